This is an optimization exercise on Yosys and OpenROAD, whose aim is small area, not a production implementation. In this exercise RTL edits were held to simulation tests only and were not proved equivalent to the original. The runs stand in the order in which they began. Some may have run side by side, so a run need not build on the results above it, and the first need not be the original design. Some runs may be left out. An edit can pass the tests and still lose a function that they never use. No activity file was given, so power comes from the tool's default toggle rates.

File: flow/constraint.sdc
create_clock -name core_clock -period 8.0 [get_ports {clk}]
set_input_delay 1.6000 -clock core_clock [delete_from_list [all_inputs] [get_ports {clk}]]
set_output_delay 1.6000 -clock core_clock [all_outputs]
set_load 0.01 [all_outputs]
File: flow/run.sh
#!/bin/bash
# synth_recipe.tcl (not shown) runs the flow's synth.tcl, then flattens the netlist and writes it again
# the make line also repeats each setting of config.mk as NAME=value (left out here)
make -C /OpenROAD-flow-scripts/flow DESIGN_CONFIG=/design/flow/config.mk WORK_HOME=/design/flow/orfs CLKGATE_MAP_FILE= SYNTH_SCRIPT=/design/flow/synth_recipe.tcl finish
File: flow/config.mk
export PLATFORM = sky130hd
export DESIGN_NAME = qos_core
export DESIGN_NICKNAME = qos_core
export VERILOG_FILES = /design/flow/design.v
export SDC_FILE = /design/flow/constraint.sdc
export NUM_CORES = 4
export LEC_CHECK = 0
export CAP_MARGIN = 20
export CORE_MARGIN = 2
export CORE_UTILIZATION = 40
export SLEW_MARGIN = 20
File: flow/design.v
module mux #(
    parameter DATA_WIDTH = 8
)(   
    input       [DATA_WIDTH-1:0] in_1,
    input       [DATA_WIDTH-1:0] in_2,
    input       [DATA_WIDTH-1:0] in_3,
    input       [DATA_WIDTH-1:0] in_4,
    input       [1:0] mux_ctrl,   
    output reg  [DATA_WIDTH-1:0] out   
);
    always @(*) begin   
        case (mux_ctrl)   
            2'b00:   out = in_1;   
            2'b01:   out = in_2;   
            2'b10:   out = in_3;   
            2'b11:   out = in_4;   
            default: out = 8'b0;   
        endcase
    end
endmodule
module sync_recovery(
    input clk, rst,
    input [7:0] byte_in,
    input byte_valid,
    output reg sync,
    output reg valid,
    output reg [7:0] byte_out
);
    localparam IDLE = 0, CONTAGEM = 1, VERIFICACAO = 2, SYNC_FOUND = 3;
    localparam SYNC_BYTE = 8'h47, MAX_REPS = 8'd125;
    reg [1:0] state;
    reg [7:0] count_bytes;
    reg [7:0] count_reps;
    reg flag;
    always@(posedge clk or negedge rst) begin
        if (!rst) begin
            state = IDLE;
            valid <= 1'b0;
            byte_out <= 1'b0;
            sync = 1'b0;
            flag <= 1'b0;
        end else if (byte_valid) begin
            valid <= byte_valid;
            byte_out <= byte_in;
            case (state)
                IDLE: begin
                    flag <= 1'b0;
                    count_bytes <= 1'b1;
                    count_reps <= 8'd0;
                    if (byte_in == SYNC_BYTE) begin
                        state <= CONTAGEM;
                    end 
                end 
                CONTAGEM: begin
                    sync <= 1'b0;
                    count_bytes <= count_bytes + 1'b1;
                    if (count_bytes == 8'd187) begin
                        state <= VERIFICACAO;
                    end
                end
                VERIFICACAO: begin
                    if (byte_in == SYNC_BYTE) begin
                        count_bytes <= 8'd1;
                        count_reps <= count_reps + 1'b1;
                        if (flag) sync <= 1'b1;
                        if (count_reps < MAX_REPS) state <= CONTAGEM;
                        if (count_reps >= MAX_REPS) begin
                            if (!flag) state <= SYNC_FOUND;
                            if (flag) state <= CONTAGEM;
                        end 
                    end else begin
                        count_reps <= 1'b0;
                        state <= IDLE;
                    end
                end
                SYNC_FOUND: begin
                    count_reps <= 4'd0;
                    count_bytes <= 8'd2;
                    flag <= 1'b1;
                    state <= CONTAGEM;
                end
                default: state <= IDLE;
            endcase
        end else begin 
            valid <= 1'b0;
            sync <= 1'b0;
        end
    end
endmodule
module top_sync_recovery (
    input  clk, rst,
    input  [7:0] byte_in1,
    input  [7:0] byte_in2,
    input  [7:0] byte_in3,
    input  [7:0] byte_in4,
    input  valid_in1,
    input  valid_in2,
    input  valid_in3,
    input  valid_in4,
    output sync1,
    output sync2,
    output sync3,
    output sync4,
    output valid_out1,
    output valid_out2,
    output valid_out3,
    output valid_out4,
    output [7:0] byte_out1,
    output [7:0] byte_out2,
    output [7:0] byte_out3,
    output [7:0] byte_out4
);
    sync_recovery  sync_recovery_inst1 (
        .clk(clk),
        .rst(rst),
        .byte_in(byte_in1),
        .byte_valid(valid_in1),
        .sync(sync1),
        .valid(valid_out1),
        .byte_out(byte_out1)
    );
    sync_recovery  sync_recovery_inst2 (
        .clk(clk),
        .rst(rst),
        .byte_in(byte_in2),
        .byte_valid(valid_in2),
        .sync(sync2),
        .valid(valid_out2),
        .byte_out(byte_out2)
    );
    sync_recovery  sync_recovery_inst3 (
        .clk(clk),
        .rst(rst),
        .byte_in(byte_in3),
        .byte_valid(valid_in3),
        .sync(sync3),
        .valid(valid_out3),
        .byte_out(byte_out3)
    );
    sync_recovery  sync_recovery_inst4 (
        .clk(clk),
        .rst(rst),
        .byte_in(byte_in4),
        .byte_valid(valid_in4),
        .sync(sync4),
        .valid(valid_out4),
        .byte_out(byte_out4)
    );
endmodule
module packet_loss_counter (
    input  clk,
    input  reset_n,
    input  valid,
    input  sync,
    input  en_reset_counter,
    input  [7:0] ts_data,
    output [7:0] error_count
);
    localparam IDLE         = 0,
               COUNT        = 1,
               PROCESSING   = 2;
    reg [1:0] state;
    reg [1:0] byte_counter;
    reg [1:0] adaption_field_ctrl;
    reg [3:0] previous_cc;           
    reg [3:0] current_cc;            
    reg firt_cc_flag;                
    reg [7:0] error_count_;
    assign error_count = en_reset_counter ? 8'd0 : error_count_;
    always @(posedge clk, negedge reset_n) begin
        if (!reset_n) begin
            state <= 0;
            byte_counter <= 0;
            adaption_field_ctrl <= 0;
            previous_cc <= 0;
            current_cc <= 0;
            firt_cc_flag <= 1;
            error_count_ <= 0;
        end else if (en_reset_counter) begin
            state <= 0;
            byte_counter <= 0;
            adaption_field_ctrl <= 0;
            previous_cc <= 0;
            current_cc <= 0;
            firt_cc_flag <= 1;
            error_count_ <= 0;
        end else if (valid) begin
            case (state)
                IDLE: begin
                    if (sync) begin
                        state <= COUNT;
                        byte_counter <= 0;
                    end
                end
                COUNT: begin
                    if (byte_counter == 2'd2) begin
                        current_cc <= ts_data[3:0];
                        adaption_field_ctrl <= ts_data[5:4];
                        byte_counter <= 0;
                        state <= PROCESSING;
                    end else begin
                        byte_counter <= byte_counter + 1'b1;
                    end
                end
                PROCESSING: begin
                    if ((adaption_field_ctrl == 2'b00) || (adaption_field_ctrl == 2'b10)) begin
                        byte_counter <= 0;
                    end else if (!firt_cc_flag) begin
                        if (current_cc == previous_cc + 1'b1) begin
                            byte_counter <= 0;
                        end else begin 
                            error_count_ <= error_count_ + 1'b1;
                        end
                        previous_cc <= current_cc;
                    end else begin
                        previous_cc <= current_cc;
                        firt_cc_flag <= 0;
                    end
                    state <= IDLE;
                end
                default: state <= IDLE;
            endcase
        end
    end
endmodule
module top_packet_loss_counter(
    input  clk,
    input  reset_n,
    input  [3:0] valid,
    input  [3:0] sync,
    input  en_reset_counter,
    input  [7:0] data0,
    input  [7:0] data1,
    input  [7:0] data2,
    input  [7:0] data3,
    output [31:0] error_count
);
    packet_loss_counter counter_unit1 (
        .clk(clk),
        .reset_n(reset_n),
        .valid(valid[0]),
        .sync(sync[0]),
        .en_reset_counter(en_reset_counter),
        .ts_data(data0),
        .error_count(error_count[7:0])
    );
    packet_loss_counter counter_unit2 (
        .clk(clk),
        .reset_n(reset_n),
        .valid(valid[1]),
        .sync(sync[1]),
        .en_reset_counter(en_reset_counter),
        .ts_data(data1),
        .error_count(error_count[15:8])
    );
    packet_loss_counter counter_unit3 (
        .clk(clk),
        .reset_n(reset_n),
        .valid(valid[2]),
        .sync(sync[2]),
        .en_reset_counter(en_reset_counter),
        .ts_data(data2),
        .error_count(error_count[23:16])
    );
    packet_loss_counter counter_unit4 (
        .clk(clk),
        .reset_n(reset_n),
        .valid(valid[3]),
        .sync(sync[3]),
        .en_reset_counter(en_reset_counter),
        .ts_data(data3),
        .error_count(error_count[31:24])
    );
endmodule
module memory_mapped (
    input              clk,
    input              rstn,
    input              mm_write_en,
    input              mm_read_en,
    input       [7:0]  mm_addr,
    input       [31:0] mm_wdata,
    output reg  [31:0] mm_rdata,
    output             fallback_enable,
    output             manual_enable,
    output      [1:0]  manual_channel,
    output      [7:0]  channel_priority,
    output      [19:0] reset_timer,   
    input       [1:0]  active_channel,
    input       [3:0]  signal_present,
    input       [7:0]  error_count_ch0,
    input       [7:0]  error_count_ch1,
    input       [7:0]  error_count_ch2,
    input       [7:0]  error_count_ch3
);
    reg [31:0] mm_reg [0:2];
    assign fallback_enable       = mm_reg[0][0];
    assign manual_enable         = mm_reg[0][1];
    assign manual_channel        = mm_reg[0][3:2];
    assign channel_priority      = mm_reg[0][11:4];
    assign reset_timer           = mm_reg[0][31:12];
    always @(posedge clk or negedge rstn) begin
        if (!rstn) begin
            mm_reg[0][0] <= 0;
            mm_reg[0][1] <= 0;
            mm_reg[0][3:2] <= 2'b00;
            mm_reg[0][11:4] <= 8'b11100100;
            mm_reg[0][31:12] <= 0;
            mm_reg[1] <= 0;
            mm_reg[2] <= 0;
        end else begin
            mm_reg[1] <= {26'd0, signal_present, active_channel};
            mm_reg[2] <= {error_count_ch3, error_count_ch2, error_count_ch1, error_count_ch0};
            if (mm_write_en)
                if      (mm_addr  == 8'h00) begin
                    mm_reg[0]    <= mm_wdata;
                end
            if (mm_read_en)
                if      (mm_addr  == 8'h00) mm_rdata  <= mm_reg[0];
                else if (mm_addr  == 8'h01) mm_rdata  <= mm_reg[1];
                else if (mm_addr  == 8'h02) mm_rdata  <= mm_reg[2];
        end
    end
endmodule
module main_control(
    input         clk,
    input         rstn,
    input  [31:0] err_count,
    input  [3:0]  sync,
    input         mm_write_en,
    input         mm_read_en,
    input  [7:0]  mm_addr,
    input  [31:0] mm_wdata,
    output [31:0] mm_rdata,
    output [1:0]  mux_control,
    output        en_reset_counter
);
    localparam IDLE        = 2'd0;
    localparam CONFIG_MODE = 2'd1;
    localparam AUTO_MODE   = 2'd2;
    localparam MANUAL_MODE = 2'd3;
    localparam CHANNEL1    = 2'd0;
    localparam CHANNEL2    = 2'd1;
    localparam CHANNEL3    = 2'd2;
    localparam CHANNEL4    = 2'd3;
    wire        fallback_enable;
    wire        manual_enable;
    wire [1:0]  manual_channel;
    wire [7:0]  channel_priority;
    wire [19:0] reset_timer;
    reg  [1:0]  active_channel;
    reg [19:0] intern_counter;
    reg [3:0]  signal_present_ctrl;
    reg        reset_packet_loss_counter;
    reg        mm_write_en_fall_detection;
    assign mux_control        = active_channel;
    assign en_reset_counter   = reset_packet_loss_counter;
    memory_mapped mm_mapped (
        .clk        (clk),
        .rstn       (rstn),
        .mm_write_en(mm_write_en),
        .mm_read_en (mm_read_en),
        .mm_addr    (mm_addr),
        .mm_wdata   (mm_wdata),
        .mm_rdata   (mm_rdata),
        .fallback_enable (fallback_enable),
        .manual_enable   (manual_enable),
        .manual_channel  (manual_channel),
        .channel_priority(channel_priority),
        .reset_timer     (reset_timer),
        .active_channel (active_channel),
        .signal_present (signal_present_ctrl),
        .error_count_ch0(err_count[7:0]),
        .error_count_ch1(err_count[15:8]),
        .error_count_ch2(err_count[23:16]),
        .error_count_ch3(err_count[31:24])
    );
    always @(posedge clk or negedge rstn) begin : INTERN_COUNTER_LOGIC
        if(!rstn) begin
            intern_counter    <= 20'd0;
        end 
        else begin 
            if      (intern_counter == reset_timer) intern_counter <= 20'd0;  
            else if (mm_write_en == 1'b1)           intern_counter <= 20'd0;  
            else                                    intern_counter <= intern_counter + 1;
        end
    end
    reg [3:0] signal_present_q;
    always @(*) begin : CHANNEL_SIGNAL_LOGIC
        if(!rstn)
            signal_present_ctrl = 4'b0000;
        else if (reset_packet_loss_counter)      
            signal_present_ctrl = 4'b0000;
        else                                     
            signal_present_ctrl = signal_present_q | sync;
    end
    always @(posedge clk or negedge rstn) begin : CHANNEL_SIGNAL_REG
        if(!rstn) signal_present_q <= 4'b0000;
        else      signal_present_q <= signal_present_ctrl;
    end
    always @(posedge clk or negedge rstn) begin : MAIN_ALWAYS
        if(!rstn) begin
            active_channel             <= CHANNEL1;
            reset_packet_loss_counter  <= 1'b0;
            mm_write_en_fall_detection <= 1'b0;
        end
        else 
            if(mm_write_en) begin
                reset_packet_loss_counter <= 1'b1;
                mm_write_en_fall_detection <= mm_write_en;
            end
            else begin
                if (manual_enable) active_channel <= manual_channel;         
                else begin
                    if (mm_write_en_fall_detection != mm_write_en) begin     
                        active_channel              <= channel_priority[1:0];
                        mm_write_en_fall_detection  <= mm_write_en;
                        reset_packet_loss_counter   <= 1'b0;
                    end
                    else begin                                               
                        reset_packet_loss_counter <= 1'b0;
                        if (intern_counter > reset_timer-1) begin
                            active_channel            <= select_new_channel(fallback_enable,channel_priority,err_count,signal_present_ctrl);
                            reset_packet_loss_counter <= 1'b1;
                        end
                    end
                end
            end
    end
    function [1:0] select_new_channel(
        input        fallback_enable,
        input [7:0]  channel_priority,
        input [31:0] err_count,
        input [3:0]  signal_present_ctrl
        );
        reg [1:0] partial_result [0:1];
        begin
            if(!valid_decode(channel_priority[7:6],signal_present_ctrl))
                partial_result[0] = channel_priority[5:4];
            else
                if(!valid_decode(channel_priority[5:4],signal_present_ctrl))
                    partial_result[0] = channel_priority[7:6];
                else begin
                    if(fallback_enable)   
                        partial_result[0] = (priority_decode(channel_priority[7:6],err_count) <  priority_decode(channel_priority[5:4],err_count)) ? channel_priority[7:6]: channel_priority[5:4];
                    else                  
                        partial_result[0] = (priority_decode(channel_priority[7:6],err_count) <= priority_decode(channel_priority[5:4],err_count)) ? channel_priority[7:6]: channel_priority[5:4];
                end
            if(!valid_decode(channel_priority[3:2],signal_present_ctrl))
                    partial_result[1] = channel_priority[1:0];
            else
                if(!valid_decode(channel_priority[1:0],signal_present_ctrl))
                        partial_result[1] = channel_priority[3:2];
                else begin
                    if(fallback_enable)   
                        partial_result[1] = (priority_decode(channel_priority[3:2],err_count) <  priority_decode(channel_priority[1:0],err_count)) ? channel_priority[3:2]: channel_priority[1:0];
                    else                  
                        partial_result[1] = (priority_decode(channel_priority[3:2],err_count) <= priority_decode(channel_priority[1:0],err_count)) ? channel_priority[3:2]: channel_priority[1:0];
                end
            if(!valid_decode(partial_result[0],signal_present_ctrl))
                    select_new_channel = partial_result[1];
            else
                if(!valid_decode(partial_result[1],signal_present_ctrl))
                    select_new_channel = partial_result[0];
                else begin
                    if(fallback_enable)   
                        select_new_channel = (priority_decode(partial_result[0],err_count) <  priority_decode(partial_result[1],err_count)) ? partial_result[0] : partial_result[1];
                    else                  
                        select_new_channel = (priority_decode(partial_result[0],err_count) <= priority_decode(partial_result[1],err_count)) ? partial_result[0] : partial_result[1];
                end
        end
    endfunction
    function [7:0] priority_decode(
        input [1:0]  var_decode,
        input [31:0] err_count
    );
        begin
            case(var_decode)
                CHANNEL1 : priority_decode = err_count[7:0];
                CHANNEL2 : priority_decode = err_count[15:8];
                CHANNEL3 : priority_decode = err_count[23:16];
                CHANNEL4 : priority_decode = err_count[31:24];
                default   : priority_decode = 8'd0;
            endcase
        end
    endfunction
    function valid_decode(
        input [1:0] var_decode,
        input [3:0] signal_present_ctrl
    );
        begin
            case(var_decode)
                CHANNEL1 : valid_decode = signal_present_ctrl[0];
                CHANNEL2 : valid_decode = signal_present_ctrl[1];
                CHANNEL3 : valid_decode = signal_present_ctrl[2];
                CHANNEL4 : valid_decode = signal_present_ctrl[3];
                default   : valid_decode = 1'b0;
            endcase
        end
    endfunction
endmodule
module qos_core (
    input         clk,
    input         rst_n,
    input         valid1,
    input  [7:0]  ts_data1,
    input         valid2,
    input  [7:0]  ts_data2,
    input         valid3,
    input  [7:0]  ts_data3,
    input         valid4,
    input  [7:0]  ts_data4,
    input         mm_write_en,
    input         mm_read_en,
    input  [7:0]  mm_addr,
    input  [31:0] mm_wdata,
    output [31:0] mm_rdata,
    output        valid_out,
    output        syn_out,
    output [7:0]  ts_data_out
);
    wire sync_out1, sync_out2, sync_out3, sync_out4;
    wire srvalid_out1, srvalid_out2, srvalid_out3, srvalid_out4;
    wire [7:0] srbyte_out1, srbyte_out2, srbyte_out3, srbyte_out4;
    wire [1:0] mux_control;
    wire en_reset_counter;
    top_sync_recovery  top_sync_recovery_inst (
        .clk(clk),
        .rst(rst_n),
        .byte_in1(ts_data1),
        .byte_in2(ts_data2),
        .byte_in3(ts_data3),
        .byte_in4(ts_data4),
        .valid_in1(valid1),
        .valid_in2(valid2),
        .valid_in3(valid3),
        .valid_in4(valid4),
        .sync1(sync_out1),
        .sync2(sync_out2),
        .sync3(sync_out3),
        .sync4(sync_out4),
        .valid_out1(srvalid_out1),
        .valid_out2(srvalid_out2),
        .valid_out3(srvalid_out3),
        .valid_out4(srvalid_out4),
        .byte_out1(srbyte_out1),
        .byte_out2(srbyte_out2),
        .byte_out3(srbyte_out3),
        .byte_out4(srbyte_out4)
    );
    wire [31:0] error_count;
    top_packet_loss_counter  top_packet_loss_counter_inst (
        .clk(clk),
        .reset_n(rst_n),
        .valid({srvalid_out4,srvalid_out3,srvalid_out2,srvalid_out1}),
        .sync({sync_out4,sync_out3,sync_out2,sync_out1}),
        .en_reset_counter(en_reset_counter),
        .data0(srbyte_out1),
        .data1(srbyte_out2),
        .data2(srbyte_out3),
        .data3(srbyte_out4),
        .error_count(error_count)
    );
    main_control  main_control_inst (
        .clk(clk),
        .rstn(rst_n),
        .err_count(error_count),
        .sync({sync_out4,sync_out3,sync_out2,sync_out1}),
        .mm_write_en(mm_write_en),
        .mm_read_en(mm_read_en),
        .mm_addr(mm_addr),
        .mm_wdata(mm_wdata),
        .mm_rdata(mm_rdata),
        .mux_control(mux_control),
        .en_reset_counter(en_reset_counter)
    );
    mux #(
        .DATA_WIDTH(8)
    ) mux_data_inst (
        .in_1(srbyte_out1),
        .in_2(srbyte_out2),
        .in_3(srbyte_out3),
        .in_4(srbyte_out4),
        .mux_ctrl(mux_control),
        .out(ts_data_out)
    );
    mux #(
        .DATA_WIDTH(1)
    ) mux_valid_inst (
        .in_1(srvalid_out1),
        .in_2(srvalid_out2),
        .in_3(srvalid_out3),
        .in_4(srvalid_out4),
        .mux_ctrl(mux_control),
        .out(valid_out)
    );
    mux #(
        .DATA_WIDTH(1)
    ) mux_sync_inst (
        .in_1(sync_out1),
        .in_2(sync_out2),
        .in_3(sync_out3),
        .in_4(sync_out4),
        .mux_ctrl(mux_control),
        .out(syn_out)
    );
endmodule
==> impl_metrics.py, run 1 <==
metrics = {
    "run_status": {
        "status": "complete, no violations",
    },
    "synth": {
        "netlist_area_um2": 18840,
        "ys_warn_count": 8,
        "synth_commonest_cells": "dfrtp_1 (226), nor2_1 (186), nand2_1 (128)",
        "async_reset_ff_share_pct": 70.91,
        "synth_top_flop_cell": "dfrtp_1",
        "synth_seq_area_share_pct": 46.43,
        "synth_seq_cells": 330,
        "post-synth-top-count-cell": "dfrtp_1",
        "syn_inst": 1715,
        "netlist_top_cells_area": "dfrtp_1 (30%), edfxtp_1 (15%), ha_1 (6.8%)",
        "synth_nets": 1898,
        "yosysTopAreaCell": "dfrtp_1",
        "synth_edf_count": 96,
        "avgSynthCellArea_um2": 10.99,
        "ys_types": 63,
        "synth.top_cell.area_share_pct": 30.01,
    },
    "cts": {
        "cts_hold_buf": 0,
        "clk_pin_slew_ns": 0.06,
        "cts_max_level": 2,
        "clock-sinks": 330,
        "clk_path_buf_depth": 3,
        "clkLatencyLatePin_ns": 0.56,
        "cts_tree": "built",
        "numCtsBuffers": 39,
        "root_buffer": "clkbuf_16",
        "post_cts_buffers": 0,
        "cts_resized": 0,
    },
    "setup_path": {
        "end_kind": "flip-flop",
        "crit_family": "compound AO/OA/AOI/OAI gates",
        "critPathMaxStageDelay_ns": 0.85,
        "cp-start-kind": "flip-flop",
        "r2r_slack_ns": 1.40,
        "cp_slowest_cell": "dfrtp_4",
        "critical_path_required_ns": 8.47,
        "worstPathCellList": "nor2b_1 > mux4_2 > ha_1 > a21oi_1 > o21ai_0 > a2111oi_0 > or3_1 > nand2_1 > mux2i_1 > buf_4 > mux2_2 > ha_1 > nor2b_1 > o21a_1 > o21ai_0 > a21oi_1 > o31a_1 > o21ai_0 > a2111oi_0 > or4_1 > o31ai_1",
        "path_buf_inv": 1,
        "critPathMaxFanout": 66,
        "crit_top_cell": "o21ai_0",
        "critPathArrivalTime_ns": 7.06,
        "critPathKind": "reg -> reg",
    },
    "finish": {
        "largest_reg_flops": 67,
        "fin_nets": 2012,
        "fillers": 4235,
        "post-route-util_pct": 47.13,
        "antennaDiodeCount": 0,
        "drive_gt1_share_pct": 12.43,
        "syn_to_final_growth_pct": 16.45,
        "ff_latch_area_um2": 8752,
        "multiInputGateArea_um2": 9594,
    },
    "power_and_ir_drop": {
        "irDropWorstVdd_mv": 0.1652,
        "power_frac_comb_pct": 16.1,
        "switching_share_pct": 28.18,
        "clkPwrFrac_pct": 38.5,
        "seqPwrFrac_pct": 45.4,
        "power.switching_uw": 1264,
        "p_int_uw": 3221,
        "power.leakage_uw": 0.009590,
        "p_per_area_nw_per_um2": 204.4,
    },
    "global_routing": {
        "grt_max_degree": 67,
        "antenna_found_initial": 1,
        "met1_usage_pct": 26.03,
        "grt.busiest_layer": "met2",
        "grt_usage_pct": 19.11,
        "met2_usage_pct": 31.02,
        "grt_pass1_wl_um": 75130,
        "grt_pass1_vias": 13640,
        "globalRouteMet3Util_pct": 3.612,
        "grt_overflow_total": 0,
    },
    "drt": {
        "firstDrtPassIters": 5,
        "drt_iter0_drc": 955,
        "drc": 0,
        "wl_per_cell_um": 18.80,
        "ant_nets": 0,
        "vias": 13320,
        "wirelength_um": 46350,
        "viasPerCell": 5.402,
    },
    "sta": {
        "final-setup-viol-count": 0,
        "layout_min_cycle_time_ns": 6.596,
        "worst_slew_pin_slew_ns": 0.9749,
        "setup_ws_ns": 1.404,
        "hold_violations": 0,
        "clock_skew_ns": 0.01388,
        "fmax_mhz": 151.6,
        "rsz0062_at_grt": "no",
        "tns_ns": 0,
        "maxSlewViolCount": 0,
        "whs_ns": 0.5076,
        "fin_crit_sh_pct": 82.44,
        "relSlewSlack_pct": 34.41,
    },
    "die": {
        "initial_core_util_pct": 40.47,
        "die_area_um2": 48860,
        "die_h_um": 221.0,
        "io_pins": 122,
        "fp.coreArea_um2": 46560,
        "rows": 79,
        "die_x_um": 221.0,
    },
    "job": {
        "max_cap_viol_count": 0,
    },
    "placed_design": {
        "place.detailed.hpwl_um": 33270,
        "place_ws_ns": 1.444,
        "portBuffers": 121,
        "gp_congestion": 0.8752,
    },
    "hold_path": {
        "hold_path_class": "reg -> reg",
    },
}
cells by family (layout without fill, tap and decap cells):
logic type,count (synthesis),in the layout,share of synthesized area [%]
xor+xnor,152,152,7.065
simple gates,602,602,15.69
compound gates,183,183,6.454
buf+inv,135,278,2.789
mux,210,210,14.73
fa+ha+maj,103,103,6.839
flops,330,330,46.43
per-layer routing:
metal	vias up	routed length [um]
met3	62	2339
li1	6328	-
met1	6596	21460
met2	329	21520
met4	0	1033
met5	-	0
power groups by stage:
| stage | clock [uW] | combinational, uW | sequential [uW] |
|---|---|---|---|
| final | 1730 | 722 | 2040 |
| after global routing | 1840 | 818 | 2060 |
| after CTS | 1780 | 729 | 2040 |
| after detailed placement | 0 | 725 | 2070 |
| after global placement | 0 | 709 | 2060 |
| after floorplan | 0 | 541 | 1990 |
cells in the final DEF (no fill, tap or decap), types with 22 or more instances in the layout:
| cell type | instances |
|---|---|
| mux2i_1 | 85 |
| nand2b_1 | 22 |
| nor2b_1 | 40 |
| nand3_1 | 71 |
| mux2_2 | 79 |
| a21oi_1 | 45 |
| xnor2_1 | 69 |
| nand4_1 | 23 |
| clkbuf_16 | 39 |
| dfrtp_1 | 225 |
| inv_1 | 66 |
| nand2_1 | 128 |
| nand3b_1 | 24 |
| o21ai_0 | 50 |
| xor2_1 | 83 |
| clkdlybuf4s50_1 | 120 |
| edfxtp_1 | 96 |
| and3_1 | 28 |
| ha_1 | 103 |
| mux4_2 | 46 |
| nor2_1 | 186 |
area by class of cell:
cell class | count | area share (%)
repair buffers | 139 | 6.158
well taps | 607 | 3.461
clock buffers | 50 | 4.818
multi-input cells | 1250 | 43.72
clock inverters | 20 | 0.7755
inverters | 69 | 1.180
flip-flops and latches | 330 | 39.88
worst register-to-register path, stage by stage, from the launching register on:
cell       delay [ns]
dfrtp_4          0.85
nor2b_1          0.29
mux4_2           0.51
ha_1             0.35
a21oi_1          0.20
o21ai_0          0.18
a2111oi_0        0.70
or3_1            0.24
nand2_1          0.06
mux2i_1          0.29
buf_4            0.27
mux2_2           0.36
ha_1             0.28
nor2b_1          0.14
o21a_1           0.16
o21ai_0          0.15
a21oi_1          0.09
o31a_1           0.32
o21ai_0          0.16
a2111oi_0        0.16
or4_1            0.52
o31ai_1          0.21
worst paths after layout:
kind,startpoint,end,cells after the start
worst min-delay path,main_control_inst.mm_write_en_fall_detection,main_control_inst.mm_write_en_fall_detection,2
worst min register to register,main_control_inst.mm_write_en_fall_detection,main_control_inst.mm_write_en_fall_detection,2
max in group asynchronous,rst_n,async pin,3
worst max register to register,main_control_inst.reset_packet_loss_counter,main_control_inst.active_channel[1],21
worst max-delay path,main_control_inst.reset_packet_loss_counter,main_control_inst.active_channel[1],21
min in group asynchronous,rst_n,main_control_inst.intern_counter[11],1
per-stage QoR:
stage                     cell area [um2]  total power [uW]  std cells
final                               21940              4485       2465
after global routing                21940              4712       2465
after CTS                           21940              4545       2465
after detailed placement            20720              2792       2395
after global placement              20720              2770       2395
after floorplan                     18840              2527       1715
==> inputs of run 2 (changes only) <==
==> flow/design.v (replaced) <==
module qos_chan (
    input            clk,
    input            rst_n,
    input            vin,
    input      [7:0] din,
    input            en,
    output reg       v,
    output reg       sync,
    output reg [7:0] b,
    output     [7:0] cnt,
    output reg [7:0] r2
);
    reg  [1:0] ph;
    reg  [5:0] pl;
    reg  [6:0] reps;
    wire [7:0] pos = {ph, pl};
    wire is47   = (din == 8'h47);
    wire hunt   = ph[1] & ph[0];
    wire verif  = ph[1] & ~ph[0] & (&pl[5:2]);
    wire locked = &reps[6:1];
    wire jump   = hunt | verif;
    wire [7:0] pinc = pos + 8'd1;
    always @(posedge clk or negedge rst_n) begin
        if (!rst_n) begin
            v    <= 1'b0;
            sync <= 1'b0;
            b    <= 8'd0;
            ph   <= 2'b11;
        end else begin
            v    <= vin;
            sync <= vin & verif & is47 & locked;
            if (vin) begin
                b  <= din;
                ph <= jump ? {2{~is47}} : pinc[7:6];
            end
        end
    end
    always @(posedge clk) begin
        if (vin) begin
            pl <= jump ? 6'd1 : pinc[5:0];
            if (hunt)
                reps <= 7'd0;
            else if (verif & is47 & ~(&reps))
                reps <= reps + 7'd1;
        end
    end
    reg  [1:0] pst;
    reg        first;
    reg  [3:0] prev;
    wire [7:0] live = r2 + {7'd0, pst[1] & pst[0]};
    assign cnt = en ? 8'd0 : live;
    always @(posedge clk or negedge rst_n) begin
        if (!rst_n) begin
            pst   <= 2'd0;
            first <= 1'b1;
            r2    <= 8'd0;
        end else begin
            r2 <= cnt;
            if (en) begin
                pst   <= 2'd0;
                first <= 1'b1;
            end else begin
                case (pst)
                    2'd0: if (sync) pst <= 2'd1;
                    2'd1: if (v & pos[2]) begin
                              pst <= (b[4] & ~first & (b[3:0] != prev + 4'd1)) ? 2'd2 : 2'd0;
                              if (b[4]) first <= 1'b0;
                          end
                    2'd2: if (v) pst <= 2'd3;
                    2'd3: pst <= 2'd0;
                endcase
            end
        end
    end
    always @(posedge clk)
        if ((pst == 2'd1) & v & pos[2] & b[4])
            prev <= b[3:0];
endmodule
module main_control (
    input             clk,
    input             rstn,
    input      [31:0] err_count,    
    input      [31:0] err_reg,      
    input      [3:0]  sync,
    input             mm_write_en,
    input             mm_read_en,
    input      [7:0]  mm_addr,
    input      [31:0] mm_wdata,
    output reg [31:0] mm_rdata,
    output reg [1:0]  mux_control,
    output reg        en_reset_counter
);
    reg  [31:0] cfg;
    reg  [19:0] ic;
    reg  [3:0]  sp_q;
    reg  [1:0]  ac_q;
    reg         fall;
    wire        fb   = cfg[0];
    wire        man  = cfg[1];
    wire [1:0]  mch  = cfg[3:2];
    wire [7:0]  prio = cfg[11:4];
    wire [19:0] rt   = cfg[31:12];
    wire [3:0] sp = en_reset_counter ? 4'd0 : (sp_q | sync);
    wire hit  = (ic == rt);
    wire fire = hit & (|rt);
    always @(posedge clk)
        ic <= (hit | mm_write_en) ? 20'd0 : ic + 20'd1;
    wire [7:0] e0 = err_count[7:0];
    wire [7:0] e1 = err_count[15:8];
    wire [7:0] e2 = err_count[23:16];
    wire [7:0] e3 = err_count[31:24];
    wire lt01 = e0 < e1, eq01 = e0 == e1;
    wire lt02 = e0 < e2, eq02 = e0 == e2;
    wire lt03 = e0 < e3, eq03 = e0 == e3;
    wire lt12 = e1 < e2, eq12 = e1 == e2;
    wire lt13 = e1 < e3, eq13 = e1 == e3;
    wire lt23 = e2 < e3, eq23 = e2 == e3;
    reg [15:0] win;
    always @(*) begin
        win = {16{~fb}};
        win[{2'd0,2'd1}] = lt01 | (eq01 & ~fb);
        win[{2'd1,2'd0}] = ~(lt01 | (eq01 & fb));
        win[{2'd0,2'd2}] = lt02 | (eq02 & ~fb);
        win[{2'd2,2'd0}] = ~(lt02 | (eq02 & fb));
        win[{2'd0,2'd3}] = lt03 | (eq03 & ~fb);
        win[{2'd3,2'd0}] = ~(lt03 | (eq03 & fb));
        win[{2'd1,2'd2}] = lt12 | (eq12 & ~fb);
        win[{2'd2,2'd1}] = ~(lt12 | (eq12 & fb));
        win[{2'd1,2'd3}] = lt13 | (eq13 & ~fb);
        win[{2'd3,2'd1}] = ~(lt13 | (eq13 & fb));
        win[{2'd2,2'd3}] = lt23 | (eq23 & ~fb);
        win[{2'd3,2'd2}] = ~(lt23 | (eq23 & fb));
    end
    function [1:0] pick(input [1:0] a, input [1:0] b, input [3:0] p, input [15:0] w);
        if (!p[a])      pick = b;
        else if (!p[b]) pick = a;
        else            pick = w[{a, b}] ? a : b;
    endfunction
    wire [1:0] p0  = pick(prio[7:6], prio[5:4], sp, win);
    wire [1:0] p1  = pick(prio[3:2], prio[1:0], sp, win);
    wire [1:0] sel = pick(p0, p1, sp, win);
    always @(posedge clk or negedge rstn) begin
        if (!rstn) begin
            cfg              <= {20'd0, 8'hE4, 4'd0};
            sp_q             <= 4'd0;
            ac_q             <= 2'd0;
            mux_control      <= 2'd0;
            en_reset_counter <= 1'b0;
            fall             <= 1'b0;
        end else begin
            if (mm_write_en && mm_addr == 8'h00)
                cfg <= mm_wdata;
            sp_q <= sp;
            ac_q <= mux_control;
            if (mm_write_en) begin
                en_reset_counter <= 1'b1;
                fall             <= 1'b1;
            end else if (man) begin
                mux_control <= mch;
            end else if (fall) begin
                mux_control      <= prio[1:0];
                fall             <= 1'b0;
                en_reset_counter <= 1'b0;
            end else begin
                en_reset_counter <= fire;
                if (fire) mux_control <= sel;
            end
        end
    end
    always @(posedge clk)
        if (rstn && mm_read_en) begin
            if      (mm_addr == 8'h00) mm_rdata <= cfg;
            else if (mm_addr == 8'h01) mm_rdata <= {26'd0, sp_q, ac_q};
            else if (mm_addr == 8'h02) mm_rdata <= err_reg;
        end
endmodule
module qos_core (
    input         clk,
    input         rst_n,
    input         valid1,
    input  [7:0]  ts_data1,
    input         valid2,
    input  [7:0]  ts_data2,
    input         valid3,
    input  [7:0]  ts_data3,
    input         valid4,
    input  [7:0]  ts_data4,
    input         mm_write_en,
    input         mm_read_en,
    input  [7:0]  mm_addr,
    input  [31:0] mm_wdata,
    output [31:0] mm_rdata,
    output        valid_out,
    output        syn_out,
    output [7:0]  ts_data_out
);
    wire [3:0]  v, s;
    wire [31:0] b, cnt, r2;
    wire [1:0]  mux_control;
    wire        en_reset_counter;
    qos_chan ch1 (.clk(clk), .rst_n(rst_n), .vin(valid1), .din(ts_data1), .en(en_reset_counter),
                  .v(v[0]), .sync(s[0]), .b(b[7:0]),   .cnt(cnt[7:0]),   .r2(r2[7:0]));
    qos_chan ch2 (.clk(clk), .rst_n(rst_n), .vin(valid2), .din(ts_data2), .en(en_reset_counter),
                  .v(v[1]), .sync(s[1]), .b(b[15:8]),  .cnt(cnt[15:8]),  .r2(r2[15:8]));
    qos_chan ch3 (.clk(clk), .rst_n(rst_n), .vin(valid3), .din(ts_data3), .en(en_reset_counter),
                  .v(v[2]), .sync(s[2]), .b(b[23:16]), .cnt(cnt[23:16]), .r2(r2[23:16]));
    qos_chan ch4 (.clk(clk), .rst_n(rst_n), .vin(valid4), .din(ts_data4), .en(en_reset_counter),
                  .v(v[3]), .sync(s[3]), .b(b[31:24]), .cnt(cnt[31:24]), .r2(r2[31:24]));
    main_control main_control_inst (
        .clk(clk), .rstn(rst_n),
        .err_count(cnt), .err_reg(r2), .sync(s),
        .mm_write_en(mm_write_en), .mm_read_en(mm_read_en),
        .mm_addr(mm_addr), .mm_wdata(mm_wdata), .mm_rdata(mm_rdata),
        .mux_control(mux_control), .en_reset_counter(en_reset_counter)
    );
    assign valid_out   = v[mux_control];
    assign syn_out     = s[mux_control];
    assign ts_data_out = b[mux_control*8 +: 8];
endmodule
==> run 2 against run 1 <==
- highest routed layer unchanged
- still clean on timing, DRC and antenna
- clock skew grew 0.013 ns
- hold slack lost 0.046 ns
- clock power shrank 18%
- area after synthesis shrank 26%
- combinational power shrank 37%
- utilization grew 1.3 points
- first-iteration DRC count shrank 37%
- synthesized cell count shrank 23%
- power shrank 23%
- critical path depth shrank 2
- global-route usage grew 0.99 points
- sequential cell count shrank 76
==> impl_metrics.py, run 2 <==
metrics = {
    "cts": {
        "clkLatencyLatePin_ns": 0.58,
        "clk_pin_slew_ns": 0.06,
        "clock-sinks": 254,
        "numCtsBuffers": 30,
        "cts_tree": "built",
        "cts_max_level": 1,
        "root_buffer": "clkbuf_16",
        "cts_resized": 0,
        "post_cts_buffers": 0,
        "clk_path_buf_depth": 3,
        "cts_hold_buf": 0,
    },
    "setup_path": {
        "crit_top_cell": "ha_1",
        "end_kind": "flip-flop",
        "critPathMaxStageDelay_ns": 0.62,
        "reg2reg_from": "ch1.pst[1]",
        "r2r_slack_ns": 2.47,
        "critPathKind": "reg -> reg",
        "worstPathCellList": "and2_1 > ha_1 > ha_1 > nand3_1 > xor2_1 > nor2_1 > ha_1 > and4_1 > a221o_1 > o221a_1 > or4b_1 > o311ai_1 > a21oi_2 > mux2i_1 > o311ai_1 > o311a_1 > o311ai_2 > o21ai_2 > mux2_4",
        "critPathMaxFanout": 11,
        "critPathArrivalTime_ns": 5.99,
        "setup.worst_path.start": "ch1.pst[1]",
        "critical_path_required_ns": 8.46,
        "cp_slowest_cell": "mux2i_1",
        "cp-start-kind": "flip-flop",
    },
    "die": {
        "die_x_um": 191.3,
        "rows": 68,
        "die_h_um": 191.3,
        "io_pins": 122,
        "initial_core_util_pct": 40.62,
        "fp.coreArea_um2": 34540,
        "die_area_um2": 36590,
    },
    "synth": {
        "synth_top_flop_cell": "dfrtp_1",
        "netlist_area_um2": 14030,
        "synth_nets": 1465,
        "async_reset_ff_share_pct": 52.76,
        "post-synth-top-count-cell": "nand2_1",
        "synth.top_cell.area_share_pct": 21.40,
        "synth_seq_area_share_pct": 48.29,
        "synth_seq_cells": 254,
        "ys_warn_count": 2,
        "ys_types": 84,
        "netlist_top_cells_area": "edfxtp_1 (21%), dfrtp_1 (21%), ha_1 (6.0%)",
        "synth_edf_count": 100,
        "avgSynthCellArea_um2": 10.65,
        "synth_commonest_cells": "nand2_1 (128), dfrtp_1 (118), edfxtp_1 (100)",
        "syn_inst": 1318,
        "yosysTopAreaCell": "edfxtp_1",
    },
    "sta": {
        "worst_slew_pin_slew_ns": 1.010,
        "fin_crit_sh_pct": 69.07,
        "maxSlewViolCount": 0,
        "rsz0062_at_grt": "no",
        "whs_ns": 0.4617,
        "clock_skew_ns": 0.02692,
        "tns_ns": 0,
        "final-setup-viol-count": 0,
        "hold_violations": 0,
        "fmax_mhz": 181.0,
        "layout_min_cycle_time_ns": 5.526,
        "relSlewSlack_pct": 32.09,
    },
    "drt": {
        "wl_per_cell_um": 18.95,
        "drt_iter0_drc": 600,
        "drc": 0,
        "ant_nets": 0,
        "vias": 10420,
        "viasPerCell": 5.453,
        "wirelength_um": 36200,
        "firstDrtPassIters": 5,
    },
    "global_routing": {
        "grt_usage_pct": 20.10,
        "grt_overflow_total": 0,
        "grt_max_degree": 89,
        "grt_pass1_wl_um": 57610,
        "antenna_found_initial": 0,
        "grt_pass1_vias": 10400,
    },
    "power_and_ir_drop": {
        "irDropWorstVdd_mv": 0.1942,
        "p_per_area_nw_per_um2": 207.3,
        "power.leakage_uw": 0.006950,
    },
    "finish": {
        "mostFrequentLayoutCell": "nand2_1",
        "syn_to_final_growth_pct": 19.28,
        "fillers": 3217,
        "drive_gt1_share_pct": 12.92,
        "antennaDiodeCount": 0,
        "mostFrequentLayoutCells": "nand2_1 (128), clkdlybuf4s50_1 (120), dfrtp_1 (118)",
        "fin_nets": 1578,
    },
    "run_status": {
        "status": "complete, no violations",
    },
    "placed_design": {
        "gp_congestion": 0.9338,
        "portBuffers": 121,
        "place.detailed.hpwl_um": 26650,
    },
    "hold_path": {
        "hold_start": "ch2.first",
        "hold_path_class": "reg -> reg",
    },
    "job": {
        "max_cap_viol_count": 0,
    },
}
==> run 2: where the power goes <==
part,internal [uW],switching (uW)
clock network,850,565
registers,1480,121
logic,222,233
==> run 2: per-stage QoR <==
stage / instances / power, uW / cell area [um2] / setup slack, ns / util [%]
6_report: 1910 / 3470 / 16740 / 2.474 / 48.45
5_1_grt: 1910 / 3629 / 16740 / 2.181 / 48.45
4_1_cts: 1910 / 3512 / 16740 / 2.493 / 48.45
3_5_place_dp: 1854 / 2082 / 15700 / 2.549 / 45.44
3_3_place_gp: 1854 / 2075 / 15700 / 2.542 / 45.44
2_1_floorplan: 1318 / 1891 / 14030 / 3.093 / -
==> run 2: logic make-up (layout without fill, tap and decap cells) <==
kind of cell / count (synthesis) / in the layout / share of synthesized area (%)
and+or+nand+nor: 487 / 487 / 17.63
DFF: 254 / 254 / 48.29
AOI/OAI and AO/OA: 212 / 212 / 10.47
xor gates and xnor gates: 120 / 120 / 7.544
buffers and inverters: 96 / 233 / 2.639
muxes: 82 / 82 / 7.454
adders and majority gates: 67 / 67 / 5.974
==> run 2: per-layer routing <==
metal / track usage [%] / up-vias / wire [um]
met2: 33.85 / 294 / 16830
met4: 5.414 / 0 / 1040
li1: - / 5012 / -
met5: 0 / - / 0
met1: 27.05 / 5051 / 16450
met3: 2.901 / 59 / 1880
==> run 2: cell type report <==
class                   count  area, um2  share of cell area [%]
multi-input cells         968       6903                   41.24
well taps                 455      569.3                   3.401
repair buffers            128       1265                   7.558
inverters                  49      183.9                   1.099
clock inverters            13      178.9                   1.069
flip-flops and latches    254       6777                   40.49
clock buffers              43      860.8                   5.143
==> run 2: critical path: cells and delay by family (launching register included) <==
family          cells  cell delay (ns)
compound gates      8             1.78
xor+xnor            1             0.16
fa+ha+maj           3             0.73
flops               1             0.45
mux                 2             0.92
simple gates        5             1.38
==> run 2: worst paths after layout <==
kind,to,cells past startpoint
min reg2reg,ch2.first,2
max,main_control_inst.mux_control[0],19
min in group asynchronous,main_control_inst.cfg[20],1
max reg2reg,main_control_inst.mux_control[0],19
max in group asynchronous,ch3.b[0],2
min,ch2.first,2
==> inputs of run 3 (changes only) <==
--- a/flow/config.mk
+++ b/flow/config.mk
@@ -8,4 +8,7 @@
 export CAP_MARGIN = 20
 export CORE_MARGIN = 2
 export CORE_UTILIZATION = 40
+export CTS_BUF_LIST = sky130_fd_sc_hd__clkbuf_8
+export CTS_CLUSTER_DIAMETER = 60
+export CTS_CLUSTER_SIZE = 12
 export SLEW_MARGIN = 20
==> run 3 against run 2 <==
- still clean on timing, DRC and antenna
- non-clock buffer count unchanged
- via count about the same
- register-to-register slack got worse by 0.06 ns
- hold slack improved by 0.0018 ns
- critical path depth unchanged
- sequential share of layout area increased by 1.1 points
- setup slack got worse by 0.061 ns
==> impl_metrics.py, run 3 <==
metrics = {
    "drt": {
        "firstDrtPassIters": 7,
        "viasPerCell": 5.454,
        "wirelength_um": 36270,
        "ant_nets": 0,
        "wl_per_cell_um": 18.99,
        "vias": 10420,
        "drc": 0,
        "drt_iter0_drc": 711,
    },
    "setup_path": {
        "cp_slowest_cell": "mux2i_1",
        "path_buf_inv": 0,
        "crit_top_cell": "ha_1",
        "cp-start-kind": "flip-flop",
        "critPathMaxFanout": 11,
        "critPathMaxStageDelay_ns": 0.62,
        "critPathArrivalTime_ns": 6.08,
        "end_kind": "flip-flop",
        "worstPathCellList": "and2_1 > ha_1 > ha_1 > nand3_1 > xor2_1 > nor2_1 > ha_1 > and4_1 > a221o_1 > o221a_1 > or4b_1 > o311ai_1 > a21oi_2 > mux2i_1 > o311ai_1 > o311a_1 > o311ai_2 > o21ai_2 > mux2_4",
        "crit_family": "compound AO/OA/AOI/OAI gates",
        "critPathKind": "reg -> reg",
        "critical_path_required_ns": 8.49,
    },
    "global_routing": {
        "antenna_found_initial": 0,
        "grt_pass1_vias": 10450,
        "grt_max_degree": 89,
        "grt_overflow_total": 0,
        "grt_usage_pct": 20.14,
        "grt_pass1_wl_um": 57720,
    },
    "synth": {
        "synth_top_flop_cell": "dfrtp_1",
        "synth_edf_count": 100,
        "ys_warn_count": 2,
        "avgSynthCellArea_um2": 10.65,
        "syn_inst": 1318,
        "synth_commonest_cells": "nand2_1 (128), dfrtp_1 (118), edfxtp_1 (100)",
        "post-synth-top-count-cell": "nand2_1",
        "netlist_area_um2": 14030,
        "yosysTopAreaCell": "edfxtp_1",
        "ys_types": 84,
        "synth_seq_area_share_pct": 48.29,
        "async_reset_ff_share_pct": 52.76,
        "netlist_top_cells_area": "edfxtp_1 (21%), dfrtp_1 (21%), ha_1 (6.0%)",
        "synth_nets": 1465,
        "synth_seq_cells": 254,
        "synth.top_cell.area_share_pct": 21.40,
    },
    "sta": {
        "setup_ws_ns": 2.413,
        "fmax_mhz": 179.0,
        "maxSlewViolCount": 0,
        "fin_crit_sh_pct": 69.84,
        "final-setup-viol-count": 0,
        "tns_ns": 0,
        "hold_violations": 0,
        "layout_min_cycle_time_ns": 5.587,
        "relSlewSlack_pct": 29.94,
        "worst_slew_pin_slew_ns": 1.042,
        "rsz0062_at_grt": "no",
        "clock_skew_ns": 0.01997,
    },
    "finish": {
        "fillers": 3256,
        "mostFrequentLayoutCell": "nand2_1",
        "fin_nets": 1578,
        "antennaDiodeCount": 0,
        "mostFrequentLayoutCells": "nand2_1 (128), clkdlybuf4s50_1 (120), dfrtp_1 (118)",
        "syn_to_final_growth_pct": 16.17,
        "ff_latch_area_um2": 6777,
        "fin_area_um2": 16300,
        "drive_gt1_share_pct": 12.65,
        "post-route-util_pct": 47.19,
        "multiInputGateArea_um2": 6903,
    },
    "placed_design": {
        "gp_congestion": 0.9338,
        "dpl_cell_area_um2": 15700,
        "place_ws_ns": 2.549,
        "place.detailed.hpwl_um": 26650,
        "portBuffers": 121,
    },
    "cts": {
        "clk_pin_slew_ns": 0.08,
        "numCtsBuffers": 30,
        "root_buffer": "clkbuf_8",
        "clk_path_buf_depth": 3,
        "post_cts_buffers": 0,
        "clock-sinks": 254,
        "cts_hold_buf": 0,
        "cts_tree": "built",
        "cts_max_level": 1,
        "cts_resized": 0,
        "clkLatencyLatePin_ns": 0.62,
    },
    "die": {
        "die_area_um2": 36590,
        "rows": 68,
        "die_x_um": 191.3,
        "die_h_um": 191.3,
        "initial_core_util_pct": 40.62,
        "io_pins": 122,
        "fp.coreArea_um2": 34540,
    },
    "power_and_ir_drop": {
        "p_total_uw": 2985,
        "power.leakage_uw": 0.006798,
        "irDropWorstVdd_mv": 0.1258,
        "p_per_area_nw_per_um2": 183.1,
    },
    "hold_path": {
        "hold_path_class": "reg -> reg",
    },
    "job": {
        "max_cap_viol_count": 0,
    },
    "run_status": {
        "status": "complete, no violations",
    },
}
## run 3: cell counts after synthesis
No cell type changed its count.
## run 3: worst paths after layout
| kind | start | endpoint | slack, ns | cells past startpoint |
|---|---|---|---|---|
| hold / removal | ch2.first | ch2.first | 0.46 | 2 |
| min in group asynchronous | rst_n | main_control_inst.cfg[30] | 1.04 | 1 |
| hold reg to reg | ch2.first | ch2.first | 0.46 | 2 |
| setup reg to reg | ch1.pst[1] | main_control_inst.mux_control[0] | 2.41 | 19 |
| max in group asynchronous | rst_n | main_control_inst.mux_control[1] | 5.72 | 2 |
| setup / recovery | ch1.pst[1] | main_control_inst.mux_control[0] | 2.41 | 19 |
## run 3: logic make-up (layout without fill, tap and decap cells)
| kind of cell | count (synthesis) | count (layout) | share of synthesized area (%) |
|---|---|---|---|
| xor gates and xnor gates | 120 | 120 | 7.544 |
| buffers and inverters | 96 | 233 | 2.639 |
| muxes | 82 | 82 | 7.454 |
| AOI/OAI and AO/OA | 212 | 212 | 10.47 |
| and+or+nand+nor | 487 | 487 | 17.63 |
| adders and majority gates | 67 | 67 | 5.974 |
| DFF | 254 | 254 | 48.29 |
## run 3: per-stage QoR
step / hold WS [ns] / std cells
floorplan: 0.3796 / 1318
global placement: 0.4468 / 1854
CTS: 0.4648 / 1910
detailed placement: 0.4504 / 1854
finish: 0.4635 / 1910
global route: 0.5135 / 1910
## run 3: power breakdown
part	switching (uW)	internal [uW]
registers	121	1480
clock network	513	417
logic	235	222
total	870	2120
## run 3: worst register-to-register path: stages, from the launching register on
cell and delay (ns):
dfrtp_1 0.46, and2_1 0.16, ha_1 0.16, ha_1 0.26, nand3_1 0.13, xor2_1 0.16
nor2_1 0.34, ha_1 0.30, and4_1 0.24, a221o_1 0.43, o221a_1 0.27, or4b_1 0.52
o311ai_1 0.16, a21oi_2 0.12, mux2i_1 0.62, o311ai_1 0.23, o311a_1 0.19, o311ai_2 0.31
o21ai_2 0.11, mux2_4 0.30
## run 3: per-layer routing
| metal | vias up | track usage (%) | share of wire [%] |
|---|---|---|---|
| li1 | 5011 | - | - |
| met1 | 5062 | 27.51 | 46 |
| met2 | 281 | 33.49 | 46 |
| met3 | 63 | 2.827 | 4.5 |
| met4 | 0 | 5.473 | 2.9 |
| met5 | - | 0 | 0 |
## run 3: area by class of cell
class,count,area share (%)
Sequential cell,254,41.57
Tap cell,455,3.492
Clock buffer,32,2.702
Clock inverter,24,1.005
Timing Repair Buffer,128,7.760
Multi-Input combinational cell,968,42.34
Inverter,49,1.128
==> inputs of run 4 (changes only) <==
--- a/flow/design.v
+++ b/flow/design.v
@@ -10,38 +10,35 @@
     output     [7:0] cnt,
     output reg [7:0] r2
 );
-    reg  [1:0] ph;
-    reg  [5:0] pl;
+    reg        hunt;
+    reg  [7:0] pos;
     reg  [6:0] reps;
-    wire [7:0] pos = {ph, pl};
     wire is47   = (din == 8'h47);
-    wire hunt   = ph[1] & ph[0];
-    wire verif  = ph[1] & ~ph[0] & (&pl[5:2]);
-    wire locked = &reps[6:1];
+    wire verif  = ~hunt & (pos == 8'h4c);
+    wire locked = (reps == 7'h40);
     wire jump   = hunt | verif;
-    wire [7:0] pinc = pos + 8'd1;
     always @(posedge clk or negedge rst_n) begin
         if (!rst_n) begin
             v    <= 1'b0;
             sync <= 1'b0;
             b    <= 8'd0;
-            ph   <= 2'b11;
+            hunt <= 1'b1;
         end else begin
             v    <= vin;
             sync <= vin & verif & is47 & locked;
             if (vin) begin
-                b  <= din;
-                ph <= jump ? {2{~is47}} : pinc[7:6];
+                b <= din;
+                if (jump) hunt <= ~is47;
             end
         end
     end
     always @(posedge clk) begin
         if (vin) begin
-            pl <= jump ? 6'd1 : pinc[5:0];
+            pos <= jump ? 8'h00 : {pos[6:0], ~(pos[7] ^ pos[5] ^ pos[4] ^ pos[3])};
             if (hunt)
                 reps <= 7'd0;
-            else if (verif & is47 & ~(&reps))
-                reps <= reps + 7'd1;
+            else if (verif & is47 & ~locked)
+                reps <= {reps[5:0], ~(reps[6] ^ reps[5])};
         end
     end
     reg  [1:0] pst;
--- a/flow/config.mk
+++ b/flow/config.mk
@@ -8,7 +8,7 @@
 export CAP_MARGIN = 20
 export CORE_MARGIN = 2
 export CORE_UTILIZATION = 40
-export CTS_BUF_LIST = sky130_fd_sc_hd__clkbuf_8
-export CTS_CLUSTER_DIAMETER = 60
-export CTS_CLUSTER_SIZE = 12
+export CTS_BUF_LIST = sky130_fd_sc_hd__clkbuf_4
+export CTS_CLUSTER_DIAMETER = 40
+export CTS_CLUSTER_SIZE = 8
 export SLEW_MARGIN = 20
==> run 4 against run 3 <==
- utilization increased by 0.56 points
- critical path depth unchanged
- global-route usage decreased by 1.1 points
- combinational power decreased by 16%
- clock skew increased by 0.021 ns
- critical path type unchanged
- critical endpoint is now main_control_inst.mux_control[1]
- largest power group unchanged
==> impl_metrics.py, run 4 <==
metrics = {
    "power_and_ir_drop": {
        "power.switching_uw": 800.1,
        "power_frac_comb_pct": 12.8,
        "p_per_area_nw_per_um2": 186.3,
        "switching_share_pct": 26.76,
        "clkPwrFrac_pct": 34.5,
        "power.leakage_uw": 0.006599,
        "seqPwrFrac_pct": 52.7,
        "irDropWorstVdd_mv": 0.1491,
        "p_int_uw": 2190,
    },
    "finish": {
        "fin_cells": 1838,
        "drive_gt1_share_pct": 15.42,
        "mostFrequentLayoutCell": "clkdlybuf4s50_1",
        "fin_nets": 1492,
        "mostFrequentLayoutCells": "clkdlybuf4s50_1 (120), dfrtp_1 (118), edfxtp_1 (108)",
        "post-route-util_pct": 47.76,
        "syn_to_final_growth_pct": 17.47,
    },
    "global_routing": {
        "grt_usage_pct": 19.00,
        "grt_max_degree": 74,
        "grt.busiest_layer": "met2",
        "grt_overflow_total": 0,
        "grt_pass1_vias": 9977,
        "met2_usage_pct": 30.18,
        "met1_usage_pct": 25.35,
        "grt_pass1_wl_um": 53560,
        "antenna_found_initial": 1,
        "globalRouteMet3Util_pct": 4.768,
    },
    "cts": {
        "cts_max_level": 2,
        "root_buffer": "clkbuf_4",
        "cts_tree": "built",
        "post_cts_buffers": 0,
        "clk_path_buf_depth": 3,
        "clkLatencyLatePin_ns": 0.72,
        "clock-sinks": 258,
        "numCtsBuffers": 45,
        "cts_hold_buf": 0,
        "clk_pin_slew_ns": 0.09,
        "cts_resized": 0,
    },
    "synth": {
        "yosysTopAreaCell": "edfxtp_1",
        "syn_inst": 1216,
        "avgSynthCellArea_um2": 11.24,
        "async_reset_ff_share_pct": 50.39,
        "synth_top_flop_cell": "dfrtp_1",
        "netlist_top_cells_area": "edfxtp_1 (24%), dfrtp_1 (22%), ha_1 (5.5%)",
        "synth_seq_area_share_pct": 50.57,
        "synth_nets": 1356,
        "netlist_area_um2": 13670,
        "synth_edf_count": 108,
        "post-synth-top-count-cell": "dfrtp_1",
        "synth_commonest_cells": "dfrtp_1 (118), edfxtp_1 (108), nand2_1 (104)",
        "ys_types": 77,
        "synth_seq_cells": 258,
        "synth.top_cell.area_share_pct": 23.73,
        "ys_warn_count": 2,
    },
    "setup_path": {
        "critical_path_required_ns": 8.62,
        "cp-start-kind": "flip-flop",
        "reg2regPathDepth": 19,
        "r2r_slack_ns": 2.26,
        "critPathKind": "reg -> reg",
        "r2r-end": "main_control_inst.mux_control[1]",
        "critPathMaxFanout": 8,
        "critPathArrivalTime_ns": 6.36,
        "end_kind": "flip-flop",
        "reg2reg_from": "ch4.pst[1]",
    },
    "die": {
        "die_area_um2": 35660,
        "die_h_um": 188.8,
        "fp.coreArea_um2": 33620,
        "die_x_um": 188.8,
        "rows": 67,
        "io_pins": 122,
        "initial_core_util_pct": 40.66,
    },
    "hold_path": {
        "hold_path_class": "reg -> reg",
        "holdPathEnd": "ch4.first",
        "whs_path_depth": 2,
        "hold_start": "ch4.first",
    },
    "sta": {
        "final-setup-viol-count": 0,
        "maxSlewViolCount": 0,
        "tns_ns": 0,
        "worst_slew_pin_slew_ns": 0.9294,
        "hold_violations": 0,
        "clock_skew_ns": 0.04059,
        "layout_min_cycle_time_ns": 5.744,
        "relSlewSlack_pct": 37.84,
        "fmax_mhz": 174.1,
        "whs_ns": 0.4923,
        "rsz0062_at_grt": "no",
        "fin_crit_sh_pct": 71.80,
    },
    "drt": {
        "drt_iter0_drc": 541,
        "drc": 0,
        "ant_nets": 0,
        "wl_per_cell_um": 18.05,
        "viasPerCell": 5.359,
        "wirelength_um": 33170,
        "vias": 9850,
        "firstDrtPassIters": 5,
    },
    "job": {
        "max_cap_viol_count": 0,
    },
    "placed_design": {
        "gp_congestion": 0.8878,
        "dp.cells": 1753,
        "place.detailed.hpwl_um": 24200,
        "portBuffers": 121,
    },
    "run_status": {
        "status": "complete, no violations",
    },
}
## run 4: changes by cell type in the layout (fill, tap and decap cells not counted), sizes merged, moves of 8 or more
cell    before  now
nor2        95   82
inv         64   41
xor2        66   51
nor4        15   25
nand2      128  104
clkbuf      32   65
nor2b       20   52
nand3       63   37
mux2i       10   23
o21ai       59   36
edfxtp     100  108
a21oi       51   43
and3        23   13
## run 4: cells by family after synthesis
logic type / share of synthesized area, %
adder cells (fa/ha/maj): 5.575
flip-flops: 50.57
AO/OA/AOI/OAI: 7.910
multiplexers: 9.411
buffers and inverters: 2.444
AND/OR/NAND/NOR: 17.37
XOR/XNOR: 6.720
## run 4: final cells by class
type / count / area [um2]
Fill cell: 3062 / 17560
Sequential cell: 258 / 6912
Multi-Input combinational cell: 874 / 6439
Timing Repair Buffer: 132 / 1295
Tap cell: 448 / 560.5
Clock buffer: 65 / 488.0
Clock inverter: 18 / 201.4
Inverter: 41 / 153.9
Antenna cell: 2 / 5.005
## run 4: layer usage
layer | wire length (um) | share of wire (%) | up-vias
met5 | 0 | 0 | -
met1 | 14900 | 45 | 4770
met2 | 15190 | 46 | 272
met3 | 2130 | 6.4 | 83
li1 | - | - | 4725
met4 | 951 | 2.9 | 0
## run 4: worst max path at each step
| stage | start | depth (start not counted) | to |
|---|---|---|---|
| global placement | ch3.pst[1] | 21 | main_control_inst.mux_control[1] |
| global route | ch4.pst[1] | 19 | main_control_inst.mux_control[1] |
| CTS | ch4.pst[1] | 19 | main_control_inst.mux_control[1] |
| finish | ch4.pst[1] | 19 | main_control_inst.mux_control[1] |
| floorplan | ch4.pst[1] | 19 | main_control_inst.mux_control[1] |
| detailed placement | ch4.pst[1] | 19 | main_control_inst.mux_control[1] |
## run 4: stage by stage
step,total power [uW],setup WS [ns],cell area (um2)
final,2990,2.256,16050
after global routing,3144,1.731,16050
after CTS,3035,2.286,16050
after detailed placement,1985,2.341,15360
after global placement,1982,2.558,15360
after floorplan,1806,3.047,13670
## run 4: critical path: stages, from the launching register on
cell and delay (ns):
dfrtp_1 0.48, and2_1 0.18, ha_1 0.16, and3_1 0.21, nand3_1 0.11, xor2_1 0.14, or2_2 0.32, ha_1 0.34
nand4_1 0.14, nor2_1 0.38, nor2_1 0.10, o221a_2 0.25, a2111oi_0 0.55, o31ai_1 0.18, a211oi_2 0.61, mux4_1 0.64
mux2i_1 0.22, a21oi_1 0.10, or3_1 0.37, a31oi_1 0.17
## run 4: power groups by stage
stage                     registers [uW]  logic (uW)  clock network, uW
after CTS                           1580         384               1070
after floorplan                     1550         260                  0
after detailed placement            1600         380                  0
after global placement              1600         378                  0
final                               1580         383               1030
after global routing                1590         418               1130
==> inputs of run 5 (changes only) <==
==> flow/flow/run.sh (new file) <==
#!/bin/bash
# Standard ORFS layout (standard.sh, unchanged synthesis), with the
# port buffers made from the smallest buffer, sky130_fd_sc_hd__buf_1.
set -o pipefail
cd "$(dirname "$0")/.."
export BUFFER_PORTS_ARGS="-buffer_cell sky130_fd_sc_hd__buf_1"
bash standard.sh > standard.log 2>&1
==> flow/standard.sh (new file) <==
#!/bin/bash
# synth_recipe.tcl (not shown) runs the flow's synth.tcl, then flattens the netlist and writes it again
# the make line also repeats each setting of config.mk as NAME=value (left out here)
make -C /OpenROAD-flow-scripts/flow DESIGN_CONFIG=/design/flow/config.mk WORK_HOME=/design/flow/orfs CLKGATE_MAP_FILE= SYNTH_SCRIPT=/design/flow/synth_recipe.tcl "${@:-finish}"
--- a/flow/config.mk
+++ b/flow/config.mk
@@ -8,7 +8,7 @@
 export CAP_MARGIN = 20
 export CORE_MARGIN = 2
 export CORE_UTILIZATION = 40
-export CTS_BUF_LIST = sky130_fd_sc_hd__clkbuf_4
-export CTS_CLUSTER_DIAMETER = 40
-export CTS_CLUSTER_SIZE = 8
+export CTS_BUF_LIST = sky130_fd_sc_hd__clkbuf_8
+export CTS_CLUSTER_DIAMETER = 60
+export CTS_CLUSTER_SIZE = 12
 export SLEW_MARGIN = 20
removed: flow/run.sh
==> run 5 against run 4 <==
- register-to-register slack better by 0.03 ns
- setup slack better by 0.027 ns
- non-clock buffer count stayed put
- via count is 2.6% lower
- sequential power hardly changed
- critical endpoint unchanged
==> impl_metrics.py, run 5 <==
metrics = {
    "synth": {
        "netlist_area_um2": 13670,
        "synth_commonest_cells": "dfrtp_1 (118), edfxtp_1 (108), nand2_1 (104)",
        "post-synth-top-count-cell": "dfrtp_1",
        "synth.top_cell.area_share_pct": 23.73,
        "synth_seq_area_share_pct": 50.57,
        "synth_nets": 1356,
        "async_reset_ff_share_pct": 50.39,
        "synth_seq_cells": 258,
        "netlist_top_cells_area": "edfxtp_1 (24%), dfrtp_1 (22%), ha_1 (5.5%)",
        "synth_edf_count": 108,
        "ys_warn_count": 2,
        "avgSynthCellArea_um2": 11.24,
        "synth_top_flop_cell": "dfrtp_1",
        "syn_inst": 1216,
        "ys_types": 77,
        "yosysTopAreaCell": "edfxtp_1",
    },
    "die": {
        "die_h_um": 188.8,
        "rows": 67,
        "io_pins": 122,
        "die_area_um2": 35660,
        "initial_core_util_pct": 40.66,
        "fp.coreArea_um2": 33620,
        "die_x_um": 188.8,
    },
    "finish": {
        "fillers": 3200,
        "antennaDiodeCount": 0,
        "mostFrequentLayoutCell": "buf_1",
        "syn_to_final_growth_pct": 11.21,
        "fin_cells": 1807,
        "ff_latch_area_um2": 6912,
        "fin_nets": 1476,
        "mostFrequentLayoutCells": "buf_1 (119), dfrtp_1 (118), edfxtp_1 (108)",
        "post-route-util_pct": 45.21,
        "multiInputGateArea_um2": 6439,
        "drive_gt1_share_pct": 12.95,
    },
    "power_and_ir_drop": {
        "irDropWorstVdd_mv": 0.1384,
        "p_per_area_nw_per_um2": 186.7,
        "p_total_uw": 2838,
        "power.leakage_uw": 0.006240,
    },
    "hold_path": {
        "hold_path_class": "reg -> reg",
        "whs_path_depth": 2,
    },
    "global_routing": {
        "grt_usage_pct": 18.27,
        "grt_overflow_total": 0,
        "grt_pass1_wl_um": 52040,
        "grt_pass1_vias": 9488,
        "antenna_found_initial": 0,
        "grt_max_degree": 69,
    },
    "setup_path": {
        "critPathKind": "reg -> reg",
        "setup.worst_path.start": "ch4.pst[1]",
        "r2r_slack_ns": 2.28,
        "cp-endpoint": "main_control_inst.mux_control[1]",
        "r2r-end": "main_control_inst.mux_control[1]",
        "critPathArrivalTime_ns": 6.24,
        "end_kind": "flip-flop",
        "cp-start-kind": "flip-flop",
        "critPathMaxFanout": 8,
        "reg2regPathDepth": 19,
        "reg2reg_from": "ch4.pst[1]",
        "critical_path_required_ns": 8.53,
    },
    "drt": {
        "drt_iter0_drc": 551,
        "viasPerCell": 5.307,
        "ant_nets": 0,
        "firstDrtPassIters": 4,
        "wirelength_um": 32490,
        "vias": 9589,
        "drc": 0,
        "wl_per_cell_um": 17.98,
    },
    "sta": {
        "final-setup-viol-count": 0,
        "worst_slew_pin_slew_ns": 0.9803,
        "tns_ns": 0,
        "fmax_mhz": 174.9,
        "layout_min_cycle_time_ns": 5.717,
        "maxSlewViolCount": 0,
        "relSlewSlack_pct": 34.65,
        "rsz0062_at_grt": "no",
        "hold_violations": 0,
        "clock_skew_ns": 0.03501,
        "fin_crit_sh_pct": 71.46,
    },
    "placed_design": {
        "place.detailed.hpwl_um": 24000,
        "gp_congestion": 0.8785,
        "portBuffers": 121,
        "dp.cells": 1753,
    },
    "cts": {
        "clock-sinks": 258,
        "root_buffer": "clkbuf_8",
        "clk_path_buf_depth": 3,
        "cts_tree": "built",
        "cts_resized": 0,
        "cts_hold_buf": 0,
        "clk_pin_slew_ns": 0.09,
        "clkLatencyLatePin_ns": 0.61,
        "cts_max_level": 1,
        "numCtsBuffers": 29,
        "post_cts_buffers": 0,
    },
    "job": {
        "max_cap_viol_count": 0,
    },
    "run_status": {
        "status": "complete, no violations",
    },
}
run 5: changes by cell type in the layout (fill, tap and decap cells not counted), moves of 3 or more:
cell / previous run / this run
clkinvlp_4: 4 / 1
clkbuf_4: 65 / 1
buf_1: 0 / 119
inv_1: 40 / 52
clkbuf_8: 0 / 30
clkdlybuf4s50_1: 120 / 0
run 5: critical path, stage by stage (launching register included):
cell and delay, ns:
dfrtp_1 0.46, and2_1 0.18, ha_1 0.17, and3_1 0.22
nand3_1 0.10, xor2_1 0.14, or2_2 0.32, ha_1 0.34
nand4_1 0.16, nor2_1 0.36, nor2_1 0.11, o221a_2 0.25
a2111oi_0 0.56, o31ai_1 0.17, a211oi_2 0.63, mux4_1 0.63
mux2i_1 0.22, a21oi_1 0.09, or3_1 0.38, a31oi_1 0.16
run 5: report_power, final:
group | switching [uW] | internal (uW) | total [uW]
registers | 106 | 1480 | 1580
clock network | 502 | 424 | 926
logic | 173 | 157 | 330
run 5: cell type report:
type                            count  area share, %
Timing Repair Buffer              132          3.565
Clock inverter                     24          1.177
Tap cell                          448          3.688
Clock buffer                       30          2.717
Sequential cell                   258          45.48
Inverter                           41          1.013
Multi-Input combinational cell    874          42.36
run 5: worst min-delay path by stage:
| stage | start | endpoint | slack (ns) |
|---|---|---|---|
| floorplan | main_control_inst.mux_control[1] | main_control_inst.ac_q[1] | 0.38 |
| global placement | ch4.first | ch4.first | 0.47 |
| detailed placement | main_control_inst.ic[0] | main_control_inst.ic[0] | 0.48 |
| CTS | ch4.first | ch4.first | 0.50 |
| global route | ch4.b[7] | ch4.b[7] | 0.53 |
| finish | ch4.first | ch4.first | 0.50 |
run 5: metal layers:
| layer | global-route usage [%] | part of all wire (%) | up-vias |
|---|---|---|---|
| li1 | - | - | 4644 |
| met1 | 26.12 | 47 | 4654 |
| met2 | 29.19 | 46 | 242 |
| met3 | 2.812 | 5.0 | 49 |
| met4 | 4.387 | 2.3 | 0 |
| met5 | 0 | 0 | - |
run 5: cells by family after synthesis:
kind of cell | Yosys count | share of synthesized area (%)
fa+ha+maj | 61 | 5.575
flops | 258 | 50.57
compound gates | 159 | 7.910
mux | 101 | 9.411
xor+xnor | 104 | 6.720
simple gates | 449 | 17.37
buf+inv | 84 | 2.444
run 5: stage by stage:
stage	hold slack [ns]	setup WS, ns	cell area (um2)
after floorplan	0.3796	3.047	13670
after global placement	0.4735	2.525	14610
after detailed placement	0.4826	2.334	14610
after CTS	0.4970	2.321	15200
after global routing	0.5309	1.842	15200
final	0.4954	2.283	15200
==> inputs of run 6 (changes only) <==
--- a/flow/design.v
+++ b/flow/design.v
@@ -129,9 +129,13 @@
         win[{2'd3,2'd2}] = ~(lt23 | (eq23 & fb));
     end
     function [1:0] pick(input [1:0] a, input [1:0] b, input [3:0] p, input [15:0] w);
-        if (!p[a])      pick = b;
-        else if (!p[b]) pick = a;
-        else            pick = w[{a, b}] ? a : b;
+        integer k;
+        begin
+            pick = 2'd0;
+            for (k = 0; k < 16; k = k + 1)
+                if ({a, b} == k[3:0])
+                    pick = (!p[k[3:2]]) ? k[1:0] : (!p[k[1:0]]) ? k[3:2] : (w[k] ? k[3:2] : k[1:0]);
+        end
     endfunction
     wire [1:0] p0  = pick(prio[7:6], prio[5:4], sp, win);
     wire [1:0] p1  = pick(prio[3:2], prio[1:0], sp, win);
==> run 6 against run 5 <==
- maximum frequency is 22% higher
- clock-buffer cell count is 2 higher
- synthesized cell count is 1.8% lower
- highest routed layer is now met5
- combinational power is 6.4% higher
- still clean
- final cell count is 1.3% lower
- hold slack worse by 0.030 ns
==> impl_metrics.py, run 6 <==
metrics = {
    "hold_path": {
        "hold_start": "ch2.first",
        "whs_path_depth": 2,
        "hold_path_class": "reg -> reg",
        "holdPathEnd": "ch2.first",
    },
    "synth": {
        "async_reset_ff_share_pct": 50.39,
        "synth_edf_count": 108,
        "muxShareOfSynthArea_pct": 7.409,
        "ys_types": 75,
        "synth_seq_cells": 258,
        "synth_seq_area_share_pct": 51.67,
        "netlist_top_cells_area": "edfxtp_1 (24%), dfrtp_1 (22%), ha_1 (5.5%)",
        "avgSynthCellArea_um2": 11.20,
        "netlist_area_um2": 13380,
        "synth_xor_area_share_pct": 6.932,
        "synth.top_cell.area_share_pct": 24.25,
        "syn_inst": 1194,
        "synth_commonest_cells": "nand2_1 (120), dfrtp_1 (118), edfxtp_1 (108)",
        "synth_top_flop_cell": "dfrtp_1",
        "synth_compound_area_share_pct": 8.232,
        "ys_warn_count": 2,
        "synth_nets": 1333,
        "yosysTopAreaCell": "edfxtp_1",
        "synth_fa_ha_area_share_pct": 5.519,
        "post-synth-top-count-cell": "nand2_1",
        "synthSimpleGateAreaFrac_pct": 17.88,
        "synth_top_family_by_area": "simple AND/OR/NAND/NOR gates",
    },
    "cts": {
        "clkLatencyLatePin_ns": 0.61,
        "numCtsBuffers": 29,
        "cts_hold_buf": 0,
        "cts_tree": "built",
        "root_buffer": "clkbuf_8",
        "cts_max_level": 1,
        "cts_resized": 0,
        "clk_pin_slew_ns": 0.08,
        "clock-sinks": 258,
        "post_cts_buffers": 0,
        "clk_path_buf_depth": 3,
    },
    "placed_design": {
        "dp.cells": 1729,
        "gp_congestion": 0.9209,
        "portBuffers": 121,
        "dpl_cell_area_um2": 14330,
        "place.detailed.hpwl_um": 24480,
    },
    "die": {
        "die_area_um2": 34920,
        "initial_core_util_pct": 40.90,
        "io_pins": 122,
        "rows": 66,
        "die_h_um": 186.9,
        "fp.coreArea_um2": 32700,
        "die_x_um": 186.9,
    },
    "setup_path": {
        "reg2regPathDepth": 17,
        "critPathKind": "reg -> reg",
        "end_kind": "flip-flop",
        "critPathArrivalTime_ns": 5.17,
        "reg2reg_from": "ch4.pst[1]",
        "r2r_slack_ns": 3.32,
        "critical_path_required_ns": 8.48,
        "cp-start-kind": "flip-flop",
        "critPathMaxFanout": 7,
        "r2r-end": "main_control_inst.mux_control[1]",
    },
    "power_and_ir_drop": {
        "irDropWorstVdd_mv": 0.1477,
        "p_per_area_nw_per_um2": 192.4,
        "power.leakage_uw": 0.006196,
        "p_total_uw": 2874,
    },
    "global_routing": {
        "grt_pass1_vias": 9506,
        "antenna_found_initial": 1,
        "grt_overflow_total": 0,
        "grt_pass1_wl_um": 53160,
        "grt_max_degree": 67,
        "grt_usage_pct": 18.98,
    },
    "sta": {
        "tns_ns": 0,
        "hold_violations": 0,
        "rsz0062_at_grt": "no",
        "worst_slew_pin_slew_ns": 0.9388,
        "layout_min_cycle_time_ns": 4.685,
        "fin_crit_sh_pct": 58.56,
        "fmax_mhz": 213.5,
        "maxSlewViolCount": 0,
        "relSlewSlack_pct": 37.07,
        "final-setup-viol-count": 0,
        "clock_skew_ns": 0.02898,
    },
    "drt": {
        "drt_iter0_drc": 597,
        "vias": 9485,
        "viasPerCell": 5.320,
        "wirelength_um": 33240,
        "drc": 0,
        "wl_per_cell_um": 18.64,
        "firstDrtPassIters": 5,
        "ant_nets": 0,
    },
    "finish": {
        "fin_area_um2": 14940,
        "post-route-util_pct": 45.68,
        "antennaDiodeCount": 0,
        "mostFrequentLayoutCells": "nand2_1 (120), dfrtp_1 (118), buf_1 (118)",
        "syn_to_final_growth_pct": 11.68,
        "fin_nets": 1457,
        "mostFrequentLayoutCell": "nand2_1",
        "drive_gt1_share_pct": 13.42,
        "fin_cells": 1783,
    },
    "run_status": {
        "status": "complete, no violations",
    },
    "job": {
        "max_cap_viol_count": 0,
    },
}
-- run 6: cell count changes in the layout (fill, tap and decap cells not counted), moves of 5 or more --
cell / change
nand2_1: +16
mux2i_1: -13
o31ai_1: +5
o21ai_1: -6
nand3_1: +8
nor2_1: -9
and3_1: +5
nand2b_1: -12
o211ai_1: -5
-- run 6: metal layers --
metal	up-vias	GRT usage (%)	routed length [um]
met5	-	0	16
met4	2	5.556	879
met3	65	3.227	1718
met2	264	31.20	15440
met1	4593	25.85	15190
li1	4561	-	-
-- run 6: final cells by class --
| cell class | instances | area (um2) |
|---|---|---|
| fill | 3174 | 17760 |
| sequential | 258 | 6912 |
| multi-input combinational | 854 | 6166 |
| tap | 442 | 553.0 |
| timing repair buffer | 131 | 535.5 |
| clock buffer | 32 | 440.4 |
| clock inverter | 22 | 166.4 |
| inverter | 44 | 165.2 |
-- run 6: worst max-delay path: stages, from the launching register on --
cell and delay (ns):
dfrtp_1 0.42, and2_1 0.22, ha_1 0.23, ha_1 0.24
xnor2_1 0.21, or2_2 0.36, ha_1 0.30, a21o_1 0.18
a221o_1 0.34, a21oi_1 0.35, o22a_1 0.28, o22ai_1 0.10
a21o_1 0.22, a211oi_4 0.44, mux2i_1 0.14, or3_1 0.34
o2111ai_1 0.09, a21oi_1 0.09
-- run 6: power breakdown --
part | internal [uW] | switching [uW]
clock network | 441 | 504
logic | 164 | 187
registers | 1480 | 100
-- run 6: how the worst max path moves through the flow --
stage                                       end  depth (start not counted)  slack, ns        from
2_1_floorplan     main_control_inst.mm_rdata[0]                          3       3.12  mm_addr[7]
3_3_place_gp   main_control_inst.mux_control[1]                         17       3.45  ch4.pst[1]
3_5_place_dp   main_control_inst.mux_control[1]                         17       3.45  ch4.pst[1]
4_1_cts        main_control_inst.mux_control[1]                         17       3.40  ch4.pst[1]
5_1_grt        main_control_inst.mux_control[1]                         17       3.03  ch4.pst[0]
6_report       main_control_inst.mux_control[1]                         17       3.32  ch4.pst[1]
-- run 6: logic make-up after synthesis --
family	Yosys count
DFF	258
and+or+nand+nor	457
xor gates and xnor gates	105
muxes	79
buffers and inverters	82
AOI/OAI and AO/OA	154
adders and majority gates	59
-- run 6: through the flow --
stage          hold WS [ns]  setup WS (ns)
2_1_floorplan        0.3727          3.121
3_3_place_gp         0.4464          3.446
3_5_place_dp         0.4556          3.449
4_1_cts              0.4683          3.399
5_1_grt              0.4942          3.032
6_report             0.4656          3.315
==> inputs of run 7 (changes only) <==
==> flow/flow/run.sh (replaced) <==
#!/bin/bash
# Standard ORFS layout (standard.sh, unchanged synthesis) with:
#  - port buffers made from the smallest buffer, sky130_fd_sc_hd__buf_1;
set -o pipefail
cd "$(dirname "$0")/.."
export BUFFER_PORTS_ARGS="-buffer_cell sky130_fd_sc_hd__buf_1"
CTS_SIZE=$(sed -n 's/^export CTS_CLUSTER_SIZE *= *//p' config.mk)
CTS_DIAM=$(sed -n 's/^export CTS_CLUSTER_DIAMETER *= *//p' config.mk)
CTS_BUFS=$(sed -n 's/^export CTS_BUF_LIST *= *//p' config.mk)
export CTS_ARGS="-sink_clustering_enable -repair_clock_nets -dont_use_dummy_load -sink_clustering_size ${CTS_SIZE:-12} -sink_clustering_max_diameter ${CTS_DIAM:-60} -buf_list {${CTS_BUFS:-sky130_fd_sc_hd__clkbuf_8}}"
echo "CTS_ARGS=$CTS_ARGS" > run_settings.log
bash standard.sh > standard.log 2>&1
==> flow/config.mk (replaced) <==
export PLATFORM = sky130hd
export DESIGN_NAME = qos_core
export DESIGN_NICKNAME = qos_core
export VERILOG_FILES = /design/flow/design.v
export SDC_FILE = /design/flow/constraint.sdc
export NUM_CORES = 4
export LEC_CHECK = 0
export CAP_MARGIN = 0
export CORE_MARGIN = 2
export CORE_UTILIZATION = 40
export CTS_BUF_LIST = sky130_fd_sc_hd__clkbuf_8
export CTS_CLUSTER_DIAMETER = 60
export CTS_CLUSTER_SIZE = 14
export SLEW_MARGIN = 0
==> run 7 against run 6 <==
- register-to-register slack better by 0.02 ns
- critical path depth stayed put
- via count is 0.51% lower
- combinational power hardly changed
- highest routed layer unchanged
- maximum frequency is 0.43% higher
- non-clock buffer count stayed put
- first-iteration DRC count is 8.4% lower
- still clean on timing, DRC and antenna
- design area is 1.6% lower
==> impl_metrics.py, run 7 <==
metrics = {
    "setup_path": {
        "critPathKind": "reg -> reg",
        "r2r_slack_ns": 3.34,
        "cp-start-kind": "flip-flop",
        "critPathArrivalTime_ns": 5.10,
        "crit_top_cell": "ha_1",
        "worstPathCellList": "and2_1 > ha_1 > ha_1 > xnor2_1 > or2_2 > ha_1 > a21o_1 > a221o_1 > a21oi_1 > o22a_1 > o22ai_1 > a21o_1 > a211oi_4 > mux2i_1 > or3_1 > o2111ai_1 > a21oi_1",
        "crit_family": "compound AO/OA/AOI/OAI gates",
        "path_buf_inv": 0,
        "critical_path_required_ns": 8.43,
        "cp.depth": 17,
        "end_kind": "flip-flop",
        "critPathMaxFanout": 7,
        "reg2regPathDepth": 17,
        "critPathMaxStageDelay_ns": 0.44,
        "cp_slowest_cell": "a211oi_4",
    },
    "cts": {
        "clock-sinks": 258,
        "cts_hold_buf": 0,
        "cts_tree": "built",
        "clk_path_buf_depth": 3,
        "cts_resized": 0,
        "root_buffer": "clkbuf_8",
        "cts_max_level": 1,
        "numCtsBuffers": 27,
        "clkLatencyLatePin_ns": 0.58,
        "clk_pin_slew_ns": 0.09,
        "post_cts_buffers": 0,
    },
    "sta": {
        "fin_crit_sh_pct": 58.31,
        "layout_min_cycle_time_ns": 4.665,
        "final-setup-viol-count": 0,
        "relSlewSlack_pct": 21.78,
        "fmax_mhz": 214.4,
        "worst_slew_pin_slew_ns": 1.173,
        "whs_ns": 0.4676,
        "tns_ns": 0,
        "rsz0062_at_grt": "no",
        "maxSlewViolCount": 0,
        "clock_skew_ns": 0.06964,
        "hold_violations": 0,
    },
    "synth": {
        "synth_top_flop_cell": "dfrtp_1",
        "avgSynthCellArea_um2": 11.20,
        "synth_compound_area_share_pct": 8.232,
        "syn_inst": 1194,
        "ys_types": 75,
        "netlist_area_um2": 13380,
        "synth_seq_cells": 258,
        "synth_nets": 1333,
        "synth_edf_count": 108,
        "synth_xor_area_share_pct": 6.932,
        "ys_warn_count": 2,
        "synth_fa_ha_area_share_pct": 5.519,
        "synth_seq_area_share_pct": 51.67,
        "muxShareOfSynthArea_pct": 7.409,
        "synth_top_family_by_area": "simple AND/OR/NAND/NOR gates",
        "netlist_top_cells_area": "edfxtp_1 (24%), dfrtp_1 (22%), ha_1 (5.5%)",
        "synth_commonest_cells": "nand2_1 (120), dfrtp_1 (118), edfxtp_1 (108)",
        "yosysTopAreaCell": "edfxtp_1",
        "post-synth-top-count-cell": "nand2_1",
        "async_reset_ff_share_pct": 50.39,
        "synth.top_cell.area_share_pct": 24.25,
        "synthSimpleGateAreaFrac_pct": 17.88,
    },
    "drt": {
        "drt_iter0_drc": 547,
        "top_layer": "met5",
        "vias": 9437,
        "firstDrtPassIters": 5,
        "wl_met2_um": 15250,
        "wl_met3_um": 1706,
        "wirelength_um": 32880,
        "ant_nets": 0,
        "viasPerCell": 5.374,
        "wl_per_cell_um": 18.72,
        "wirelength_met1_um": 14920,
        "drc": 0,
    },
    "finish": {
        "fin_area_um2": 14700,
        "fin_nets": 1455,
        "antennaDiodeCount": 0,
        "fin_cells": 1756,
        "drive_gt1_share_pct": 12.40,
        "syn_to_final_growth_pct": 9.906,
        "fillers": 3170,
        "ff_latch_area_um2": 6912,
        "multiInputGateArea_um2": 6166,
        "mostFrequentLayoutCells": "nand2_1 (120), buf_1 (120), dfrtp_1 (118)",
    },
    "placed_design": {
        "place.detailed.hpwl_um": 24480,
        "gp_congestion": 0.9209,
        "portBuffers": 121,
        "dpl_cell_area_um2": 14330,
        "dp.cells": 1729,
    },
    "die": {
        "fp.coreArea_um2": 32700,
        "initial_core_util_pct": 40.90,
        "io_pins": 122,
        "die_h_um": 186.9,
        "die_area_um2": 34920,
        "die_x_um": 186.9,
        "rows": 66,
    },
    "global_routing": {
        "grt_usage_pct": 18.73,
        "grt_pass1_wl_um": 52430,
        "grt_pass1_vias": 9461,
        "grt_max_degree": 67,
        "grt_overflow_total": 0,
        "antenna_found_initial": 1,
    },
    "power_and_ir_drop": {
        "p_total_uw": 2658,
        "irDropWorstVdd_mv": 0.1354,
        "p_per_area_nw_per_um2": 180.8,
        "power.leakage_uw": 0.006034,
    },
    "run_status": {
        "status": "complete, no violations",
    },
    "job": {
        "max_cap_viol_count": 0,
    },
    "hold_path": {
        "whs_path_depth": 2,
        "hold_path_class": "reg -> reg",
    },
}
-- run 7: path summary, 6_finish.rpt --
path	start	to
worst max-delay path	ch4.pst[1]	main_control_inst.mux_control[1]
worst min-delay path	ch3.first	ch3.first
worst max register to register	ch4.pst[1]	main_control_inst.mux_control[1]
worst min register to register	ch3.first	ch3.first
max in group asynchronous	rst_n	ch1.r2[1]
min in group asynchronous	rst_n	ch2.r2[0]
-- run 7: logic make-up (layout without fill, tap and decap cells) --
family,count (synthesis),in the layout
flip-flops,258,258
buffers and inverters,82,202
XOR/XNOR,105,105
multiplexers,79,79
AO/OA/AOI/OAI,154,154
adder cells (fa/ha/maj),59,59
AND/OR/NAND/NOR,457,457
-- run 7: layout make-up --
class | count | share of cell area (%)
Tap cell | 442 | 3.762
Sequential cell | 258 | 47.02
Timing Repair Buffer | 131 | 3.626
Multi-Input combinational cell | 854 | 41.94
Inverter | 44 | 1.124
Clock buffer | 27 | 2.528
-- run 7: power breakdown --
group          internal [uW]  total [uW]  switching (uW)
registers               1480        1580             101
clock network            298         729             430
logic                    164         350             186
total                   1940        2660             717
-- run 7: per-stage QoR --
step / utilization, % / worst slack [ns]
6_report: 44.95 / 3.335
5_1_grt: 44.95 / 2.984
4_1_cts: 44.95 / 3.373
2_1_floorplan: - / 3.121
3_5_place_dp: 43.82 / 3.449
3_3_place_gp: 43.82 / 3.446
-- run 7: worst register-to-register path: stages (launching register included) --
cell and delay (ns):
dfrtp_1 0.42, and2_1 0.22, ha_1 0.23, ha_1 0.25, xnor2_1 0.21, or2_2 0.36
ha_1 0.30, a21o_1 0.18, a221o_1 0.34, a21oi_1 0.32, o22a_1 0.27, o22ai_1 0.10
a21o_1 0.23, a211oi_4 0.44, mux2i_1 0.14, or3_1 0.34, o2111ai_1 0.09, a21oi_1 0.09
-- run 7: per-layer routing --
metal	global-route usage, %	vias up
li1	-	4527
met1	25.46	4588
met2	30.71	260
met3	3.152	60
met4	5.830	2
met5	0	-
==> inputs of run 8 (changes only) <==
--- a/flow/config.mk
+++ b/flow/config.mk
@@ -5,10 +5,10 @@
 export SDC_FILE = /design/flow/constraint.sdc
 export NUM_CORES = 4
 export LEC_CHECK = 0
-export CAP_MARGIN = 0
+export CAP_MARGIN = 20
 export CORE_MARGIN = 2
 export CORE_UTILIZATION = 40
 export CTS_BUF_LIST = sky130_fd_sc_hd__clkbuf_8
 export CTS_CLUSTER_DIAMETER = 60
 export CTS_CLUSTER_SIZE = 14
-export SLEW_MARGIN = 0
+export SLEW_MARGIN = 20
==> run 8 against run 7 <==
- via count barely moved
- clock skew barely moved
- power barely moved
- register-to-register slack barely moved
- clock power barely moved
- sequential share of layout area barely moved
- final cell count did not move
- synthesized cell count did not move
- global-route usage did not move
- design area barely moved
- maximum frequency did not move
- hold slack did not move
- largest power group unchanged
==> impl_metrics.py, run 8 <==
metrics = {
    "setup_path": {
        "critPathKind": "reg -> reg",
        "reg2reg_from": "ch4.pst[1]",
        "setup.worst_path.start": "ch4.pst[1]",
        "critPathArrivalTime_ns": 5.10,
        "end_kind": "flip-flop",
        "critPathMaxFanout": 7,
        "critical_path_required_ns": 8.43,
        "cp-start-kind": "flip-flop",
    },
    "cts": {
        "numCtsBuffers": 27,
        "cts_resized": 0,
        "cts_max_level": 1,
        "clock-sinks": 258,
        "clkLatencyLatePin_ns": 0.58,
        "clk_path_buf_depth": 3,
        "clk_pin_slew_ns": 0.09,
        "cts_tree": "built",
        "cts_hold_buf": 0,
        "post_cts_buffers": 0,
        "root_buffer": "clkbuf_8",
    },
    "sta": {
        "tns_ns": 0,
        "worst_slew_pin_slew_ns": 0.9444,
        "maxSlewViolCount": 0,
        "rsz0062_at_grt": "no",
        "relSlewSlack_pct": 36.69,
        "fin_crit_sh_pct": 58.31,
        "setup_ws_ns": 3.335,
        "final-setup-viol-count": 0,
        "whs_ns": 0.4676,
        "clock_skew_ns": 0.06962,
        "hold_violations": 0,
        "layout_min_cycle_time_ns": 4.665,
        "fmax_mhz": 214.4,
    },
    "placed_design": {
        "dp.cells": 1729,
        "place.detailed.hpwl_um": 24480,
        "portBuffers": 121,
        "gp_congestion": 0.9209,
        "place_ws_ns": 3.449,
    },
    "finish": {
        "fin_cells": 1756,
        "fillers": 3168,
        "post-route-util_pct": 44.96,
        "multiInputGateArea_um2": 6166,
        "drive_gt1_share_pct": 12.56,
        "antennaDiodeCount": 0,
        "fin_nets": 1455,
        "mostFrequentLayoutCell": "nand2_1",
        "ff_latch_area_um2": 6912,
        "mostFrequentLayoutCells": "nand2_1 (120), dfrtp_1 (118), buf_1 (118)",
        "syn_to_final_growth_pct": 9.926,
    },
    "die": {
        "initial_core_util_pct": 40.90,
        "fp.coreArea_um2": 32700,
        "io_pins": 122,
        "die_x_um": 186.9,
        "die_h_um": 186.9,
        "rows": 66,
        "die_area_um2": 34920,
    },
    "drt": {
        "ant_nets": 0,
        "top_layer": "met5",
        "viasPerCell": 5.374,
        "drc": 0,
        "drt_iter0_drc": 547,
        "wl_met2_um": 15250,
        "wirelength_met1_um": 14910,
        "wl_per_cell_um": 18.73,
        "wirelength_um": 32880,
        "vias": 9436,
        "wl_met3_um": 1713,
        "firstDrtPassIters": 5,
    },
    "global_routing": {
        "grt_max_degree": 67,
        "antenna_found_initial": 1,
        "grt_pass1_vias": 9461,
        "grt_overflow_total": 0,
        "grt_pass1_wl_um": 52430,
        "grt_usage_pct": 18.73,
    },
    "synth": {
        "post-synth-top-count-cell": "nand2_1",
        "synth_nets": 1333,
        "netlist_area_um2": 13380,
        "async_reset_ff_share_pct": 50.39,
        "syn_inst": 1194,
        "synth_seq_area_share_pct": 51.67,
        "ys_types": 75,
        "synth_top_flop_cell": "dfrtp_1",
        "synth_commonest_cells": "nand2_1 (120), dfrtp_1 (118), edfxtp_1 (108)",
        "avgSynthCellArea_um2": 11.20,
        "netlist_top_cells_area": "edfxtp_1 (24%), dfrtp_1 (22%), ha_1 (5.5%)",
        "synth_edf_count": 108,
        "synth_seq_cells": 258,
        "ys_warn_count": 2,
        "synth.top_cell.area_share_pct": 24.25,
        "yosysTopAreaCell": "edfxtp_1",
    },
    "hold_path": {
        "hold_start": "ch3.first",
        "hold_path_class": "reg -> reg",
    },
    "run_status": {
        "status": "complete, no violations",
    },
    "power_and_ir_drop": {
        "power.leakage_uw": 0.006040,
        "p_per_area_nw_per_um2": 180.8,
        "irDropWorstVdd_mv": 0.1354,
    },
    "job": {
        "max_cap_viol_count": 0,
    },
}
## run 8: cell counts after synthesis
No cell type changed its count.
## run 8: cell families after synthesis
logic type,synth area share [%]
fa+ha+maj,5.519
mux,7.409
simple gates,17.88
buf+inv,2.357
flops,51.67
compound gates,8.232
xor+xnor,6.932
## run 8: critical path, stage by stage (launching register included)
cell	delay [ns]
dfrtp_1	0.42
and2_1	0.22
ha_1	0.23
ha_1	0.25
xnor2_1	0.21
or2_2	0.36
ha_1	0.30
a21o_1	0.18
a221o_1	0.34
a21oi_1	0.32
o22a_1	0.27
o22ai_1	0.10
a21o_1	0.23
a211oi_4	0.44
mux2i_1	0.14
or3_1	0.34
o2111ai_1	0.09
a21oi_1	0.09
## run 8: stage by stage
step           total power [uW]  instance area [um2]
6_report                   2658                14700
4_1_cts                    2689                14700
5_1_grt                    2791                14700
2_1_floorplan              1821                13380
3_3_place_gp               1954                14330
3_5_place_dp               1957                14330
## run 8: worst paths after layout
kind,to,slack (ns),cells past startpoint
worst max-delay path,main_control_inst.mux_control[1],3.34,17
worst min-delay path,ch3.first,0.47,2
worst max register to register,main_control_inst.mux_control[1],3.34,17
worst min register to register,ch3.first,0.47,2
max in group asynchronous,ch1.r2[1],5.32,3
min in group asynchronous,ch2.r2[0],1.29,2
## run 8: layout make-up
cell class / count / share of cell area, %
repair buffers: 131 / 3.642
well taps: 442 / 3.761
flip-flops and latches: 258 / 47.01
multi-input cells: 854 / 41.94
inverters: 44 / 1.123
clock buffers: 27 / 2.527
## run 8: routing by layer
| layer | vias to the layer above | track usage (%) |
|---|---|---|
| met5 | - | 0 |
| met4 | 2 | 5.830 |
| met3 | 60 | 3.152 |
| met2 | 260 | 30.71 |
| met1 | 4587 | 25.46 |
| li1 | 4527 | - |
## run 8: report_power, final
group,internal (uW),switching [uW]
combinational,164,186
sequential,1480,101
clock,298,430
total,1940,717
==> inputs of run 9 (changes only) <==
--- a/flow/config.mk
+++ b/flow/config.mk
@@ -7,8 +7,8 @@
 export LEC_CHECK = 0
 export CAP_MARGIN = 20
 export CORE_MARGIN = 2
-export CORE_UTILIZATION = 40
+export CORE_UTILIZATION = 65
 export CTS_BUF_LIST = sky130_fd_sc_hd__clkbuf_8
-export CTS_CLUSTER_DIAMETER = 60
-export CTS_CLUSTER_SIZE = 14
+export CTS_CLUSTER_DIAMETER = 45
+export CTS_CLUSTER_SIZE = 22
 export SLEW_MARGIN = 20
==> run 9 against run 8 <==
- still clean
- first-iteration DRC count shrank 0.37%
- via count grew 2.0%
- die area shrank 38%
- global-route usage grew 11 points
- sequential power is essentially flat
- non-clock buffer count grew 2
- largest power group unchanged
==> impl_metrics.py, run 9 <==
metrics = {
    "synth": {
        "netlist_top_cells_area": "edfxtp_1 (24%), dfrtp_1 (22%), ha_1 (5.5%)",
        "syn_inst": 1194,
        "synth_commonest_cells": "nand2_1 (120), dfrtp_1 (118), edfxtp_1 (108)",
        "yosysTopAreaCell": "edfxtp_1",
        "avgSynthCellArea_um2": 11.20,
        "async_reset_ff_share_pct": 50.39,
        "post-synth-top-count-cell": "nand2_1",
        "synth_nets": 1333,
        "synth_seq_cells": 258,
        "synth_edf_count": 108,
        "ys_types": 75,
        "synth_seq_area_share_pct": 51.67,
        "netlist_area_um2": 13380,
        "synth_top_flop_cell": "dfrtp_1",
        "synth.top_cell.area_share_pct": 24.25,
        "ys_warn_count": 2,
    },
    "power_and_ir_drop": {
        "p_total_uw": 2676,
        "power.leakage_uw": 0.006060,
        "switching_share_pct": 26.64,
        "irDropWorstVdd_mv": 0.1744,
        "seqPwrFrac_pct": 59.0,
        "clkPwrFrac_pct": 27.9,
        "power.switching_uw": 712.9,
        "p_int_uw": 1963,
        "p_per_area_nw_per_um2": 184.1,
        "power_frac_comb_pct": 13.1,
    },
    "sta": {
        "final-setup-viol-count": 0,
        "fin_crit_sh_pct": 58.78,
        "rsz0062_at_grt": "no",
        "tns_ns": 0,
        "layout_min_cycle_time_ns": 4.703,
        "maxSlewViolCount": 0,
        "relSlewSlack_pct": 35.35,
        "worst_slew_pin_slew_ns": 0.9697,
        "fmax_mhz": 212.6,
        "hold_violations": 0,
        "setup_ws_ns": 3.297,
        "clock_skew_ns": 0.04681,
    },
    "die": {
        "fp.coreArea_um2": 20230,
        "rows": 52,
        "die_h_um": 147.5,
        "initial_core_util_pct": 66.10,
        "die_area_um2": 21740,
        "die_x_um": 147.5,
        "io_pins": 122,
    },
    "finish": {
        "syn_to_final_growth_pct": 8.662,
        "post-route-util_pct": 71.83,
        "mostFrequentLayoutCells": "nand2_1 (120), buf_1 (120), dfrtp_1 (118)",
        "multiInputGateArea_um2": 6166,
        "fillers": 1518,
        "fin_nets": 1459,
        "ff_latch_area_um2": 6912,
        "drive_gt1_share_pct": 12.67,
    },
    "global_routing": {
        "grt_overflow_total": 0,
        "grt_max_degree": 68,
        "grt_usage_pct": 29.29,
        "grt_pass1_vias": 9404,
        "antenna_found_initial": 1,
        "grt_pass1_wl_um": 50120,
    },
    "placed_design": {
        "portBuffers": 121,
        "place_ws_ns": 3.418,
        "place.detailed.hpwl_um": 23230,
        "gp_congestion": 0.9117,
    },
    "drt": {
        "wl_per_cell_um": 19.82,
        "wirelength_um": 31490,
        "drc": 0,
        "viasPerCell": 6.056,
        "drt_iter0_drc": 545,
        "firstDrtPassIters": 5,
        "vias": 9623,
        "ant_nets": 0,
    },
    "cts": {
        "post_cts_buffers": 0,
        "clk_pin_slew_ns": 0.09,
        "numCtsBuffers": 29,
        "cts_hold_buf": 0,
        "cts_tree": "built",
        "cts_max_level": 1,
        "cts_resized": 0,
        "clk_path_buf_depth": 3,
        "root_buffer": "clkbuf_8",
        "clkLatencyLatePin_ns": 0.59,
        "clock-sinks": 258,
    },
    "run_status": {
        "status": "complete, no violations",
    },
    "job": {
        "max_cap_viol_count": 0,
    },
    "setup_path": {
        "critPathKind": "reg -> reg",
        "end_kind": "flip-flop",
        "cp-start-kind": "flip-flop",
        "critical_path_required_ns": 8.46,
        "critPathMaxFanout": 6,
        "critPathArrivalTime_ns": 5.16,
    },
    "hold_path": {
        "hold_path_class": "reg -> reg",
    },
}
-- run 9: changes by cell type in the layout (fill, tap and decap cells not counted) --
cell	delta
clkbuf_2	-2
diode_2	+1
buf_4	+1
buf_6	+1
clkbuf_8	+2
buf_1	+2
-- run 9: cell families after synthesis --
kind of cell | count (synthesis) | share of synthesized area (%)
buffers and inverters | 82 | 2.357
AOI/OAI and AO/OA | 154 | 8.232
muxes | 79 | 7.409
and+or+nand+nor | 457 | 17.88
xor gates and xnor gates | 105 | 6.932
adders and majority gates | 59 | 5.519
DFF | 258 | 51.67
-- run 9: layout make-up --
class / instances / share of cell area [%]
clock buffers: 29 / 2.746
flip-flops and latches: 258 / 47.56
repair buffers: 133 / 3.796
well taps: 270 / 2.324
multi-input cells: 854 / 42.42
inverters: 44 / 1.136
diodes: 1 / 0.01722
-- run 9: per-stage QoR --
step | hold slack [ns] | instance area (um2) | std cells
global route | 0.5011 | 14530 | 1588
detailed placement | 0.4540 | 14120 | 1558
finish | 0.4709 | 14530 | 1589
floorplan | 0.3727 | 13380 | 1194
CTS | 0.4683 | 14520 | 1587
global placement | 0.4468 | 14120 | 1558
-- run 9: worst max-delay path, cell delays in order, from the launching register on --
cell,delay [ns]
dfrtp_1,0.41
and2_1,0.21
ha_1,0.19
and3_1,0.24
nand3_1,0.11
xor2_1,0.14
or2_2,0.32
ha_1,0.33
nand4_1,0.20
a21oi_1,0.27
a2bb2oi_1,0.62
nor2_1,0.14
a2111oi_2,0.51
nand2_1,0.13
a31oi_1,0.24
a221oi_2,0.09
nor4b_1,0.32
a21oi_1,0.11
-- run 9: final timing paths --
check                           startpoint                                to  slack, ns  cells past startpoint
min in group asynchronous            rst_n                         ch1.r2[6]       1.21                      1
worst min-delay path             ch3.first                         ch3.first       0.47                      2
worst max register to register  ch3.pst[1]  main_control_inst.mux_control[0]       3.30                     17
worst min register to register   ch3.first                         ch3.first       0.47                      2
worst max-delay path            ch3.pst[1]  main_control_inst.mux_control[0]       3.30                     17
max in group asynchronous            rst_n                          ch1.b[0]       5.36                      2
-- run 9: power by group through the flow --
stage / combinational (uW) / sequential (uW) / clock (uW)
5_1_grt: 387 / 1590 / 802
6_report: 351 / 1580 / 746
4_1_cts: 352 / 1580 / 761
3_3_place_gp: 343 / 1600 / 0
2_1_floorplan: 273 / 1550 / 0
3_5_place_dp: 347 / 1610 / 0
-- run 9: metal layers --
| layer | global-route usage (%) | vias up | routed length, um |
|---|---|---|---|
| met5 | 0 | - | 0 |
| met4 | 9.231 | 0 | 940 |
| met3 | 4.877 | 72 | 1939 |
| met2 | 47.55 | 331 | 14730 |
| met1 | 40.98 | 4671 | 13880 |
| li1 | - | 4549 | - |
==> inputs of run 10 (changes only) <==
--- a/flow/config.mk
+++ b/flow/config.mk
@@ -7,8 +7,8 @@
 export LEC_CHECK = 0
 export CAP_MARGIN = 20
 export CORE_MARGIN = 2
-export CORE_UTILIZATION = 65
+export CORE_UTILIZATION = 40
 export CTS_BUF_LIST = sky130_fd_sc_hd__clkbuf_8
-export CTS_CLUSTER_DIAMETER = 45
-export CTS_CLUSTER_SIZE = 22
+export CTS_CLUSTER_DIAMETER = 50
+export CTS_CLUSTER_SIZE = 16
 export SLEW_MARGIN = 20
==> run 10 against run 9 <==
- hold slack got worse by 0.0073 ns
- critical endpoint is now main_control_inst.mux_control[1]
- critical path type unchanged
- clock skew up 0.035 ns
- still clean
- die area is 61% higher
==> impl_metrics.py, run 10 <==
metrics = {
    "run_status": {
        "status": "complete, no violations",
    },
    "drt": {
        "firstDrtPassIters": 5,
        "wl_per_cell_um": 18.64,
        "drt_iter0_drc": 486,
        "wirelength_um": 32880,
        "vias": 9447,
        "viasPerCell": 5.355,
        "drc": 0,
        "ant_nets": 0,
    },
    "synth": {
        "post-synth-top-count-cell": "nand2_1",
        "syn_inst": 1194,
        "synth_commonest_cells": "nand2_1 (120), dfrtp_1 (118), edfxtp_1 (108)",
        "synth_nets": 1333,
        "ys_types": 75,
        "netlist_top_cells_area": "edfxtp_1 (24%), dfrtp_1 (22%), ha_1 (5.5%)",
        "yosysTopAreaCell": "edfxtp_1",
        "synth_seq_area_share_pct": 51.67,
        "synth_seq_cells": 258,
        "netlist_area_um2": 13380,
        "avgSynthCellArea_um2": 11.20,
        "async_reset_ff_share_pct": 50.39,
        "ys_warn_count": 2,
        "synth_top_flop_cell": "dfrtp_1",
        "synth_edf_count": 108,
        "synth.top_cell.area_share_pct": 24.25,
    },
    "sta": {
        "setup_ws_ns": 3.347,
        "relSlewSlack_pct": 35.13,
        "maxSlewViolCount": 0,
        "tns_ns": 0,
        "rsz0062_at_grt": "no",
        "hold_violations": 0,
        "clock_skew_ns": 0.08187,
        "worst_slew_pin_slew_ns": 0.9677,
        "final-setup-viol-count": 0,
        "fin_crit_sh_pct": 58.16,
        "fmax_mhz": 214.9,
        "layout_min_cycle_time_ns": 4.653,
    },
    "die": {
        "die_x_um": 186.9,
        "initial_core_util_pct": 40.90,
        "die_area_um2": 34920,
        "rows": 66,
        "io_pins": 122,
        "fp.coreArea_um2": 32700,
        "die_h_um": 186.9,
    },
    "setup_path": {
        "reg2reg_from": "ch4.pst[1]",
        "critPathMaxFanout": 7,
        "cp-start-kind": "flip-flop",
        "r2r_slack_ns": 3.35,
        "critical_path_required_ns": 8.38,
        "critPathArrivalTime_ns": 5.04,
        "end_kind": "flip-flop",
        "r2r-end": "main_control_inst.mux_control[1]",
        "critPathKind": "reg -> reg",
        "reg2regPathDepth": 17,
    },
    "finish": {
        "multiInputGateArea_um2": 6166,
        "mostFrequentLayoutCell": "nand2_1",
        "fin_cells": 1764,
        "ff_latch_area_um2": 6912,
        "fin_nets": 1463,
        "antennaDiodeCount": 0,
        "syn_to_final_growth_pct": 10.75,
        "fillers": 3173,
        "mostFrequentLayoutCells": "nand2_1 (120), dfrtp_1 (118), buf_1 (118)",
        "post-route-util_pct": 45.30,
        "drive_gt1_share_pct": 13.09,
    },
    "cts": {
        "clk_path_buf_depth": 3,
        "root_buffer": "clkbuf_8",
        "clock-sinks": 258,
        "numCtsBuffers": 35,
        "post_cts_buffers": 0,
        "cts_tree": "built",
        "cts_max_level": 2,
        "cts_resized": 0,
        "cts_hold_buf": 0,
        "clkLatencyLatePin_ns": 0.53,
        "clk_pin_slew_ns": 0.07,
    },
    "global_routing": {
        "grt_usage_pct": 18.89,
        "met2_usage_pct": 30.75,
        "met1_usage_pct": 25.51,
        "grt_pass1_wl_um": 52670,
        "grt_pass1_vias": 9552,
        "grt.busiest_layer": "met2",
        "grt_overflow_total": 0,
        "grt_max_degree": 67,
        "antenna_found_initial": 1,
        "globalRouteMet3Util_pct": 3.358,
    },
    "power_and_ir_drop": {
        "irDropWorstVdd_mv": 0.1176,
        "power.leakage_uw": 0.006098,
        "p_per_area_nw_per_um2": 186.6,
        "p_total_uw": 2764,
    },
    "placed_design": {
        "gp_congestion": 0.9209,
        "portBuffers": 121,
        "place_ws_ns": 3.449,
        "place.detailed.hpwl_um": 24480,
        "dp.cells": 1729,
    },
    "job": {
        "max_cap_viol_count": 0,
    },
    "hold_path": {
        "holdPathEnd": "ch3.first",
        "hold_path_class": "reg -> reg",
        "whs_path_depth": 2,
        "hold_start": "ch3.first",
    },
}
run 10: cell count changes in the layout (fill, tap and decap cells not counted), sizes merged:
cell,before,now
buf,132,128
clkbuf,30,38
diode,1,0
run 10: how the worst max path moves through the flow:
stage               startpoint                               end  slack, ns  cells after the start
floorplan           mm_addr[7]     main_control_inst.mm_rdata[0]       3.12                      3
detailed placement  ch4.pst[1]  main_control_inst.mux_control[1]       3.45                     17
CTS                 ch4.pst[1]  main_control_inst.mux_control[1]       3.41                     17
global placement    ch4.pst[1]  main_control_inst.mux_control[1]       3.45                     17
global route        ch2.pst[1]  main_control_inst.mux_control[0]       2.95                     19
finish              ch4.pst[1]  main_control_inst.mux_control[1]       3.35                     17
run 10: routing by layer:
metal / up-vias / part of all wire, %
li1: 4547 / -
met1: 4566 / 45
met2: 264 / 46
met3: 68 / 5.7
met4: 2 / 3.3
met5: - / 0.036
run 10: cell families after synthesis:
family / after synthesis / share of synthesized area [%]
AND/OR/NAND/NOR: 457 / 17.88
flip-flops: 258 / 51.67
AO/OA/AOI/OAI: 154 / 8.232
XOR/XNOR: 105 / 6.932
buffers and inverters: 82 / 2.357
multiplexers: 79 / 7.409
adder cells (fa/ha/maj): 59 / 5.519
run 10: area by class of cell:
class / instances / area share (%)
Clock buffer: 35 / 3.252
Sequential cell: 258 / 46.66
Inverter: 44 / 1.115
Timing Repair Buffer: 131 / 3.615
Tap cell: 442 / 3.733
Multi-Input combinational cell: 854 / 41.62
run 10: report_power, final:
part / switching, uW / internal (uW) / total (uW) / leakage, uW
clock network: 446 / 388 / 834 / 0.000252
logic: 187 / 164 / 351 / 0.00297
registers: 99.9 / 1480 / 1580 / 0.00287
total: 733 / 2030 / 2760 / 0.00610
run 10: per-stage QoR:
step                cell area (um2)  hold slack (ns)
floorplan                     13380           0.3727
global route                  14810           0.4940
detailed placement            14330           0.4556
CTS                           14810           0.4656
global placement              14330           0.4464
finish                        14810           0.4636
run 10: critical path: stages (launching register included):
cell,delay [ns]
dfrtp_1,0.41
and2_1,0.22
ha_1,0.22
ha_1,0.24
xnor2_1,0.21
or2_2,0.36
ha_1,0.30
a21o_1,0.18
a221o_1,0.34
a21oi_1,0.33
o22a_1,0.27
o22ai_1,0.10
a21o_1,0.23
a211oi_4,0.45
mux2i_1,0.14
or3_1,0.34
o2111ai_1,0.09
a21oi_1,0.09
==> inputs of run 11 (changes only) <==
==> flow/config.mk (replaced) <==
export PLATFORM = sky130hd
export DESIGN_NAME = qos_core
export DESIGN_NICKNAME = qos_core
export VERILOG_FILES = /design/flow/design.v
export SDC_FILE = /design/flow/constraint.sdc
export NUM_CORES = 4
export LEC_CHECK = 0
export CAP_MARGIN = 20
export CORE_MARGIN = 2
export CORE_UTILIZATION = 60
export CTS_BUF_LIST = sky130_fd_sc_hd__clkbuf_16
export CTS_CLUSTER_DIAMETER = 80
export CTS_CLUSTER_SIZE = 30
export SLEW_MARGIN = 20
==> run 11 against run 10 <==
- synthesized cell count unchanged
- register-to-register slack worse by 0.096 ns
- clock skew down 0.0099 ns
- hold slack better by 0.00097 ns
- maximum frequency down 2.0%
- power down 3.2%
- largest cell class unchanged
- highest routed layer unchanged
==> impl_metrics.py, run 11 <==
metrics = {
    "cts": {
        "root_buffer": "clkbuf_16",
        "cts_resized": 0,
        "cts_hold_buf": 0,
        "clk_pin_slew_ns": 0.11,
        "numCtsBuffers": 15,
        "clk_path_buf_depth": 3,
        "post_cts_buffers": 0,
        "clock-sinks": 258,
        "cts_tree": "built",
        "clkLatencyLatePin_ns": 0.52,
        "cts_max_level": 1,
    },
    "run_status": {
        "status": "complete, no violations",
    },
    "setup_path": {
        "critPathMaxFanout": 6,
        "critical_path_required_ns": 8.37,
        "critPathKind": "reg -> reg",
        "end_kind": "flip-flop",
        "cp-start-kind": "flip-flop",
        "critPathArrivalTime_ns": 5.12,
    },
    "sta": {
        "rsz0062_at_grt": "no",
        "whs_ns": 0.4646,
        "maxSlewViolCount": 0,
        "final-setup-viol-count": 0,
        "clock_skew_ns": 0.07199,
        "tns_ns": 0,
        "relSlewSlack_pct": 30.44,
        "fmax_mhz": 210.6,
        "layout_min_cycle_time_ns": 4.749,
        "fin_crit_sh_pct": 59.37,
        "worst_slew_pin_slew_ns": 1.043,
        "hold_violations": 0,
    },
    "die": {
        "die_h_um": 153.3,
        "rows": 54,
        "die_area_um2": 23500,
        "die_x_um": 153.3,
        "fp.coreArea_um2": 21820,
        "initial_core_util_pct": 61.29,
        "io_pins": 122,
    },
    "synth": {
        "async_reset_ff_share_pct": 50.39,
        "synth_seq_area_share_pct": 51.67,
        "avgSynthCellArea_um2": 11.20,
        "synth.top_cell.area_share_pct": 24.25,
        "ys_warn_count": 2,
        "synth_edf_count": 108,
        "ys_types": 75,
        "synth_commonest_cells": "nand2_1 (120), dfrtp_1 (118), edfxtp_1 (108)",
        "post-synth-top-count-cell": "nand2_1",
        "synth_top_flop_cell": "dfrtp_1",
        "synth_nets": 1333,
        "netlist_top_cells_area": "edfxtp_1 (24%), dfrtp_1 (22%), ha_1 (5.5%)",
        "syn_inst": 1194,
        "netlist_area_um2": 13380,
        "yosysTopAreaCell": "edfxtp_1",
        "synth_seq_cells": 258,
    },
    "finish": {
        "drive_gt1_share_pct": 11.53,
        "syn_to_final_growth_pct": 8.363,
        "mostFrequentLayoutCells": "nand2_1 (120), buf_1 (120), dfrtp_1 (118)",
        "fillers": 1731,
        "fin_nets": 1442,
        "antennaDiodeCount": 0,
    },
    "drt": {
        "wirelength_um": 31190,
        "drt_iter0_drc": 531,
        "viasPerCell": 5.968,
        "firstDrtPassIters": 5,
        "drc": 0,
        "wl_per_cell_um": 19.73,
        "vias": 9435,
        "ant_nets": 0,
    },
    "global_routing": {
        "grt_pass1_wl_um": 49690,
        "grt_max_degree": 75,
        "antenna_found_initial": 1,
        "grt_pass1_vias": 9164,
        "grt_usage_pct": 26.51,
        "grt_overflow_total": 0,
    },
    "job": {
        "max_cap_viol_count": 0,
    },
    "power_and_ir_drop": {
        "p_per_area_nw_per_um2": 184.7,
        "irDropWorstVdd_mv": 0.2067,
        "power.leakage_uw": 0.006021,
    },
    "placed_design": {
        "gp_congestion": 0.9358,
        "place.detailed.hpwl_um": 23240,
        "portBuffers": 121,
    },
    "hold_path": {
        "hold_path_class": "reg -> reg",
    },
}
run 11: path summary, 6_finish.rpt:
kind / cells past startpoint / slack [ns] / end / from
max in group asynchronous: 2 / 5.24 / ch2.r2[7] / rst_n
min in group asynchronous: 1 / 1.24 / main_control_inst.cfg[3] / rst_n
worst max register to register: 19 / 3.25 / main_control_inst.mux_control[0] / ch2.pst[1]
worst min register to register: 2 / 0.46 / ch2.first / ch2.first
worst min-delay path: 2 / 0.46 / ch2.first / ch2.first
worst max-delay path: 19 / 3.25 / main_control_inst.mux_control[0] / ch2.pst[1]
run 11: area by class of cell:
type | count | area, um2 | area share [%]
timing repair buffer | 130 | 525.5 | 3.626
tap | 280 | 350.3 | 2.417
inverter | 44 | 165.2 | 1.140
multi-input combinational | 854 | 6166 | 42.54
sequential | 258 | 6912 | 47.69
clock buffer | 15 | 375.4 | 2.590
run 11: kinds of logic after synthesis:
family / after synthesis / share of synthesized area [%]
AOI/OAI and AO/OA: 154 / 8.232
xor gates and xnor gates: 105 / 6.932
adders and majority gates: 59 / 5.519
buffers and inverters: 82 / 2.357
DFF: 258 / 51.67
muxes: 79 / 7.409
and+or+nand+nor: 457 / 17.88
run 11: routing by layer:
metal / GRT usage [%] / part of all wire [%] / vias to the layer above
li1: - / - / 4521
met3: 4.338 / 5.7 / 47
met1: 37.36 / 45 / 4613
met5: 0 / 0.042 / -
met4: 5.511 / 2.1 / 2
met2: 43.84 / 47 / 252
run 11: critical path, cell delays in order, from the launching register on:
cell	delay, ns
dfrtp_1	0.43
and2_1	0.25
ha_1	0.21
ha_1	0.22
nand3_1	0.11
xor2_1	0.15
or2_2	0.29
inv_1	0.15
ha_1	0.18
a21oi_1	0.06
o21ai_0	0.24
or3_1	0.15
a2bb2oi_1	0.58
nor2_1	0.15
a2111oi_2	0.55
nand2_1	0.15
a31oi_1	0.23
a221oi_2	0.08
nor4b_1	0.31
a21oi_1	0.10
run 11: per-stage QoR:
step	instances	setup slack, ns	area [um2]	util, %	power, uW
floorplan	1194	3.121	13380	-	1821
detailed placement	1566	3.436	14120	64.69	1954
global placement	1566	3.492	14120	64.69	1951
finish	1581	3.251	14490	66.41	2676
global route	1581	2.933	14490	66.41	2786
CTS	1581	3.380	14490	66.41	2696
run 11: power by group:
part	switching [uW]	total, uW	internal (uW)
combinational	186	350	165
sequential	99.1	1580	1480
clock	413	750	337
total	698	2680	1980
==> inputs of run 12 (changes only) <==
--- a/flow/config.mk
+++ b/flow/config.mk
@@ -8,7 +8,7 @@
 export CAP_MARGIN = 20
 export CORE_MARGIN = 2
 export CORE_UTILIZATION = 60
-export CTS_BUF_LIST = sky130_fd_sc_hd__clkbuf_16
-export CTS_CLUSTER_DIAMETER = 80
-export CTS_CLUSTER_SIZE = 30
+export CTS_BUF_LIST = sky130_fd_sc_hd__clkbuf_8 sky130_fd_sc_hd__clkbuf_16
+export CTS_CLUSTER_DIAMETER = 100
+export CTS_CLUSTER_SIZE = 24
 export SLEW_MARGIN = 20
==> run 12 against run 11 <==
- highest routed layer unchanged
- setup slack gained 0.030 ns
- utilization fell by 0.11 points
- sequential power is essentially flat
- maximum frequency grew 0.64%
- critical endpoint unchanged
- hold slack got worse by 0.0012 ns
- wire length increased by 0.18%
- non-clock buffer count did not move
- register-to-register slack gained 0.03 ns
- power decreased by 1.0%
- combinational power hardly changed
- clock-buffer cell count is 1 lower
- first-iteration DRC count is 11% lower
==> impl_metrics.py, run 12 <==
metrics = {
    "cts": {
        "cts_resized": 0,
        "clk_path_buf_depth": 3,
        "cts_tree": "built",
        "clock-sinks": 258,
        "cts_hold_buf": 0,
        "root_buffer": "clkbuf_16",
        "clkLatencyLatePin_ns": 0.51,
        "clk_pin_slew_ns": 0.11,
        "cts_max_level": 1,
        "numCtsBuffers": 14,
        "post_cts_buffers": 0,
    },
    "global_routing": {
        "grt_max_degree": 75,
        "met1_usage_pct": 37.41,
        "grt_pass1_vias": 9143,
        "globalRouteMet3Util_pct": 4.111,
        "met2_usage_pct": 43.92,
        "antenna_found_initial": 1,
        "grt_overflow_total": 0,
        "grt_pass1_wl_um": 49590,
        "grt_usage_pct": 26.47,
        "grt.busiest_layer": "met2",
    },
    "finish": {
        "drive_gt1_share_pct": 11.46,
        "antennaDiodeCount": 0,
        "mostFrequentLayoutCells": "nand2_1 (120), buf_1 (120), dfrtp_1 (118)",
        "fin_nets": 1441,
        "fin_area_um2": 14470,
        "syn_to_final_growth_pct": 8.176,
    },
    "synth": {
        "post-synth-top-count-cell": "nand2_1",
        "synth.top_cell.area_share_pct": 24.25,
        "netlist_area_um2": 13380,
        "synth_top_flop_cell": "dfrtp_1",
        "netlist_top_cells_area": "edfxtp_1 (24%), dfrtp_1 (22%), ha_1 (5.5%)",
        "synth_commonest_cells": "nand2_1 (120), dfrtp_1 (118), edfxtp_1 (108)",
        "syn_inst": 1194,
        "synth_nets": 1333,
        "avgSynthCellArea_um2": 11.20,
        "synth_seq_area_share_pct": 51.67,
        "async_reset_ff_share_pct": 50.39,
        "yosysTopAreaCell": "edfxtp_1",
        "ys_types": 75,
        "ys_warn_count": 2,
        "synth_edf_count": 108,
        "synth_seq_cells": 258,
    },
    "hold_path": {
        "whs_path_depth": 2,
        "hold_start": "ch2.first",
        "hold_path_class": "reg -> reg",
        "holdPathEnd": "ch2.first",
    },
    "setup_path": {
        "critical_path_required_ns": 8.41,
        "cp.depth": 19,
        "critPathMaxFanout": 6,
        "critPathKind": "reg -> reg",
        "reg2regPathDepth": 19,
        "reg2reg_from": "ch2.pst[1]",
        "crit_top_cell": "ha_1",
        "r2r_slack_ns": 3.28,
        "worstPathCellList": "and2_1 > ha_1 > ha_1 > nand3_1 > xor2_1 > or2_2 > inv_1 > ha_1 > a21oi_1 > o21ai_0 > or3_1 > a2bb2oi_1 > nor2_1 > a2111oi_2 > nand2_1 > a31oi_1 > a221oi_2 > nor4b_1 > a21oi_1",
        "path_buf_inv": 1,
        "r2r-end": "main_control_inst.mux_control[0]",
        "end_kind": "flip-flop",
        "cp-start-kind": "flip-flop",
        "cp_slowest_cell": "a2bb2oi_1",
        "crit_family": "compound AO/OA/AOI/OAI gates",
        "critPathMaxStageDelay_ns": 0.58,
        "critPathArrivalTime_ns": 5.13,
    },
    "sta": {
        "tns_ns": 0,
        "worst_slew_pin_slew_ns": 1.037,
        "fin_crit_sh_pct": 58.99,
        "hold_violations": 0,
        "fmax_mhz": 211.9,
        "clock_skew_ns": 0.05943,
        "layout_min_cycle_time_ns": 4.719,
        "maxSlewViolCount": 0,
        "relSlewSlack_pct": 30.88,
        "rsz0062_at_grt": "no",
        "final-setup-viol-count": 0,
    },
    "placed_design": {
        "portBuffers": 121,
        "gp_congestion": 0.9358,
        "dpl_cell_area_um2": 14120,
        "place.detailed.hpwl_um": 23240,
    },
    "drt": {
        "drt_iter0_drc": 474,
        "ant_nets": 0,
        "wl_per_cell_um": 19.77,
        "firstDrtPassIters": 4,
        "wirelength_um": 31240,
        "viasPerCell": 6.003,
        "drc": 0,
        "vias": 9484,
    },
    "power_and_ir_drop": {
        "power.leakage_uw": 0.006008,
        "p_per_area_nw_per_um2": 183.1,
        "irDropWorstVdd_mv": 0.1761,
    },
    "die": {
        "die_area_um2": 23500,
        "io_pins": 122,
        "rows": 54,
        "die_h_um": 153.3,
        "die_x_um": 153.3,
        "fp.coreArea_um2": 21820,
        "initial_core_util_pct": 61.29,
    },
    "job": {
        "max_cap_viol_count": 0,
    },
    "run_status": {
        "status": "complete, no violations",
    },
}
-- run 12: cell counts after synthesis --
Identical to the previous run, type by type.
-- run 12: layout make-up --
cell class | count | area, um2
Timing Repair Buffer | 130 | 525.5
Fill cell | 1738 | 7355
Sequential cell | 258 | 6912
Inverter | 44 | 165.2
Clock buffer | 14 | 350.3
Multi-Input combinational cell | 854 | 6166
Tap cell | 280 | 350.3
-- run 12: worst min-delay path, cell delays in order, from the launching register on --
cell     delay (ns)
dfstp_2        0.38
nand2_1        0.05
nand2_1        0.05
-- run 12: worst max-delay path by stage --
stage                    start                          endpoint  slack (ns)
floorplan           mm_addr[7]     main_control_inst.mm_rdata[0]        3.12
global placement    ch2.pst[1]  main_control_inst.mux_control[0]        3.49
detailed placement  ch2.pst[1]  main_control_inst.mux_control[0]        3.44
CTS                 ch2.pst[1]  main_control_inst.mux_control[0]        3.42
global route        ch2.pst[1]  main_control_inst.mux_control[0]        2.98
finish              ch2.pst[1]  main_control_inst.mux_control[0]        3.28
-- run 12: report_power, final --
part | leakage [uW] | switching [uW] | internal (uW)
sequential | 0.00287 | 99.3 | 1480
clock | 0.000173 | 405 | 315
combinational | 0.00296 | 187 | 165
total | 0.00601 | 691 | 1960
-- run 12: routing by layer --
layer	vias up	share of wire, %
met1	4665	45
met4	2	1.9
met3	42	5.5
met2	263	48
met5	-	0.042
li1	4512	-
-- run 12: metrics by stage --
| stage | total power [uW] | util [%] | setup slack (ns) | hold WS [ns] | instances |
|---|---|---|---|---|---|
| 4_1_cts | 2665 | 66.30 | 3.423 | 0.4642 | 1580 |
| 3_5_place_dp | 1954 | 64.69 | 3.436 | 0.4494 | 1566 |
| 5_1_grt | 2756 | 66.30 | 2.982 | 0.4737 | 1580 |
| 6_report | 2649 | 66.30 | 3.281 | 0.4634 | 1580 |
| 2_1_floorplan | 1821 | - | 3.121 | 0.3727 | 1194 |
| 3_3_place_gp | 1951 | 64.69 | 3.492 | 0.4468 | 1566 |
-- run 12: cell families (layout without fill, tap and decap cells) --
group	after synthesis	count (layout)	synth area share, %
xor gates and xnor gates	105	105	6.932
and+or+nand+nor	457	457	17.88
AOI/OAI and AO/OA	154	154	8.232
muxes	79	79	7.409
buffers and inverters	82	188	2.357
DFF	258	258	51.67
adders and majority gates	59	59	5.519
==> inputs of run 13 (changes only) <==
--- a/flow/config.mk
+++ b/flow/config.mk
@@ -8,7 +8,7 @@
 export CAP_MARGIN = 20
 export CORE_MARGIN = 2
 export CORE_UTILIZATION = 60
-export CTS_BUF_LIST = sky130_fd_sc_hd__clkbuf_8 sky130_fd_sc_hd__clkbuf_16
-export CTS_CLUSTER_DIAMETER = 100
-export CTS_CLUSTER_SIZE = 24
+export CTS_BUF_LIST = sky130_fd_sc_hd__clkbuf_8
+export CTS_CLUSTER_DIAMETER = 60
+export CTS_CLUSTER_SIZE = 18
 export SLEW_MARGIN = 20
==> run 13 against run 12 <==
- non-clock buffer count is the same
- still clean on timing, DRC and antenna
- setup slack improved by 0.029 ns
- clock power decreased by 3.2%
- sequential cell count unchanged
- maximum frequency increased by 0.63%
==> impl_metrics.py, run 13 <==
metrics = {
    "run_status": {
        "status": "complete, no violations",
    },
    "cts": {
        "clock-sinks": 258,
        "clk_pin_slew_ns": 0.09,
        "numCtsBuffers": 25,
        "post_cts_buffers": 0,
        "clk_path_buf_depth": 3,
        "cts_resized": 0,
        "cts_tree": "built",
        "cts_hold_buf": 0,
        "clkLatencyLatePin_ns": 0.58,
        "root_buffer": "clkbuf_8",
        "cts_max_level": 1,
    },
    "sta": {
        "tns_ns": 0,
        "worst_slew_pin_slew_ns": 1.030,
        "whs_ns": 0.4600,
        "rsz0062_at_grt": "no",
        "maxSlewViolCount": 0,
        "clock_skew_ns": 0.06347,
        "layout_min_cycle_time_ns": 4.690,
        "fmax_mhz": 213.2,
        "fin_crit_sh_pct": 58.62,
        "hold_violations": 0,
        "final-setup-viol-count": 0,
        "relSlewSlack_pct": 31.33,
        "setup_ws_ns": 3.310,
    },
    "synth": {
        "synthSimpleGateAreaFrac_pct": 17.88,
        "synth_edf_count": 108,
        "synth_top_family_by_area": "simple AND/OR/NAND/NOR gates",
        "avgSynthCellArea_um2": 11.20,
        "synth_seq_cells": 258,
        "synth_nets": 1333,
        "ys_warn_count": 2,
        "async_reset_ff_share_pct": 50.39,
        "syn_inst": 1194,
        "yosysTopAreaCell": "edfxtp_1",
        "synth_fa_ha_area_share_pct": 5.519,
        "synth_top_flop_cell": "dfrtp_1",
        "ys_types": 75,
        "synth_compound_area_share_pct": 8.232,
        "netlist_area_um2": 13380,
        "post-synth-top-count-cell": "nand2_1",
        "synth.top_cell.area_share_pct": 24.25,
        "netlist_top_cells_area": "edfxtp_1 (24%), dfrtp_1 (22%), ha_1 (5.5%)",
        "synth_commonest_cells": "nand2_1 (120), dfrtp_1 (118), edfxtp_1 (108)",
        "muxShareOfSynthArea_pct": 7.409,
        "synth_xor_area_share_pct": 6.932,
        "synth_seq_area_share_pct": 51.67,
    },
    "setup_path": {
        "critical_path_required_ns": 8.43,
        "cp-start-kind": "flip-flop",
        "worstPathCellList": "and2_1 > ha_1 > ha_1 > nand3_1 > xor2_1 > or2_2 > inv_1 > ha_1 > a21oi_1 > o21ai_0 > or3_1 > a2bb2oi_1 > nor2_1 > a2111oi_2 > nand2_1 > a31oi_1 > a221oi_2 > nor4b_1 > a21oi_1",
        "crit_top_cell": "ha_1",
        "critPathKind": "reg -> reg",
        "critPathMaxFanout": 6,
        "critPathArrivalTime_ns": 5.12,
        "critPathMaxStageDelay_ns": 0.56,
        "end_kind": "flip-flop",
        "cp_slowest_cell": "a2bb2oi_1",
    },
    "global_routing": {
        "grt_overflow_total": 0,
        "grt_pass1_wl_um": 49890,
        "globalRouteMet3Util_pct": 4.310,
        "grt_pass1_vias": 9207,
        "grt_usage_pct": 26.61,
        "grt.busiest_layer": "met2",
        "antenna_found_initial": 0,
        "met2_usage_pct": 43.66,
        "met1_usage_pct": 37.61,
        "grt_max_degree": 75,
    },
    "finish": {
        "antennaDiodeCount": 0,
        "mostFrequentLayoutCells": "nand2_1 (120), buf_1 (120), dfrtp_1 (118)",
        "drive_gt1_share_pct": 12.20,
        "fillers": 1761,
        "fin_nets": 1452,
        "syn_to_final_growth_pct": 8.129,
    },
    "drt": {
        "wirelength_um": 31350,
        "drt_iter0_drc": 610,
        "firstDrtPassIters": 5,
        "viasPerCell": 5.962,
        "ant_nets": 0,
        "wl_per_cell_um": 19.70,
        "drc": 0,
        "vias": 9486,
    },
    "die": {
        "die_x_um": 153.3,
        "io_pins": 122,
        "die_h_um": 153.3,
        "die_area_um2": 23500,
        "initial_core_util_pct": 61.29,
        "fp.coreArea_um2": 21820,
        "rows": 54,
    },
    "power_and_ir_drop": {
        "power.leakage_uw": 0.006016,
        "p_total_uw": 2625,
        "irDropWorstVdd_mv": 0.1715,
        "p_per_area_nw_per_um2": 181.5,
    },
    "placed_design": {
        "portBuffers": 121,
        "place.detailed.hpwl_um": 23240,
        "gp_congestion": 0.9358,
        "place_ws_ns": 3.436,
    },
    "hold_path": {
        "hold_path_class": "reg -> reg",
    },
    "job": {
        "max_cap_viol_count": 0,
    },
}
run 13: changes by cell type in the layout (fill, tap and decap cells not counted), sizes merged:
cell,change
clkbuf,+11
run 13: cell type report:
class / count / area (um2) / share of cell area, %
sequential: 258 / 6912 / 47.79
tap: 280 / 350.3 / 2.422
timing repair buffer: 130 / 525.5 / 3.634
clock buffer: 25 / 344.1 / 2.379
inverter: 44 / 165.2 / 1.142
multi-input combinational: 854 / 6166 / 42.63
run 13: per-layer routing:
metal	wire (um)	vias to the layer above
li1	-	4538
met1	14250	4634
met2	14720	264
met3	1712	50
met4	667	0
met5	0	-
run 13: cell families after synthesis:
logic type / Yosys count
AO/OA/AOI/OAI: 154
XOR/XNOR: 105
flip-flops: 258
adder cells (fa/ha/maj): 59
multiplexers: 79
buffers and inverters: 82
AND/OR/NAND/NOR: 457
run 13: critical path: cells and delay by family, from the launching register on:
family          cells  cell delay [ns]
simple gates        7             1.39
fa+ha+maj           3             0.60
compound gates      7             1.83
buf+inv             1             0.16
xor+xnor            1             0.15
flops               1             0.42
run 13: stage by stage:
step           utilization (%)  instance area, um2  cells
2_1_floorplan                -               13380   1194
3_3_place_gp             64.69               14120   1566
3_5_place_dp             64.69               14120   1566
4_1_cts                  66.27               14460   1591
5_1_grt                  66.27               14460   1591
6_report                 66.27               14460   1591
run 13: final timing paths:
path	cells after the start	endpoint	slack, ns	startpoint
worst max-delay path	19	main_control_inst.mux_control[0]	3.31	ch2.pst[1]
worst min-delay path	2	ch2.first	0.46	ch2.first
worst max register to register	19	main_control_inst.mux_control[0]	3.31	ch2.pst[1]
worst min register to register	2	ch2.first	0.46	ch2.first
max in group asynchronous	2	main_control_inst.sp_q[1]	5.29	rst_n
min in group asynchronous	1	ch1.sync	1.16	rst_n
run 13: where the power goes:
group	total (uW)	internal [uW]	leakage [uW]	switching (uW)
clock network	697	277	0.000180	420
registers	1580	1480	0.00287	98.9
logic	351	165	0.00296	187
total	2630	1920	0.00602	705
==> inputs of run 14 (changes only) <==
==> flow/flow/run.sh (replaced) <==
#!/bin/bash
# Standard ORFS layout (standard.sh, its synthesis unchanged) with:
#  - port buffers made from the smallest buffer, sky130_fd_sc_hd__buf_1;
#  - the combinational cells that synthesis upsized put back to their
#    smallest drive strength (downsize.sed; same function and pins,
#    flip-flops untouched) before floorplanning. Later repair steps size
#    them up again where timing, slew or capacitance needs it.
set -eo pipefail
cd "$(dirname "$0")/.."
export BUFFER_PORTS_ARGS="-buffer_cell sky130_fd_sc_hd__buf_1"
CTS_SIZE=$(sed -n 's/^export CTS_CLUSTER_SIZE *= *//p' config.mk)
CTS_DIAM=$(sed -n 's/^export CTS_CLUSTER_DIAMETER *= *//p' config.mk)
CTS_BUFS=$(sed -n 's/^export CTS_BUF_LIST *= *//p' config.mk)
export CTS_ARGS="-sink_clustering_enable -repair_clock_nets -dont_use_dummy_load -sink_clustering_size ${CTS_SIZE:-12} -sink_clustering_max_diameter ${CTS_DIAM:-60} -buf_list {${CTS_BUFS:-sky130_fd_sc_hd__clkbuf_8}}"
echo "CTS_ARGS=$CTS_ARGS" > run_settings.log

bash standard.sh synth > synth.log 2>&1
R=orfs/results/sky130hd/qos_core/base
cp $R/1_2_yosys.v yosys_before_downsize.v.log
sed -i -f flow/downsize.sed $R/1_2_yosys.v
diff yosys_before_downsize.v.log $R/1_2_yosys.v > downsize_diff.log || true
rm -f $R/1_synth.odb $R/1_synth.sdc
bash standard.sh > standard.log 2>&1
==> flow/flow/downsize.sed (new file) <==
s/\bsky130_fd_sc_hd__a2111o_2\b/sky130_fd_sc_hd__a2111o_1/g
s/\bsky130_fd_sc_hd__a2111o_4\b/sky130_fd_sc_hd__a2111o_1/g
s/\bsky130_fd_sc_hd__a2111oi_1\b/sky130_fd_sc_hd__a2111oi_0/g
s/\bsky130_fd_sc_hd__a2111oi_2\b/sky130_fd_sc_hd__a2111oi_0/g
s/\bsky130_fd_sc_hd__a2111oi_4\b/sky130_fd_sc_hd__a2111oi_0/g
s/\bsky130_fd_sc_hd__a211o_2\b/sky130_fd_sc_hd__a211o_1/g
s/\bsky130_fd_sc_hd__a211o_4\b/sky130_fd_sc_hd__a211o_1/g
s/\bsky130_fd_sc_hd__a211oi_2\b/sky130_fd_sc_hd__a211oi_1/g
s/\bsky130_fd_sc_hd__a211oi_4\b/sky130_fd_sc_hd__a211oi_1/g
s/\bsky130_fd_sc_hd__a21bo_4\b/sky130_fd_sc_hd__a21bo_1/g
s/\bsky130_fd_sc_hd__a21boi_2\b/sky130_fd_sc_hd__a21boi_1/g
s/\bsky130_fd_sc_hd__a21boi_4\b/sky130_fd_sc_hd__a21boi_1/g
s/\bsky130_fd_sc_hd__a21o_2\b/sky130_fd_sc_hd__a21o_1/g
s/\bsky130_fd_sc_hd__a21o_4\b/sky130_fd_sc_hd__a21o_1/g
s/\bsky130_fd_sc_hd__a21oi_2\b/sky130_fd_sc_hd__a21oi_1/g
s/\bsky130_fd_sc_hd__a21oi_4\b/sky130_fd_sc_hd__a21oi_1/g
s/\bsky130_fd_sc_hd__a221o_2\b/sky130_fd_sc_hd__a221o_1/g
s/\bsky130_fd_sc_hd__a221o_4\b/sky130_fd_sc_hd__a221o_1/g
s/\bsky130_fd_sc_hd__a221oi_2\b/sky130_fd_sc_hd__a221oi_1/g
s/\bsky130_fd_sc_hd__a221oi_4\b/sky130_fd_sc_hd__a221oi_1/g
s/\bsky130_fd_sc_hd__a22o_2\b/sky130_fd_sc_hd__a22o_1/g
s/\bsky130_fd_sc_hd__a22o_4\b/sky130_fd_sc_hd__a22o_1/g
s/\bsky130_fd_sc_hd__a22oi_2\b/sky130_fd_sc_hd__a22oi_1/g
s/\bsky130_fd_sc_hd__a22oi_4\b/sky130_fd_sc_hd__a22oi_1/g
s/\bsky130_fd_sc_hd__a2bb2o_2\b/sky130_fd_sc_hd__a2bb2o_1/g
s/\bsky130_fd_sc_hd__a2bb2o_4\b/sky130_fd_sc_hd__a2bb2o_1/g
s/\bsky130_fd_sc_hd__a2bb2oi_2\b/sky130_fd_sc_hd__a2bb2oi_1/g
s/\bsky130_fd_sc_hd__a2bb2oi_4\b/sky130_fd_sc_hd__a2bb2oi_1/g
s/\bsky130_fd_sc_hd__a311o_2\b/sky130_fd_sc_hd__a311o_1/g
s/\bsky130_fd_sc_hd__a311o_4\b/sky130_fd_sc_hd__a311o_1/g
s/\bsky130_fd_sc_hd__a311oi_2\b/sky130_fd_sc_hd__a311oi_1/g
s/\bsky130_fd_sc_hd__a311oi_4\b/sky130_fd_sc_hd__a311oi_1/g
s/\bsky130_fd_sc_hd__a31o_4\b/sky130_fd_sc_hd__a31o_1/g
s/\bsky130_fd_sc_hd__a31oi_2\b/sky130_fd_sc_hd__a31oi_1/g
s/\bsky130_fd_sc_hd__a31oi_4\b/sky130_fd_sc_hd__a31oi_1/g
s/\bsky130_fd_sc_hd__a32o_2\b/sky130_fd_sc_hd__a32o_1/g
s/\bsky130_fd_sc_hd__a32o_4\b/sky130_fd_sc_hd__a32o_1/g
s/\bsky130_fd_sc_hd__a32oi_2\b/sky130_fd_sc_hd__a32oi_1/g
s/\bsky130_fd_sc_hd__a32oi_4\b/sky130_fd_sc_hd__a32oi_1/g
s/\bsky130_fd_sc_hd__a41o_2\b/sky130_fd_sc_hd__a41o_1/g
s/\bsky130_fd_sc_hd__a41o_4\b/sky130_fd_sc_hd__a41o_1/g
s/\bsky130_fd_sc_hd__a41oi_2\b/sky130_fd_sc_hd__a41oi_1/g
s/\bsky130_fd_sc_hd__a41oi_4\b/sky130_fd_sc_hd__a41oi_1/g
s/\bsky130_fd_sc_hd__and2_2\b/sky130_fd_sc_hd__and2_1/g
s/\bsky130_fd_sc_hd__and2_4\b/sky130_fd_sc_hd__and2_1/g
s/\bsky130_fd_sc_hd__and2b_2\b/sky130_fd_sc_hd__and2b_1/g
s/\bsky130_fd_sc_hd__and2b_4\b/sky130_fd_sc_hd__and2b_1/g
s/\bsky130_fd_sc_hd__and3_2\b/sky130_fd_sc_hd__and3_1/g
s/\bsky130_fd_sc_hd__and3_4\b/sky130_fd_sc_hd__and3_1/g
s/\bsky130_fd_sc_hd__and3b_2\b/sky130_fd_sc_hd__and3b_1/g
s/\bsky130_fd_sc_hd__and3b_4\b/sky130_fd_sc_hd__and3b_1/g
s/\bsky130_fd_sc_hd__and4_2\b/sky130_fd_sc_hd__and4_1/g
s/\bsky130_fd_sc_hd__and4_4\b/sky130_fd_sc_hd__and4_1/g
s/\bsky130_fd_sc_hd__and4b_2\b/sky130_fd_sc_hd__and4b_1/g
s/\bsky130_fd_sc_hd__and4b_4\b/sky130_fd_sc_hd__and4b_1/g
s/\bsky130_fd_sc_hd__and4bb_4\b/sky130_fd_sc_hd__and4bb_1/g
s/\bsky130_fd_sc_hd__fa_2\b/sky130_fd_sc_hd__fa_1/g
s/\bsky130_fd_sc_hd__fa_4\b/sky130_fd_sc_hd__fa_1/g
s/\bsky130_fd_sc_hd__ha_2\b/sky130_fd_sc_hd__ha_1/g
s/\bsky130_fd_sc_hd__ha_4\b/sky130_fd_sc_hd__ha_1/g
s/\bsky130_fd_sc_hd__maj3_2\b/sky130_fd_sc_hd__maj3_1/g
s/\bsky130_fd_sc_hd__maj3_4\b/sky130_fd_sc_hd__maj3_1/g
s/\bsky130_fd_sc_hd__mux2_4\b/sky130_fd_sc_hd__mux2_1/g
s/\bsky130_fd_sc_hd__mux2_8\b/sky130_fd_sc_hd__mux2_1/g
s/\bsky130_fd_sc_hd__mux2i_2\b/sky130_fd_sc_hd__mux2i_1/g
s/\bsky130_fd_sc_hd__mux2i_4\b/sky130_fd_sc_hd__mux2i_1/g
s/\bsky130_fd_sc_hd__mux4_4\b/sky130_fd_sc_hd__mux4_2/g
s/\bsky130_fd_sc_hd__mux4_1\b/sky130_fd_sc_hd__mux4_2/g
s/\bsky130_fd_sc_hd__nand2_2\b/sky130_fd_sc_hd__nand2_1/g
s/\bsky130_fd_sc_hd__nand2_4\b/sky130_fd_sc_hd__nand2_1/g
s/\bsky130_fd_sc_hd__nand2_8\b/sky130_fd_sc_hd__nand2_1/g
s/\bsky130_fd_sc_hd__nand2b_2\b/sky130_fd_sc_hd__nand2b_1/g
s/\bsky130_fd_sc_hd__nand2b_4\b/sky130_fd_sc_hd__nand2b_1/g
s/\bsky130_fd_sc_hd__nand3_2\b/sky130_fd_sc_hd__nand3_1/g
s/\bsky130_fd_sc_hd__nand3_4\b/sky130_fd_sc_hd__nand3_1/g
s/\bsky130_fd_sc_hd__nand3b_2\b/sky130_fd_sc_hd__nand3b_1/g
s/\bsky130_fd_sc_hd__nand3b_4\b/sky130_fd_sc_hd__nand3b_1/g
s/\bsky130_fd_sc_hd__nand4_2\b/sky130_fd_sc_hd__nand4_1/g
s/\bsky130_fd_sc_hd__nand4_4\b/sky130_fd_sc_hd__nand4_1/g
s/\bsky130_fd_sc_hd__nand4b_2\b/sky130_fd_sc_hd__nand4b_1/g
s/\bsky130_fd_sc_hd__nand4b_4\b/sky130_fd_sc_hd__nand4b_1/g
s/\bsky130_fd_sc_hd__nand4bb_2\b/sky130_fd_sc_hd__nand4bb_1/g
s/\bsky130_fd_sc_hd__nand4bb_4\b/sky130_fd_sc_hd__nand4bb_1/g
s/\bsky130_fd_sc_hd__nor2_2\b/sky130_fd_sc_hd__nor2_1/g
s/\bsky130_fd_sc_hd__nor2_4\b/sky130_fd_sc_hd__nor2_1/g
s/\bsky130_fd_sc_hd__nor2_8\b/sky130_fd_sc_hd__nor2_1/g
s/\bsky130_fd_sc_hd__nor2b_2\b/sky130_fd_sc_hd__nor2b_1/g
s/\bsky130_fd_sc_hd__nor2b_4\b/sky130_fd_sc_hd__nor2b_1/g
s/\bsky130_fd_sc_hd__nor3_2\b/sky130_fd_sc_hd__nor3_1/g
s/\bsky130_fd_sc_hd__nor3_4\b/sky130_fd_sc_hd__nor3_1/g
s/\bsky130_fd_sc_hd__nor3b_2\b/sky130_fd_sc_hd__nor3b_1/g
s/\bsky130_fd_sc_hd__nor3b_4\b/sky130_fd_sc_hd__nor3b_1/g
s/\bsky130_fd_sc_hd__nor4_2\b/sky130_fd_sc_hd__nor4_1/g
s/\bsky130_fd_sc_hd__nor4_4\b/sky130_fd_sc_hd__nor4_1/g
s/\bsky130_fd_sc_hd__nor4b_2\b/sky130_fd_sc_hd__nor4b_1/g
s/\bsky130_fd_sc_hd__nor4b_4\b/sky130_fd_sc_hd__nor4b_1/g
s/\bsky130_fd_sc_hd__nor4bb_2\b/sky130_fd_sc_hd__nor4bb_1/g
s/\bsky130_fd_sc_hd__nor4bb_4\b/sky130_fd_sc_hd__nor4bb_1/g
s/\bsky130_fd_sc_hd__o2111a_2\b/sky130_fd_sc_hd__o2111a_1/g
s/\bsky130_fd_sc_hd__o2111a_4\b/sky130_fd_sc_hd__o2111a_1/g
s/\bsky130_fd_sc_hd__o2111ai_2\b/sky130_fd_sc_hd__o2111ai_1/g
s/\bsky130_fd_sc_hd__o2111ai_4\b/sky130_fd_sc_hd__o2111ai_1/g
s/\bsky130_fd_sc_hd__o211a_4\b/sky130_fd_sc_hd__o211a_1/g
s/\bsky130_fd_sc_hd__o211ai_2\b/sky130_fd_sc_hd__o211ai_1/g
s/\bsky130_fd_sc_hd__o211ai_4\b/sky130_fd_sc_hd__o211ai_1/g
s/\bsky130_fd_sc_hd__o21a_2\b/sky130_fd_sc_hd__o21a_1/g
s/\bsky130_fd_sc_hd__o21a_4\b/sky130_fd_sc_hd__o21a_1/g
s/\bsky130_fd_sc_hd__o21ai_2\b/sky130_fd_sc_hd__o21ai_1/g
s/\bsky130_fd_sc_hd__o21ai_4\b/sky130_fd_sc_hd__o21ai_1/g
s/\bsky130_fd_sc_hd__o21ba_4\b/sky130_fd_sc_hd__o21ba_1/g
s/\bsky130_fd_sc_hd__o21bai_2\b/sky130_fd_sc_hd__o21bai_1/g
s/\bsky130_fd_sc_hd__o21bai_4\b/sky130_fd_sc_hd__o21bai_1/g
s/\bsky130_fd_sc_hd__o221a_4\b/sky130_fd_sc_hd__o221a_1/g
s/\bsky130_fd_sc_hd__o221ai_2\b/sky130_fd_sc_hd__o221ai_1/g
s/\bsky130_fd_sc_hd__o221ai_4\b/sky130_fd_sc_hd__o221ai_1/g
s/\bsky130_fd_sc_hd__o22a_2\b/sky130_fd_sc_hd__o22a_1/g
s/\bsky130_fd_sc_hd__o22a_4\b/sky130_fd_sc_hd__o22a_1/g
s/\bsky130_fd_sc_hd__o22ai_2\b/sky130_fd_sc_hd__o22ai_1/g
s/\bsky130_fd_sc_hd__o22ai_4\b/sky130_fd_sc_hd__o22ai_1/g
s/\bsky130_fd_sc_hd__o2bb2a_2\b/sky130_fd_sc_hd__o2bb2a_1/g
s/\bsky130_fd_sc_hd__o2bb2a_4\b/sky130_fd_sc_hd__o2bb2a_1/g
s/\bsky130_fd_sc_hd__o2bb2ai_2\b/sky130_fd_sc_hd__o2bb2ai_1/g
s/\bsky130_fd_sc_hd__o2bb2ai_4\b/sky130_fd_sc_hd__o2bb2ai_1/g
s/\bsky130_fd_sc_hd__o311a_2\b/sky130_fd_sc_hd__o311a_1/g
s/\bsky130_fd_sc_hd__o311a_4\b/sky130_fd_sc_hd__o311a_1/g
s/\bsky130_fd_sc_hd__o311ai_2\b/sky130_fd_sc_hd__o311ai_1/g
s/\bsky130_fd_sc_hd__o311ai_4\b/sky130_fd_sc_hd__o311ai_1/g
s/\bsky130_fd_sc_hd__o31a_2\b/sky130_fd_sc_hd__o31a_1/g
s/\bsky130_fd_sc_hd__o31a_4\b/sky130_fd_sc_hd__o31a_1/g
s/\bsky130_fd_sc_hd__o31ai_2\b/sky130_fd_sc_hd__o31ai_1/g
s/\bsky130_fd_sc_hd__o31ai_4\b/sky130_fd_sc_hd__o31ai_1/g
s/\bsky130_fd_sc_hd__o32a_2\b/sky130_fd_sc_hd__o32a_1/g
s/\bsky130_fd_sc_hd__o32a_4\b/sky130_fd_sc_hd__o32a_1/g
s/\bsky130_fd_sc_hd__o32ai_2\b/sky130_fd_sc_hd__o32ai_1/g
s/\bsky130_fd_sc_hd__o32ai_4\b/sky130_fd_sc_hd__o32ai_1/g
s/\bsky130_fd_sc_hd__o41a_2\b/sky130_fd_sc_hd__o41a_1/g
s/\bsky130_fd_sc_hd__o41a_4\b/sky130_fd_sc_hd__o41a_1/g
s/\bsky130_fd_sc_hd__o41ai_2\b/sky130_fd_sc_hd__o41ai_1/g
s/\bsky130_fd_sc_hd__o41ai_4\b/sky130_fd_sc_hd__o41ai_1/g
s/\bsky130_fd_sc_hd__or2_4\b/sky130_fd_sc_hd__or2_1/g
s/\bsky130_fd_sc_hd__or2b_2\b/sky130_fd_sc_hd__or2b_1/g
s/\bsky130_fd_sc_hd__or2b_4\b/sky130_fd_sc_hd__or2b_1/g
s/\bsky130_fd_sc_hd__or3_2\b/sky130_fd_sc_hd__or3_1/g
s/\bsky130_fd_sc_hd__or3_4\b/sky130_fd_sc_hd__or3_1/g
s/\bsky130_fd_sc_hd__or3b_4\b/sky130_fd_sc_hd__or3b_1/g
s/\bsky130_fd_sc_hd__or4_2\b/sky130_fd_sc_hd__or4_1/g
s/\bsky130_fd_sc_hd__or4_4\b/sky130_fd_sc_hd__or4_1/g
s/\bsky130_fd_sc_hd__or4b_4\b/sky130_fd_sc_hd__or4b_1/g
s/\bsky130_fd_sc_hd__or4bb_2\b/sky130_fd_sc_hd__or4bb_1/g
s/\bsky130_fd_sc_hd__or4bb_4\b/sky130_fd_sc_hd__or4bb_1/g
s/\bsky130_fd_sc_hd__xnor2_2\b/sky130_fd_sc_hd__xnor2_1/g
s/\bsky130_fd_sc_hd__xnor2_4\b/sky130_fd_sc_hd__xnor2_1/g
s/\bsky130_fd_sc_hd__xnor3_2\b/sky130_fd_sc_hd__xnor3_1/g
s/\bsky130_fd_sc_hd__xnor3_4\b/sky130_fd_sc_hd__xnor3_1/g
s/\bsky130_fd_sc_hd__xor2_2\b/sky130_fd_sc_hd__xor2_1/g
s/\bsky130_fd_sc_hd__xor2_4\b/sky130_fd_sc_hd__xor2_1/g
s/\bsky130_fd_sc_hd__xor3_2\b/sky130_fd_sc_hd__xor3_1/g
s/\bsky130_fd_sc_hd__xor3_4\b/sky130_fd_sc_hd__xor3_1/g
==> run 14 against run 13 <==
- via count increased by 0.82%
- synthesized cell count unchanged
- largest cell class unchanged
- highest routed layer unchanged
- sequential share of layout area increased by 0.38 points
- critical path type unchanged
- combinational power decreased by 1%
==> impl_metrics.py, run 14 <==
metrics = {
    "power_and_ir_drop": {
        "irDropWorstVdd_mv": 0.1518,
        "power.switching_uw": 692.8,
        "p_per_area_nw_per_um2": 180.5,
        "clkPwrFrac_pct": 25.7,
        "switching_share_pct": 26.75,
        "power.leakage_uw": 0.005993,
        "p_int_uw": 1897,
        "seqPwrFrac_pct": 60.9,
        "power_frac_comb_pct": 13.4,
    },
    "cts": {
        "clk_pin_slew_ns": 0.08,
        "cts_max_level": 1,
        "root_buffer": "clkbuf_8",
        "cts_hold_buf": 0,
        "clk_path_buf_depth": 3,
        "cts_tree": "built",
        "cts_resized": 0,
        "clkLatencyLatePin_ns": 0.57,
        "numCtsBuffers": 23,
        "clock-sinks": 258,
        "post_cts_buffers": 0,
    },
    "drt": {
        "vias": 9564,
        "viasPerCell": 6.004,
        "drc": 0,
        "drt_iter0_drc": 720,
        "wl_per_cell_um": 20.03,
        "firstDrtPassIters": 5,
        "ant_nets": 0,
        "wirelength_um": 31900,
    },
    "synth": {
        "ys_warn_count": 2,
        "yosysTopAreaCell": "edfxtp_1",
        "async_reset_ff_share_pct": 50.39,
        "synth_top_flop_cell": "dfrtp_1",
        "synth_edf_count": 108,
        "synth_seq_cells": 258,
        "synth_commonest_cells": "nand2_1 (120), dfrtp_1 (118), edfxtp_1 (108)",
        "syn_inst": 1194,
        "ys_types": 75,
        "netlist_area_um2": 13270,
        "avgSynthCellArea_um2": 11.11,
        "synth_nets": 1333,
        "synth.top_cell.area_share_pct": 24.25,
        "ys_area_um2": 13380,
        "synth_seq_area_share_pct": 51.67,
        "netlist_top_cells_area": "edfxtp_1 (24%), dfrtp_1 (22%), ha_1 (5.5%)",
        "post-synth-top-count-cell": "nand2_1",
    },
    "die": {
        "die_h_um": 152.7,
        "io_pins": 122,
        "die_area_um2": 23310,
        "rows": 54,
        "fp.coreArea_um2": 21760,
        "die_x_um": 152.7,
        "initial_core_util_pct": 60.97,
    },
    "setup_path": {
        "critPathMaxFanout": 6,
        "critPathMaxStageDelay_ns": 0.81,
        "end_kind": "flip-flop",
        "path_buf_inv": 0,
        "cp_slowest_cell": "a2111oi_0",
        "r2r_slack_ns": 3.00,
        "reg2regPathDepth": 18,
        "cp-start-kind": "flip-flop",
        "worstPathCellList": "and2_1 > ha_1 > and3_1 > nand3_1 > xor2_1 > or2_2 > ha_1 > nand2_1 > o21ai_0 > or3_1 > a2bb2oi_1 > nor2_1 > a2111oi_0 > and2_1 > a211o_1 > a221oi_1 > nor4b_1 > a21oi_1",
        "reg2reg_from": "ch3.pst[1]",
        "critPathKind": "reg -> reg",
        "r2r-end": "main_control_inst.mux_control[0]",
        "critical_path_required_ns": 8.40,
        "critPathArrivalTime_ns": 5.40,
        "crit_family": "compound AO/OA/AOI/OAI gates",
    },
    "job": {
        "max_cap_viol_count": 0,
    },
    "run_status": {
        "status": "complete, no violations",
    },
    "sta": {
        "fin_crit_sh_pct": 62.54,
        "tns_ns": 0,
        "maxSlewViolCount": 0,
        "layout_min_cycle_time_ns": 5.003,
        "relSlewSlack_pct": 26.89,
        "rsz0062_at_grt": "no",
        "clock_skew_ns": 0.06127,
        "hold_violations": 0,
        "final-setup-viol-count": 0,
        "fmax_mhz": 199.9,
        "worst_slew_pin_slew_ns": 1.080,
        "whs_ns": 0.4592,
    },
    "hold_path": {
        "hold_path_class": "reg -> reg",
        "hold_start": "ch3.first",
        "holdPathEnd": "ch3.first",
        "whs_path_depth": 2,
    },
    "global_routing": {
        "globalRouteMet3Util_pct": 4.579,
        "grt_overflow_total": 0,
        "grt_pass1_vias": 9572,
        "met2_usage_pct": 44.59,
        "met1_usage_pct": 38.85,
        "antenna_found_initial": 1,
        "grt_max_degree": 64,
        "grt.busiest_layer": "met2",
        "grt_usage_pct": 27.60,
        "grt_pass1_wl_um": 51610,
    },
    "finish": {
        "fin_area_um2": 14350,
        "drive_gt1_share_pct": 10.98,
        "multiInputGateArea_um2": 6056,
        "mostFrequentLayoutCells": "nand2_1 (120), buf_1 (120), dfrtp_1 (118)",
        "syn_to_final_growth_pct": 8.159,
        "post-route-util_pct": 65.95,
        "fin_nets": 1453,
        "fin_cells": 1593,
        "fillers": 1783,
        "ff_latch_area_um2": 6912,
    },
    "placed_design": {
        "gp_congestion": 0.9182,
        "dp.cells": 1568,
        "portBuffers": 121,
        "dpl_cell_area_um2": 14020,
        "place.detailed.hpwl_um": 24030,
    },
}
## run 14: cell counts after synthesis
No cell type changed its count.
## run 14: power by group through the flow
stage          logic, uW  registers (uW)  clock network, uW
2_1_floorplan        267            1550                  0
3_3_place_gp         341            1600                  0
3_5_place_dp         344            1610                  0
4_1_cts              347            1580                678
5_1_grt              383            1590                720
6_report             347            1580                665
## run 14: final cells by class
type	instances	area share, %
timing repair buffer	133	3.802
sequential	258	48.17
inverter	44	1.151
multi-input combinational	854	42.21
clock buffer	23	2.206
tap	280	2.442
antenna	1	0.01744
## run 14: worst max-delay path by stage
stage                           from                                to  slack (ns)  cells past startpoint
after CTS                 ch4.pst[1]  main_control_inst.mux_control[1]        2.96                     17
final                     ch3.pst[1]  main_control_inst.mux_control[0]        3.00                     18
after global routing      ch1.pst[1]  main_control_inst.mux_control[0]        2.49                     18
after floorplan           mm_addr[7]     main_control_inst.mm_rdata[0]        3.12                      3
after detailed placement  ch4.pst[1]  main_control_inst.mux_control[1]        3.05                     17
after global placement    ch4.pst[1]  main_control_inst.mux_control[0]        3.08                     16
## run 14: worst min-delay path, delay by kind of cell (launching register included)
family           cells  cell delay, ns
and+or+nand+nor      2            0.09
DFF                  1            0.37
## run 14: cell families (layout without fill, tap and decap cells)
family | Yosys count | count (layout) | share of synthesized area, %
AO/OA/AOI/OAI | 154 | 154 | 8.232
XOR/XNOR | 105 | 105 | 6.932
adder cells (fa/ha/maj) | 59 | 59 | 5.519
buffers and inverters | 82 | 200 | 2.357
flip-flops | 258 | 258 | 51.67
multiplexers | 79 | 79 | 7.409
other | 0 | 1 | 0
AND/OR/NAND/NOR | 457 | 457 | 17.88
## run 14: routing by layer
metal | vias up | routed length [um] | part of all wire (%)
li1 | 4542 | - | -
met1 | 4647 | 14160 | 44
met2 | 312 | 14830 | 46
met3 | 63 | 2012 | 6.3
met4 | 0 | 897 | 2.8
met5 | - | 0 | 0
## run 14: per-stage QoR
stage / worst slack (ns) / total power, uW
floorplan: 3.121 / 1815
finish: 2.997 / 2590
global route: 2.494 / 2696
detailed placement: 3.053 / 1950
CTS: 2.961 / 2604
global placement: 3.076 / 1944
==> inputs of run 15 (changes only) <==
==> flow/flow/run.sh (replaced) <==
#!/bin/bash
# Standard ORFS layout (standard.sh) with:
#  - the standard synthesis (standard.sh synth), then its combinational
#    logic re-mapped by ABC with an area-oriented script (remap.ys); the
#    flip-flops are kept as blackboxes, so their names and cell types stay
#    those of the standard synthesis;
#  - the combinational cells put back to their smallest drive strength
#    (downsize.sed; same function and pins) before floorplanning; later
#    repair steps size them up where timing, slew or capacitance needs it;
#  - port buffers made from the smallest buffer, sky130_fd_sc_hd__buf_1;
set -eo pipefail
cd "$(dirname "$0")/.."
WORK=$(pwd)
export BUFFER_PORTS_ARGS="-buffer_cell sky130_fd_sc_hd__buf_1"
CTS_SIZE=$(sed -n 's/^export CTS_CLUSTER_SIZE *= *//p' config.mk)
CTS_DIAM=$(sed -n 's/^export CTS_CLUSTER_DIAMETER *= *//p' config.mk)
CTS_BUFS=$(sed -n 's/^export CTS_BUF_LIST *= *//p' config.mk)
export CTS_ARGS="-sink_clustering_enable -repair_clock_nets -dont_use_dummy_load -sink_clustering_size ${CTS_SIZE:-12} -sink_clustering_max_diameter ${CTS_DIAM:-60} -buf_list {${CTS_BUFS:-sky130_fd_sc_hd__clkbuf_8}}"
echo "CTS_ARGS=$CTS_ARGS" > run_settings.log

bash standard.sh synth > synth.log 2>&1
R=orfs/results/sky130hd/qos_core/base

YOSYS=$(command -v yosys || echo /OpenROAD-flow-scripts/tools/install/yosys/bin/yosys)
mkdir -p remap
cp $R/1_2_yosys.v remap/in.v
ln -sf ${FLOW_HOME:-/OpenROAD-flow-scripts/flow}/platforms/sky130hd/lib/sky130_fd_sc_hd__tt_025C_1v80.lib remap/lib.lib
cp flow/remap.ys remap/
(cd remap && "$YOSYS" -l remap.log -s remap.ys > /dev/null 2>&1)
(cd remap && "$YOSYS" -l check.log -p "read_liberty -lib lib.lib; read_verilog out.v; hierarchy -top qos_core; check -assert -mapped" > /dev/null 2>&1)
rm -f remap/lib.lib
sed -f flow/downsize.sed remap/out.v > $R/1_2_yosys.v
rm -f $R/1_synth.odb $R/1_synth.sdc
bash standard.sh > standard.log 2>&1
==> flow/flow/remap.ys (new file) <==
# Re-map the combinational logic of the standard synthesis netlist for area.
# Flip-flops stay as they are (blackboxes), with their names and cell types.
read_liberty -ignore_miss_func lib.lib
blackbox sky130_fd_sc_hd__df* sky130_fd_sc_hd__edf* sky130_fd_sc_hd__sdf* sky130_fd_sc_hd__sedf* sky130_fd_sc_hd__dl*
read_verilog in.v
hierarchy -top qos_core
flatten
opt -purge
abc -liberty lib.lib -dont_use sky130_fd_sc_hd__lpflow* -dont_use sky130_fd_sc_hd__probe* -script +strash;dch,-f;map,-a,-B,0;topo;strash;dch,-f;map,-a;
opt_clean -purge
hilomap -singleton -hicell sky130_fd_sc_hd__conb_1 HI -locell sky130_fd_sc_hd__conb_1 LO
splitnets
opt_clean -purge
insbuf -buf sky130_fd_sc_hd__buf_4 A X
stat -liberty lib.lib
write_verilog -noattr -nohex -nodec out.v
==> run 15 against run 14 <==
- register-to-register slack got worse by 1.2 ns
- utilization increased by 1.5 points
- maximum frequency decreased by 20%
- sequential power decreased by 6%
- sequential cell count unchanged
- synthesized cell count increased by 21%
- largest cell class unchanged
- largest power group unchanged
==> impl_metrics.py, run 15 <==
metrics = {
    "run_status": {
        "status": "complete, no violations",
    },
    "die": {
        "fp.coreArea_um2": 20360,
        "die_x_um": 148.6,
        "die_h_um": 148.6,
        "die_area_um2": 22070,
        "io_pins": 122,
        "rows": 52,
        "initial_core_util_pct": 61.58,
    },
    "cts": {
        "clk_path_buf_depth": 3,
        "clock-sinks": 258,
        "clkLatencyLatePin_ns": 0.56,
        "cts_max_level": 1,
        "numCtsBuffers": 21,
        "post_cts_buffers": 0,
        "cts_hold_buf": 0,
        "clk_pin_slew_ns": 0.08,
        "cts_tree": "built",
        "cts_resized": 0,
        "root_buffer": "clkbuf_8",
    },
    "setup_path": {
        "critPathMaxFanout": 4,
        "critical_path_required_ns": 8.43,
        "reg2regPathDepth": 30,
        "critPathArrivalTime_ns": 6.68,
        "critPathKind": "reg -> reg",
        "crit_top_cell": "clkinv_1",
        "reg2reg_from": "ch2.pst[1]",
        "critPathMaxStageDelay_ns": 0.65,
        "r2r_slack_ns": 1.75,
        "r2r-end": "main_control_inst.mux_control[0]",
        "cp-start-kind": "flip-flop",
        "cp_slowest_cell": "o311ai_0",
        "end_kind": "flip-flop",
    },
    "hold_path": {
        "whs_path_depth": 2,
        "hold_path_class": "reg -> reg",
        "holdPathEnd": "ch3.b[5]",
        "hold_start": "ch3.b[5]",
    },
    "sta": {
        "layout_min_cycle_time_ns": 6.253,
        "hold_violations": 0,
        "fmax_mhz": 159.9,
        "rsz0062_at_grt": "no",
        "setup_ws_ns": 1.747,
        "maxSlewViolCount": 0,
        "clock_skew_ns": 0.04530,
        "worst_slew_pin_slew_ns": 1.062,
        "tns_ns": 0,
        "relSlewSlack_pct": 29.00,
        "final-setup-viol-count": 0,
        "fin_crit_sh_pct": 78.16,
    },
    "power_and_ir_drop": {
        "power.switching_uw": 616.8,
        "switching_share_pct": 26.03,
        "p_per_area_nw_per_um2": 172.4,
        "p_int_uw": 1753,
        "clkPwrFrac_pct": 27.1,
        "power_frac_comb_pct": 10.0,
        "irDropWorstVdd_mv": 0.1443,
        "power.leakage_uw": 0.004812,
        "seqPwrFrac_pct": 63.0,
    },
    "global_routing": {
        "antenna_found_initial": 0,
        "grt_usage_pct": 28.82,
        "grt_pass1_vias": 10380,
        "grt_overflow_total": 0,
        "grt_pass1_wl_um": 51130,
        "grt_max_degree": 66,
    },
    "synth": {
        "avgSynthCellArea_um2": 8.703,
        "synth_nets": 1521,
        "ys_warn_count": 2,
        "syn_inst": 1441,
        "netlist_area_um2": 12540,
    },
    "drt": {
        "viasPerCell": 5.664,
        "ant_nets": 0,
        "wirelength_um": 30850,
        "vias": 10570,
        "firstDrtPassIters": 6,
        "drc": 0,
        "wl_per_cell_um": 16.53,
        "drt_iter0_drc": 800,
    },
    "finish": {
        "syn_to_final_growth_pct": 9.598,
        "antennaDiodeCount": 0,
        "mostFrequentLayoutCells": "clkinv_1 (259), nor2_1 (250), nand2_1 (168)",
        "mostFrequentLayoutCell": "clkinv_1",
        "fin_nets": 1678,
        "drive_gt1_share_pct": 3.822,
    },
    "job": {
        "max_cap_viol_count": 0,
    },
    "placed_design": {
        "portBuffers": 121,
        "gp_congestion": 0.9113,
        "place.detailed.hpwl_um": 23040,
        "place_ws_ns": 1.933,
    },
}
## run 15: power groups by stage
stage	clock [uW]	sequential [uW]	combinational, uW
finish	641	1490	237
global route	701	1500	269
CTS	656	1490	237
detailed placement	0	1520	235
global placement	0	1520	231
floorplan	0	1500	142
## run 15: critical path, delay by kind of cell (launching register included)
kind	cells	cell delay (ns)
xor gates and xnor gates	1	0.38
buffers and inverters	9	1.10
and+or+nand+nor	12	2.21
DFF	1	0.41
AOI/OAI and AO/OA	8	2.04
## run 15: metal layers
metal | GRT usage [%] | wire (um) | up-vias
met4 | 8.857 | 1009 | 0
met1 | 40.47 | 13670 | 4897
met5 | 0 | 0 | -
li1 | - | - | 5256
met3 | 3.865 | 1816 | 63
met2 | 47.29 | 14360 | 353
## run 15: area by class of cell
class	count	area (um2)
fillers	1706	6620
flip-flops and latches	258	6912
well taps	270	337.8
multi-input cells	924	4678
repair buffers	134	555.5
clock buffers	21	289.0
inverters	259	972.2
## run 15: worst max-delay path by stage
stage	from	endpoint	cells past startpoint
detailed placement	ch2.pst[1]	main_control_inst.mux_control[0]	28
global placement	ch2.pst[1]	main_control_inst.mux_control[0]	30
floorplan	mm_addr[2]	main_control_inst.cfg[3]	7
CTS	ch2.pst[1]	main_control_inst.mux_control[0]	28
global route	ch4.pst[1]	main_control_inst.mux_control[1]	33
finish	ch2.pst[1]	main_control_inst.mux_control[0]	30
## run 15: metrics by stage
step / power (uW) / std cells / hold slack (ns) / area (um2) / util (%)
2_1_floorplan: 1646 / 1441 / 0.4347 / 12540 / -
3_3_place_gp: 1749 / 1845 / 0.4562 / 13460 / 66.07
5_1_grt: 2471 / 1866 / 0.5032 / 13740 / 67.49
3_5_place_dp: 1754 / 1845 / 0.4613 / 13460 / 66.07
4_1_cts: 2384 / 1866 / 0.4819 / 13740 / 67.49
6_report: 2369 / 1866 / 0.4814 / 13740 / 67.49
==> inputs of run 16 (changes only) <==
--- a/flow/flow/remap.ys
+++ b/flow/flow/remap.ys
@@ -6,7 +6,7 @@
 hierarchy -top qos_core
 flatten
 opt -purge
-abc -liberty lib.lib -dont_use sky130_fd_sc_hd__lpflow* -dont_use sky130_fd_sc_hd__probe* -script +strash;dch,-f;map,-a,-B,0;topo;strash;dch,-f;map,-a;
+abc -liberty lib.lib -dont_use sky130_fd_sc_hd__lpflow* -dont_use sky130_fd_sc_hd__probe* -script +strash;ifraig;dc2;dch,-f;map,-a,-B,0;topo;strash;ifraig;dc2;dch,-f;map,-a,-B,0;topo;strash;dc2;dch,-f;map,-a;
 opt_clean -purge
 hilomap -singleton -hicell sky130_fd_sc_hd__conb_1 HI -locell sky130_fd_sc_hd__conb_1 LO
 splitnets
==> run 16 against run 15 <==
- clock power is 1% higher
- hold slack lost 0.066 ns
- still clean
- largest power group unchanged
- die area decreased by 0.77%
==> impl_metrics.py, run 16 <==
metrics = {
    "setup_path": {
        "cp-start-kind": "flip-flop",
        "path_buf_inv": 9,
        "end_kind": "flip-flop",
        "r2r_slack_ns": 1.29,
        "reg2reg_from": "ch4.pst[0]",
        "critPathMaxFanout": 7,
        "crit_family": "simple AND/OR/NAND/NOR gates",
        "reg2regPathDepth": 31,
        "critPathMaxStageDelay_ns": 0.72,
        "r2r-end": "main_control_inst.mux_control[0]",
        "critical_path_required_ns": 8.43,
        "cp_slowest_cell": "a2111oi_0",
        "cp.depth": 31,
        "critPathArrivalTime_ns": 7.14,
        "crit_top_cell": "clkinv_1",
        "critPathKind": "reg -> reg",
    },
    "cts": {
        "clock-sinks": 258,
        "clk_path_buf_depth": 3,
        "root_buffer": "clkbuf_8",
        "cts_hold_buf": 0,
        "post_cts_buffers": 0,
        "clkLatencyLatePin_ns": 0.57,
        "numCtsBuffers": 22,
        "clk_pin_slew_ns": 0.11,
        "cts_resized": 0,
        "cts_max_level": 1,
        "cts_tree": "built",
    },
    "synth": {
        "avgSynthCellArea_um2": 8.682,
        "syn_inst": 1433,
        "synth_nets": 1513,
        "netlist_area_um2": 12440,
        "ys_warn_count": 2,
    },
    "finish": {
        "post-route-util_pct": 67.18,
        "mostFrequentLayoutCell": "clkinv_1",
        "fin_area_um2": 13640,
        "drive_gt1_share_pct": 3.909,
        "fin_nets": 1668,
        "antennaDiodeCount": 0,
        "mostFrequentLayoutCells": "clkinv_1 (280), nor2_1 (208), nand2_1 (200)",
        "syn_to_final_growth_pct": 9.625,
    },
    "drt": {
        "drt_iter0_drc": 660,
        "wirelength_um": 31240,
        "vias": 10550,
        "viasPerCell": 5.685,
        "wl_per_cell_um": 16.83,
        "firstDrtPassIters": 7,
        "ant_nets": 0,
        "drc": 0,
    },
    "sta": {
        "clock_skew_ns": 0.09625,
        "layout_min_cycle_time_ns": 6.713,
        "tns_ns": 0,
        "final-setup-viol-count": 0,
        "rsz0062_at_grt": "no",
        "hold_violations": 0,
        "worst_slew_pin_slew_ns": 1.019,
        "fmax_mhz": 149.0,
        "fin_crit_sh_pct": 83.91,
        "relSlewSlack_pct": 31.55,
        "whs_ns": 0.4156,
        "maxSlewViolCount": 0,
    },
    "placed_design": {
        "place.detailed.hpwl_um": 23320,
        "portBuffers": 121,
        "gp_congestion": 0.9655,
        "dpl_cell_area_um2": 13330,
    },
    "global_routing": {
        "grt_pass1_vias": 10080,
        "grt_pass1_wl_um": 50670,
        "grt_usage_pct": 28.85,
        "grt_overflow_total": 0,
        "antenna_found_initial": 0,
        "grt_max_degree": 66,
    },
    "die": {
        "initial_core_util_pct": 61.29,
        "io_pins": 122,
        "rows": 52,
        "die_h_um": 148.0,
        "die_x_um": 148.0,
        "die_area_um2": 21900,
        "fp.coreArea_um2": 20300,
    },
    "power_and_ir_drop": {
        "p_total_uw": 2390,
        "power.leakage_uw": 0.004725,
        "p_per_area_nw_per_um2": 175.2,
        "irDropWorstVdd_mv": 0.1562,
    },
    "hold_path": {
        "holdPathEnd": "main_control_inst.ac_q[1]",
        "hold_path_class": "reg -> reg",
        "whs_path_depth": 0,
        "hold_start": "main_control_inst.mux_control[1]",
    },
    "job": {
        "max_cap_viol_count": 0,
    },
    "run_status": {
        "status": "complete, no violations",
    },
}
run 16: per-stage QoR:
step,std cells,worst slack [ns]
4_1_cts,1856,1.481
3_5_place_dp,1834,1.538
6_report,1856,1.287
2_1_floorplan,1433,1.556
3_3_place_gp,1834,1.759
5_1_grt,1856,0.3377
run 16: routing by layer:
metal	up-vias	global-route usage (%)	share of wire (%)
met3	75	3.519	6.4
met4	0	9.952	3.6
met1	4902	40.45	44
li1	5193	-	-
met5	-	0	0
met2	382	47.04	46
run 16: cell type report:
type / count / area (um2)
Tap cell: 270 / 337.8
Fill cell: 1758 / 6661
Multi-Input combinational cell: 895 / 4502
Sequential cell: 258 / 6912
Inverter: 280 / 1051
Timing Repair Buffer: 131 / 533.0
Clock buffer: 22 / 302.8
run 16: power by group:
group	internal, uW	switching, uW
sequential	1440	55.4
combinational	78.7	166
clock	246	404
total	1760	625
run 16: worst max path at each step:
stage / startpoint / end / slack [ns]
after floorplan: mm_addr[2] / main_control_inst.cfg[0] / 1.56
after global placement: ch4.pst[1] / main_control_inst.mux_control[0] / 1.76
after detailed placement: ch4.pst[1] / main_control_inst.mux_control[0] / 1.54
after CTS: ch4.pst[0] / main_control_inst.mux_control[0] / 1.48
after global routing: ch4.pst[0] / main_control_inst.mux_control[0] / 0.34
final: ch4.pst[0] / main_control_inst.mux_control[0] / 1.29

[static timing again, ports no longer ideal]
The results above use ideal ports. As a check the final layouts listed here were re-extracted and re-timed, cells and wires unchanged. Step 1 assumes that a clkbuf_16 drives the clock port and a buf_2 every other input. Step 2 moves the port delays by t, midway between the first and last clock arrival at a register: inputs arrive t later, outputs are due t later. That takes back most of the time a late clock gives input paths. a / b / c = ideal ports / drivers / drivers and shift; a / b = the first two.
run | shift t [ns] | setup slack, ns | worst hold slack (ns) | worst data-port slew with drivers (ns)
run 1 | 0.610 | 1.404 / 1.404 / 1.393 | 0.508 / 0.508 / 0.508 | 0.06
run 2 | 0.617 | 2.474 / 2.474 / 2.474 | 0.462 / 0.462 / 0.462 | 0.05
run 3 | 0.652 | 2.413 / 2.413 / 2.413 | 0.463 / 0.463 / 0.463 | 0.05
run 4 | 0.745 | 2.256 / 2.256 / 2.256 | 0.492 / 0.492 / 0.492 | 0.04
run 5 | 0.641 | 2.283 / 2.283 / 2.283 | 0.495 / 0.495 / 0.495 | 0.05
run 6 | 0.639 | 3.315 / 3.315 / 3.315 | 0.466 / 0.466 / 0.466 | 0.07
run 7 | 0.591 | 3.335 / 3.335 / 3.335 | 0.468 / 0.468 / 0.468 | 0.07
run 8 | 0.591 | 3.335 / 3.335 / 3.335 | 0.468 / 0.468 / 0.468 | 0.07
run 9 | 0.609 | 3.297 / 3.297 / 3.297 | 0.471 / 0.471 / 0.471 | 0.08
run 10 | 0.544 | 3.347 / 3.347 / 3.347 | 0.464 / 0.464 / 0.464 | 0.07
run 11 | 0.528 | 3.251 / 3.251 / 3.251 | 0.465 / 0.465 / 0.465 | 0.07
run 12 | 0.532 | 3.281 / 3.281 / 3.281 | 0.463 / 0.463 / 0.463 | 0.07
run 13 | 0.590 | 3.310 / 3.310 / 3.310 | 0.460 / 0.460 / 0.460 | 0.07
run 14 | 0.582 | 2.997 / 2.997 / 2.997 | 0.459 / 0.459 / 0.459 | 0.07
run 15 | 0.579 | 1.747 / 1.747 / 1.747 | 0.481 / 0.481 / 0.481 | 0.04
run 16 | 0.568 | 1.287 / 1.287 / 1.287 | 0.416 / 0.416 / 0.416 | 0.04
After both steps every run listed still meets setup and hold. The setup slack of run 1, which loses most, moves by 0.000 ns with the drivers and by -0.011 ns with both steps.
